Context: an optimization exercise on an open-source flow, tuned for small area and a short achievable clock period. The choices shown serve that exercise and are no tape-out recipe.
In this exercise RTL edits were held to simulation tests only and were not proved equivalent to the original.
Order is by start time. A run may have started before the one above it ended, and the first run may already hold edits.
Some runs may be left out. An edit can pass the tests and still lose a function that they never use.

## design/flow/design.v

```verilog
`timescale 1ns/1ps
module fir_lpf (
    input clk,                      
    input reset,                    
    input enable,                    
    input signed [31:0] out_ecg,     
    output reg signed [31:0] filtered_ecg  
);
    parameter signed [31:0] COEF0 = 32'h00000800;  
    parameter signed [31:0] COEF1 = 32'h00001800;  
    parameter signed [31:0] COEF2 = 32'h00002800;  
    parameter signed [31:0] COEF3 = 32'h00003800;  
    parameter signed [31:0] COEF4 = COEF3;  
    parameter signed [31:0] COEF5 = COEF2;  
    reg signed [31:0] delay_line [5:0];
    wire signed [31:0] prod0, prod1, prod2, prod3, prod4, prod5;
    assign prod0 = (delay_line[0] >>> 5);  
    assign prod1 = (delay_line[1] >>> 4) + (delay_line[1] >>> 6);  
    assign prod2 = (delay_line[2] >>> 3) + (delay_line[2] >>> 6);  
    assign prod3 = (delay_line[3] >>> 2) + (delay_line[3] >>> 6);  
    assign prod4 = prod3;  
    assign prod5 = prod2;  
    always @(posedge clk or posedge reset) begin
        if (reset) begin
            delay_line[0] <= 32'b0;
            delay_line[1] <= 32'b0;
            delay_line[2] <= 32'b0;
            delay_line[3] <= 32'b0;
            delay_line[4] <= 32'b0;
            delay_line[5] <= 32'b0;
            filtered_ecg <= 32'b0;
        end else if (enable) begin
            delay_line[5] <= delay_line[4];
            delay_line[4] <= delay_line[3];
            delay_line[3] <= delay_line[2];
            delay_line[2] <= delay_line[1];
            delay_line[1] <= delay_line[0];
            delay_line[0] <= out_ecg;
            filtered_ecg <= prod0 + prod1 + prod2 + prod3 + prod4 + prod5;
        end
    end
endmodule
`timescale 1ns / 1ps
module wavelet_decomposer (
    input clk,               
    input rst,               
    input [31:0] filtered_ecg,  
    output reg [15:0] D1,    
    output reg [15:0] D2,    
    output reg [15:0] D3,    
    output reg [15:0] D4     
);
    parameter signed [15:0] H0 = 16'sd125,    
                            H1 = 16'sd475,    
                            H2 = 16'sd475,    
                            H3 = 16'sd125;    
    parameter signed [15:0] G0 = -16'sd125,   
                            G1 = 16'sd475,    
                            G2 = -16'sd475,   
                            G3 = 16'sd125;    
    reg signed [31:0] temp_L, temp_H;   
    reg [15:0] D1_n, D2_n, D3_n, D4_n;  
    always @(*) begin
        begin
            temp_L = (H0 * filtered_ecg[31:16]) + (H1 * filtered_ecg[15:0]) +
                     (H2 * filtered_ecg[31:16]) + (H3 * filtered_ecg[15:0]);
            temp_H = (G0 * filtered_ecg[31:16]) + (G1 * filtered_ecg[15:0]) +
                     (G2 * filtered_ecg[31:16]) + (G3 * filtered_ecg[15:0]);
            D1_n = temp_H[31:16];   
            temp_L = (H0 * temp_L[31:16]) + (H1 * temp_L[15:0]) +
                     (H2 * temp_L[31:16]) + (H3 * temp_L[15:0]);
            temp_H = (G0 * temp_L[31:16]) + (G1 * temp_L[15:0]) +
                     (G2 * temp_L[31:16]) + (G3 * temp_L[15:0]);
            D2_n = temp_H[31:16];
            temp_L = (H0 * temp_L[31:16]) + (H1 * temp_L[15:0]) +
                     (H2 * temp_L[31:16]) + (H3 * temp_L[15:0]);
            temp_H = (G0 * temp_L[31:16]) + (G1 * temp_L[15:0]) +
                     (G2 * temp_L[31:16]) + (G3 * temp_L[15:0]);
            D3_n = temp_H[31:16];
            temp_L = (H0 * temp_L[31:16]) + (H1 * temp_L[15:0]) +
                     (H2 * temp_L[31:16]) + (H3 * temp_L[15:0]);
            temp_H = (G0 * temp_L[31:16]) + (G1 * temp_L[15:0]) +
                     (G2 * temp_L[31:16]) + (G3 * temp_L[15:0]);
            D4_n = temp_H[31:16];
        end
    end
    always @(posedge clk or posedge rst) begin
        if (rst) begin
            D1 <= 16'd0;
            D2 <= 16'd0;
            D3 <= 16'd0;
            D4 <= 16'd0;
        end else begin
            D1 <= D1_n;
            D2 <= D2_n;
            D3 <= D3_n;
            D4 <= D4_n;
        end
    end
endmodule
`timescale 1ns / 1ps
module noise_detector (
    input wire clk,                 
    input wire reset,               
    input wire [15:0] D1,           
    input wire [15:0] Tn,           
    output reg Select               
);
    reg [15:0] accumulator_reg;     
    reg [3:0] count;                
    reg comparator_result;          
    always @(posedge clk or posedge reset) begin
        if (reset) begin
            accumulator_reg <= 16'b0;
            count <= 4'b0;
            comparator_result <= 0;
            Select <= 0;  
        end else begin
            if (D1 > Tn) begin
                comparator_result <= 1;
            end else begin
                comparator_result <= 0;
            end
            if (comparator_result) begin
                accumulator_reg <= accumulator_reg + 1;
            end
            if (accumulator_reg >= 3) begin
                count <= count + 1;
                accumulator_reg <= 16'b0;  
            end
            if (count >= 9) begin
                Select <= 1;   
            end else begin
                Select <= 0;   
            end
        end
    end
endmodule
module SignalMultiplier (
    input [15:0] D1,
    input [15:0] D2,
    input [15:0] D3,
    input [15:0] D4,
    input Select,
    output [31:0] MPavg
);
    reg [31:0] product;
    always @(*) begin
        if (Select)
            product = D3 * D4;   
        else
            product = D1 * D2;   
    end
    assign MPavg = (Select) ? (3 * product) >> 3 : (9 * product) >> 3;
endmodule
module AdaptiveThreshold (
    input [15:0] Vt1, Vt2, Vt3, Vt4,   
    input [31:0] MPavg,                
    output reg Out                     
);
    reg [15:0] lambda1, lambda2, lambda3;
    reg [15:0] mean_vt;
    reg MPavg_2_found;  
    always @(*) begin
        MPavg_2_found = (MPavg > 32'd500);  
        mean_vt = (Vt1 + Vt2 + Vt3 + Vt4) >> 2;   
        lambda1 = mean_vt + 16'd8;                
        lambda2 = (lambda1 * 5) >> 2;             
        lambda3 = MPavg_2_found ? (lambda1 * 3) >> 1 : (2 * Vt1 - lambda1);
        Out = (MPavg > lambda3);   
    end
endmodule
module qrs_top (
    input         clk,
    input         rst,
    input         enable,
    input  [31:0] ecg_in,
    input  [15:0] Tn,
    input  [15:0] Vt1,
    input  [15:0] Vt2,
    input  [15:0] Vt3,
    input  [15:0] Vt4,
    output [15:0] D1,
    output [15:0] D2,
    output [15:0] D3,
    output [15:0] D4,
    output        Select,
    output [31:0] MPavg,
    output        FinalOut
);
    wire signed [31:0] filtered_ecg;
    fir_lpf lpf (
        .clk(clk),
        .reset(rst),
        .enable(enable),
        .out_ecg(ecg_in),
        .filtered_ecg(filtered_ecg)
    );
    wavelet_decomposer wavelet (
        .clk(clk),
        .rst(rst),
        .filtered_ecg(filtered_ecg),
        .D1(D1),
        .D2(D2),
        .D3(D3),
        .D4(D4)
    );
    noise_detector noise (
        .clk(clk),
        .reset(rst),
        .D1(D1),
        .Tn(Tn),
        .Select(Select)
    );
    SignalMultiplier signal (
        .D1(D1),
        .D2(D2),
        .D3(D3),
        .D4(D4),
        .Select(Select),
        .MPavg(MPavg)
    );
    AdaptiveThreshold adaptive (
        .Vt1(Vt1),
        .Vt2(Vt2),
        .Vt3(Vt3),
        .Vt4(Vt4),
        .MPavg(MPavg),
        .Out(FinalOut)
    );
endmodule
```

## design/flow/run.sh

```bash
#!/bin/bash
# synth_recipe.tcl (not shown) runs the flow's synth.tcl, then flattens the netlist and writes it again
# the make line also repeats each setting of config.mk as NAME=value (left out here)
make -C /OpenROAD-flow-scripts/flow DESIGN_CONFIG=/design/flow/config.mk WORK_HOME=/design/flow/orfs CLKGATE_MAP_FILE= SYNTH_SCRIPT=/design/flow/synth_recipe.tcl finish
```

## design/flow/config.mk

```make
export PLATFORM = sky130hd
export DESIGN_NAME = qrs_top
export DESIGN_NICKNAME = qrs_top
export VERILOG_FILES = /design/flow/design.v
export SDC_FILE = /design/flow/constraint.sdc
export NUM_CORES = 4
export LEC_CHECK = 0
export CAP_MARGIN = 20
export CORE_MARGIN = 2
export CORE_UTILIZATION = 40
export SLEW_MARGIN = 20
```

## design/flow/constraint.sdc

```tcl
create_clock -name core_clock -period 36.0 [get_ports {clk}]
set_input_delay 7.2000 -clock core_clock [delete_from_list [all_inputs] [get_ports {clk}]]
set_output_delay 7.2000 -clock core_clock [all_outputs]
set_load 0.01 [all_outputs]
```

==> results.txt, run 1 <==
* Fmax achieved at 28.96 MHz
* First-pass DRT Iterations at 6
* CTS max path bufs at 3
* Share of cells above drive strength 1 at about 8.7%
* Net count reported at finish at 16970
* Fin. Hold Viols at 0
* Initial antenna violation count at 3
* Hold_buf cts at 0
* Post-synthesis to final-layout area growth at 12.10%
* Post-DP Area at 123100 um2
* Hold path depth at 1
* Commonest cells after routing, fill and taps aside: inv_1 (3230), ha_1 (2045), fa_1 (2043), buf_4 (678), nand2_1 (465)
* Synth warn at 6
* Fill count at 27120
* Crit Reg-Reg Startpoint: lpf.filtered_ecg[1]
* Clk sinks at 229
* Clk pin slew, worst setup/hold paths at 0.08 ns
* Die width at 532.9 um
* Initial core utilization at 40.12%
* CP Launch Type: flip-flop
* Cell area after synthesis at 111900 um2
* Status: finished clean
* Max stage delay on crit path at 0.62 ns
* Post-synth EDFFs at 0
* Crit-path most repeated cell: fa_1
* GR Overflow Total at 0
* Vias at 80510
* Post-synth ARST share at 100.0%
* CP required at 36.57 ns
* Port-buffer cells at 198
* H-tree depth at 2
* Final antenna-violating net count at 0
* Slew @ Worst Pin at 1.224 ns
* Crit share post-route at 95.93%
* Worst path slowest cell: fa_1
* Largest net degree at the start of global routing at 109
* Max FFs per register at 120
* Core region area at 278900 um2
* TritonCTS buffer count at 34
* Routed WL at 290400 um
* Max_cap viols at 0
* Syn Inst Count at 11920
* Biggest registers after layout: lpf.delay_line: 120 flops, lpf.filtered_ecg: 32 flops
* Initial drt markers at 4190
* Critical Path Fanout Max at 6
* Die height at between 500 and 600 um
* First-pass GRT wire length at between 400000 and 500000 um
* Critical path capture point type: flip-flop
* Clk Latency, worst-skew pair at 0.65 ns
* Final min period at 34.53 ns
* Reg with most FFs: lpf.delay_line
* Root buffer cell: clkbuf_16
* Most common cell after layout, fill and taps aside: inv_1
* Worst Hold Endpoint: noise.count[3]
* WP data arrival at 35.10 ns
* Total track usage at 20.65%
* Drt drc at 0
* Dpl hpwl at 259100 um
* Worst reg2reg setup slack at roughly 1.5 ns
* Critical R2R Capture: wavelet.D4[3]
* Pins Over Slew Limit at 0
* Setup Viol. Count Final at 0
* Relative slew slack at 17.80%
* Die area at 284000 um2
* Sequential area share after synthesis at 5.121%
* RePlAce Congestion at ~0.94
* #FFs+latches synth at 229
* HP Class: reg -> reg
* CP Class: reg -> reg
* Routed vias/inst at 4.879
* Hold Startpoint: noise.count[3]
* Design area at 125400 um2
* Number of global-route vias before repair at roughly 84000
* Worst clock skew at 0.04754 ns
* CTS tree: built
* Row count at approximately 190
* DR WL/cell at roughly 18 um
* Post-synth cell types at 85
* Most used flip-flop cell after synthesis: dfrtp_1
* IO Pins at 213
* Mapped Avg Cell Area at 9.390 um2
* Path depth of the worst reg2reg path at 144
-- timing repair --
item / 4_1_cts / 5_1_grt
buffers inserted: 0 / 27
hold endpoints to repair: 0 / 0
setup endpoints to repair: 11 / 13
pin swaps: 0 / 81
resized for setup: 12 / 199
-- logic make-up (layout without fill, tap and decap cells) --
| group | after synthesis | after routing | share of synthesized area (%) |
|---|---|---|---|
| AO/OA/AOI/OAI | 1552 | 1552 | 8.846 |
| XOR/XNOR | 710 | 710 | 5.558 |
| adder cells (fa/ha/maj) | 4108 | 4108 | 59.66 |
| buffers and inverters | 3364 | 4183 | 11.35 |
| flip-flops | 229 | 229 | 5.121 |
| multiplexers | 162 | 162 | 1.591 |
| other | 2 | 43 | 0.006712 |
| AND/OR/NAND/NOR | 1789 | 1789 | 7.863 |
-- through the flow --
| stage | worst slack (ns) | utilization, % | hold slack [ns] | setup TNS, ns | std cells |
|---|---|---|---|---|---|
| after floorplan | 0.4762 | - | 0.4393 | 0 | 11960 |
| after global placement | -0.1465 | 44.15 | 0.4577 | -0.4709 | 16410 |
| after detailed placement | -0.2065 | 44.15 | 0.4628 | -0.9071 | 16410 |
| after CTS | 0.01901 | 44.59 | 0.4739 | 0 | 16470 |
| after global routing | -0.1427 | 44.97 | 0.4996 | -0.7108 | 16500 |
| final | 1.465 | 44.97 | 0.4719 | 0 | 16500 |
-- cells in the mapped netlist (all sizes together), types with 45 or more instances --
cell	count	area (um2)
inv	3240	12160
ha	2062	25800
fa	2046	40960
a21oi	497	2491
nand2	468	1759
xnor2	456	3994
nor2	379	1423
o21ai	309	1546
xor2	254	2225
dfrtp	229	5731
and2	215	1345
a21o	202	1516
nor3	165	825.8
nand3	136	680.7
mux2	124	1400
o21bai	104	780.8
clkbuf	98	367.9
nand2b	97	606.8
nor2b	82	513.0
o21a	80	600.6
and3	60	375.4
a31oi	47	309.0
or2	46	287.8
a211oi	45	342.8
-- how the worst max path moves through the flow --
stage | from | end | cells past startpoint
global placement | lpf.filtered_ecg[0] | wavelet.D4[10] | 145
global route | lpf.filtered_ecg[2] | wavelet.D4[3] | 149
CTS | lpf.filtered_ecg[0] | wavelet.D4[10] | 151
detailed placement | lpf.filtered_ecg[0] | wavelet.D4[10] | 144
finish | lpf.filtered_ecg[1] | wavelet.D4[3] | 144
floorplan | lpf.filtered_ecg[16] | wavelet.D4[10] | 143
-- cell type report --
class                      instances  area [um2]  area share, %
antenna                            1       2.502       0.001995
clock buffer                      38       895.9         0.7142
clock inverter                    23       250.2         0.1995
inverter                        3242       12180          9.708
multi-input combinational       8363       94560          75.39
sequential                       229        5736          4.573
tap                             3724        4659          3.715
timing repair buffer             880        7147          5.698
-- routing by layer --
| layer | part of all wire [%] | wire [um] | track usage (%) |
|---|---|---|---|
| met2 | 45 | 131100 | 33.11 |
| met1 | 49 | 141200 | 30.16 |
| met5 | 0 | 0 | 0 |
| met4 | 1.9 | 5568 | 3.786 |
| met3 | 4.3 | 12540 | 2.273 |
-- critical path, delay by kind of cell, from the launching register on --
| family | cells | cell delay [ns] |
|---|---|---|
| adder cells (fa/ha/maj) | 46 | 19.62 |
| AO/OA/AOI/OAI | 35 | 6.47 |
| buffers and inverters | 40 | 3.91 |
| AND/OR/NAND/NOR | 16 | 2.31 |
| XOR/XNOR | 6 | 1.34 |
| flip-flops | 1 | 0.41 |
| multiplexers | 1 | 0.32 |
Power of run 1 is not shown: default switching activity piles up to over one toggle a cycle in this logic, so the estimate is an artifact.
==> run 2, diff against run 1 <==
==> design/flow/design.v (replaced) <==
module fir_lpf (
    input         clk,
    input         reset,
    input         enable,
    input  [31:0] out_ecg,
    output [31:0] q
);
    reg  signed [31:2] d0;
    reg         [31:1] r3, r2;
    reg         [31:0] qr;
    assign q = qr;
    wire signed [31:0] x  = out_ecg;
    wire signed [31:0] y  = {d0, 2'b00};
    wire        [31:0] y2 = y >>> 2;
    wire        [31:0] y3 = y >>> 3;
    wire        [31:0] y4 = y >>> 4;
    wire        [31:0] y6 = y >>> 6;
    wire [30:0] r3n, r2n;
    rca #(31) a3 (.a(y2[30:0]), .b(y6[30:0]), .ci(1'b0), .s(r3n), .co());
    wire [30:0] c2s = r3 ^ y3[30:0] ^ y6[30:0];
    wire [30:0] c2c = (r3 & y3[30:0]) | (r3 & y6[30:0]) | (y3[30:0] & y6[30:0]);
    rca #(31) a2 (.a(c2s), .b({c2c[29:0], 1'b0}), .ci(1'b0), .s(r2n), .co());
    wire [31:0] r2w = {r2, 1'b0};
    wire [31:0] c1s = r2w ^ y4 ^ y6;
    wire [31:0] c1c = (r2w & y4) | (r2w & y6) | (y4 & y6);
    wire [31:0] r1;
    rca #(32) a1 (.a(c1s), .b({c1c[30:0], 1'b0}), .ci(1'b0), .s(r1), .co());
    wire [31:0] x5 = x >>> 5;
    wire [31:0] qn = r1 + x5;
    always @(posedge clk or posedge reset) begin
        if (reset) begin
            d0 <= 30'd0;
            r3 <= 31'd0;
            r2 <= 31'd0;
            qr <= 32'd0;
        end else if (enable) begin
            d0 <= out_ecg[31:2];
            r3 <= r3n;
            r2 <= r2n;
            qr <= qn;
        end
    end
endmodule
module rca #(parameter N = 8) (
    input  [N-1:0] a,
    input  [N-1:0] b,
    input          ci,
    output [N-1:0] s,
    output         co
);
    wire [N:0] c;
    assign c[0] = ci;
    genvar i;
    generate
        for (i = 0; i < N; i = i + 1) begin : bit_
            assign s[i]   = a[i] ^ b[i] ^ c[i];
            assign c[i+1] = (a[i] & b[i]) | (c[i] & (a[i] ^ b[i]));
        end
    endgenerate
    assign co = c[N];
endmodule
module wavelet_decomposer (
    input             clk,
    input             rst,
    input             enable,
    input      [31:0] q,
    output reg [15:0] D1,
    output     [15:0] D2,
    output     [15:0] D3,
    output     [15:0] D4
);
    wire [15:0] a = q[31:16];
    wire [15:0] b = q[15:0];
    wire        [16:0] s0 = a + b;
    wire        [23:0] u1 = {s0, 6'd0} + {s0, 3'd0} + {s0, 1'b0} + s0;
    wire        [16:0] s1n = u1[23:13] + {u1[12:0], 3'b000};
    wire        [16:0] e0  = {1'b0, b} - {1'b0, a};           
    wire        [23:0] e0x = {{7{e0[16]}}, e0};
    wire        [23:0] e75 = {e0x[17:0], 6'd0} + {e0x[20:0], 3'd0} + {e0x[22:0], 1'b0} + e0x;
    wire        [15:0] d1n = {a[14:0], 1'b0} + {{5{e75[23]}}, e75[23:13]};
    reg [15:0] d1q;
    reg [16:0] s1;
    wire [16:0] s2, s3, s4_unused;
    wire [10:0] d2n, d3n, d4n;
    wavelet_level l2 (.s(s1), .s_next(s2),        .d(d2n));
    wavelet_level l3 (.s(s2), .s_next(s3),        .d(d3n));
    wavelet_level l4 (.s(s3), .s_next(s4_unused), .d(d4n));
    reg [10:0] d2r, d3r, d4r;
    assign D2 = {5'd0, d2r};
    assign D3 = {5'd0, d3r};
    assign D4 = {5'd0, d4r};
    always @(posedge clk or posedge rst) begin
        if (rst) begin
            d1q <= 16'd0;
            s1  <= 17'd0;
        end else if (enable) begin
            d1q <= d1n;
            s1  <= s1n;
        end
    end
    always @(posedge clk or posedge rst) begin
        if (rst) begin
            D1  <= 16'd0;
            d2r <= 11'd0;
            d3r <= 11'd0;
            d4r <= 11'd0;
        end else begin
            D1  <= d1q;
            d2r <= d2n;
            d3r <= d3n;
            d4r <= d4n;
        end
    end
endmodule
module wavelet_level (
    input  [16:0] s,
    output [16:0] s_next,
    output [10:0] d
);
    wire        [22:0] u  = {s, 6'd0} + {s, 3'd0} + {s, 1'b0} + s;
    wire        [9:0]  hi = u[22:13];
    wire        [12:0] lo = u[12:0];
    assign s_next = hi + {lo, 3'b000};
    wire        [16:0] e   = {1'b0, lo, 3'b000} - {7'd0, hi};   
    wire        [23:0] ex  = {{7{e[16]}}, e};
    wire        [23:0] e75 = {ex[17:0], 6'd0} + {ex[20:0], 3'd0} + {ex[22:0], 1'b0} + ex;
    assign d = {hi, 1'b0} + e75[23:13];
endmodule
module noise_detector (
    input             clk,
    input             reset,
    input      [15:0] D1,
    input      [15:0] Tn,
    output reg        Select
);
    reg [1:0] acc;
    reg [3:0] count;
    reg       cmp;
    always @(posedge clk or posedge reset) begin
        if (reset) begin
            acc    <= 2'd0;
            count  <= 4'd0;
            cmp    <= 1'b0;
            Select <= 1'b0;
        end else begin
            cmp <= (D1 > Tn);
            if (acc == 2'd3) begin
                acc   <= 2'd0;
                count <= count + 4'd1;
            end else if (cmp) begin
                acc <= acc + 2'd1;
            end
            Select <= (count >= 4'd9);
        end
    end
endmodule
module SignalMultiplier (
    input  [15:0] D1,
    input  [15:0] D2,
    input  [15:0] D3,
    input  [15:0] D4,
    input         Select,
    output [31:0] MPavg
);
    wire [15:0] m1 = Select ? D3 : D1;
    wire [10:0] m2 = Select ? D4[10:0] : D2[10:0];
    wire [26:0] p  = m1 * m2;
    wire [30:0] q  = Select ? ({p, 1'b0} + p) : ({p, 3'b000} + p);
    assign MPavg = {4'd0, q[30:3]};
endmodule
module AdaptiveThreshold (
    input  [15:0] Vt1, Vt2, Vt3, Vt4,
    input  [31:0] MPavg,
    output        Out
);
    wire [15:0] sum     = Vt1 + Vt2 + Vt3 + Vt4;
    wire [15:0] lambda1 = {2'b00, sum[15:2]} + 16'd8;
    wire [15:0] l3a     = lambda1 + {1'b0, lambda1[15:1]};
    wire [15:0] l3b     = {Vt1[14:0], 1'b0} - lambda1;
    wire        found   = (MPavg > 32'd500);
    wire [15:0] lambda3 = found ? l3a : l3b;
    assign Out = (MPavg > {16'd0, lambda3});
endmodule
module qrs_top (
    input         clk,
    input         rst,
    input         enable,
    input  [31:0] ecg_in,
    input  [15:0] Tn,
    input  [15:0] Vt1,
    input  [15:0] Vt2,
    input  [15:0] Vt3,
    input  [15:0] Vt4,
    output [15:0] D1,
    output [15:0] D2,
    output [15:0] D3,
    output [15:0] D4,
    output        Select,
    output [31:0] MPavg,
    output        FinalOut
);
    wire [31:0] fq;
    fir_lpf lpf (
        .clk(clk),
        .reset(rst),
        .enable(enable),
        .out_ecg(ecg_in),
        .q(fq)
    );
    wavelet_decomposer wavelet (
        .clk(clk),
        .rst(rst),
        .enable(enable),
        .q(fq),
        .D1(D1),
        .D2(D2),
        .D3(D3),
        .D4(D4)
    );
    noise_detector noise (
        .clk(clk),
        .reset(rst),
        .D1(D1),
        .Tn(Tn),
        .Select(Select)
    );
    SignalMultiplier signal (
        .D1(D1),
        .D2(D2),
        .D3(D3),
        .D4(D4),
        .Select(Select),
        .MPavg(MPavg)
    );
    AdaptiveThreshold adaptive (
        .Vt1(Vt1),
        .Vt2(Vt2),
        .Vt3(Vt3),
        .Vt4(Vt4),
        .MPavg(MPavg),
        .Out(FinalOut)
    );
endmodule
==> run 2 against run 1 <==
  * Flip-flop and latch count decreased by 15
  * Core utilization is 0.42 points lower
  * Synthesized area down 63%
  * Sequential share of layout area rose by 7.0 points
==> results.txt, run 2 <==
* Core region area at 103600 um2 (-63%)
* Post-synth cell types at 93 (+9.4%)
* Setup Viol. Count Final at 0 (unchanged)
* Cell area after synthesis at 41900 um2 (-63%)
* Commonest cells after routing, fill and taps aside: inv_1 (735), ha_1 (608), fa_1 (507), nand2_1 (302), nor2_1 (277)
* RSZ-0062 raised after global routing: no
* Root buffer cell: clkbuf_16
* Final antenna-violating net count at 0 (unchanged)
* Post-synth ARST share at 100.0% (unchanged)
* Mapped Avg Cell Area at 9.105 um2 (-3.0%)
* Pins Over Slew Limit at 0 (unchanged)
* CP required at 28.80 ns (-7.77 ns)
* Final worst hold slack at 0.3712 ns (-0.1008 ns)
* Most used flip-flop cell after synthesis: dfrtp_1
* Critical Path Fanout Max at 4 (-2)
* Status: finished clean
* Setup TNS at 0 ns (unchanged)
* Reg with most FFs: lpf.qr
* Worst Hold Endpoint: wavelet.D1[0]
* Post-cts resize count at 0 (-12)
* Initial antenna violation count at 5 (+2)
* Yosys top cell by area: fa_1
* Fmax achieved at 45.59 MHz (+57%)
* Synth warn at 3 (-3)
* Count leader, synth: inv_1
* CTS max path bufs at 3 (unchanged)
* Hold_buf cts at 0 (unchanged)
* Max FFs per register at 32 (-73%)
* TritonCTS buffer count at 26 (-24%)
* Slew @ Worst Pin at 1.073 ns (-0.1512 ns)
* CTS tree: built
* Number of global-route vias before repair at 32300 (-62%)
* Fin. Hold Viols at 0 (unchanged)
* Clk sinks at 214 (-6.6%)
* Hold path depth at 0 (-1)
* Total track usage at 19.23% (-1.4 points)
* Share of cells above drive strength 1 at 4.079% (-4.6 points)
* Clk pin slew, worst setup/hold paths at 0.05 ns (-0.03 ns)
* Critical path capture point type: output pin
* Port-buffer cells at 191 (-3.5%)
* Net count reported at finish at 5994 (-65%)
* WP data arrival at 14.74 ns (-20.36 ns)
* Critical R2R Capture: wavelet.d4r[10]
* Vias at 31510 (-61%)
* Sequential area share after synthesis at 12.78% (+7.7 points)
* Drt drc at 0 (unchanged)
* Post-synth EDFFs at 0 (unchanged)
* Die area at 107400 um2 (-62%)
* Path depth of the worst reg2reg path at 97 (-33%)
* GR Overflow Total at 0 (unchanged)
* Relative slew slack at 26.42% (+8.6 points)
* Post-CTS setup buffer count at 0 (unchanged)
* Crit Reg-Reg Startpoint: wavelet.s1[0]
* Ranking of synthesized cells by area: fa_1 (24%), ha_1 (18%), dfrtp_1 (13%)
* #FFs+latches synth at 214 (-6.6%)
* Routed WL at 101300 um (-65%)
* RePlAce Congestion at 0.9178 (-2.5%)
* Synth top area share at 24.22% (-12 points)
* Most common cell after layout, fill and taps aside: inv_1
* Die height at 327.7 um (-39%)
* Post-synthesis to final-layout area growth at 10.20%
* Clk Latency, worst-skew pair at 0.58 ns (-0.07 ns)
* Biggest registers after layout: lpf.qr: 32 flops, lpf.r2: 31 flops, lpf.r3: 31 flops
* Max_cap viols at 0 (unchanged)
* Post-synth top cells: inv_1 (736), ha_1 (608), fa_1 (507)
* Hold Startpoint: wavelet.d1q[0]
* Worst clock skew at 0.01014 ns (-0.03740 ns)
* DR WL/cell at 16.45 um (-6.6%)
* Syn Inst Count at 4602 (-61%)
* Routed vias/inst at 5.115 (+4.8%)
* Initial core utilization at 40.43% (+0.31 points)
* Dpl hpwl at 87720 um (-66%)
* Row count at 118 (-39%)
* CP Class: in -> out
* Crit share post-route at 60.93% (-35 points)
* Antenna cells at 0 (-1)
* Initial drt markers at 1740 (-58%)
* Die width at 327.7 um (-39%)
* First-pass DRT Iterations at 5 (-1)
* Fill count at 10210 (-62%)
* Final min period at 21.94 ns (-12.60 ns)
* H-tree depth at 1 (-1)
* Largest net degree at the start of global routing at 100 (-8.3%)
* HP Class: reg -> reg
* Worst reg2reg setup slack at 14.44 ns (+12.97 ns)
* IO Pins at 213 (unchanged)
* First-pass GRT wire length at 167400 um (-64%)
* CP Launch Type: input port
-- run 2: cell count changes in the layout (fill, tap and decap cells not counted), sizes merged, moves of 88 or more --
cell / change
and2: -171
buf: -665
xor2: -123
fa: -1539
nand2: -166
a21oi: -235
xnor2: -180
ha: -1454
nor3: -104
nor2: -102
a21o: -88
inv: -2507
o21ai: -95
-- run 2: cell type report --
type                    count  area, um2  area share, %
multi-input cells        3577      33430          72.39
flip-flops and latches    214       5359          11.61
inverters                 737       2774          6.007
repair buffers            208       2043          4.425
well taps                1380       1727          3.739
clock buffers              37      752.0          1.628
clock inverters             8      96.34         0.2086
-- run 2: logic make-up (layout without fill, tap and decap cells) --
| kind of cell | after synthesis | after routing | synth area share (%) |
|---|---|---|---|
| multiplexers | 124 | 124 | 3.207 |
| flip-flops | 214 | 214 | 12.78 |
| XOR/XNOR | 409 | 409 | 8.654 |
| adder cells (fa/ha/maj) | 1116 | 1116 | 42.40 |
| AO/OA/AOI/OAI | 909 | 909 | 13.98 |
| AND/OR/NAND/NOR | 1000 | 1000 | 11.35 |
| buffers and inverters | 829 | 990 | 7.617 |
| other | 1 | 19 | 0.008950 |
-- run 2: worst max-delay path: stages --
cell	delay [ns]
clkdlybuf4s50_1	0.47
fa_1	0.59
fa_1	0.48
ha_1	0.31
and4b_1	0.20
o211ai_1	0.24
a21oi_1	0.14
o31a_1	0.28
o41ai_1	0.52
o21ai_0	0.23
or3_1	0.46
nor3_1	0.34
xor2_1	0.30
inv_1	0.08
ha_1	0.23
a2111oi_0	0.61
o31ai_1	0.17
a21oi_1	0.20
xnor2_1	0.14
mux2i_1	0.11
ha_1	0.31
a21o_1	0.16
a21oi_1	0.13
o21ai_0	0.10
o41ai_1	0.08
nand3_1	0.12
clkdlybuf4s50_1	0.56
-- run 2: how the worst max path moves through the flow --
stage                        from               to  slack (ns)  depth (start not counted)
floorplan                  Vt1[2]         FinalOut       15.84                         26
global placement           Vt1[2]         FinalOut       14.00                         27
detailed placement         Vt1[2]         FinalOut       13.98                         27
CTS                        Vt1[2]         FinalOut       13.94                         27
global route        wavelet.s1[0]  wavelet.d4r[10]       12.46                         97
finish                     Vt1[2]         FinalOut       14.06                         27
-- run 2: per-layer routing --
metal  share of wire, %  up-vias  global-route usage (%)
met4                2.3        2                   4.338
li1                   -    15600                       -
met2                 47      489                   32.57
met1                 46    15330                   26.20
met5              0.057        -                       0
met3                4.3      100                   2.434
-- run 2: metrics by stage --
step / std cells / util [%] / cell area (um2) / worst slack (ns)
final: 6161 / 44.55 / 46180 / 14.06
after global routing: 6161 / 44.55 / 46180 / 12.46
after CTS: 6160 / 44.54 / 46170 / 13.94
after detailed placement: 6115 / 43.72 / 45320 / 13.98
after global placement: 6115 / 43.72 / 45320 / 14.00
after floorplan: 4620 / - / 41970 / 15.84
Power of run 2 is left out for the same reason.
==> run 3, diff against run 2 <==
--- a/design/flow/design.v
+++ b/design/flow/design.v
@@ -165,7 +165,7 @@
     wire [15:0] m1 = Select ? D3 : D1;
     wire [10:0] m2 = Select ? D4[10:0] : D2[10:0];
     wire [26:0] p  = m1 * m2;
-    wire [30:0] q  = Select ? ({p, 1'b0} + p) : ({p, 3'b000} + p);
+    wire [30:0] q  = {4'd0, p} + (Select ? {3'd0, p, 1'b0} : {1'b0, p, 3'b000});
     assign MPavg = {4'd0, q[30:3]};
 endmodule
 module AdaptiveThreshold (
@@ -173,13 +173,15 @@
     input  [31:0] MPavg,
     output        Out
 );
-    wire [15:0] sum     = Vt1 + Vt2 + Vt3 + Vt4;
-    wire [15:0] lambda1 = {2'b00, sum[15:2]} + 16'd8;
-    wire [15:0] l3a     = lambda1 + {1'b0, lambda1[15:1]};
-    wire [15:0] l3b     = {Vt1[14:0], 1'b0} - lambda1;
-    wire        found   = (MPavg > 32'd500);
-    wire [15:0] lambda3 = found ? l3a : l3b;
-    assign Out = (MPavg > {16'd0, lambda3});
+    wire [15:0] sum = Vt1 + Vt2 + Vt3 + Vt4;
+    wire [13:0] m   = sum[15:2];
+    wire [15:0] mp  = MPavg[15:0];
+    wire [17:0] ta  = {2'b00, mp} - {4'd0, m} - {5'd0, m[13:1]} - 18'd13;
+    wire        gta = ~ta[17];
+    wire [15:0] l3b = {Vt1[14:0], 1'b0} - {2'b00, m} - 16'd8;
+    wire        gtb = mp > l3b;
+    wire found = (MPavg > 32'd500);
+    assign Out = (MPavg[31:16] != 16'd0) | (found ? gta : gtb);
 endmodule
 module qrs_top (
     input         clk,
--- a/design/flow/config.mk
+++ b/design/flow/config.mk
@@ -7,5 +7,5 @@
 export LEC_CHECK = 0
 export CAP_MARGIN = 20
 export CORE_MARGIN = 2
-export CORE_UTILIZATION = 40
+export CORE_UTILIZATION = 65
 export SLEW_MARGIN = 20
==> run 3 against run 2 <==
  * Still clean
  * Die area decreased by 39%
  * Core utilization rose by 27 points
  * Clock skew is 0.022 ns higher
  * Global-route usage increased by 11 points
  * First-iteration DRC count increased by 2.6%
  * Critical path depth increased by 5
  * Flip-flop and latch count did not move
  * Clock-buffer cell count shrank 4
  * Cell count is 11% lower
  * Worst setup slack worse by 0.31 ns
  * Highest routed layer unchanged
==> results.txt, run 3 <==
* Status: finished clean
* Reg with most FFs: lpf.qr
* Net count reported at finish at 5866 (-2.1%)
* Hold path depth at 0 (unchanged)
* Clk Latency, worst-skew pair at 0.60 ns (+0.02 ns)
* Crit Reg-Reg Startpoint: wavelet.s1[0]
* HP Class: reg -> reg
* WP data arrival at 15.04 ns (+0.30 ns)
* Most common cell after layout, fill and taps aside: inv_1
* WL met3 at 4989 um (+14%)
* Syn Inst Count at 4459 (-3.1%)
* Critical Path Fanout Max at 4 (unchanged)
* Die width at 255.8 um (-22%)
* Share of cells above drive strength 1 at 4.879% (+0.80 points)
* First-pass GRT wire length at 161200 um (-3.7%)
* Clk pin slew, worst setup/hold paths at 0.07 ns (+0.02 ns)
* Crit share post-route at 61.79% (+0.86 points)
* Drt drc at 0 (unchanged)
* Worst path slowest cell: or4b_2
* Setup TNS at 0 ns (unchanged)
* Crit-path most repeated cell: a21oi_1
* Met2 WL at 47710 um (about the same)
* Port-buffer cells at 191 (unchanged)
* Routed WL at 98170 um (-3.1%)
* Synth warn at 3 (unchanged)
* Largest net degree at the start of global routing at 88 (-12%)
* Post-synth cell types at 103 (+11%)
* CTS max path bufs at 3 (unchanged)
* Commonest cells after routing, fill and taps aside: inv_1 (785), ha_1 (616), fa_1 (503), nand2_1 (277), xnor2_1 (261)
* IO Pins at 213 (unchanged)
* CP Class: in -> out
* Yosys top cell by area: fa_1
* Count leader, synth: inv_1
* Mapped Avg Cell Area at 9.239 um2 (+1.5%)
* RePlAce Congestion at 0.9408 (+2.5%)
* Post-synth top cells: inv_1 (786), ha_1 (616), fa_1 (503)
* Max FFs per register at 32 (unchanged)
* Hold Startpoint: wavelet.d1q[15]
* #FFs+latches synth at 214 (unchanged)
* Post-CTS setup buffer count at 0 (unchanged)
* Path depth of the worst reg2reg path at 84 (-13%)
* Worst reg2reg setup slack at 15.38 ns (+0.94 ns)
* Row count at 92 (-22%)
* Fmax achieved at 44.95 MHz (-1.4%)
* Root buffer cell: clkbuf_16
* Relative slew slack at 34.69% (+8.3 points)
* Post-synthesis to final-layout area growth at 9.190%
* Number of global-route vias before repair at 30750 (-4.8%)
* Hold_buf cts at 0 (unchanged)
* Die height at 255.8 um (-22%)
* First-pass DRT Iterations at 6 (+1)
* Fin. Hold Viols at 0 (unchanged)
* Most used flip-flop cell after synthesis: dfrtp_1
* Design area at 44980 um2 (-2.6%)
* Clk sinks at 214 (unchanged)
* Cell area after synthesis at 41200 um2 (-1.7%)
* Core region area at 62850 um2 (-39%)
* Post-cts resize count at 0 (unchanged)
* CTS tree: built
* Worst Hold Endpoint: wavelet.D1[15]
* Setup Viol. Count Final at 0 (unchanged)
* Die area at 65410 um2 (-39%)
* Final min period at 22.24 ns (+0.3087 ns)
* Biggest registers after layout: lpf.qr: 32 flops, lpf.r2: 31 flops, lpf.r3: 31 flops
* Highest metal used: met5
* Dpl hpwl at 83190 um (-5.2%)
* GR Overflow Total at 0 (unchanged)
* Initial drt markers at 1785 (+2.6%)
* CP Launch Type: input port
* Routed vias/inst at 5.613 (+9.7%)
* Antenna cells at 0 (unchanged)
* Critical R2R Capture: wavelet.d4r[10]
* DR WL/cell at 17.85 um (+8.6%)
* Final antenna-violating net count at 0 (unchanged)
* Post-DP Area at 43980 um2 (-2.9%)
* Worst clock skew at 0.03219 ns (+0.02205 ns)
* Slew @ Worst Pin at 0.9550 ns (-0.1181 ns)
* Initial core utilization at 65.55% (+25 points)
* Total track usage at 30.55% (+11 points)
* Sequential area share after synthesis at 13.00% (+0.22 points)
* Post-synth EDFFs at 0 (unchanged)
* Max stage delay on crit path at 0.67 ns (+0.06 ns)
* RSZ-0062 raised after global routing: no
* Synth top area share at 24.44% (+0.22 points)
* Initial antenna violation count at 3 (-2)
* Met1 Wirelength at 43130 um (-7.9%)
* Critical path capture point type: output pin
* Max_cap viols at 0 (unchanged)
* Ranking of synthesized cells by area: fa_1 (24%), ha_1 (19%), dfrtp_1 (13%)
* CP required at 28.80 ns (about the same)
* H-tree depth at 1 (unchanged)
* Vias at 30870 (-2.1%)
* Post-synth ARST share at 100.0% (unchanged)
* TritonCTS buffer count at 27 (+3.8%)
* Pins Over Slew Limit at 0 (unchanged)
[run 3: cell count changes in the layout (fill, tap and decap cells not counted), moves of 9 or more]
cell,before,now
a21oi_1,260,247
a21boi_0,23,10
nand4_1,24,13
nand2_1,302,277
a31oi_1,14,28
xnor2_1,275,261
nor2_1,277,226
mux2i_1,43,21
a211oi_1,26,17
o21bai_1,64,54
inv_1,735,785
[run 3: worst max-delay path, delay by kind of cell]
family	cells	cell delay, ns
AOI/OAI and AO/OA	15	2.73
xor gates and xnor gates	1	0.30
adders and majority gates	6	2.09
buffers and inverters	5	1.40
and+or+nand+nor	5	1.29
[run 3: worst max path at each step]
stage          slack [ns]    from  depth (start not counted)       end
5_1_grt             13.15  Vt1[0]                         32  FinalOut
3_3_place_gp        13.81  Vt1[0]                         32  FinalOut
4_1_cts             13.74  Vt1[0]                         32  FinalOut
2_1_floorplan       15.47  Vt1[1]                         28  FinalOut
3_5_place_dp        13.76  Vt1[0]                         32  FinalOut
6_report            13.76  Vt1[0]                         32  FinalOut
[run 3: per-layer routing]
layer,GRT usage (%),vias to the layer above
met2,52.07,679
met1,41.69,15000
met4,7.083,4
met5,0,-
met3,3.951,120
li1,-,15060
[run 3: layout make-up]
class	instances	area [um2]
multi-input combinational	3390	32540
fill	5015	17870
sequential	214	5359
clock inverter	17	274.0
tap	846	1059
inverter	789	2969
timing repair buffer	210	2056
clock buffer	33	728.2
[run 3: kinds of logic after synthesis]
group / after synthesis / share of synthesized area (%)
compound gates: 855 / 13.50
xor+xnor: 396 / 8.804
fa+ha+maj: 1124 / 43.27
buf+inv: 873 / 8.182
flops: 214 / 13.00
mux: 107 / 2.861
other cells: 1 / 0.009102
simple gates: 889 / 10.37
[run 3: through the flow]
step                      utilization [%]  setup WS, ns  hold slack [ns]  std cells
after CTS                           71.57         13.74           0.3748       5499
after floorplan                         -         15.47           0.3501       4477
final                               71.57         13.76           0.3708       5499
after global placement              69.98         13.81           0.3580       5449
after global routing                71.57         13.15           0.3824       5499
after detailed placement            69.98         13.76           0.3619       5449
Power of run 3 is left out for the same reason.
==> run 4, diff against run 3 <==
--- a/design/flow/config.mk
+++ b/design/flow/config.mk
@@ -5,6 +5,7 @@
 export SDC_FILE = /design/flow/constraint.sdc
 export NUM_CORES = 4
 export LEC_CHECK = 0
+export ABC_AREA = 1
 export CAP_MARGIN = 20
 export CORE_MARGIN = 2
 export CORE_UTILIZATION = 65
==> run 4 against run 3 <==
  * Still clean on timing, DRC and antenna
  * Cell count is 21% higher
  * Flip-flop and latch count unchanged
  * Routed wire length up 8.3%
  * Design area is 4.5% higher
==> results.txt, run 4 <==
* Status: finished clean
* First-pass DRT Iterations at 6 (unchanged)
* Sequential area share after synthesis at 12.34% (-0.66 points)
* First-pass GRT wire length at 178200 um (+10%)
* Cell area after synthesis at 43390 um2 (+5.3%)
* Post-synth ARST share at 100.0% (unchanged)
* Post-layout util at 71.27% (-0.31 points)
* Reg with most FFs: lpf.qr
* CTS max path bufs at 3 (unchanged)
* Clk pin slew, worst setup/hold paths at 0.06 ns (about the same)
* Crit-path most repeated cell: nand2_1
* RePlAce Congestion at 0.9718 (+3.3%)
* Critical path capture point type: output pin
* TritonCTS buffer count at 26 (-3.7%)
* Synth warn at 3 (unchanged)
* Hold Startpoint: wavelet.d1q[3]
* CP required at 28.80 ns (about the same)
* Crit Reg-Reg Startpoint: wavelet.s1[0]
* Post-cts resize count at 0 (unchanged)
* RSZ-0062 raised after global routing: no
* IO Pins at 213 (unchanged)
* Hold_buf cts at 0 (unchanged)
* Synth top area share at 23.21% (-1.2 points)
* Commonest cells after routing, fill and taps aside: inv_1 (1148), nand2_1 (1131), ha_1 (616), fa_1 (503), a21oi_1 (363)
* Post-synth cell types at 68 (-34%)
* H-tree depth at 1 (unchanged)
* Worst path top cell family by delay: adder cells
* Max stage delay on crit path at 0.56 ns (-0.11 ns)
* Clk sinks at 214 (unchanged)
* Fin. Hold Viols at 0 (unchanged)
* CTS tree: built
* Row count at 94 (+2.2%)
* Max FFs per register at 32 (unchanged)
* Die width at 262.4 um (+2.6%)
* Most used flip-flop cell after synthesis: dfrtp_1
* Die area at 68840 um2 (+5.2%)
* Register area at 5356 um2 (about the same)
* Drt drc at 0 (unchanged)
* Setup Viol. Count Final at 0 (unchanged)
* DR WL/cell at 15.95 um (-11%)
* Total track usage at 31.50% (+0.95 points)
* Buffers & Inverters on Critical Path at 5 (unchanged)
* WP data arrival at 14.21 ns (-0.83 ns)
* Final min period at 21.41 ns (-0.8334 ns)
* Die height at 262.4 um (+2.6%)
* Core region area at 65980 um2 (+5.0%)
* Syn Inst Count at 5609 (+26%)
* Number of global-route vias before repair at 35890 (+17%)
* Pins Over Slew Limit at 0 (unchanged)
* Routed WL at 106400 um (+8.3%)
* Worst setup path startpoint: Vt1[1]
* Port-buffer cells at 191 (unchanged)
* Ranking of synthesized cells by area: fa_1 (23%), ha_1 (18%), dfrtp_1 (12%)
* Net count reported at finish at 7017 (+20%)
* Multi-input logic area at 33360 um2 (+2.5%)
* Relative slew slack at 36.94% (+2.2 points)
* Slew @ Worst Pin at 0.9459 ns (-0.009037 ns)
* Dpl hpwl at 91040 um (+9.4%)
* Post-synth top cells: inv_1 (1150), nand2_1 (1131), ha_1 (616)
* HP Class: reg -> reg
* Biggest registers after layout: lpf.qr: 32 flops, lpf.r2: 31 flops, lpf.r3: 31 flops
* Most common cell after layout, fill and taps aside: inv_1
* Root buffer cell: clkbuf_16
* Count leader, synth: inv_1
* Fill count at 5519 (+10%)
* Worst clock skew at 0.01498 ns (-0.01721 ns)
* GR Overflow Total at 0 (unchanged)
* Fmax achieved at 46.70 MHz (+3.9%)
* Final antenna-violating net count at 0 (unchanged)
* Setup TNS at 0 ns (unchanged)
* Largest net degree at the start of global routing at 142 (+61%)
* Yosys top cell by area: fa_1
* #FFs+latches synth at 214 (unchanged)
* Max_cap viols at 0 (unchanged)
* Initial drt markers at 2346 (+31%)
* Initial core utilization at 65.76% (+0.21 points)
* Vias at 36500 (+18%)
* Mapped Avg Cell Area at 7.736 um2 (-16%)
* Crit share post-route at 59.48% (-2.3 points)
* Critical Path Fanout Max at 4 (unchanged)
* Post-synthesis to final-layout area growth at 8.371%
* Worst path slowest cell: clkdlybuf4s50_1
* Post-CTS setup buffer count at 0 (unchanged)
* Post-synth EDFFs at 0 (unchanged)
* Clk Latency, worst-skew pair at 0.57 ns (-0.03 ns)
* CP Launch Type: input port
* CP Class: in -> out
* Antenna cells at 0 (unchanged)
* Placed cell count at 6618 (+21%)
* Routed vias/inst at 5.475 (-2.5%)
* Initial antenna violation count at 0 (-3)
* Share of cells above drive strength 1 at 3.154% (-1.7 points)
* Final Non-Filler Cells at 6667 (+21%)
==> run 4: cell types whose count changed after synthesis, moves of 78 or more <==
cell / delta
a21oi_1: +116
inv_1: +364
nand3_1: +151
nand2_1: +854
mux2_2: -85
a21o_1: -78
nor2_1: +95
xnor2_1: -188
xor2_1: +112
==> run 4: worst paths after layout <==
check	to	depth (start not counted)	slack, ns
max	FinalOut	37	14.59
min	wavelet.D1[3]	0	0.38
max reg2reg	wavelet.d4r[9]	89	17.32
min reg2reg	wavelet.D1[3]	0	0.38
max in group asynchronous	noise.count[0]	4	27.29
min in group asynchronous	wavelet.s1[15]	2	7.12
==> run 4: cell type report <==
class	instances	area share [%]
Multi-Input combinational cell	4171	70.94
Sequential cell	214	11.39
Timing Repair Buffer	208	4.383
Tap cell	864	2.299
Clock inverter	18	0.2528
Clock buffer	30	1.437
Inverter	1162	9.295
==> run 4: stage by stage <==
stage                     hold slack, ns  cell area, um2  setup slack, ns
after global routing              0.3830           47020            14.01
after detailed placement          0.3594           46200            14.63
after floorplan                   0.3540           43460            16.53
final                             0.3753           47020            14.59
after CTS                         0.3726           46990            14.61
after global placement            0.3590           46200            14.74
==> run 4: logic make-up after synthesis <==
kind of cell	count (synthesis)	share of synthesized area (%)
and+or+nand+nor	1862	17.87
muxes	1	0.02595
AOI/OAI and AO/OA	850	11.14
other	1	0.008643
DFF	214	12.34
buffers and inverters	1242	10.93
adders and majority gates	1119	40.97
xor gates and xnor gates	320	6.710
==> run 4: per-layer routing <==
layer,share of wire (%),vias to the layer above,routed length (um),track usage [%]
met2,47,973,49580,52.70
li1,-,18010,-,-
met3,5.7,121,6074,3.504
met5,0,-,0,0
met1,46,17390,48800,44.84
met4,1.8,0,1907,5.685
Power of run 4 is left out for the same reason.
==> run 5, diff against run 4 <==
--- a/design/flow/design.v
+++ b/design/flow/design.v
@@ -65,48 +65,56 @@
     input             enable,
     input      [31:0] q,
     output reg [15:0] D1,
-    output     [15:0] D2,
+    output reg [15:0] D2,
     output     [15:0] D3,
     output     [15:0] D4
 );
     wire [15:0] a = q[31:16];
     wire [15:0] b = q[15:0];
-    wire        [16:0] s0 = a + b;
-    wire        [23:0] u1 = {s0, 6'd0} + {s0, 3'd0} + {s0, 1'b0} + s0;
-    wire        [16:0] s1n = u1[23:13] + {u1[12:0], 3'b000};
-    wire        [16:0] e0  = {1'b0, b} - {1'b0, a};           
-    wire        [23:0] e0x = {{7{e0[16]}}, e0};
-    wire        [23:0] e75 = {e0x[17:0], 6'd0} + {e0x[20:0], 3'd0} + {e0x[22:0], 1'b0} + e0x;
-    wire        [15:0] d1n = {a[14:0], 1'b0} + {{5{e75[23]}}, e75[23:13]};
+    wire [16:0] s0 = a + b;
+    wire [23:0] u1 = {s0, 6'd0} + {s0, 3'd0} + {s0, 1'b0} + s0;
+    wire [16:0] s1 = u1[23:13] + {u1[12:0], 3'b000};
+    wire [16:0] e0;
+    rca #(16) ae0 (.a(b), .b(~a), .ci(1'b1), .s(e0[15:0]), .co(e0[16]));
+    wire [23:0] e0x = {{8{~e0[16]}}, e0[15:0]};     
+    wire [23:0] e05, e75;
+    rca #(24) a05 (.a({e0x[21:0], 2'b00}), .b(e0x), .ci(1'b0), .s(e05), .co());
+    rca #(24) a75 (.a({e05[19:0], 4'b0000}), .b(~e05), .ci(1'b1), .s(e75), .co());
+    wire [15:0] d1n;
+    rca #(16) ad1 (.a({a[14:0], 1'b0}), .b({{5{e75[23]}}, e75[23:13]}), .ci(1'b0), .s(d1n), .co());
+    wire [16:0] s2;
+    wire [10:0] d2n;
+    wavelet_level l2 (.s(s1), .s_next(s2), .d(d2n));
     reg [15:0] d1q;
-    reg [16:0] s1;
-    wire [16:0] s2, s3, s4_unused;
-    wire [10:0] d2n, d3n, d4n;
-    wavelet_level l2 (.s(s1), .s_next(s2),        .d(d2n));
-    wavelet_level l3 (.s(s2), .s_next(s3),        .d(d3n));
-    wavelet_level l4 (.s(s3), .s_next(s4_unused), .d(d4n));
+    reg [10:0] d2q;
+    reg [16:0] s2q;
+    wire [16:0] s3, s4_unused;
+    wire [10:0] d3n, d4n;
+    wavelet_level l3 (.s(s2q), .s_next(s3),        .d(d3n));
+    wavelet_level l4 (.s(s3),  .s_next(s4_unused), .d(d4n));
     reg [10:0] d2r, d3r, d4r;
-    assign D2 = {5'd0, d2r};
     assign D3 = {5'd0, d3r};
     assign D4 = {5'd0, d4r};
     always @(posedge clk or posedge rst) begin
         if (rst) begin
             d1q <= 16'd0;
-            s1  <= 17'd0;
+            d2q <= 11'd0;
+            s2q <= 17'd0;
         end else if (enable) begin
             d1q <= d1n;
-            s1  <= s1n;
+            d2q <= d2n;
+            s2q <= s2;
         end
     end
     always @(posedge clk or posedge rst) begin
         if (rst) begin
             D1  <= 16'd0;
-            d2r <= 11'd0;
+            D2  <= 16'd0;
             d3r <= 11'd0;
             d4r <= 11'd0;
         end else begin
             D1  <= d1q;
-            d2r <= d2n;
+            D2  <= {5'd0, d2q};
             d3r <= d3n;
             d4r <= d4n;
         end
@@ -121,10 +129,13 @@
     wire        [9:0]  hi = u[22:13];
     wire        [12:0] lo = u[12:0];
     assign s_next = hi + {lo, 3'b000};
-    wire        [16:0] e   = {1'b0, lo, 3'b000} - {7'd0, hi};   
-    wire        [23:0] ex  = {{7{e[16]}}, e};
-    wire        [23:0] e75 = {ex[17:0], 6'd0} + {ex[20:0], 3'd0} + {ex[22:0], 1'b0} + ex;
-    assign d = {hi, 1'b0} + e75[23:13];
+    wire [16:0] e;
+    rca #(17) ae (.a({1'b0, lo, 3'b000}), .b(~{7'd0, hi}), .ci(1'b1), .s(e), .co());
+    wire [23:0] ex = {{7{e[16]}}, e};
+    wire [23:0] e5, e75;
+    rca #(24) a5 (.a({ex[21:0], 2'b00}), .b(ex), .ci(1'b0), .s(e5), .co());
+    rca #(24) a75 (.a({e5[19:0], 4'b0000}), .b(~e5), .ci(1'b1), .s(e75), .co());
+    rca #(11) ad (.a({hi, 1'b0}), .b(e75[23:13]), .ci(1'b0), .s(d), .co());
 endmodule
 module noise_detector (
     input             clk,
@@ -164,24 +175,303 @@
 );
     wire [15:0] m1 = Select ? D3 : D1;
     wire [10:0] m2 = Select ? D4[10:0] : D2[10:0];
-    wire [26:0] p  = m1 * m2;
+    wire [26:0] px, py;
+    mul16x11 mul (.a(m1), .b(m2), .x(px), .y(py));
+    wire [26:0] p  = px + py;
     wire [30:0] q  = {4'd0, p} + (Select ? {3'd0, p, 1'b0} : {1'b0, p, 3'b000});
     assign MPavg = {4'd0, q[30:3]};
 endmodule
+module mul16x11 (
+    input  [15:0] a,
+    input  [10:0] b,
+    output [26:0] x,
+    output [26:0] y
+);
+    wire t1 = (a[9] & b[0]) ^ (a[8] & b[1]);
+    wire t2 = (a[9] & b[0]) & (a[8] & b[1]);
+    wire t3 = (a[10] & b[0]) ^ (a[9] & b[1]) ^ (a[8] & b[2]);
+    wire t4 = ((a[10] & b[0]) & (a[9] & b[1])) | ((a[10] & b[0]) & (a[8] & b[2])) | ((a[9] & b[1]) & (a[8] & b[2]));
+    wire t5 = (a[7] & b[3]) ^ (a[6] & b[4]);
+    wire t6 = (a[7] & b[3]) & (a[6] & b[4]);
+    wire t7 = (a[11] & b[0]) ^ (a[10] & b[1]) ^ (a[9] & b[2]);
+    wire t8 = ((a[11] & b[0]) & (a[10] & b[1])) | ((a[11] & b[0]) & (a[9] & b[2])) | ((a[10] & b[1]) & (a[9] & b[2]));
+    wire t9 = (a[8] & b[3]) ^ (a[7] & b[4]) ^ (a[6] & b[5]);
+    wire t10 = ((a[8] & b[3]) & (a[7] & b[4])) | ((a[8] & b[3]) & (a[6] & b[5])) | ((a[7] & b[4]) & (a[6] & b[5]));
+    wire t11 = (a[12] & b[0]) ^ (a[11] & b[1]) ^ (a[10] & b[2]);
+    wire t12 = ((a[12] & b[0]) & (a[11] & b[1])) | ((a[12] & b[0]) & (a[10] & b[2])) | ((a[11] & b[1]) & (a[10] & b[2]));
+    wire t13 = (a[9] & b[3]) ^ (a[8] & b[4]) ^ (a[7] & b[5]);
+    wire t14 = ((a[9] & b[3]) & (a[8] & b[4])) | ((a[9] & b[3]) & (a[7] & b[5])) | ((a[8] & b[4]) & (a[7] & b[5]));
+    wire t15 = (a[13] & b[0]) ^ (a[12] & b[1]) ^ (a[11] & b[2]);
+    wire t16 = ((a[13] & b[0]) & (a[12] & b[1])) | ((a[13] & b[0]) & (a[11] & b[2])) | ((a[12] & b[1]) & (a[11] & b[2]));
+    wire t17 = (a[10] & b[3]) ^ (a[9] & b[4]) ^ (a[8] & b[5]);
+    wire t18 = ((a[10] & b[3]) & (a[9] & b[4])) | ((a[10] & b[3]) & (a[8] & b[5])) | ((a[9] & b[4]) & (a[8] & b[5]));
+    wire t19 = (a[14] & b[0]) ^ (a[13] & b[1]) ^ (a[12] & b[2]);
+    wire t20 = ((a[14] & b[0]) & (a[13] & b[1])) | ((a[14] & b[0]) & (a[12] & b[2])) | ((a[13] & b[1]) & (a[12] & b[2]));
+    wire t21 = (a[11] & b[3]) ^ (a[10] & b[4]) ^ (a[9] & b[5]);
+    wire t22 = ((a[11] & b[3]) & (a[10] & b[4])) | ((a[11] & b[3]) & (a[9] & b[5])) | ((a[10] & b[4]) & (a[9] & b[5]));
+    wire t23 = (a[15] & b[0]) ^ (a[14] & b[1]) ^ (a[13] & b[2]);
+    wire t24 = ((a[15] & b[0]) & (a[14] & b[1])) | ((a[15] & b[0]) & (a[13] & b[2])) | ((a[14] & b[1]) & (a[13] & b[2]));
+    wire t25 = (a[12] & b[3]) ^ (a[11] & b[4]) ^ (a[10] & b[5]);
+    wire t26 = ((a[12] & b[3]) & (a[11] & b[4])) | ((a[12] & b[3]) & (a[10] & b[5])) | ((a[11] & b[4]) & (a[10] & b[5]));
+    wire t27 = (a[15] & b[1]) ^ (a[14] & b[2]) ^ (a[13] & b[3]);
+    wire t28 = ((a[15] & b[1]) & (a[14] & b[2])) | ((a[15] & b[1]) & (a[13] & b[3])) | ((a[14] & b[2]) & (a[13] & b[3]));
+    wire t29 = (a[12] & b[4]) ^ (a[11] & b[5]);
+    wire t30 = (a[12] & b[4]) & (a[11] & b[5]);
+    wire t31 = (a[15] & b[2]) ^ (a[14] & b[3]) ^ (a[13] & b[4]);
+    wire t32 = ((a[15] & b[2]) & (a[14] & b[3])) | ((a[15] & b[2]) & (a[13] & b[4])) | ((a[14] & b[3]) & (a[13] & b[4]));
+    wire t33 = (a[6] & b[0]) ^ (a[5] & b[1]);
+    wire t34 = (a[6] & b[0]) & (a[5] & b[1]);
+    wire t35 = (a[7] & b[0]) ^ (a[6] & b[1]) ^ (a[5] & b[2]);
+    wire t36 = ((a[7] & b[0]) & (a[6] & b[1])) | ((a[7] & b[0]) & (a[5] & b[2])) | ((a[6] & b[1]) & (a[5] & b[2]));
+    wire t37 = (a[4] & b[3]) ^ (a[3] & b[4]);
+    wire t38 = (a[4] & b[3]) & (a[3] & b[4]);
+    wire t39 = (a[8] & b[0]) ^ (a[7] & b[1]) ^ (a[6] & b[2]);
+    wire t40 = ((a[8] & b[0]) & (a[7] & b[1])) | ((a[8] & b[0]) & (a[6] & b[2])) | ((a[7] & b[1]) & (a[6] & b[2]));
+    wire t41 = (a[5] & b[3]) ^ (a[4] & b[4]) ^ (a[3] & b[5]);
+    wire t42 = ((a[5] & b[3]) & (a[4] & b[4])) | ((a[5] & b[3]) & (a[3] & b[5])) | ((a[4] & b[4]) & (a[3] & b[5]));
+    wire t43 = (a[2] & b[6]) ^ (a[1] & b[7]);
+    wire t44 = (a[2] & b[6]) & (a[1] & b[7]);
+    wire t45 = (a[7] & b[2]) ^ (a[6] & b[3]) ^ (a[5] & b[4]);
+    wire t46 = ((a[7] & b[2]) & (a[6] & b[3])) | ((a[7] & b[2]) & (a[5] & b[4])) | ((a[6] & b[3]) & (a[5] & b[4]));
+    wire t47 = (a[4] & b[5]) ^ (a[3] & b[6]) ^ (a[2] & b[7]);
+    wire t48 = ((a[4] & b[5]) & (a[3] & b[6])) | ((a[4] & b[5]) & (a[2] & b[7])) | ((a[3] & b[6]) & (a[2] & b[7]));
+    wire t49 = (a[1] & b[8]) ^ (a[0] & b[9]) ^ t1;
+    wire t50 = ((a[1] & b[8]) & (a[0] & b[9])) | ((a[1] & b[8]) & t1) | ((a[0] & b[9]) & t1);
+    wire t51 = (a[5] & b[5]) ^ (a[4] & b[6]) ^ (a[3] & b[7]);
+    wire t52 = ((a[5] & b[5]) & (a[4] & b[6])) | ((a[5] & b[5]) & (a[3] & b[7])) | ((a[4] & b[6]) & (a[3] & b[7]));
+    wire t53 = (a[2] & b[8]) ^ (a[1] & b[9]) ^ (a[0] & b[10]);
+    wire t54 = ((a[2] & b[8]) & (a[1] & b[9])) | ((a[2] & b[8]) & (a[0] & b[10])) | ((a[1] & b[9]) & (a[0] & b[10]));
+    wire t55 = t2 ^ t3 ^ t5;
+    wire t56 = (t2 & t3) | (t2 & t5) | (t3 & t5);
+    wire t57 = (a[5] & b[6]) ^ (a[4] & b[7]) ^ (a[3] & b[8]);
+    wire t58 = ((a[5] & b[6]) & (a[4] & b[7])) | ((a[5] & b[6]) & (a[3] & b[8])) | ((a[4] & b[7]) & (a[3] & b[8]));
+    wire t59 = (a[2] & b[9]) ^ (a[1] & b[10]) ^ t4;
+    wire t60 = ((a[2] & b[9]) & (a[1] & b[10])) | ((a[2] & b[9]) & t4) | ((a[1] & b[10]) & t4);
+    wire t61 = t6 ^ t7 ^ t9;
+    wire t62 = (t6 & t7) | (t6 & t9) | (t7 & t9);
+    wire t63 = (a[6] & b[6]) ^ (a[5] & b[7]) ^ (a[4] & b[8]);
+    wire t64 = ((a[6] & b[6]) & (a[5] & b[7])) | ((a[6] & b[6]) & (a[4] & b[8])) | ((a[5] & b[7]) & (a[4] & b[8]));
+    wire t65 = (a[3] & b[9]) ^ (a[2] & b[10]) ^ t8;
+    wire t66 = ((a[3] & b[9]) & (a[2] & b[10])) | ((a[3] & b[9]) & t8) | ((a[2] & b[10]) & t8);
+    wire t67 = t10 ^ t11 ^ t13;
+    wire t68 = (t10 & t11) | (t10 & t13) | (t11 & t13);
+    wire t69 = (a[7] & b[6]) ^ (a[6] & b[7]) ^ (a[5] & b[8]);
+    wire t70 = ((a[7] & b[6]) & (a[6] & b[7])) | ((a[7] & b[6]) & (a[5] & b[8])) | ((a[6] & b[7]) & (a[5] & b[8]));
+    wire t71 = (a[4] & b[9]) ^ (a[3] & b[10]) ^ t12;
+    wire t72 = ((a[4] & b[9]) & (a[3] & b[10])) | ((a[4] & b[9]) & t12) | ((a[3] & b[10]) & t12);
+    wire t73 = t14 ^ t15 ^ t17;
+    wire t74 = (t14 & t15) | (t14 & t17) | (t15 & t17);
+    wire t75 = (a[8] & b[6]) ^ (a[7] & b[7]) ^ (a[6] & b[8]);
+    wire t76 = ((a[8] & b[6]) & (a[7] & b[7])) | ((a[8] & b[6]) & (a[6] & b[8])) | ((a[7] & b[7]) & (a[6] & b[8]));
+    wire t77 = (a[5] & b[9]) ^ (a[4] & b[10]) ^ t16;
+    wire t78 = ((a[5] & b[9]) & (a[4] & b[10])) | ((a[5] & b[9]) & t16) | ((a[4] & b[10]) & t16);
+    wire t79 = t18 ^ t19 ^ t21;
+    wire t80 = (t18 & t19) | (t18 & t21) | (t19 & t21);
+    wire t81 = (a[9] & b[6]) ^ (a[8] & b[7]) ^ (a[7] & b[8]);
+    wire t82 = ((a[9] & b[6]) & (a[8] & b[7])) | ((a[9] & b[6]) & (a[7] & b[8])) | ((a[8] & b[7]) & (a[7] & b[8]));
+    wire t83 = (a[6] & b[9]) ^ (a[5] & b[10]) ^ t20;
+    wire t84 = ((a[6] & b[9]) & (a[5] & b[10])) | ((a[6] & b[9]) & t20) | ((a[5] & b[10]) & t20);
+    wire t85 = t22 ^ t23 ^ t25;
+    wire t86 = (t22 & t23) | (t22 & t25) | (t23 & t25);
+    wire t87 = (a[10] & b[6]) ^ (a[9] & b[7]) ^ (a[8] & b[8]);
+    wire t88 = ((a[10] & b[6]) & (a[9] & b[7])) | ((a[10] & b[6]) & (a[8] & b[8])) | ((a[9] & b[7]) & (a[8] & b[8]));
+    wire t89 = (a[7] & b[9]) ^ (a[6] & b[10]) ^ t24;
+    wire t90 = ((a[7] & b[9]) & (a[6] & b[10])) | ((a[7] & b[9]) & t24) | ((a[6] & b[10]) & t24);
+    wire t91 = t26 ^ t27 ^ t29;
+    wire t92 = (t26 & t27) | (t26 & t29) | (t27 & t29);
+    wire t93 = (a[12] & b[5]) ^ (a[11] & b[6]) ^ (a[10] & b[7]);
+    wire t94 = ((a[12] & b[5]) & (a[11] & b[6])) | ((a[12] & b[5]) & (a[10] & b[7])) | ((a[11] & b[6]) & (a[10] & b[7]));
+    wire t95 = (a[9] & b[8]) ^ (a[8] & b[9]) ^ (a[7] & b[10]);
+    wire t96 = ((a[9] & b[8]) & (a[8] & b[9])) | ((a[9] & b[8]) & (a[7] & b[10])) | ((a[8] & b[9]) & (a[7] & b[10]));
+    wire t97 = t28 ^ t30 ^ t31;
+    wire t98 = (t28 & t30) | (t28 & t31) | (t30 & t31);
+    wire t99 = (a[15] & b[3]) ^ (a[14] & b[4]) ^ (a[13] & b[5]);
+    wire t100 = ((a[15] & b[3]) & (a[14] & b[4])) | ((a[15] & b[3]) & (a[13] & b[5])) | ((a[14] & b[4]) & (a[13] & b[5]));
+    wire t101 = (a[12] & b[6]) ^ (a[11] & b[7]) ^ (a[10] & b[8]);
+    wire t102 = ((a[12] & b[6]) & (a[11] & b[7])) | ((a[12] & b[6]) & (a[10] & b[8])) | ((a[11] & b[7]) & (a[10] & b[8]));
+    wire t103 = (a[9] & b[9]) ^ (a[8] & b[10]) ^ t32;
+    wire t104 = ((a[9] & b[9]) & (a[8] & b[10])) | ((a[9] & b[9]) & t32) | ((a[8] & b[10]) & t32);
+    wire t105 = (a[15] & b[4]) ^ (a[14] & b[5]) ^ (a[13] & b[6]);
+    wire t106 = ((a[15] & b[4]) & (a[14] & b[5])) | ((a[15] & b[4]) & (a[13] & b[6])) | ((a[14] & b[5]) & (a[13] & b[6]));
+    wire t107 = (a[12] & b[7]) ^ (a[11] & b[8]) ^ (a[10] & b[9]);
+    wire t108 = ((a[12] & b[7]) & (a[11] & b[8])) | ((a[12] & b[7]) & (a[10] & b[9])) | ((a[11] & b[8]) & (a[10] & b[9]));
+    wire t109 = (a[15] & b[5]) ^ (a[14] & b[6]) ^ (a[13] & b[7]);
+    wire t110 = ((a[15] & b[5]) & (a[14] & b[6])) | ((a[15] & b[5]) & (a[13] & b[7])) | ((a[14] & b[6]) & (a[13] & b[7]));
+    wire t111 = (a[4] & b[0]) ^ (a[3] & b[1]);
+    wire t112 = (a[4] & b[0]) & (a[3] & b[1]);
+    wire t113 = (a[5] & b[0]) ^ (a[4] & b[1]) ^ (a[3] & b[2]);
+    wire t114 = ((a[5] & b[0]) & (a[4] & b[1])) | ((a[5] & b[0]) & (a[3] & b[2])) | ((a[4] & b[1]) & (a[3] & b[2]));
+    wire t115 = (a[2] & b[3]) ^ (a[1] & b[4]);
+    wire t116 = (a[2] & b[3]) & (a[1] & b[4]);
+    wire t117 = (a[4] & b[2]) ^ (a[3] & b[3]) ^ (a[2] & b[4]);
+    wire t118 = ((a[4] & b[2]) & (a[3] & b[3])) | ((a[4] & b[2]) & (a[2] & b[4])) | ((a[3] & b[3]) & (a[2] & b[4]));
+    wire t119 = (a[1] & b[5]) ^ (a[0] & b[6]) ^ t33;
+    wire t120 = ((a[1] & b[5]) & (a[0] & b[6])) | ((a[1] & b[5]) & t33) | ((a[0] & b[6]) & t33);
+    wire t121 = (a[2] & b[5]) ^ (a[1] & b[6]) ^ (a[0] & b[7]);
+    wire t122 = ((a[2] & b[5]) & (a[1] & b[6])) | ((a[2] & b[5]) & (a[0] & b[7])) | ((a[1] & b[6]) & (a[0] & b[7]));
+    wire t123 = t34 ^ t35 ^ t37;
+    wire t124 = (t34 & t35) | (t34 & t37) | (t35 & t37);
+    wire t125 = (a[0] & b[8]) ^ t36 ^ t38;
+    wire t126 = ((a[0] & b[8]) & t36) | ((a[0] & b[8]) & t38) | (t36 & t38);
+    wire t127 = t39 ^ t41 ^ t43;
+    wire t128 = (t39 & t41) | (t39 & t43) | (t41 & t43);
+    wire t129 = t40 ^ t42 ^ t44;
+    wire t130 = (t40 & t42) | (t40 & t44) | (t42 & t44);
+    wire t131 = t45 ^ t47 ^ t49;
+    wire t132 = (t45 & t47) | (t45 & t49) | (t47 & t49);
+    wire t133 = t46 ^ t48 ^ t50;
+    wire t134 = (t46 & t48) | (t46 & t50) | (t48 & t50);
+    wire t135 = t51 ^ t53 ^ t55;
+    wire t136 = (t51 & t53) | (t51 & t55) | (t53 & t55);
+    wire t137 = t52 ^ t54 ^ t56;
+    wire t138 = (t52 & t54) | (t52 & t56) | (t54 & t56);
+    wire t139 = t57 ^ t59 ^ t61;
+    wire t140 = (t57 & t59) | (t57 & t61) | (t59 & t61);
+    wire t141 = t58 ^ t60 ^ t62;
+    wire t142 = (t58 & t60) | (t58 & t62) | (t60 & t62);
+    wire t143 = t63 ^ t65 ^ t67;
+    wire t144 = (t63 & t65) | (t63 & t67) | (t65 & t67);
+    wire t145 = t64 ^ t66 ^ t68;
+    wire t146 = (t64 & t66) | (t64 & t68) | (t66 & t68);
+    wire t147 = t69 ^ t71 ^ t73;
+    wire t148 = (t69 & t71) | (t69 & t73) | (t71 & t73);
+    wire t149 = t70 ^ t72 ^ t74;
+    wire t150 = (t70 & t72) | (t70 & t74) | (t72 & t74);
+    wire t151 = t75 ^ t77 ^ t79;
+    wire t152 = (t75 & t77) | (t75 & t79) | (t77 & t79);
+    wire t153 = t76 ^ t78 ^ t80;
+    wire t154 = (t76 & t78) | (t76 & t80) | (t78 & t80);
+    wire t155 = t81 ^ t83 ^ t85;
+    wire t156 = (t81 & t83) | (t81 & t85) | (t83 & t85);
+    wire t157 = t82 ^ t84 ^ t86;
+    wire t158 = (t82 & t84) | (t82 & t86) | (t84 & t86);
+    wire t159 = t87 ^ t89 ^ t91;
+    wire t160 = (t87 & t89) | (t87 & t91) | (t89 & t91);
+    wire t161 = t88 ^ t90 ^ t92;
+    wire t162 = (t88 & t90) | (t88 & t92) | (t90 & t92);
+    wire t163 = t93 ^ t95 ^ t97;
+    wire t164 = (t93 & t95) | (t93 & t97) | (t95 & t97);
+    wire t165 = t94 ^ t96 ^ t98;
+    wire t166 = (t94 & t96) | (t94 & t98) | (t96 & t98);
+    wire t167 = t99 ^ t101 ^ t103;
+    wire t168 = (t99 & t101) | (t99 & t103) | (t101 & t103);
+    wire t169 = (a[9] & b[10]) ^ t100 ^ t102;
+    wire t170 = ((a[9] & b[10]) & t100) | ((a[9] & b[10]) & t102) | (t100 & t102);
+    wire t171 = t104 ^ t105 ^ t107;
+    wire t172 = (t104 & t105) | (t104 & t107) | (t105 & t107);
+    wire t173 = (a[12] & b[8]) ^ (a[11] & b[9]) ^ (a[10] & b[10]);
+    wire t174 = ((a[12] & b[8]) & (a[11] & b[9])) | ((a[12] & b[8]) & (a[10] & b[10])) | ((a[11] & b[9]) & (a[10] & b[10]));
+    wire t175 = t106 ^ t108 ^ t109;
+    wire t176 = (t106 & t108) | (t106 & t109) | (t108 & t109);
+    wire t177 = (a[15] & b[6]) ^ (a[14] & b[7]) ^ (a[13] & b[8]);
+    wire t178 = ((a[15] & b[6]) & (a[14] & b[7])) | ((a[15] & b[6]) & (a[13] & b[8])) | ((a[14] & b[7]) & (a[13] & b[8]));
+    wire t179 = (a[12] & b[9]) ^ (a[11] & b[10]) ^ t110;
+    wire t180 = ((a[12] & b[9]) & (a[11] & b[10])) | ((a[12] & b[9]) & t110) | ((a[11] & b[10]) & t110);
+    wire t181 = (a[15] & b[7]) ^ (a[14] & b[8]) ^ (a[13] & b[9]);
+    wire t182 = ((a[15] & b[7]) & (a[14] & b[8])) | ((a[15] & b[7]) & (a[13] & b[9])) | ((a[14] & b[8]) & (a[13] & b[9]));
+    wire t183 = (a[3] & b[0]) ^ (a[2] & b[1]);
+    wire t184 = (a[3] & b[0]) & (a[2] & b[1]);
+    wire t185 = (a[2] & b[2]) ^ (a[1] & b[3]) ^ (a[0] & b[4]);
+    wire t186 = ((a[2] & b[2]) & (a[1] & b[3])) | ((a[2] & b[2]) & (a[0] & b[4])) | ((a[1] & b[3]) & (a[0] & b[4]));
+    wire t187 = (a[0] & b[5]) ^ t112 ^ t113;
+    wire t188 = ((a[0] & b[5]) & t112) | ((a[0] & b[5]) & t113) | (t112 & t113);
+    wire t189 = t114 ^ t116 ^ t117;
+    wire t190 = (t114 & t116) | (t114 & t117) | (t116 & t117);
+    wire t191 = t118 ^ t120 ^ t121;
+    wire t192 = (t118 & t120) | (t118 & t121) | (t120 & t121);
+    wire t193 = t122 ^ t124 ^ t125;
+    wire t194 = (t122 & t124) | (t122 & t125) | (t124 & t125);
+    wire t195 = t126 ^ t128 ^ t129;
+    wire t196 = (t126 & t128) | (t126 & t129) | (t128 & t129);
+    wire t197 = t130 ^ t132 ^ t133;
+    wire t198 = (t130 & t132) | (t130 & t133) | (t132 & t133);
+    wire t199 = t134 ^ t136 ^ t137;
+    wire t200 = (t134 & t136) | (t134 & t137) | (t136 & t137);
+    wire t201 = t138 ^ t140 ^ t141;
+    wire t202 = (t138 & t140) | (t138 & t141) | (t140 & t141);
+    wire t203 = t142 ^ t144 ^ t145;
+    wire t204 = (t142 & t144) | (t142 & t145) | (t144 & t145);
+    wire t205 = t146 ^ t148 ^ t149;
+    wire t206 = (t146 & t148) | (t146 & t149) | (t148 & t149);
+    wire t207 = t150 ^ t152 ^ t153;
+    wire t208 = (t150 & t152) | (t150 & t153) | (t152 & t153);
+    wire t209 = t154 ^ t156 ^ t157;
+    wire t210 = (t154 & t156) | (t154 & t157) | (t156 & t157);
+    wire t211 = t158 ^ t160 ^ t161;
+    wire t212 = (t158 & t160) | (t158 & t161) | (t160 & t161);
+    wire t213 = t162 ^ t164 ^ t165;
+    wire t214 = (t162 & t164) | (t162 & t165) | (t164 & t165);
+    wire t215 = t166 ^ t168 ^ t169;
+    wire t216 = (t166 & t168) | (t166 & t169) | (t168 & t169);
+    wire t217 = t170 ^ t172 ^ t173;
+    wire t218 = (t170 & t172) | (t170 & t173) | (t172 & t173);
+    wire t219 = t174 ^ t176 ^ t177;
+    wire t220 = (t174 & t176) | (t174 & t177) | (t176 & t177);
+    wire t221 = (a[12] & b[10]) ^ t178 ^ t180;
+    wire t222 = ((a[12] & b[10]) & t178) | ((a[12] & b[10]) & t180) | (t178 & t180);
+    wire t223 = (a[15] & b[8]) ^ (a[14] & b[9]) ^ (a[13] & b[10]);
+    wire t224 = ((a[15] & b[8]) & (a[14] & b[9])) | ((a[15] & b[8]) & (a[13] & b[10])) | ((a[14] & b[9]) & (a[13] & b[10]));
+    wire t225 = (a[2] & b[0]) ^ (a[1] & b[1]);
+    wire t226 = (a[2] & b[0]) & (a[1] & b[1]);
+    wire t227 = (a[1] & b[2]) ^ (a[0] & b[3]) ^ t183;
+    wire t228 = ((a[1] & b[2]) & (a[0] & b[3])) | ((a[1] & b[2]) & t183) | ((a[0] & b[3]) & t183);
+    wire t229 = t111 ^ t184 ^ t185;
+    wire t230 = (t111 & t184) | (t111 & t185) | (t184 & t185);
+    wire t231 = t115 ^ t186 ^ t187;
+    wire t232 = (t115 & t186) | (t115 & t187) | (t186 & t187);
+    wire t233 = t119 ^ t188 ^ t189;
+    wire t234 = (t119 & t188) | (t119 & t189) | (t188 & t189);
+    wire t235 = t123 ^ t190 ^ t191;
+    wire t236 = (t123 & t190) | (t123 & t191) | (t190 & t191);
+    wire t237 = t127 ^ t192 ^ t193;
+    wire t238 = (t127 & t192) | (t127 & t193) | (t192 & t193);
+    wire t239 = t131 ^ t194 ^ t195;
+    wire t240 = (t131 & t194) | (t131 & t195) | (t194 & t195);
+    wire t241 = t135 ^ t196 ^ t197;
+    wire t242 = (t135 & t196) | (t135 & t197) | (t196 & t197);
+    wire t243 = t139 ^ t198 ^ t199;
+    wire t244 = (t139 & t198) | (t139 & t199) | (t198 & t199);
+    wire t245 = t143 ^ t200 ^ t201;
+    wire t246 = (t143 & t200) | (t143 & t201) | (t200 & t201);
+    wire t247 = t147 ^ t202 ^ t203;
+    wire t248 = (t147 & t202) | (t147 & t203) | (t202 & t203);
+    wire t249 = t151 ^ t204 ^ t205;
+    wire t250 = (t151 & t204) | (t151 & t205) | (t204 & t205);
+    wire t251 = t155 ^ t206 ^ t207;
+    wire t252 = (t155 & t206) | (t155 & t207) | (t206 & t207);
+    wire t253 = t159 ^ t208 ^ t209;
+    wire t254 = (t159 & t208) | (t159 & t209) | (t208 & t209);
+    wire t255 = t163 ^ t210 ^ t211;
+    wire t256 = (t163 & t210) | (t163 & t211) | (t210 & t211);
+    wire t257 = t167 ^ t212 ^ t213;
+    wire t258 = (t167 & t212) | (t167 & t213) | (t212 & t213);
+    wire t259 = t171 ^ t214 ^ t215;
+    wire t260 = (t171 & t214) | (t171 & t215) | (t214 & t215);
+    wire t261 = t175 ^ t216 ^ t217;
+    wire t262 = (t175 & t216) | (t175 & t217) | (t216 & t217);
+    wire t263 = t179 ^ t218 ^ t219;
+    wire t264 = (t179 & t218) | (t179 & t219) | (t218 & t219);
+    wire t265 = t181 ^ t220 ^ t221;
+    wire t266 = (t181 & t220) | (t181 & t221) | (t220 & t221);
+    wire t267 = t182 ^ t222 ^ t223;
+    wire t268 = (t182 & t222) | (t182 & t223) | (t222 & t223);
+    wire t269 = (a[15] & b[9]) ^ (a[14] & b[10]) ^ t224;
+    wire t270 = ((a[15] & b[9]) & (a[14] & b[10])) | ((a[15] & b[9]) & t224) | ((a[14] & b[10]) & t224);
+    assign x = {1'b0, (a[15] & b[10]), t268, t266, t264, t262, t260, t258, t256, t254, t252, t250, t248, t246, t244, t242, t240, t238, t236, t234, t232, t230, t228, t226, (a[0] & b[2]), (a[1] & b[0]), (a[0] & b[0])};
+    assign y = {1'b0, t270, t269, t267, t265, t263, t261, t259, t257, t255, t253, t251, t249, t247, t245, t243, t241, t239, t237, t235, t233, t231, t229, t227, t225, (a[0] & b[1]), 1'b0};
+endmodule
 module AdaptiveThreshold (
     input  [15:0] Vt1, Vt2, Vt3, Vt4,
     input  [31:0] MPavg,
     output        Out
 );
-    wire [15:0] sum = Vt1 + Vt2 + Vt3 + Vt4;
-    wire [13:0] m   = sum[15:2];
-    wire [15:0] mp  = MPavg[15:0];
-    wire [17:0] ta  = {2'b00, mp} - {4'd0, m} - {5'd0, m[13:1]} - 18'd13;
-    wire        gta = ~ta[17];
-    wire [15:0] l3b = {Vt1[14:0], 1'b0} - {2'b00, m} - 16'd8;
-    wire        gtb = mp > l3b;
-    wire found = (MPavg > 32'd500);
-    assign Out = (MPavg[31:16] != 16'd0) | (found ? gta : gtb);
+    wire [15:0] sum     = Vt1 + Vt2 + Vt3 + Vt4;
+    wire [15:0] lambda1 = {2'b00, sum[15:2]} + 16'd8;
+    wire [15:0] l3a     = lambda1 + {1'b0, lambda1[15:1]};
+    wire [15:0] l3b     = {Vt1[14:0], 1'b0} - lambda1;
+    wire        found   = (MPavg > 32'd500);
+    wire [15:0] lambda3 = found ? l3a : l3b;
+    assign Out = (MPavg > {16'd0, lambda3});
 endmodule
 module qrs_top (
     input         clk,
--- a/design/flow/config.mk
+++ b/design/flow/config.mk
@@ -5,8 +5,7 @@
 export SDC_FILE = /design/flow/constraint.sdc
 export NUM_CORES = 4
 export LEC_CHECK = 0
-export ABC_AREA = 1
 export CAP_MARGIN = 20
 export CORE_MARGIN = 2
-export CORE_UTILIZATION = 65
+export CORE_UTILIZATION = 40
 export SLEW_MARGIN = 20
==> run 5 against run 4 <==
  * Clock skew is 0.026 ns higher
  * Synthesized cell count is 30% lower
  * Synthesized area is 14% lower
  * Critical path depth is 11 lower
  * Maximum frequency is 2.1% lower
  * Still clean on timing, DRC and antenna
  * Register-to-register slack worse by 1.5 ns
  * First-iteration DRC count is 47% lower
  * Largest cell class unchanged
  * Core utilization is 26 points lower
==> results.txt, run 5 <==
* WP data arrival at 14.66 ns (+0.45 ns)
* Post-CTS setup buffer count at 0 (unchanged)
* IO Pins at 213 (unchanged)
* Reg with most FFs: lpf.qr
* Relative slew slack at 33.74% (-3.2 points)
* Sequential area share after synthesis at 15.02% (+2.7 points)
* Drt drc at 0 (unchanged)
* Post-synthesis to final-layout area growth at 11.51%
* First-pass DRT Iterations at 5 (-1)
* CP required at 28.80 ns (about the same)
* Routed WL at 86600 um (-19%)
* First-pass GRT wire length at 142600 um (-20%)
* Vias at 26620 (-27%)
* Slew @ Worst Pin at 0.9906 ns (+0.04468 ns)
* Port-buffer cells at 191 (unchanged)
* Share of cells above drive strength 1 at 4.905% (+1.8 points)
* Synth top area share at 30.33% (+7.1 points)
* Largest net degree at the start of global routing at 136 (-4.2%)
* Buffers & Inverters on Critical Path at 3 (-2)
* Fin. Hold Viols at 0 (unchanged)
* Mapped Avg Cell Area at 9.555 um2 (+24%)
* Ranking of synthesized cells by area: fa_1 (30%), dfrtp_1 (15%), ha_1 (15%)
* Path depth of the worst reg2reg path at 72 (-19%)
* GR Overflow Total at 0 (unchanged)
* Total track usage at 18.51% (-13 points)
* Die height at 310.2 um (+18%)
* Worst Hold Endpoint: wavelet.D1[13]
* Crit Reg-Reg Startpoint: lpf.qr[16]
* RePlAce Congestion at 0.9145 (-5.9%)
* Die width at 310.2 um (+18%)
* Net count reported at finish at 5225 (-26%)
* RSZ-0062 raised after global routing: no
* Max FFs per register at 32 (unchanged)
* Post-cts resize count at 0 (unchanged)
* Max_cap viols at 0 (unchanged)
* Hold_buf cts at 0 (unchanged)
* Yosys top cell by area: fa_1
* Worst path top cell family by delay: compound AO/OA/AOI/OAI gates
* Worst setup path startpoint: Vt1[6]
* Routed vias/inst at 4.956 (-9.5%)
* Max stage delay on crit path at 0.64 ns (+0.08 ns)
* Pins Over Slew Limit at 0 (unchanged)
* Setup Viol. Count Final at 0 (unchanged)
* Crit share post-route at 60.73% (+1.3 points)
* Clk Latency, worst-skew pair at 0.60 ns (+0.03 ns)
* Setup TNS at 0 ns (unchanged)
* TritonCTS buffer count at 30 (+15%)
* Hold Startpoint: wavelet.d1q[13]
* Post-synth ARST share at 100.0% (unchanged)
* Initial antenna violation count at 2 (+2)
* CP Class: in -> out
* Biggest registers after layout: lpf.qr: 32 flops, lpf.r2: 31 flops, lpf.r3: 31 flops
* Worst clock skew at 0.04139 ns (+0.02641 ns)
* Clk pin slew, worst setup/hold paths at 0.06 ns (about the same)
* CTS tree: built
* Post-synth cell types at 82 (+21%)
* Row count at 112 (+19%)
* Worst path slowest cell: clkdlybuf4s50_1
* Most used flip-flop cell after synthesis: dfrtp_1
* Final min period at 21.86 ns (+0.4503 ns)
* Fmax achieved at 45.74 MHz (-2.1%)
* Most common cell after layout, fill and taps aside: inv_1
* Synth warn at 3 (unchanged)
* Number of global-route vias before repair at 27280 (-24%)
* Initial core utilization at 40.30% (-25 points)
* Critical R2R Capture: wavelet.d2q[10]
* Post-synth top cells: inv_1 (771), fa_1 (568), ha_1 (445)
* Syn Inst Count at 3924 (-30%)
* Core region area at 93050 um2 (+41%)
* #FFs+latches synth at 225 (+5.1%)
* Cell area after synthesis at 37490 um2 (-14%)
* Dpl hpwl at 74900 um (-18%)
* Status: finished clean
* Critical Path Fanout Max at 11 (+7)
* Clk sinks at 225 (+5.1%)
* Die area at 96200 um2 (+40%)
* Count leader, synth: inv_1
* Hold path depth at 0 (unchanged)
* Commonest cells after routing, fill and taps aside: inv_1 (770), fa_1 (568), ha_1 (445), nand2_1 (251), dfrtp_1 (224)
* Root buffer cell: clkbuf_16
* Worst reg2reg setup slack at 15.79 ns (-1.53 ns)
* Fill count at 9041 (+64%)
* H-tree depth at 1 (unchanged)
* Post-synth EDFFs at 0 (unchanged)
* Antenna cells at 0 (unchanged)
* Critical path capture point type: output pin
* HP Class: reg -> reg
* Final antenna-violating net count at 0 (unchanged)
* Initial drt markers at 1243 (-47%)
* CTS max path bufs at 3 (unchanged)
* DR WL/cell at 16.12 um (+1.1%)
* CP Launch Type: input port
-- run 5: cell count changes in the layout (fill, tap and decap cells not counted), moves of 65 or more --
cell	change
nand3_1	-159
fa_1	+65
o21ai_0	-106
nand2_1	-880
inv_1	-378
ha_1	-171
xnor2_1	+111
a21oi_1	-143
nor2_1	-127
xor2_1	-151
mux2_2	+98
-- run 5: layout make-up --
class                           instances  area [um2]  area share (%)
Inverter                              771        2902           6.940
Sequential cell                       225        5632           13.47
Multi-Input combinational cell       2868       28650           68.51
Timing Repair Buffer                  201        1991           4.761
Clock inverter                         16       246.5          0.5895
Tap cell                             1254        1569           3.753
Clock buffer                           37       827.0           1.978
-- run 5: kinds of logic after synthesis --
logic type | after synthesis | synth area share [%]
AO/OA/AOI/OAI | 676 | 11.37
XOR/XNOR | 268 | 6.260
adder cells (fa/ha/maj) | 1013 | 45.18
buffers and inverters | 849 | 8.766
flip-flops | 225 | 15.02
multiplexers | 125 | 3.667
other | 1 | 0.01000
AND/OR/NAND/NOR | 767 | 9.737
-- run 5: worst max-delay path by stage --
| stage | end | slack, ns | cells past startpoint |
|---|---|---|---|
| global route | FinalOut | 13.39 | 31 |
| finish | FinalOut | 14.14 | 26 |
| global placement | FinalOut | 14.19 | 31 |
| CTS | FinalOut | 14.07 | 31 |
| detailed placement | FinalOut | 14.13 | 31 |
| floorplan | FinalOut | 16.01 | 26 |
-- run 5: stage by stage --
stage	hold WS [ns]	util (%)	cells	setup WS [ns]	area, um2
finish	0.3641	44.93	5372	14.14	41810
global route	0.3417	44.93	5372	13.39	41810
CTS	0.3435	44.93	5372	14.07	41810
detailed placement	0.3609	43.78	5319	14.13	40740
global placement	0.3567	43.78	5319	14.19	40740
floorplan	0.3501	-	3942	16.01	37560
-- run 5: metal layers --
layer | global-route usage [%] | share of wire (%) | vias up
met3 | 1.948 | 3.9 | 79
met4 | 3.123 | 1.5 | 2
met2 | 32.37 | 49 | 417
li1 | - | - | 12990
met5 | 0 | 0.013 | -
met1 | 25.10 | 45 | 13140
Power of run 5 is left out for the same reason.
==> run 6, diff against run 5 <==
==> design/flow/flow/run.sh (new file) <==
#!/bin/bash
# The standard layout, with plain buffers (instead of the flow's default
# choice) on the input and output ports.
set -euo pipefail
export BUFFER_PORTS_ARGS="-buffer_cell sky130_fd_sc_hd__buf_2"
bash standard.sh > standard.log 2>&1
==> design/flow/standard.sh (new file) <==
#!/bin/bash
# synth_recipe.tcl (not shown) runs the flow's synth.tcl, then flattens the netlist and writes it again
# the make line also repeats each setting of config.mk as NAME=value (left out here)
make -C /OpenROAD-flow-scripts/flow DESIGN_CONFIG=/design/flow/config.mk WORK_HOME=/design/flow/orfs CLKGATE_MAP_FILE= SYNTH_SCRIPT=/design/flow/synth_recipe.tcl "${@:-finish}"
removed: design/flow/run.sh
==> run 6 against run 5 <==
  * Worst setup slack gained 0.76 ns
  * Synthesized area unchanged
  * Routed wire length barely moved
  * Design area is 2.5% lower
  * Via count is 0.50% lower
  * Die area did not move
  * Core utilization fell by 1.1 points
  * Clock-buffer cell count rose by 4
  * Flip-flop and latch count is the same
  * Critical endpoint unchanged
==> results.txt, run 6 <==
* Initial antenna violation count at 2 (unchanged)
* CP Class: in -> out
* Die width at 310.2 um (unchanged)
* Synth top area share at 30.33% (unchanged)
* Clk pin slew, worst setup/hold paths at 0.06 ns (about the same)
* Critical R2R Capture: wavelet.d2q[10]
* Post-cts resize count at 0 (unchanged)
* Post-synth EDFFs at 0 (unchanged)
* Cell area after synthesis at 37490 um2 (unchanged)
* Final worst hold slack at 0.3694 ns (+0.005316 ns)
* Count leader, synth: inv_1
* Fmax achieved at 47.40 MHz (+3.6%)
* Worst reg2reg setup slack at 15.77 ns (-0.02 ns)
* Post-synth top cells: inv_1 (771), fa_1 (568), ha_1 (445)
* Max_cap viols at 0 (unchanged)
* Total track usage at 18.39% (-0.12 points)
* Path depth of the worst reg2reg path at 75 (+4.2%)
* Yosys top cell by area: fa_1
* Initial core utilization at 40.30% (unchanged)
* Dpl hpwl at 75420 um (+0.70%)
* Worst path slowest cell: a2111oi_0
* Critical Path Fanout Max at 11 (unchanged)
* Die area at 96200 um2 (unchanged)
* #FFs+latches synth at 225 (unchanged)
* Die height at 310.2 um (unchanged)
* Clk sinks at 225 (unchanged)
* Worst Hold Endpoint: wavelet.D1[1]
* CP required at 28.80 ns (about the same)
* Antenna cells at 0 (unchanged)
* Routed WL at 86570 um (about the same)
* Row count at 112 (unchanged)
* Clk Latency, worst-skew pair at 0.59 ns (about the same)
* Number of global-route vias before repair at 26930 (-1.3%)
* Post-synthesis to final-layout area growth at 8.680%
* Biggest registers after layout: lpf.qr: 32 flops, lpf.r2: 31 flops, lpf.r3: 31 flops
* Commonest cells after routing, fill and taps aside: inv_1 (770), fa_1 (568), ha_1 (445), nand2_1 (251), dfrtp_1 (224)
* Reg with most FFs: lpf.qr
* Hold Startpoint: wavelet.d1q[1]
* CP Launch Type: input port
* Setup TNS at 0 ns (unchanged)
* Setup Viol. Count Final at 0 (unchanged)
* Synth warn at 3 (unchanged)
* Status: finished clean
* Worst clock skew at 0.03881 ns (-0.002579 ns)
* Register area at 5632 um2 (unchanged)
* IO Pins at 213 (unchanged)
* CTS max path bufs at 3 (unchanged)
* Ranking of synthesized cells by area: fa_1 (30%), dfrtp_1 (15%), ha_1 (15%)
* Initial drt markers at 1123 (-9.7%)
* Post-synth ARST share at 100.0% (unchanged)
* RePlAce Congestion at 0.9132 (-0.14%)
* Multi-input logic area at 28650 um2 (unchanged)
* Syn Inst Count at 3924 (unchanged)
* Share of cells above drive strength 1 at 9.312% (+4.4 points)
* Fin. Hold Viols at 0 (unchanged)
* Hold path depth at 0 (unchanged)
* HP Class: reg -> reg
* Net count reported at finish at 5220 (-0.096%)
* Routed vias/inst at 4.935 (-0.41%)
* RSZ-0062 raised after global routing: no
* Largest net degree at the start of global routing at 101 (-26%)
* Port-buffer cells at 191 (unchanged)
* Final min period at 21.10 ns (-0.7647 ns)
* Most used flip-flop cell after synthesis: dfrtp_1
* Max stage delay on crit path at 0.61 ns (-0.03 ns)
* Fill count at 9103 (+0.69%)
* TritonCTS buffer count at 28 (-6.7%)
* Core region area at 93050 um2 (unchanged)
* First-pass DRT Iterations at 5 (unchanged)
* Post-CTS setup buffer count at 0 (unchanged)
* CTS tree: built
* GR Overflow Total at 0 (unchanged)
* H-tree depth at 1 (unchanged)
* Relative slew slack at 21.96% (-12 points)
* Crit share post-route at 58.60% (-2.1 points)
* Crit Reg-Reg Startpoint: lpf.qr[16]
* Root buffer cell: clkbuf_16
* Vias at 26490 (-0.50%)
* Sequential area share after synthesis at 15.02% (unchanged)
* Critical path capture point type: output pin
* First-pass GRT wire length at 140800 um (-1.2%)
* Slew @ Worst Pin at 1.164 ns (+0.1730 ns)
* Hold_buf cts at 0 (unchanged)
* DR WL/cell at 16.13 um (about the same)
* Drt drc at 0 (unchanged)
* Final antenna-violating net count at 0 (unchanged)
* Mapped Avg Cell Area at 9.555 um2 (unchanged)
* Post-synth cell types at 82 (unchanged)
* Most common cell after layout, fill and taps aside: inv_1
* Max FFs per register at 32 (unchanged)
* Pins Over Slew Limit at 0 (unchanged)
* WP data arrival at 13.90 ns (-0.76 ns)
[run 6: cell counts after synthesis]
No cell type changed its count.
[run 6: worst max-delay path by stage]
stage,from,endpoint,slack [ns],depth (start not counted)
finish,Vt1[6],FinalOut,14.90,26
global route,Vt1[6],FinalOut,14.28,26
CTS,Vt1[6],FinalOut,14.88,26
detailed placement,Vt1[6],FinalOut,14.92,26
global placement,Vt1[6],FinalOut,14.98,26
floorplan,Vt1[1],FinalOut,16.01,26
[run 6: cell type report]
type / instances / area share, %
clock inverters: 10 / 0.3961
multi-input cells: 2868 / 70.30
repair buffers: 198 / 2.506
inverters: 771 / 7.120
clock buffers: 41 / 2.011
well taps: 1254 / 3.850
flip-flops and latches: 225 / 13.82
[run 6: worst max-delay path, delay by kind of cell]
family                     cells  cell delay, ns
buffers and inverters          3            0.44
muxes                          1            0.10
xor gates and xnor gates       2            0.44
adders and majority gates      6            2.40
and+or+nand+nor                3            0.52
AOI/OAI and AO/OA             11            2.78
[run 6: kinds of logic after synthesis]
| kind of cell | after synthesis | share of synthesized area, % |
|---|---|---|
| AOI/OAI and AO/OA | 676 | 11.37 |
| muxes | 125 | 3.667 |
| and+or+nand+nor | 767 | 9.737 |
| buffers and inverters | 849 | 8.766 |
| adders and majority gates | 1013 | 45.18 |
| xor gates and xnor gates | 268 | 6.260 |
| DFF | 225 | 15.02 |
| other | 1 | 0.01000 |
[run 6: stage by stage]
| step | std cells | util (%) | setup slack [ns] | instance area [um2] |
|---|---|---|---|---|
| 2_1_floorplan | 3942 | - | 16.01 | 37560 |
| 3_3_place_gp | 5316 | 42.73 | 14.98 | 39760 |
| 3_5_place_dp | 5316 | 42.73 | 14.92 | 39760 |
| 4_1_cts | 5367 | 43.79 | 14.88 | 40750 |
| 5_1_grt | 5367 | 43.79 | 14.28 | 40750 |
| 6_report | 5367 | 43.79 | 14.90 | 40750 |
[run 6: layer usage]
layer	track usage [%]	wire (um)	up-vias
li1	-	-	12970
met1	24.34	38370	13040
met2	31.78	42250	403
met3	2.758	4085	82
met4	4.078	1854	2
met5	0	13	-
Power of run 6 is left out for the same reason.
==> run 7, diff against run 6 <==
==> design/flow/flow/run.sh (replaced) <==
#!/bin/bash
# The standard layout, with plain buffers (instead of the flow's default
# choice) on the input and output ports, and timing repair asked to leave
# more setup slack than the clock period needs.
set -euo pipefail
export BUFFER_PORTS_ARGS="-buffer_cell sky130_fd_sc_hd__buf_2"
export SETUP_SLACK_MARGIN=16
bash standard.sh > standard.log 2>&1
==> run 7 against run 6 <==
  * Die area did not move
  * Cell count rose by 0.43%
  * Flip-flop and latch count did not move
  * Global-route usage rose by 0.15 points
==> results.txt, run 7 <==
* Buffers & Inverters on Critical Path at 2 (-1)
* DR WL/cell at 16.28 um (+0.95%)
* Post-synthesis to final-layout area growth at 11.04%
* Critical Path Fanout Max at 3 (-8)
* TritonCTS buffer count at 28 (unchanged)
* Count leader, synth: inv_1
* Vias at 26700 (+0.80%)
* Most common cell after layout, fill and taps aside: inv_1
* Fin. Hold Viols at 0 (unchanged)
* Placed cell count at 5316 (unchanged)
* Port-buffer cells at 191 (unchanged)
* Yosys top cell by area: fa_1
* GR Overflow Total at 0 (unchanged)
* Post-synth ARST share at 100.0% (unchanged)
* Relative slew slack at 19.16% (-2.8 points)
* Die area at 96200 um2 (unchanged)
* Fill count at 9004 (-1.1%)
* Worst path slowest cell: fa_1
* H-tree depth at 1 (unchanged)
* Post-synth EDFFs at 0 (unchanged)
* Clk Latency, worst-skew pair at 0.59 ns (about the same)
* Final antenna-violating net count at 0 (unchanged)
* Crit-path most repeated cell: a21oi_1
* Max stage delay on crit path at 0.56 ns (-0.05 ns)
* HP Class: reg -> reg
* Max_cap viols at 0 (unchanged)
* Drt drc at 0 (unchanged)
* WP data arrival at 13.17 ns (-0.73 ns)
* Pins Over Slew Limit at 0 (unchanged)
* Syn Inst Count at 3924 (unchanged)
* Worst clock skew at 0.03759 ns (-0.001219 ns)
* Net count reported at finish at 5243 (+0.44%)
* Total track usage at 18.54% (+0.15 points)
* Largest net degree at the start of global routing at 101 (unchanged)
* Worst path top cell family by delay: adder cells
* Clk sinks at 225 (unchanged)
* Clk pin slew, worst setup/hold paths at 0.06 ns (about the same)
* Cell area after synthesis at 37490 um2 (unchanged)
* Die height at 310.2 um (unchanged)
* Mapped Avg Cell Area at 9.555 um2 (unchanged)
* Status: finished clean
* Setup TNS at 0 ns (unchanged)
* Biggest registers after layout: lpf.qr: 32 flops, lpf.r2: 31 flops, lpf.r3: 31 flops
* Crit share post-route at 56.59% (-2.0 points)
* CP required at 28.80 ns (about the same)
* Final Non-Filler Cells at 5390 (+0.43%)
* Critical path capture point type: output pin
* CP Class: in -> out
* Synth warn at 3 (unchanged)
* Final min period at 20.37 ns (-0.7229 ns)
* RSZ-0062 raised after global routing: yes
* CTS tree: built
* IO Pins at 213 (unchanged)
* Share of cells above drive strength 1 at 12.35% (+3.0 points)
* Max FFs per register at 32 (unchanged)
* Routed WL at 87770 um (+1.4%)
* Initial antenna violation count at 2 (unchanged)
* Routed vias/inst at 4.954 (+0.37%)
* Core region area at 93050 um2 (unchanged)
* Fmax achieved at 49.08 MHz (+3.5%)
* Dpl hpwl at 75420 um (unchanged)
* Root buffer cell: clkbuf_16
* Post-synth cell types at 82 (unchanged)
* Slew @ Worst Pin at 1.205 ns (+0.04164 ns)
* Antenna cells at 0 (unchanged)
* Die width at 310.2 um (unchanged)
* Ranking of synthesized cells by area: fa_1 (30%), dfrtp_1 (15%), ha_1 (15%)
* Initial core utilization at 40.30% (unchanged)
* CTS max path bufs at 3 (unchanged)
* Commonest cells after routing, fill and taps aside: inv_1 (766), fa_1 (565), ha_1 (431), nand2_1 (251), dfrtp_1 (222)
* Sequential area share after synthesis at 15.02% (unchanged)
* RePlAce Congestion at 0.9132 (unchanged)
* CP Launch Type: input port
* Post-synth top cells: inv_1 (771), fa_1 (568), ha_1 (445)
* First-pass DRT Iterations at 5 (unchanged)
* Synth top area share at 30.33% (unchanged)
* First-pass GRT wire length at 142100 um (+0.87%)
* Most used flip-flop cell after synthesis: dfrtp_1
* Initial drt markers at 1132 (+0.80%)
* #FFs+latches synth at 225 (unchanged)
* Number of global-route vias before repair at 27230 (+1.1%)
* Row count at 112 (unchanged)
* Setup Viol. Count Final at 0 (unchanged)
* Reg with most FFs: lpf.qr
-- run 7: cell counts after synthesis --
Identical to the previous run, type by type.
-- run 7: path summary, 6_finish.rpt --
kind | start | endpoint | slack (ns) | cells past startpoint
setup / recovery | Vt1[2] | FinalOut | 15.63 | 27
hold / removal | wavelet.d1q[1] | wavelet.D1[1] | 0.37 | 0
setup reg to reg | lpf.qr[16] | wavelet.d2q[10] | 16.75 | 75
hold reg to reg | wavelet.d1q[1] | wavelet.D1[1] | 0.37 | 0
max in group asynchronous | rst | wavelet.d3r[0] | 27.33 | 4
min in group asynchronous | rst | lpf.d0[5] | 6.67 | 2
-- run 7: cell type report --
| cell class | instances | area, um2 | area share (%) |
|---|---|---|---|
| multi-input combinational | 2868 | 29350 | 70.49 |
| sequential | 225 | 5634 | 13.53 |
| inverter | 771 | 2902 | 6.969 |
| tap | 1254 | 1569 | 3.769 |
| timing repair buffer | 221 | 1202 | 2.888 |
| clock buffer | 41 | 819.5 | 1.968 |
| clock inverter | 10 | 161.4 | 0.3877 |
-- run 7: what timing repair did --
item	in CTS	in global routing
hold buffers	0	0
endpoints found under the setup margin	3	4
gates resized for setup	78	54
pin swaps	35	20
buffers inserted	13	10
-- run 7: per-layer routing --
| metal | part of all wire, % | vias up | wire length [um] | GRT usage, % |
|---|---|---|---|---|
| met5 | 0.015 | - | 13 | 0 |
| met4 | 2.2 | 2 | 1951 | 4.191 |
| met3 | 4.7 | 84 | 4095 | 2.758 |
| met2 | 49 | 395 | 43100 | 32.17 |
| met1 | 44 | 13210 | 38610 | 24.42 |
| li1 | - | 13020 | - | - |
-- run 7: cells by family after synthesis --
kind of cell / share of synthesized area (%)
multiplexers: 3.667
AO/OA/AOI/OAI: 11.37
flip-flops: 15.02
AND/OR/NAND/NOR: 9.737
adder cells (fa/ha/maj): 45.18
other: 0.01000
XOR/XNOR: 6.260
buffers and inverters: 8.766
-- run 7: metrics by stage --
step	cell area [um2]	util, %	setup WS, ns	hold WS (ns)
2_1_floorplan	37560	-	16.01	0.3501
3_3_place_gp	39760	42.73	14.98	0.3554
3_5_place_dp	39760	42.73	14.92	0.3585
4_1_cts	41320	44.40	15.66	0.3721
5_1_grt	41630	44.74	15.32	0.3750
6_report	41630	44.74	15.63	0.3692
-- run 7: worst reg2reg max path, delay by kind of cell, from the launching register on --
kind | cells | cell delay, ns
adder cells (fa/ha/maj) | 34 | 12.56
AO/OA/AOI/OAI | 19 | 3.48
XOR/XNOR | 6 | 1.19
buffers and inverters | 13 | 0.89
flip-flops | 1 | 0.42
multiplexers | 1 | 0.27
AND/OR/NAND/NOR | 2 | 0.26
Power of run 7 is left out for the same reason.
==> run 8, diff against run 7 <==
--- a/design/flow/config.mk
+++ b/design/flow/config.mk
@@ -8,4 +8,5 @@
 export CAP_MARGIN = 20
 export CORE_MARGIN = 2
 export CORE_UTILIZATION = 40
+export CTS_BUF_LIST = sky130_fd_sc_hd__clkbuf_4 sky130_fd_sc_hd__clkbuf_8
 export SLEW_MARGIN = 20
==> run 8 against run 7 <==
  * Global-route usage grew 0.087 points
  * Design area shrank 0.17%
  * Critical path type unchanged
  * Worst hold slack lost 0.0023 ns
  * Flip-flop and latch count is the same
  * Largest cell class unchanged
  * Die area is the same
==> results.txt, run 8 <==
* Post-synthesis xor/xnor area fraction at 6.260% (unchanged)
* Most used flip-flop cell after synthesis: dfrtp_1
* Final Non-Filler Cells at 5421 (+0.58%)
* RSZ-0062 raised after global routing: yes
* Post-synth ARST share at 100.0% (unchanged)
* RePlAce Congestion at 0.9132 (unchanged)
* Pre-CTS setup slack at 14.92 ns (unchanged)
* Count leader, synth: inv_1
* Net count reported at finish at 5262 (+0.36%)
* Synth top area share at 30.33% (unchanged)
* Yosys top cell by area: fa_1
* Biggest registers after layout: lpf.qr: 32 flops, lpf.r2: 31 flops, lpf.r3: 31 flops
* Max stage delay on crit path at 0.55 ns (about the same)
* CP required at 28.80 ns (about the same)
* Crit-path most repeated cell: a21o_1
* Drt drc at 0 (unchanged)
* Final min period at 20.40 ns (+0.03030 ns)
* Vias at 26780 (+0.31%)
* Port-buffer cells at 191 (unchanged)
* DR WL/cell at 16.22 um (-0.42%)
* CP Class: in -> out
* Reg with most FFs: lpf.qr
* Critical path capture point type: output pin
* Relative slew slack at 21.53% (+2.4 points)
* Max_cap viols at 0 (unchanged)
* Total track usage at 18.63% (+0.087 points)
* Die width at 310.2 um (unchanged)
* Routed vias/inst at 4.941 (-0.27%)
* Row count at 112 (unchanged)
* Post-synth top cells: inv_1 (771), fa_1 (568), ha_1 (445)
* Ranking of synthesized cells by area: fa_1 (30%), dfrtp_1 (15%), ha_1 (15%)
* Routed WL at 87910 um (+0.15%)
* IO Pins at 213 (unchanged)
* Clk Latency, worst-skew pair at 0.66 ns (+0.07 ns)
* Synth warn at 3 (unchanged)
* GR Overflow Total at 0 (unchanged)
* Fin. Hold Viols at 0 (unchanged)
* First-pass GRT wire length at 142200 um (about the same)
* Die area at 96200 um2 (unchanged)
* Dpl hpwl at 75420 um (unchanged)
* GR Util met1 at 24.47% (+0.057 points)
* Clk sinks at 225 (unchanged)
* Slew @ Worst Pin at 1.170 ns (-0.03532 ns)
* Post-synthesis to final-layout area growth at 10.85%
* Die height at 310.2 um (unchanged)
* Placed cell count at 5316 (unchanged)
* First-pass DRT Iterations at 6 (+1)
* CTS max path bufs at 3 (unchanged)
* TritonCTS buffer count at 44 (+57%)
* Final worst hold slack at 0.3670 ns (-0.002275 ns)
* Share of cells above drive strength 1 at 12.77% (+0.42 points)
* H-tree depth at 2 (+1)
* Max FFs per register at 32 (unchanged)
* WP data arrival at 13.20 ns (+0.03 ns)
* Crit share post-route at 56.68% (+0.084 points)
* Root buffer cell: clkbuf_8
* Pins Over Slew Limit at 0 (unchanged)
* Initial core utilization at 40.30% (unchanged)
* Post-Synth Adder-Cell Area at 45.18% (unchanged)
* HP Class: reg -> reg
* Met2 Usage GRT at 32.00% (-0.17 points)
* Post-synthesis compound-gate area fraction at 11.37% (unchanged)
* Commonest cells after routing, fill and taps aside: inv_1 (767), fa_1 (566), ha_1 (436), nand2_1 (251), dfrtp_1 (223)
* Number of global-route vias before repair at 27330 (+0.39%)
* Worst clock skew at 0.1169 ns (+0.07934 ns)
* Setup ws final at 15.60 ns (-0.03030 ns)
* Core region area at 93050 um2 (unchanged)
* Most common cell after layout, fill and taps aside: inv_1
* #FFs+latches synth at 225 (unchanged)
* Final antenna-violating net count at 0 (unchanged)
* Worst path slowest cell: fa_1
* Syn Inst Count at 3924 (unchanged)
* Post-synth EDFFs at 0 (unchanged)
* Post-synth cell types at 82 (unchanged)
* Simple-gate share of the synthesized area at 9.737% (unchanged)
* CP Launch Type: input port
* GRT busiest layer: met2
* Sequential area share after synthesis at 15.02% (unchanged)
* Initial antenna violation count at 2 (unchanged)
* Clk pin slew, worst setup/hold paths at 0.05 ns (about the same)
* Largest net degree at the start of global routing at 101 (unchanged)
* Status: finished clean
* Initial drt markers at 1196 (+5.7%)
* Cell area after synthesis at 37490 um2 (unchanged)
* GR Layer Usage met3 at 2.949% (+0.19 points)
* Post-synthesis mux area share at 3.667% (unchanged)
* Critical Path Fanout Max at 4 (+1)
* Main combinational cell family by area after synthesis: adder cells
* Mapped Avg Cell Area at 9.555 um2 (unchanged)
* CTS tree: built
* Setup TNS at 0 ns (unchanged)
* Setup Viol. Count Final at 0 (unchanged)
* Fmax achieved at 49.01 MHz (-0.15%)
## run 8: cell counts after synthesis
No cell type changed its count.
## run 8: metal layers
metal / routed length, um / up-vias
met5: 0 / -
met4: 2086 / 0
met3: 3926 / 94
met2: 42880 / 381
met1: 39010 / 13250
li1: - / 13050
## run 8: area by class of cell
| class | count | area (um2) |
|---|---|---|
| Tap cell | 1254 | 1569 |
| Sequential cell | 225 | 5633 |
| Multi-Input combinational cell | 2868 | 29230 |
| Clock buffer | 63 | 823.3 |
| Fill cell | 9040 | 51490 |
| Timing Repair Buffer | 224 | 1222 |
| Inverter | 771 | 2902 |
| Antenna cell | 1 | 2.502 |
| Clock inverter | 15 | 180.2 |
## run 8: worst max-delay path, delay by kind of cell
family                     cells  cell delay, ns
xor gates and xnor gates       2            0.32
muxes                          1            0.11
AOI/OAI and AO/OA             12            2.12
adders and majority gates      5            1.95
buffers and inverters          3            0.39
and+or+nand+nor                6            1.10
## run 8: kinds of logic after synthesis
logic type / count (synthesis)
flip-flops: 225
AND/OR/NAND/NOR: 767
multiplexers: 125
XOR/XNOR: 268
AO/OA/AOI/OAI: 676
adder cells (fa/ha/maj): 1013
other: 1
buffers and inverters: 849
## run 8: metrics by stage
stage | cell area (um2) | util [%]
final | 41560 | 44.67
after global routing | 41560 | 44.67
after CTS | 41160 | 44.23
after detailed placement | 39760 | 42.73
after global placement | 39760 | 42.73
after floorplan | 37560 | -
## run 8: path summary, 6_finish.rpt
kind,from,endpoint,slack [ns],cells after the start
worst max-delay path,Vt1[1],FinalOut,15.60,29
worst min-delay path,wavelet.d1q[1],wavelet.D1[1],0.37,0
worst max register to register,lpf.qr[16],wavelet.d2q[10],16.76,75
worst min register to register,wavelet.d1q[1],wavelet.D1[1],0.37,0
max in group asynchronous,rst,noise.Select,27.34,4
min in group asynchronous,rst,lpf.r3[9],6.63,2
## run 8: timing repair
item,CTS,global route
resized for setup,58,54
endpoints found under the setup margin,3,4
pin swaps,18,20
hold buffers,0,0
setup buffers,8,18
endpoints found under the hold margin,0,0
Power of run 8 is left out for the same reason.
==> run 9, diff against run 8 <==
--- a/design/flow/flow/run.sh
+++ b/design/flow/flow/run.sh
@@ -4,5 +4,5 @@
 # more setup slack than the clock period needs.
 set -euo pipefail
 export BUFFER_PORTS_ARGS="-buffer_cell sky130_fd_sc_hd__buf_2"
-export SETUP_SLACK_MARGIN=16
+export SETUP_SLACK_MARGIN=18
 bash standard.sh > standard.log 2>&1
--- a/design/flow/config.mk
+++ b/design/flow/config.mk
@@ -8,5 +8,4 @@
 export CAP_MARGIN = 20
 export CORE_MARGIN = 2
 export CORE_UTILIZATION = 40
-export CTS_BUF_LIST = sky130_fd_sc_hd__clkbuf_4 sky130_fd_sc_hd__clkbuf_8
 export SLEW_MARGIN = 20
==> run 9 against run 8 <==
  * Design area increased by 3.8%
  * Synthesized area did not move
  * Highest routed layer is now met5
  * Worst setup slack worse by 0.054 ns
  * Non-clock buffer count is 62 higher
  * Still clean on timing, DRC and antenna
  * Via count increased by 0.67%
  * Critical path type unchanged
  * Clock-buffer cell count down 24
  * Register-to-register slack better by 1.5 ns
  * Sequential share of layout area shrank 0.48 points
  * First-iteration DRC count increased by 16%
==> results.txt, run 9 <==
* Yosys top cell by area: fa_1
* Post-synth top cells: inv_1 (771), fa_1 (568), ha_1 (445)
* Final antenna-violating net count at 0 (unchanged)
* Die area at 96200 um2 (unchanged)
* Routed vias/inst at 4.939 (about the same)
* Ranking of synthesized cells by area: fa_1 (30%), dfrtp_1 (15%), ha_1 (15%)
* Clk sinks at 225 (unchanged)
* Post-synth EDFFs at 0 (unchanged)
* Relative slew slack at 35.38% (+14 points)
* Reg with most FFs: lpf.qr
* Initial core utilization at 40.30% (unchanged)
* Setup Viol. Count Final at 0 (unchanged)
* Count leader, synth: inv_1
* #FFs+latches synth at 225 (unchanged)
* Status: finished clean
* Crit share post-route at 56.83% (+0.15 points)
* Max FFs per register at 32 (unchanged)
* First-pass GRT wire length at 146300 um (+2.9%)
* Biggest registers after layout: lpf.qr: 32 flops, lpf.r2: 31 flops, lpf.r3: 31 flops
* Die height at 310.2 um (unchanged)
* Slew @ Worst Pin at 0.9660 ns (-0.2039 ns)
* Root buffer cell: clkbuf_16
* Total track usage at 19.12% (+0.49 points)
* CP Launch Type: input port
* Cell area after synthesis at 37490 um2 (unchanged)
* Syn Inst Count at 3924 (unchanged)
* Most used flip-flop cell after synthesis: dfrtp_1
* Max stage delay on crit path at 0.55 ns (about the same)
* Net count reported at finish at 5310 (+0.91%)
* Row count at 112 (unchanged)
* Commonest cells after routing, fill and taps aside: inv_1 (753), fa_1 (533), ha_1 (417), nand2_1 (251), dfrtp_1 (217)
* Fin. Hold Viols at 0 (unchanged)
* Initial antenna violation count at 3 (+1)
* Post-synthesis to final-layout area growth at 15.03%
* Clk Latency, worst-skew pair at 0.62 ns (-0.04 ns)
* Synth warn at 3 (unchanged)
* Most common cell after layout, fill and taps aside: inv_1
* Fmax achieved at 48.88 MHz (-0.26%)
* Synth top area share at 30.33% (unchanged)
* Crit Reg-Reg Startpoint: lpf.qr[17]
* CP required at 28.80 ns (about the same)
* Share of cells above drive strength 1 at 17.36% (+4.6 points)
* CTS tree: built
* RePlAce Congestion at 0.9167 (+0.38%)
* IO Pins at 213 (unchanged)
* Sequential area share after synthesis at 15.02% (unchanged)
* Die width at 310.2 um (unchanged)
* Dpl hpwl at 76100 um (+0.90%)
* GR Overflow Total at 0 (unchanged)
* Post-synth cell types at 82 (unchanged)
* Initial drt markers at 1388 (+16%)
* Setup TNS at 0 ns (unchanged)
* DR WL/cell at 16.55 um (+2.1%)
* Vias at 26960 (+0.67%)
* CTS max path bufs at 3 (unchanged)
* RSZ-0062 raised after global routing: yes
* HP Class: reg -> reg
* Worst clock skew at 0.05771 ns (-0.05923 ns)
* WP data arrival at 13.26 ns (+0.06 ns)
* Post-synth ARST share at 100.0% (unchanged)
* H-tree depth at 1 (-1)
* Clk pin slew, worst setup/hold paths at 0.05 ns (about the same)
* Mapped Avg Cell Area at 9.555 um2 (unchanged)
* Drt drc at 0 (unchanged)
* Largest net degree at the start of global routing at 97 (-4.0%)
* Worst path slowest cell: fa_1
* Final min period at 20.46 ns (+0.05380 ns)
* Number of global-route vias before repair at 27720 (+1.4%)
* Crit-path most repeated cell: a21o_1
* Critical path capture point type: output pin
* Core region area at 93050 um2 (unchanged)
* TritonCTS buffer count at 30 (-32%)
* Antenna cells at 0 (-1)
* CP Class: in -> out
* Critical Path Fanout Max at 4 (unchanged)
* Worst setup path startpoint: Vt3[1]
* Max_cap viols at 0 (unchanged)
* Hold Startpoint: wavelet.d2q[9]
* Routed WL at 90360 um (+2.8%)
* Port-buffer cells at 191 (unchanged)
* Pins Over Slew Limit at 0 (unchanged)
* First-pass DRT Iterations at 6 (unchanged)
==> run 9: changes by cell type in the layout (fill, tap and decap cells not counted), moves of 20 or more <==
cell	delta
a21oi_1	-20
buf_4	+61
clkbuf_16	+30
clkbuf_8	-48
fa_1	-33
fa_2	+33
xnor2_1	-24
==> run 9: stage by stage <==
stage,cells,setup slack [ns],area (um2),hold slack (ns),utilization [%]
CTS,5415,15.56,42010,0.3700,45.14
floorplan,3942,16.27,37660,0.3501,-
finish,5459,15.54,43130,0.3696,46.35
global placement,5317,15.34,39870,0.3553,42.84
detailed placement,5317,15.31,39870,0.3575,42.84
global route,5459,15.11,43130,0.3857,46.35
==> run 9: logic make-up after synthesis <==
group / synth area share [%]
multiplexers: 3.667
flip-flops: 15.02
AO/OA/AOI/OAI: 11.37
buffers and inverters: 8.766
other: 0.01000
adder cells (fa/ha/maj): 45.18
AND/OR/NAND/NOR: 9.737
XOR/XNOR: 6.260
==> run 9: area by class of cell <==
type / count / area, um2
well taps: 1254 / 1569
inverters: 771 / 2902
flip-flops and latches: 225 / 5640
clock inverters: 16 / 182.7
multi-input cells: 2868 / 30260
clock buffers: 39 / 864.6
repair buffers: 286 / 1713
fillers: 8939 / 49920
==> run 9: routing by layer <==
metal  part of all wire, %  track usage, %  vias to the layer above
li1                      -               -                    13130
met1                    44           25.22                    13410
met5                 0.018               0                        -
met3                   3.4           1.968                       82
met4                   1.9           3.663                        2
met2                    51           34.11                      346
==> run 9: final timing paths <==
path | endpoint | slack, ns | cells past startpoint
max | FinalOut | 15.54 | 29
max in group asynchronous | wavelet.s2q[5] | 27.05 | 4
max reg2reg | wavelet.d2q[10] | 18.29 | 75
min in group asynchronous | lpf.r3[4] | 6.67 | 2
min reg2reg | wavelet.D2[9] | 0.37 | 0
min | wavelet.D2[9] | 0.37 | 0
==> run 9: critical path: cells and delay by family <==
kind	cells	cell delay, ns
xor gates and xnor gates	3	0.53
and+or+nand+nor	3	0.52
muxes	1	0.10
adders and majority gates	5	1.87
AOI/OAI and AO/OA	12	2.32
buffers and inverters	5	0.71
==> run 9: what timing repair did <==
action / in CTS / in global routing
hold buffers: 0 / 0
resized for setup: 151 / 147
buffers inserted: 43 / 44
endpoints found under the setup margin: 8 / 12
pin swaps: 71 / 95
Power of run 9 is left out for the same reason.
==> run 10, diff against run 9 <==
==> design/flow/flow/run.sh (replaced) <==
#!/bin/bash
# The standard layout, with plain buffers (instead of the flow's default
# choice) on the input and output ports, and timing repair asked to leave
# more setup slack than the clock period needs.
set -euo pipefail
export BUFFER_PORTS_ARGS="-buffer_cell sky130_fd_sc_hd__buf_1"
export SETUP_SLACK_MARGIN=16
bash standard.sh > standard.log 2>&1
--- a/design/flow/config.mk
+++ b/design/flow/config.mk
@@ -7,5 +7,5 @@
 export LEC_CHECK = 0
 export CAP_MARGIN = 20
 export CORE_MARGIN = 2
-export CORE_UTILIZATION = 40
+export CORE_UTILIZATION = 60
 export SLEW_MARGIN = 20
==> run 10 against run 9 <==
  * Still clean
  * Via count fell by 0.83%
  * Flip-flop and latch count did not move
  * First-iteration DRC count fell by 4.2%
  * Global-route usage rose by 8.2 points
  * Maximum frequency barely moved
  * Critical path depth fell by 3
  * Cell count fell by 8.7%
  * Non-clock buffer count fell by 57
  * Design area fell by 5.3%
  * Die area fell by 33%
  * Largest cell class unchanged
==> results.txt, run 10 <==
* First-pass DRT Iterations at 7 (+1)
* Clk pin slew, worst setup/hold paths at 0.06 ns (about the same)
* Die width at 254.0 um (-18%)
* Design area at 40860 um2 (-5.3%)
* Critical path capture point type: output pin
* RePlAce Congestion at 0.9240 (+0.80%)
* Final min period at 20.47 ns (+0.01100 ns)
* Commonest cells after routing, fill and taps aside: inv_1 (768), fa_1 (567), ha_1 (435), nand2_1 (251), dfrtp_1 (222)
* Relative slew slack at 31.04% (-4.3 points)
* Port-buffer cells at 191 (unchanged)
* Crit Reg-Reg Startpoint: lpf.qr[16]
* Biggest registers after layout: lpf.qr: 32 flops, lpf.r2: 31 flops, lpf.r3: 31 flops
* H-tree depth at 1 (unchanged)
* Clk sinks at 225 (unchanged)
* Worst setup path startpoint: Vt1[3]
* Status: finished clean
* Final antenna-violating net count at 0 (unchanged)
* Post-synth ARST share at 100.0% (unchanged)
* Clk Latency, worst-skew pair at 0.60 ns (-0.02 ns)
* Slew @ Worst Pin at 1.034 ns (+0.06838 ns)
* HP Class: reg -> reg
* Routed WL at 84890 um (-6.0%)
* Most common cell after layout, fill and taps aside: inv_1
* Post-layout util at 66.22% (+20 points)
* GR Overflow Total at 0 (unchanged)
* Setup TNS at 0 ns (unchanged)
* Drt drc at 0 (unchanged)
* Fmax achieved at 48.85 MHz (about the same)
* Die height at 254.0 um (-18%)
* RSZ-0062 raised after global routing: yes
* Total track usage at 27.33% (+8.2 points)
* Row count at 91 (-19%)
* CP Launch Type: input port
* Initial drt markers at 1330 (-4.2%)
* Yosys top cell by area: fa_1
* Post-Synth Adder-Cell Area at 45.18% (unchanged)
* Net count reported at finish at 5251 (-1.1%)
* Core region area at 61710 um2 (-34%)
* DR WL/cell at 17.04 um (+2.9%)
* Fill count at 5257 (-41%)
* Post-synthesis compound-gate area fraction at 11.37% (unchanged)
* Mapped Avg Cell Area at 9.555 um2 (unchanged)
* Largest net degree at the start of global routing at 104 (+7.2%)
* Post-synth top cells: inv_1 (771), fa_1 (568), ha_1 (445)
* Post-synthesis to final-layout area growth at 8.987%
* Syn Inst Count at 3924 (unchanged)
* WP data arrival at 13.27 ns (about the same)
* Setup Viol. Count Final at 0 (unchanged)
* First-pass GRT wire length at 139700 um (-4.6%)
* Final worst hold slack at 0.3710 ns (+0.001445 ns)
* Root buffer cell: clkbuf_16
* Most used flip-flop cell after synthesis: dfrtp_1
* Sequential area share after synthesis at 15.02% (unchanged)
* #FFs+latches synth at 225 (unchanged)
* Reg with most FFs: lpf.qr
* Fin. Hold Viols at 0 (unchanged)
* Post-DP Area at 39040 um2 (-2.1%)
* Initial core utilization at 60.76% (+20 points)
* Initial antenna violation count at 2 (-1)
* CP required at 28.80 ns (about the same)
* CTS tree: built
* Die area at 64510 um2 (-33%)
* Crit share post-route at 56.86% (about the same)
* Max FFs per register at 32 (unchanged)
* Main combinational cell family by area after synthesis: adder cells
* Hold Startpoint: wavelet.d1q[15]
* Number of global-route vias before repair at 27480 (-0.88%)
* IO Pins at 213 (unchanged)
* Pins Over Slew Limit at 0 (unchanged)
* Post-synth EDFFs at 0 (unchanged)
* Synth top area share at 30.33% (unchanged)
* Post-synthesis mux area share at 3.667% (unchanged)
* Share of cells above drive strength 1 at 7.794% (-9.6 points)
* Hold_buf cts at 0 (unchanged)
* Post-synth cell types at 82 (unchanged)
* TritonCTS buffer count at 28 (-6.7%)
* Synth warn at 3 (unchanged)
* Simple-gate share of the synthesized area at 9.737% (unchanged)
* Max_cap viols at 0 (unchanged)
* CP Class: in -> out
* Post-synthesis xor/xnor area fraction at 6.260% (unchanged)
* Cell area after synthesis at 37490 um2 (unchanged)
* Count leader, synth: inv_1
* Vias at 26740 (-0.83%)
* Worst clock skew at 0.04874 ns (-0.008970 ns)
* Routed vias/inst at 5.367 (+8.7%)
* Critical Path Fanout Max at 4 (unchanged)
* CTS max path bufs at 3 (unchanged)
* Dpl hpwl at 71550 um (-6.0%)
* Ranking of synthesized cells by area: fa_1 (30%), dfrtp_1 (15%), ha_1 (15%)
run 10: cell counts after synthesis:
No cell type changed its count.
run 10: cell type report:
class	count	area (um2)	area share [%]
multi-input combinational	2868	29290	71.68
tap	837	1047	2.563
clock buffer	38	808.3	1.978
antenna	1	2.502	0.006124
sequential	225	5634	13.79
clock inverter	13	152.6	0.3735
timing repair buffer	229	1026	2.511
inverter	771	2902	7.100
run 10: path summary, 6_finish.rpt:
| kind | to | slack [ns] | depth (start not counted) |
|---|---|---|---|
| max | FinalOut | 15.53 | 26 |
| min | wavelet.D1[15] | 0.37 | 0 |
| max reg2reg | wavelet.d2q[10] | 16.61 | 72 |
| min reg2reg | wavelet.D1[15] | 0.37 | 0 |
| max in group asynchronous | wavelet.d4r[2] | 27.13 | 4 |
| min in group asynchronous | lpf.r3[18] | 6.74 | 2 |
run 10: logic make-up after synthesis:
group	Yosys count
AO/OA/AOI/OAI	676
XOR/XNOR	268
adder cells (fa/ha/maj)	1013
buffers and inverters	849
flip-flops	225
multiplexers	125
other	1
AND/OR/NAND/NOR	767
run 10: layer usage:
layer | share of wire (%) | vias up | global-route usage [%]
met2 | 48 | 458 | 46.40
met5 | 0.014 | - | 0
met1 | 44 | 13130 | 36.52
li1 | - | 13040 | -
met4 | 2.5 | 2 | 6.118
met3 | 5.1 | 106 | 5.050
run 10: timing repair:
item | 4_1_cts | 5_1_grt
gates resized for setup | 82 | 42
pin swaps | 45 | 24
endpoints found under the setup margin | 3 | 4
buffers inserted | 18 | 8
run 10: through the flow:
stage / cells / worst slack [ns]
6_report: 4982 / 15.53
5_1_grt: 4981 / 15.28
4_1_cts: 4973 / 15.62
3_5_place_dp: 4904 / 14.84
3_3_place_gp: 4904 / 14.92
2_1_floorplan: 3942 / 16.01
run 10: critical path: stages:
cell       delay [ns]
buf_1            0.13
fa_1             0.58
fa_1             0.43
ha_1             0.39
o21ai_4          0.24
a22oi_1          0.12
a211o_1          0.35
and2_1           0.21
ha_1             0.28
xor2_2           0.20
buf_4            0.15
ha_1             0.32
inv_1            0.09
o31ai_1          0.38
a31oi_2          0.19
nor2b_2          0.19
o2111ai_2        0.16
a31o_2           0.27
xnor2_1          0.12
mux2i_1          0.09
ha_1             0.33
nand4_1          0.18
nor2_1           0.12
and3_1           0.20
o2111ai_2        0.15
buf_2            0.19
Power of run 10 is left out for the same reason.
==> run 11, diff against run 10 <==
--- a/design/flow/flow/run.sh
+++ b/design/flow/flow/run.sh
@@ -4,5 +4,5 @@
 # more setup slack than the clock period needs.
 set -euo pipefail
 export BUFFER_PORTS_ARGS="-buffer_cell sky130_fd_sc_hd__buf_1"
-export SETUP_SLACK_MARGIN=16
+export SETUP_SLACK_MARGIN=15
 bash standard.sh > standard.log 2>&1
==> run 11 against run 10 <==
  * Clock skew hardly changed
  * Worst hold slack hardly changed
  * Cell count is 0.42% lower
  * Die area stayed put
  * Maximum frequency is 1.4% lower
  * Worst setup slack worse by 0.29 ns
  * Still clean
  * Sequential share of layout area is 0.19 points higher
  * Non-clock buffer count is 21 lower
  * Synthesized cell count stayed put
==> results.txt, run 11 <==
* Status: finished clean
* Worst path slowest cell: fa_1
* Setup TNS at 0 ns (unchanged)
* Post-synthesis to final-layout area growth at 7.431%
* Worst clock skew at 0.04861 ns (-0.0001280 ns)
* Dpl hpwl at 71550 um (unchanged)
* Mapped Avg Cell Area at 9.555 um2 (unchanged)
* Clk Latency, worst-skew pair at 0.60 ns (about the same)
* Fmax achieved at 48.16 MHz (-1.4%)
* Critical Path Fanout Max at 5 (+1)
* Most common cell after layout, fill and taps aside: inv_1
* Yosys top cell by area: fa_1
* GR Overflow Total at 0 (unchanged)
* Ranking of synthesized cells by area: fa_1 (30%), dfrtp_1 (15%), ha_1 (15%)
* CP Launch Type: input port
* Drt drc at 0 (unchanged)
* Row count at 91 (unchanged)
* Synth top area share at 30.33% (unchanged)
* Syn Inst Count at 3924 (unchanged)
* Core region area at 61710 um2 (unchanged)
* Clk pin slew, worst setup/hold paths at 0.06 ns (about the same)
* CTS max path bufs at 3 (unchanged)
* Critical R2R Capture: wavelet.d2q[10]
* Max stage delay on crit path at 0.57 ns (about the same)
* Fin. Hold Viols at 0 (unchanged)
* Post-synth cell types at 82 (unchanged)
* Register area at 5632 um2 (about the same)
* IO Pins at 213 (unchanged)
* Die width at 254.0 um (unchanged)
* Pre-CTS setup slack at 14.84 ns (unchanged)
* Sequential area share after synthesis at 15.02% (unchanged)
* Initial drt markers at 1327 (-0.23%)
* Root buffer cell: clkbuf_16
* Multi-input logic area at 28890 um2 (-1.4%)
* Post-synth top cells: inv_1 (771), fa_1 (568), ha_1 (445)
* WP data arrival at 13.56 ns (+0.29 ns)
* Total track usage at 27.06% (-0.27 points)
* Clk sinks at 225 (unchanged)
* Most used flip-flop cell after synthesis: dfrtp_1
* Initial antenna violation count at 2 (unchanged)
* Number of global-route vias before repair at 27200 (-1.0%)
* Post-layout util at 65.27% (-0.94 points)
* Hold path depth at 0 (unchanged)
* Crit share post-route at 57.68% (+0.82 points)
* Slew @ Worst Pin at 1.027 ns (-0.007049 ns)
* RSZ-0062 raised after global routing: yes
* Design area at 40280 um2 (-1.4%)
* Net count reported at finish at 5230 (-0.40%)
* Hold Startpoint: wavelet.d1q[15]
* Port-buffer cells at 191 (unchanged)
* Share of cells above drive strength 1 at 5.821% (-2.0 points)
* Max FFs per register at 32 (unchanged)
* Crit-path most repeated cell: fa_1
* Pins Over Slew Limit at 0 (unchanged)
* Initial core utilization at 60.76% (unchanged)
* Post-DP Area at 39040 um2 (unchanged)
* DR WL/cell at 16.94 um (-0.61%)
* H-tree depth at 1 (unchanged)
* Cell area after synthesis at 37490 um2 (unchanged)
* Max_cap viols at 0 (unchanged)
* Fill count at 5326 (+1.3%)
* Die height at 254.0 um (unchanged)
* Post-synth ARST share at 100.0% (unchanged)
* Setup ws final at 15.24 ns (-0.2950 ns)
* Biggest registers after layout: lpf.qr: 32 flops, lpf.r2: 31 flops, lpf.r3: 31 flops
* Path depth of the worst reg2reg path at 74 (+2.8%)
* Count leader, synth: inv_1
* Commonest cells after routing, fill and taps aside: inv_1 (770), fa_1 (568), ha_1 (441), nand2_1 (251), dfrtp_1 (224)
* Crit Reg-Reg Startpoint: lpf.qr[16]
* Relative slew slack at 31.51% (+0.47 points)
* Synth warn at 3 (unchanged)
* Critical path capture point type: output pin
* First-pass GRT wire length at 138300 um (-0.98%)
* #FFs+latches synth at 225 (unchanged)
* CP Class: in -> out
* Largest net degree at the start of global routing at 104 (unchanged)
* Routed WL at 84020 um (-1.0%)
* Worst Hold Endpoint: wavelet.D1[15]
* Worst reg2reg setup slack at 16.02 ns (-0.59 ns)
* CP required at 28.80 ns (about the same)
* HP Class: reg -> reg
* Routed vias/inst at 5.374 (+0.13%)
* Post-synth EDFFs at 0 (unchanged)
* First-pass DRT Iterations at 5 (-2)
* Vias at 26660 (-0.29%)
* Final min period at 20.76 ns (+0.2950 ns)
* Final antenna-violating net count at 0 (unchanged)
* Reg with most FFs: lpf.qr
* Setup Viol. Count Final at 0 (unchanged)
* TritonCTS buffer count at 28 (unchanged)
* Die area at 64510 um2 (unchanged)
* CTS tree: built
* RePlAce Congestion at 0.9240 (unchanged)
run 11: through the flow:
stage,std cells,hold WS [ns]
global placement,4904,0.3541
floorplan,3942,0.3501
CTS,4955,0.3716
detailed placement,4904,0.3588
finish,4961,0.3710
global route,4960,0.3799
run 11: worst max path at each step:
stage | start | end | slack, ns | cells after the start
5_1_grt | Vt1[0] | FinalOut | 14.84 | 32
2_1_floorplan | Vt1[1] | FinalOut | 16.01 | 26
6_report | Vt1[1] | FinalOut | 15.24 | 30
3_3_place_gp | Vt1[0] | FinalOut | 14.92 | 31
4_1_cts | Vt1[6] | FinalOut | 15.05 | 26
3_5_place_dp | Vt1[0] | FinalOut | 14.84 | 31
run 11: routing by layer:
layer	vias to the layer above	part of all wire (%)	global-route usage (%)
li1	13010	-	-
met1	13070	44	36.31
met2	481	48	45.93
met3	100	5.2	5.039
met4	2	2.3	5.597
met5	-	0.014	0
run 11: logic make-up (layout without fill, tap and decap cells):
kind of cell | Yosys count | after routing | synth area share, %
adder cells (fa/ha/maj) | 1013 | 1013 | 45.18
buffers and inverters | 849 | 1030 | 8.766
flip-flops | 225 | 225 | 15.02
AND/OR/NAND/NOR | 767 | 767 | 9.737
XOR/XNOR | 268 | 268 | 6.260
AO/OA/AOI/OAI | 676 | 676 | 11.37
other | 1 | 20 | 0.01000
multiplexers | 125 | 125 | 3.667
run 11: repair_timing:
action                                  4_1_cts  5_1_grt
setup buffers                                 0        5
gates resized for setup                       2       42
endpoints found under the setup margin        1        3
cloned                                        0        0
hold buffers                                  0        0
pin swaps                                     0       11
run 11: cell type report:
type | instances | share of cell area [%]
diodes | 1 | 0.006212
clock buffers | 38 | 2.007
clock inverters | 13 | 0.3790
inverters | 771 | 7.203
multi-input cells | 2868 | 71.71
flip-flops and latches | 225 | 13.98
well taps | 837 | 2.600
repair buffers | 208 | 2.112
run 11: worst max-delay path: cells and delay by family:
family,cells,cell delay (ns)
xor+xnor,3,0.62
fa+ha+maj,5,2.04
compound gates,9,1.79
buf+inv,3,0.36
mux,1,0.13
simple gates,9,1.41
Power of run 11 is left out for the same reason.
==> run 12, diff against run 11 <==
--- a/design/flow/config.mk
+++ b/design/flow/config.mk
@@ -7,5 +7,6 @@
 export LEC_CHECK = 0
 export CAP_MARGIN = 20
 export CORE_MARGIN = 2
-export CORE_UTILIZATION = 60
+export CORE_UTILIZATION = 70
+export CTS_BUF_LIST = sky130_fd_sc_hd__clkbuf_4 sky130_fd_sc_hd__clkbuf_8
 export SLEW_MARGIN = 20
==> run 12 against run 11 <==
  * Still clean
  * Clock-buffer cell count increased by 19
  * Flip-flop and latch count unchanged
  * Design area decreased by 0.34%
  * Die area decreased by 14%
  * First-iteration DRC count increased by 9.1%
  * Global-route usage increased by 3.9 points
  * Worst hold slack got worse by 0.0052 ns
  * Non-clock buffer count decreased by 2
  * Maximum frequency increased by 0.27%
  * Cell count decreased by 2.5%
==> results.txt, run 12 <==
* Post-synth ARST share at 100.0% (unchanged)
* Die width at 235.4 um (-7.3%)
* Post-synthesis to final-layout area growth at 7.061%
* Final min period at 20.71 ns (-0.05550 ns)
* Syn Inst Count at 3924 (unchanged)
* CP required at 28.80 ns (about the same)
* Total track usage at 30.93% (+3.9 points)
* Max FFs per register at 32 (unchanged)
* Count leader, synth: inv_1
* Yosys top cell by area: fa_1
* Most common cell after layout, fill and taps aside: inv_1
* Clk sinks at 225 (unchanged)
* Synth warn at 3 (unchanged)
* Setup TNS at 0 ns (unchanged)
* Vias at 27130 (+1.8%)
* Ranking of synthesized cells by area: fa_1 (30%), dfrtp_1 (15%), ha_1 (15%)
* Die area at 55430 um2 (-14%)
* Critical Path Fanout Max at 4 (-1)
* Number of global-route vias before repair at 28050 (+3.1%)
* Fmax achieved at 48.29 MHz (+0.27%)
* Drt drc at 0 (unchanged)
* #FFs+latches synth at 225 (unchanged)
* Slew @ Worst Pin at 1.035 ns (+0.007850 ns)
* CTS tree: built
* DR WL/cell at 16.96 um (+0.17%)
* Largest net degree at the start of global routing at 229 (+120%)
* Final antenna-violating net count at 0 (unchanged)
* Initial core utilization at 71.07% (+10 points)
* CTS max path bufs at 3 (unchanged)
* Clk Latency, worst-skew pair at 0.64 ns (+0.04 ns)
* WP data arrival at 13.51 ns (-0.05 ns)
* Post-synth top cells: inv_1 (771), fa_1 (568), ha_1 (445)
* Commonest cells after routing, fill and taps aside: inv_1 (770), fa_1 (568), ha_1 (442), nand2_1 (251), dfrtp_1 (223)
* Synth top area share at 30.33% (unchanged)
* CP Class: in -> out
* Most used flip-flop cell after synthesis: dfrtp_1
* Critical path capture point type: output pin
* Initial drt markers at 1448 (+9.1%)
* Hold_buf cts at 0 (unchanged)
* Routed vias/inst at 5.609 (+4.4%)
* TritonCTS buffer count at 42 (+50%)
* HP Class: reg -> reg
* Post-synth cell types at 82 (unchanged)
* Relative slew slack at 30.99% (-0.52 points)
* Core region area at 52760 um2 (-15%)
* Dpl hpwl at 68600 um (-4.1%)
* RePlAce Congestion at 0.9453 (+2.3%)
* RSZ-0062 raised after global routing: no
* Status: finished clean
* Net count reported at finish at 5242 (+0.23%)
* Clk pin slew, worst setup/hold paths at 0.06 ns (about the same)
* Root buffer cell: clkbuf_8
* Routed WL at 82060 um (-2.3%)
* Crit share post-route at 57.52% (-0.15 points)
* Post-synth EDFFs at 0 (unchanged)
* Pins Over Slew Limit at 0 (unchanged)
* Biggest registers after layout: lpf.qr: 32 flops, lpf.r2: 31 flops, lpf.r3: 31 flops
* First-pass DRT Iterations at 7 (+2)
* Mapped Avg Cell Area at 9.555 um2 (unchanged)
* Setup Viol. Count Final at 0 (unchanged)
* GR Overflow Total at 0 (unchanged)
* H-tree depth at 2 (+1)
* Port-buffer cells at 191 (unchanged)
* Fin. Hold Viols at 0 (unchanged)
* Worst clock skew at 0.05142 ns (+0.002815 ns)
* Die height at 235.4 um (-7.3%)
* Reg with most FFs: lpf.qr
* CP Launch Type: input port
* Max_cap viols at 0 (unchanged)
* Cell area after synthesis at 37490 um2 (unchanged)
* First-pass GRT wire length at 138500 um (+0.13%)
* Initial antenna violation count at 2 (unchanged)
* Share of cells above drive strength 1 at 6.607% (+0.79 points)
* Sequential area share after synthesis at 15.02% (unchanged)
* IO Pins at 213 (unchanged)
* Row count at 84 (-7.7%)
run 12: area by class of cell:
class,instances,area [um2]
multi-input combinational,2868,28900
tap,688,860.8
antenna,2,5.005
inverter,771,2902
clock inverter,20,254.0
clock buffer,57,740.7
timing repair buffer,206,848.3
sequential,225,5633
fill,3900,12620
run 12: logic make-up (layout without fill, tap and decap cells):
kind of cell | Yosys count | after routing | synth area share [%]
flip-flops | 225 | 225 | 15.02
XOR/XNOR | 268 | 268 | 6.260
adder cells (fa/ha/maj) | 1013 | 1013 | 45.18
AND/OR/NAND/NOR | 767 | 767 | 9.737
multiplexers | 125 | 125 | 3.667
other | 1 | 21 | 0.01000
buffers and inverters | 849 | 1054 | 8.766
AO/OA/AOI/OAI | 676 | 676 | 11.37
run 12: what timing repair did:
| item | in CTS | in global routing |
|---|---|---|
| resized for setup | 3 | 47 |
| setup buffers | 0 | 8 |
| hold endpoints to repair | 0 | 0 |
| setup endpoints to repair | 1 | 3 |
| pin swaps | 0 | 13 |
run 12: worst max-delay path, cell delays in order:
cell and delay, ns:
buf_1 0.12, fa_1 0.57, fa_1 0.42, ha_1 0.35, o21ai_0 0.36, a22oi_1 0.17, a211o_1 0.36, and2_1 0.21
ha_1 0.28, xor2_2 0.24, inv_1 0.06, ha_1 0.31, a21oi_1 0.23, o21bai_1 0.12, a211o_1 0.32, a2111oi_4 0.40
buf_4 0.17, nor2_1 0.04, xnor2_1 0.13, mux2_2 0.27, ha_1 0.27, nand4_1 0.18, nor2_1 0.13, and3_1 0.22
o2111ai_2 0.18, buf_2 0.20
run 12: final timing paths:
check	slack (ns)	start	to	depth (start not counted)
worst max-delay path	15.29	Vt1[3]	FinalOut	26
worst min-delay path	0.37	wavelet.d2q[4]	wavelet.D2[4]	0
worst max register to register	15.84	lpf.qr[16]	wavelet.d2q[10]	75
worst min register to register	0.37	wavelet.d2q[4]	wavelet.D2[4]	0
max in group asynchronous	27.76	rst	noise.Select	3
min in group asynchronous	6.69	rst	lpf.r3[19]	2
run 12: per-layer routing:
layer	GRT usage, %	vias to the layer above	wire (um)
li1	-	13010	-
met1	41.08	13390	35440
met2	52.88	612	40050
met3	5.417	114	4545
met4	8.029	0	2024
met5	0	-	0
run 12: stage by stage:
stage                     instance area [um2]  setup slack, ns  instances  util, %  hold slack (ns)
after floorplan                         37560            16.01       3942        -           0.3501
after detailed placement                38820            14.94       4750    73.59           0.3607
after global placement                  38820            14.99       4750    73.59           0.3541
after CTS                               39830            15.08       4827    75.50           0.3747
final                                   40140            15.29       4837    76.08           0.3658
after global routing                    40140            14.94       4836    76.08           0.3808
Power of run 12 is left out for the same reason.
==> run 13, diff against run 12 <==
--- a/design/flow/config.mk
+++ b/design/flow/config.mk
@@ -5,6 +5,7 @@
 export SDC_FILE = /design/flow/constraint.sdc
 export NUM_CORES = 4
 export LEC_CHECK = 0
+export ABC_AREA = 1
 export CAP_MARGIN = 20
 export CORE_MARGIN = 2
 export CORE_UTILIZATION = 70
==> run 13 against run 12 <==
  * Via count increased by 16%
  * Worst hold slack gained 0.0078 ns
  * Critical path type unchanged
  * Design area increased by 3.7%
  * Maximum frequency is 1.3% higher
  * Cell count is 20% higher
  * Core utilization is 0.68 points lower
  * Die area up 4.2%
  * First-iteration DRC count grew 22%
  * Synthesized area grew 4.3%
  * Critical path depth rose by 9
  * Clock skew up 0.0061 ns
  * Still clean on timing, DRC and antenna
  * Register-to-register slack gained 0.23 ns
  * Largest cell class unchanged
==> results.txt, run 13 <==
* CP required at 28.80 ns (about the same)
* Total track usage at 33.51% (+2.6 points)
* Critical R2R Capture: wavelet.d2q[10]
* Initial antenna violation count at 2 (unchanged)
* Synth top area share at 29.09% (-1.2 points)
* CTS max path bufs at 3 (unchanged)
* Critical path capture point type: output pin
* CP Class: in -> out
* Die width at 240.3 um (+2.1%)
* Reg with most FFs: lpf.qr
* Slew @ Worst Pin at 1.007 ns (-0.02840 ns)
* Clk sinks at 225 (unchanged)
* Net count reported at finish at 6165 (+18%)
* Share of cells above drive strength 1 at 3.437% (-3.2 points)
* RSZ-0062 raised after global routing: no
* Port-buffer cells at 191 (unchanged)
* Hold path depth at 0 (unchanged)
* Initial core utilization at 70.82% (-0.24 points)
* Fin. Hold Viols at 0 (unchanged)
* GR Overflow Total at 0 (unchanged)
* Commonest cells after routing, fill and taps aside: inv_1 (1060), nand2_1 (1011), fa_1 (568), ha_1 (444), nor2_1 (284)
* Post-synth cell types at 59 (-28%)
* Hold Startpoint: wavelet.d2q[5]
* Crit Reg-Reg Startpoint: lpf.qr[16]
* Path depth of the worst reg2reg path at 73 (-2.7%)
* Worst clock skew at 0.05749 ns (+0.006069 ns)
* RePlAce Congestion at 0.9547 (+0.99%)
* Row count at 86 (+2.4%)
* Worst Hold Endpoint: wavelet.D2[5]
* Biggest registers after layout: lpf.qr: 32 flops, lpf.r2: 31 flops, lpf.r3: 31 flops
* #FFs+latches synth at 225 (unchanged)
* Fill count at 4355 (+12%)
* CTS tree: built
* Count leader, synth: inv_1
* Setup Viol. Count Final at 0 (unchanged)
* Drt drc at 0 (unchanged)
* Post-synthesis to final-layout area growth at 6.468%
* Worst reg2reg setup slack at 16.07 ns (+0.23 ns)
* Final min period at 20.44 ns (-0.2681 ns)
* Initial drt markers at 1760 (+22%)
* Root buffer cell: clkbuf_8
* Cell area after synthesis at 39090 um2 (+4.3%)
* Setup TNS at 0 ns (unchanged)
* Die area at 57760 um2 (+4.2%)
* DR WL/cell at 15.94 um (-6.0%)
* Routed WL at 92650 um (+13%)
* Clk Latency, worst-skew pair at 0.65 ns (about the same)
* Die height at 240.3 um (+2.1%)
* Core region area at 55200 um2 (+4.6%)
* Pins Over Slew Limit at 0 (unchanged)
* Status: finished clean
* Post-synth top cells: inv_1 (1061), nand2_1 (1011), fa_1 (568)
* Syn Inst Count at 4839 (+23%)
* Largest net degree at the start of global routing at 127 (-45%)
* TritonCTS buffer count at 42 (unchanged)
* IO Pins at 213 (unchanged)
* Final antenna-violating net count at 0 (unchanged)
* Vias at 31470 (+16%)
* Number of global-route vias before repair at 31800 (+13%)
* Relative slew slack at 32.88% (+1.9 points)
* Yosys top cell by area: fa_1
* Dpl hpwl at 78410 um (+14%)
* Worst path top cell family by delay: adder cells
* First-pass GRT wire length at 153600 um (+11%)
* Crit-path most repeated cell: nand2_1
* First-pass DRT Iterations at 5 (-2)
* Post-synth ARST share at 100.0% (unchanged)
* Post-layout util at 75.40% (-0.68 points)
* Sequential area share after synthesis at 14.40% (-0.61 points)
* Most used flip-flop cell after synthesis: dfrtp_1
* CP Launch Type: input port
* Max_cap viols at 0 (unchanged)
* HP Class: reg -> reg
* Critical Path Fanout Max at 7 (+3)
* Fmax achieved at 48.92 MHz (+1.3%)
* Mapped Avg Cell Area at 8.079 um2 (-15%)
* Routed vias/inst at 5.414 (-3.5%)
* Max FFs per register at 32 (unchanged)
* WP data arrival at 13.24 ns (-0.27 ns)
* Ranking of synthesized cells by area: fa_1 (29%), dfrtp_1 (14%), ha_1 (14%)
* Max stage delay on crit path at 0.58 ns (about the same)
* Buffers & Inverters on Critical Path at 5 (+1)
* Crit share post-route at 56.78% (-0.74 points)
* H-tree depth at 2 (unchanged)
* Most common cell after layout, fill and taps aside: inv_1
* Worst path slowest cell: fa_1
* Clk pin slew, worst setup/hold paths at 0.06 ns (about the same)
* Post-synth EDFFs at 0 (unchanged)
* Synth warn at 3 (unchanged)
==> run 13: cell families (layout without fill, tap and decap cells) <==
logic type / count (synthesis) / after routing / share of synthesized area (%)
AO/OA/AOI/OAI: 663 / 663 / 9.460
XOR/XNOR: 222 / 222 / 5.012
adder cells (fa/ha/maj): 1013 / 1013 / 43.33
buffers and inverters: 1141 / 1347 / 11.21
flip-flops: 225 / 225 / 14.40
multiplexers: 1 / 1 / 0.02880
other: 1 / 20 / 0.009592
AND/OR/NAND/NOR: 1573 / 1573 / 16.55
==> run 13: per-layer routing <==
| metal | global-route usage, % | wire (um) |
|---|---|---|
| met5 | 0 | 0 |
| met1 | 44.83 | 39670 |
| met2 | 55.96 | 44250 |
| met3 | 5.982 | 5902 |
| met4 | 10.20 | 2824 |
==> run 13: worst max-delay path by stage <==
stage | start | to | cells past startpoint
2_1_floorplan | Vt1[3] | FinalOut | 31
3_3_place_gp | Vt1[3] | FinalOut | 33
3_5_place_dp | Vt1[3] | FinalOut | 33
4_1_cts | Vt1[3] | FinalOut | 33
5_1_grt | lpf.qr[16] | wavelet.d2q[10] | 73
6_report | Vt1[3] | FinalOut | 35
==> run 13: per-stage QoR <==
| stage | hold WS [ns] | instances | instance area, um2 | setup slack, ns |
|---|---|---|---|---|
| after floorplan | 0.3540 | 4857 | 39160 | 16.53 |
| after global placement | 0.3582 | 5732 | 40530 | 15.48 |
| after detailed placement | 0.3593 | 5732 | 40530 | 15.39 |
| after CTS | 0.3681 | 5802 | 41450 | 15.37 |
| after global routing | 0.3792 | 5812 | 41620 | 14.97 |
| final | 0.3736 | 5812 | 41620 | 15.56 |
==> run 13: timing repair <==
item                                    4_1_cts  5_1_grt
hold buffers                                  0        0
setup buffers                                 0        9
gates resized for setup                       0       21
endpoints found under the setup margin        0        4
==> run 13: final cells by class <==
cell class	count	area [um2]	share of cell area (%)
Tap cell	748	935.9	2.248
Clock buffer	61	777.0	1.867
Clock inverter	9	150.1	0.3607
Antenna cell	1	2.502	0.006012
Timing Repair Buffer	209	859.6	2.065
Inverter	1068	4020	9.658
Sequential cell	225	5634	13.54
Multi-Input combinational cell	3491	29240	70.26
Power of run 13 is left out for the same reason.

## static timing again, ports no longer ideal
In the flow no input, the clock included, has a driving cell. The finished layouts below were timed again as built, in two steps.
Step 1: set_driving_cell puts a clkbuf_16 on clk and a buf_2 on each other input, an assumption about the parent block.
Step 2 times the ports against the registers' clock, not the clock port: input delays grow and output delays shrink by t, the midpoint of the rising clock arrivals with the driver on.
a / b / c = ideal ports / drivers / drivers and shift; a / b = the first two.
run	t, ns	setup slack, ns	hold WS [ns]	worst setup path after step 2	worst register clock-pin slew, ns
run 1	0.695	1.465 / 1.465 / 1.465	0.472 / 0.472 / 0.472	register to register	0.08 / 0.08
run 2	0.642	14.064 / 14.042 / 14.042	0.371 / 0.371 / 0.371	input to output	0.06 / 0.06
run 3	0.651	13.755 / 13.730 / 13.730	0.371 / 0.371 / 0.371	input to output	0.07 / 0.07
run 4	0.631	14.589 / 14.563 / 14.563	0.375 / 0.375 / 0.375	input to output	0.07 / 0.07
run 5	0.650	14.139 / 14.112 / 14.112	0.364 / 0.364 / 0.364	input to output	0.06 / 0.06
run 6	0.641	14.903 / 14.883 / 14.883	0.369 / 0.369 / 0.369	input to output	0.06 / 0.06
run 7	0.641	15.626 / 15.602 / 15.602	0.369 / 0.369 / 0.369	input to output	0.06 / 0.06
run 8	0.655	15.596 / 15.576 / 15.576	0.367 / 0.367 / 0.367	input to output	0.07 / 0.07
run 9	0.662	15.542 / 15.505 / 15.505	0.370 / 0.370 / 0.370	input to output	0.07 / 0.07
run 10	0.643	15.531 / 15.509 / 15.509	0.371 / 0.371 / 0.371	input to output	0.06 / 0.06
run 11	0.643	15.236 / 15.215 / 15.215	0.371 / 0.371 / 0.371	input to output	0.06 / 0.06
run 12	0.675	15.292 / 15.271 / 15.271	0.366 / 0.366 / 0.366	input to output	0.07 / 0.07
run 13	0.681	15.560 / 15.540 / 15.540	0.374 / 0.374 / 0.374	input to output	0.06 / 0.06
After both steps setup and hold are still met in every run listed. The setup slack of run 9, which loses most, moves by -0.037 ns with the drivers and by -0.037 ns with both steps.
